What follows belongs to an exercise in optimizing a design on an open flow for small area; a production flow would make more cautious choices. Function was checked by simulation only, so behaviour that the tests miss may differ from the original. The runs stand in the order in which they began. Some may have run side by side, so a run need not build on the results above it, and the first need not be the original design. Some runs may be left out. An edit can pass the tests and still lose a function that they never use. The flow treats the clock pin as an ideal source, which a real chip does not have. Power figures rest on the tool's default switching activity, not on a simulated workload.

==> flow/design.v <==
module one_pulse (
    input wire clk,
    input wire pb_in,
    output reg pb_out
);
	reg pb_in_delay;
	always @(posedge clk) begin
		if (pb_in == 1'b1 && pb_in_delay == 1'b0) begin
			pb_out <= 1'b1;
		end else begin
			pb_out <= 1'b0;
		end
	end
	always @(posedge clk) begin
		pb_in_delay <= pb_in;
	end
endmodule
module Map (
    input rst,
    input clk,
    input [2:0] state,
    output [0:899] map  
);
    localparam [0:899] MAZE = {  
                3'd0, 3'd0, 3'd0, 3'd0, 3'd0, 3'd0, 3'd0, 3'd0, 3'd0, 3'd0, 3'd0, 3'd0, 3'd0, 3'd0, 3'd0, 3'd0, 3'd0, 3'd0, 3'd0, 3'd0, 
                3'd0, 3'd1, 3'd1, 3'd1, 3'd0, 3'd0, 3'd0, 3'd0, 3'd0, 3'd1, 3'd0, 3'd1, 3'd0, 3'd0, 3'd1, 3'd0, 3'd1, 3'd1, 3'd1, 3'd0, 
                3'd0, 3'd0, 3'd0, 3'd1, 3'd0, 3'd0, 3'd0, 3'd1, 3'd0, 3'd1, 3'd0, 3'd1, 3'd0, 3'd1, 3'd1, 3'd0, 3'd1, 3'd0, 3'd0, 3'd0, 
                3'd0, 3'd0, 3'd1, 3'd1, 3'd1, 3'd0, 3'd1, 3'd1, 3'd1, 3'd1, 3'd1, 3'd1, 3'd0, 3'd1, 3'd0, 3'd0, 3'd1, 3'd1, 3'd0, 3'd0, 
                3'd0, 3'd0, 3'd1, 3'd0, 3'd1, 3'd0, 3'd1, 3'd0, 3'd0, 3'd0, 3'd0, 3'd1, 3'd0, 3'd1, 3'd1, 3'd1, 3'd1, 3'd1, 3'd1, 3'd0, 
                3'd0, 3'd1, 3'd1, 3'd0, 3'd1, 3'd0, 3'd1, 3'd0, 3'd0, 3'd0, 3'd0, 3'd1, 3'd0, 3'd0, 3'd1, 3'd0, 3'd0, 3'd0, 3'd1, 3'd0, 
                3'd0, 3'd1, 3'd0, 3'd0, 3'd0, 3'd0, 3'd1, 3'd0, 3'd0, 3'd1, 3'd0, 3'd1, 3'd0, 3'd0, 3'd1, 3'd0, 3'd1, 3'd1, 3'd1, 3'd0, 
                3'd0, 3'd1, 3'd0, 3'd0, 3'd0, 3'd0, 3'd0, 3'd0, 3'd0, 3'd1, 3'd1, 3'd1, 3'd1, 3'd0, 3'd1, 3'd0, 3'd0, 3'd0, 3'd1, 3'd0, 
                3'd0, 3'd1, 3'd0, 3'd0, 3'd0, 3'd0, 3'd0, 3'd0, 3'd1, 3'd1, 3'd0, 3'd0, 3'd1, 3'd1, 3'd1, 3'd0, 3'd0, 3'd0, 3'd1, 3'd0, 
                3'd0, 3'd1, 3'd1, 3'd1, 3'd1, 3'd1, 3'd1, 3'd0, 3'd0, 3'd1, 3'd1, 3'd1, 3'd1, 3'd0, 3'd0, 3'd0, 3'd1, 3'd1, 3'd1, 3'd0, 
                3'd0, 3'd0, 3'd0, 3'd0, 3'd0, 3'd1, 3'd0, 3'd0, 3'd0, 3'd0, 3'd0, 3'd1, 3'd0, 3'd0, 3'd0, 3'd0, 3'd1, 3'd0, 3'd0, 3'd0, 
                3'd0, 3'd1, 3'd1, 3'd1, 3'd1, 3'd1, 3'd0, 3'd0, 3'd0, 3'd1, 3'd1, 3'd1, 3'd0, 3'd2, 3'd0, 3'd0, 3'd1, 3'd1, 3'd1, 3'd0, 
                3'd0, 3'd0, 3'd1, 3'd0, 3'd0, 3'd0, 3'd0, 3'd1, 3'd1, 3'd1, 3'd0, 3'd0, 3'd0, 3'd1, 3'd0, 3'd0, 3'd1, 3'd0, 3'd0, 3'd0, 
                3'd0, 3'd0, 3'd1, 3'd1, 3'd1, 3'd1, 3'd1, 3'd1, 3'd0, 3'd1, 3'd1, 3'd0, 3'd0, 3'd1, 3'd1, 3'd1, 3'd1, 3'd0, 3'd0, 3'd0, 
                3'd0, 3'd0, 3'd0, 3'd0, 3'd0, 3'd0, 3'd0, 3'd0, 3'd0, 3'd0, 3'd0, 3'd0, 3'd0, 3'd0, 3'd0, 3'd0, 3'd0, 3'd0, 3'd0, 3'd0
            };
    localparam [0:899] WINMAP = {
                3'd0, 3'd0, 3'd0, 3'd0, 3'd0, 3'd0, 3'd0, 3'd0, 3'd0, 3'd0, 3'd0, 3'd0, 3'd0, 3'd0, 3'd0, 3'd0, 3'd0, 3'd0, 3'd0, 3'd0, 
                3'd0, 3'd1, 3'd0, 3'd0, 3'd0, 3'd0, 3'd0, 3'd1, 3'd0, 3'd0, 3'd0, 3'd0, 3'd0, 3'd0, 3'd0, 3'd0, 3'd0, 3'd0, 3'd0, 3'd0, 
                3'd0, 3'd1, 3'd0, 3'd0, 3'd1, 3'd0, 3'd0, 3'd1, 3'd0, 3'd0, 3'd0, 3'd0, 3'd0, 3'd0, 3'd0, 3'd0, 3'd0, 3'd0, 3'd0, 3'd0, 
                3'd0, 3'd1, 3'd1, 3'd1, 3'd0, 3'd1, 3'd1, 3'd1, 3'd0, 3'd0, 3'd0, 3'd0, 3'd0, 3'd0, 3'd0, 3'd0, 3'd0, 3'd0, 3'd0, 3'd0, 
                3'd0, 3'd1, 3'd1, 3'd0, 3'd0, 3'd0, 3'd1, 3'd1, 3'd0, 3'd1, 3'd1, 3'd1, 3'd0, 3'd0, 3'd0, 3'd0, 3'd0, 3'd0, 3'd0, 3'd0, 
                3'd0, 3'd0, 3'd1, 3'd0, 3'd0, 3'd0, 3'd1, 3'd0, 3'd0, 3'd0, 3'd1, 3'd0, 3'd0, 3'd0, 3'd0, 3'd0, 3'd0, 3'd0, 3'd0, 3'd0, 
                3'd0, 3'd0, 3'd1, 3'd0, 3'd0, 3'd0, 3'd1, 3'd0, 3'd0, 3'd0, 3'd1, 3'd0, 3'd0, 3'd0, 3'd0, 3'd0, 3'd0, 3'd0, 3'd0, 3'd0, 
                3'd0, 3'd0, 3'd0, 3'd0, 3'd0, 3'd0, 3'd0, 3'd0, 3'd0, 3'd0, 3'd1, 3'd0, 3'd0, 3'd0, 3'd0, 3'd0, 3'd0, 3'd0, 3'd0, 3'd0, 
                3'd0, 3'd0, 3'd0, 3'd0, 3'd0, 3'd0, 3'd0, 3'd0, 3'd0, 3'd0, 3'd1, 3'd0, 3'd0, 3'd1, 3'd0, 3'd0, 3'd0, 3'd1, 3'd0, 3'd0, 
                3'd0, 3'd0, 3'd0, 3'd0, 3'd0, 3'd0, 3'd0, 3'd0, 3'd0, 3'd1, 3'd1, 3'd1, 3'd0, 3'd1, 3'd1, 3'd0, 3'd0, 3'd1, 3'd0, 3'd0, 
                3'd0, 3'd0, 3'd0, 3'd0, 3'd0, 3'd0, 3'd0, 3'd0, 3'd0, 3'd0, 3'd0, 3'd0, 3'd0, 3'd1, 3'd1, 3'd1, 3'd0, 3'd1, 3'd0, 3'd0, 
                3'd0, 3'd0, 3'd0, 3'd0, 3'd0, 3'd0, 3'd0, 3'd0, 3'd0, 3'd0, 3'd0, 3'd0, 3'd0, 3'd1, 3'd0, 3'd1, 3'd0, 3'd1, 3'd0, 3'd0,
                3'd0, 3'd0, 3'd0, 3'd0, 3'd0, 3'd0, 3'd0, 3'd0, 3'd0, 3'd0, 3'd0, 3'd0, 3'd0, 3'd1, 3'd0, 3'd0, 3'd1, 3'd1, 3'd0, 3'd0,
                3'd0, 3'd0, 3'd0, 3'd0, 3'd0, 3'd0, 3'd0, 3'd0, 3'd0, 3'd0, 3'd0, 3'd0, 3'd0, 3'd1, 3'd0, 3'd0, 3'd0, 3'd1, 3'd0, 3'd0,
                3'd0, 3'd0, 3'd0, 3'd0, 3'd0, 3'd0, 3'd0, 3'd0, 3'd0, 3'd0, 3'd0, 3'd0, 3'd0, 3'd0, 3'd0, 3'd0, 3'd0, 3'd0, 3'd0, 3'd0
            };
    localparam [0:899] LOSEMAP = {
                3'd0, 3'd0, 3'd0, 3'd0, 3'd0, 3'd0, 3'd0, 3'd0, 3'd0, 3'd0, 3'd0, 3'd0, 3'd0, 3'd0, 3'd0, 3'd0, 3'd0, 3'd0, 3'd0, 3'd0, 
                3'd0, 3'd0, 3'd0, 3'd0, 3'd0, 3'd0, 3'd0, 3'd0, 3'd0, 3'd0, 3'd0, 3'd0, 3'd0, 3'd0, 3'd0, 3'd0, 3'd0, 3'd0, 3'd0, 3'd0, 
                3'd0, 3'd0, 3'd0, 3'd0, 3'd0, 3'd1, 3'd1, 3'd1, 3'd0, 3'd0, 3'd0, 3'd0, 3'd0, 3'd0, 3'd0, 3'd0, 3'd0, 3'd0, 3'd0, 3'd0, 
                3'd0, 3'd0, 3'd0, 3'd0, 3'd1, 3'd0, 3'd0, 3'd0, 3'd1, 3'd0, 3'd0, 3'd0, 3'd0, 3'd0, 3'd0, 3'd1, 3'd1, 3'd1, 3'd1, 3'd0, 
                3'd0, 3'd1, 3'd0, 3'd0, 3'd1, 3'd0, 3'd0, 3'd0, 3'd1, 3'd0, 3'd0, 3'd1, 3'd1, 3'd1, 3'd0, 3'd1, 3'd0, 3'd0, 3'd0, 3'd0, 
                3'd0, 3'd1, 3'd0, 3'd0, 3'd1, 3'd0, 3'd0, 3'd0, 3'd1, 3'd0, 3'd1, 3'd0, 3'd0, 3'd0, 3'd0, 3'd1, 3'd0, 3'd0, 3'd0, 3'd0, 
                3'd0, 3'd1, 3'd0, 3'd0, 3'd1, 3'd0, 3'd0, 3'd0, 3'd1, 3'd0, 3'd1, 3'd0, 3'd0, 3'd0, 3'd0, 3'd1, 3'd1, 3'd1, 3'd1, 3'd0, 
                3'd0, 3'd1, 3'd0, 3'd0, 3'd0, 3'd1, 3'd1, 3'd1, 3'd0, 3'd0, 3'd0, 3'd1, 3'd1, 3'd0, 3'd0, 3'd1, 3'd0, 3'd0, 3'd0, 3'd0, 
                3'd0, 3'd1, 3'd0, 3'd0, 3'd0, 3'd0, 3'd0, 3'd0, 3'd0, 3'd0, 3'd0, 3'd0, 3'd0, 3'd1, 3'd0, 3'd1, 3'd0, 3'd0, 3'd0, 3'd0, 
                3'd0, 3'd1, 3'd1, 3'd1, 3'd1, 3'd0, 3'd0, 3'd0, 3'd0, 3'd0, 3'd0, 3'd0, 3'd0, 3'd1, 3'd0, 3'd1, 3'd1, 3'd1, 3'd1, 3'd0, 
                3'd0, 3'd0, 3'd0, 3'd0, 3'd0, 3'd0, 3'd0, 3'd0, 3'd0, 3'd0, 3'd1, 3'd1, 3'd1, 3'd0, 3'd0, 3'd0, 3'd0, 3'd0, 3'd0, 3'd0, 
                3'd0, 3'd0, 3'd0, 3'd0, 3'd0, 3'd0, 3'd0, 3'd0, 3'd0, 3'd0, 3'd0, 3'd0, 3'd0, 3'd0, 3'd0, 3'd0, 3'd0, 3'd0, 3'd0, 3'd0,
                3'd0, 3'd0, 3'd0, 3'd0, 3'd0, 3'd0, 3'd0, 3'd0, 3'd0, 3'd0, 3'd0, 3'd0, 3'd0, 3'd0, 3'd0, 3'd0, 3'd0, 3'd0, 3'd0, 3'd0,
                3'd0, 3'd0, 3'd0, 3'd0, 3'd0, 3'd0, 3'd0, 3'd0, 3'd0, 3'd0, 3'd0, 3'd0, 3'd0, 3'd0, 3'd0, 3'd0, 3'd0, 3'd0, 3'd0, 3'd0,
                3'd0, 3'd0, 3'd0, 3'd0, 3'd0, 3'd0, 3'd0, 3'd0, 3'd0, 3'd0, 3'd0, 3'd0, 3'd0, 3'd0, 3'd0, 3'd0, 3'd0, 3'd0, 3'd0, 3'd0
            };
    reg [1:0] sel;
    always @(posedge clk or posedge rst) begin
        if(rst) sel <= 2'd0;
        else if(state==3'b010) sel <= 2'd0;
        else if(state==3'b011) sel <= 2'd1;
        else if(state==3'b100) sel <= 2'd2;
    end
    assign map = (sel == 2'd0) ? MAZE : ((sel == 2'd1) ? WINMAP : LOSEMAP);
endmodule
module Charactor (
    input rst,
    input clk,
    input [2:0] state,
    input [2:0] key_num,
    input key,
    input [0:899] map,  
    output reg [8:0] charactor_h,  
    output reg [8:0] charactor_v,  
    output reg charactor_dir  
);  
    parameter MAX_CNT = 32'd500;  
    parameter INIT = 3'b000;
    parameter WAIT = 3'b001;
    parameter GAME = 3'b010;
    parameter WIN  = 3'b011;
    parameter LOSE = 3'b100;
    parameter [2:0] UP    = 3'd0;  
	parameter [2:0] LEFT  = 3'd1; 
	parameter [2:0] DOWN  = 3'd2; 
	parameter [2:0] RIGHT = 3'd3; 
    parameter NONE = 3'd0;
    parameter LINE = 3'd1;
    parameter TERMINAL = 3'd2;
    reg [2:0] target_key;
    reg [31:0] cnt;
    reg [8:0] nxt_charactor_h, nxt_charactor_v;
    reg [4:0] nxt_map_h, nxt_map_v;
    always @(posedge clk or posedge rst) begin
        if(rst) target_key <= UP;
        else if(key && (cnt == 1'b0)) target_key <= key_num;
        else target_key <= target_key;
    end
    always @(posedge clk) begin
        if(key && ((cnt == 1'b0) || (target_key == key_num))) 
            cnt <= ((cnt < MAX_CNT) ? (cnt + 1'b1) : 1'b0);
        else cnt <= 1'b0;
    end
    always @(*) begin
        case (target_key)
            UP: begin
                nxt_charactor_h <= charactor_h;
                nxt_charactor_v <= charactor_v - 1;
            end
            LEFT: begin
                nxt_charactor_h <= charactor_h - 1;
                nxt_charactor_v <= charactor_v;
            end
            DOWN: begin
                nxt_charactor_h <= charactor_h;
                nxt_charactor_v <= charactor_v + 1;
            end
            RIGHT: begin
                nxt_charactor_h <= charactor_h + 1;
                nxt_charactor_v <= charactor_v;
            end
            default: begin
                nxt_charactor_h <= charactor_h;
                nxt_charactor_v <= charactor_v;
            end
        endcase
    end
    always @(posedge clk) begin
        if(cnt == 1'b0) nxt_map_h <= 1'b0;
        else if(((nxt_map_h + 1) * 16) < nxt_charactor_h) 
            nxt_map_h <= nxt_map_h + 1'b1;
        else nxt_map_h <= nxt_map_h;
    end
    always @(posedge clk) begin
        if(cnt == 1'b0) nxt_map_v <= 1'b0;
        else if(((nxt_map_v + 1) * 16) < nxt_charactor_v) 
            nxt_map_v <= nxt_map_v + 1'b1;
        else nxt_map_v <= nxt_map_v;
    end
    always @(posedge clk) begin
        case (state)
            INIT: begin
                charactor_h <= 4*16 + 8;
                charactor_v <= 4*16 + 8;
            end
            WAIT: begin
                charactor_h <= 4*16 + 8;
                charactor_v <= 4*16 + 8;
            end
            GAME: begin
                if((cnt == MAX_CNT) && ( 
                    {map[(nxt_map_h + nxt_map_v*20)*3], 
                    map[(nxt_map_h + nxt_map_v*20)*3 + 1], 
                    map[(nxt_map_h + nxt_map_v*20)*3 + 2]} != NONE
                )) begin 
                    charactor_h <= nxt_charactor_h;
                    charactor_v <= nxt_charactor_v;
                end
                else begin
                    charactor_h <= charactor_h;
                    charactor_v <= charactor_v;
                end
            end
            WIN: begin
                charactor_h <= charactor_h;
                charactor_v <= charactor_v;
            end
            LOSE: begin
                charactor_h <= charactor_h;
                charactor_v <= charactor_v;
            end 
            default: begin
                charactor_h <= charactor_h;
                charactor_v <= charactor_v;
            end
        endcase
    end
    always @(posedge clk or posedge rst) begin
        if(rst) charactor_dir <= 1'b0;
        else if(key && (cnt == 1'b0)) begin
            case (key_num)
                UP:      charactor_dir <= 1'b0;
                LEFT:    charactor_dir <= 1'b0;
                DOWN:    charactor_dir <= 1'b1;
                RIGHT:   charactor_dir <= 1'b1;
                default: charactor_dir <= charactor_dir;
            endcase
        end
    end
endmodule
module Screen (
    input rst,
    input clk,
    input [2:0] state,
    input [0:899] map,
    input [8:0] charactor_h,
    input [8:0] charactor_v,
    input charactor_dir,
    output all_star_collect,  
    output reg star_countA,
    output reg star_countB,
    output reg star_countC,
    output [3:0] vgaRed,    
    output [3:0] vgaGreen,
    output [3:0] vgaBlue,   
    output hsync,           
    output vsync       
);
    parameter INIT = 3'b000;
    parameter WAIT = 3'b001;
    parameter GAME = 3'b010;
    parameter WIN  = 3'b011;
    parameter LOSE = 3'b100;
    wire valid;
    wire [9:0] h_cnt, v_cnt;  
    wire on_char,on_starA,on_starB,on_starC;  
    wire [11:0] pixel_char, pixel_map,pixel_starA,pixel_starB,pixel_starC;
    reg [4:0] map_h, map_v;  
    reg [3:0] pigeon_h, pigeon_v;  
    reg [11:0] pixel;
    assign all_star_collect = star_countA & star_countB & star_countC;
    Vga_controller vga_controller(
        .clk(clk),
        .rst(rst),
        .hsync(hsync),  
        .vsync(vsync),  
        .valid(valid),  
        .h_cnt(h_cnt),  
        .v_cnt(v_cnt)   
    );
    always @(*) map_h = (h_cnt>>5);
    always @(*) map_v = (v_cnt>>5);
    always @(*) pigeon_h = ((h_cnt>>1) - map_h*16);
    always @(*) pigeon_v = ((v_cnt>>1) - map_v*16);
    Data_charactor data_charactor(
        .charactor_h(charactor_h),
        .charactor_v(charactor_v),
        .charactor_dir(charactor_dir),
        .h_cnt(h_cnt),  
        .v_cnt(v_cnt),  
        .on_char(on_char),  
        .pixel_char(pixel_char)
    );
    Data_star data_starA( 
        .star_h(1*16+7),
        .star_v(1*16+7),
        .h_cnt(h_cnt),  
        .v_cnt(v_cnt),  
        .on_star(on_starA),  
        .pixel_star(pixel_starA) 
    );
    Data_star data_starB( 
        .star_h(6*16+7),
        .star_v(6*16+7),
        .h_cnt(h_cnt),  
        .v_cnt(v_cnt),  
        .on_star(on_starB),  
        .pixel_star(pixel_starB) 
    );
    Data_star data_starC( 
        .star_h(14*16+7),
        .star_v(1*16+7),
        .h_cnt(h_cnt),  
        .v_cnt(v_cnt),  
        .on_star(on_starC),  
        .pixel_star(pixel_starC) 
    );
    Data_map data_map( 
        .map(map),
        .map_h(map_h),
        .map_v(map_v),
        .pigeon_h(pigeon_h),
        .pigeon_v(pigeon_v),
        .all_star_collect(all_star_collect),
        .pixel_map(pixel_map)
    );
    reg [5:0] disx,disy;  
    wire [3:0] char_distance,dis;
    always @(*) begin
        if((h_cnt>>1)>charactor_h) begin
            disx = ((h_cnt>>1)-charactor_h)>>4;
        end else begin
            disx = (charactor_h-(h_cnt>>1))>>4;
        end
    end
    always @(*) begin
        if((v_cnt>>1) > charactor_v) begin
            disy = ((v_cnt>>1)-charactor_v)>>4;
        end else begin
            disy = (charactor_v-(v_cnt>>1))>>4;
        end
    end
    assign char_distance = disx+disy > 7 ? 7 :disx+disy;
    always @(*) begin
        case (state)
            GAME: begin
                if(on_char) pixel = pixel_char;
                else if(on_starA && star_countA ==0) pixel = pixel_starA;
                else if(on_starB && star_countB ==0) pixel = pixel_starB;
                else if(on_starC && star_countC ==0) pixel = pixel_starC;
                else pixel = pixel_map;
            end
            WIN: pixel = pixel_map;
            LOSE: pixel = pixel_map;
            default: pixel = 0;
        endcase
    end
    always @(posedge clk) begin
        case (state)
            GAME: begin
                if(on_char) begin
                    if(charactor_h >16 && charactor_h<32 && charactor_v>16 && charactor_v <32) 
                        star_countA <=1;
                    else if(charactor_h>96  && charactor_h < 112 && charactor_v >96 && charactor_v <112) 
                        star_countB <=1;
                    else if(charactor_h>224  && charactor_h < 240 && charactor_v >16 && charactor_v <32)
                        star_countC <=1;
                end
            end
            WIN: ;
            LOSE: ;
            default: begin
                star_countA <=0;
                star_countB <=0;
                star_countC <=0;
            end
        endcase
    end
    wire [3:0] Redtem,Greentem,Bluetem; 
    assign {Redtem,Greentem,Bluetem} = (valid ? pixel : 0);
    assign vgaRed   = (state==GAME) ? ((Redtem>2*char_distance) ? (Redtem   - 2*char_distance ) : 0) : Redtem; 
    assign vgaGreen = (state==GAME) ? ((Greentem>2*char_distance) ? (Greentem -2* char_distance ) : 0) : Greentem;
    assign vgaBlue  = (state==GAME) ? ((Bluetem > 2*char_distance) ? (Bluetem  - 2*char_distance) : 0) : Bluetem;
endmodule
module Vga_controller (
    input wire clk, rst,
    output wire hsync, vsync, valid,
    output wire [9:0] h_cnt,
    output wire [9:0] v_cnt
    );
    reg [9:0]pixel_cnt;
    reg [9:0]line_cnt;
    reg hsync_i,vsync_i;
    parameter HD = 640;
    parameter HF = 16;
    parameter HS = 96;
    parameter HB = 48;
    parameter HT = 800; 
    parameter VD = 480;
    parameter VF = 10;
    parameter VS = 2;
    parameter VB = 33;
    parameter VT = 525;
    parameter hsync_default = 1'b1;
    parameter vsync_default = 1'b1;
    always @(posedge clk)
        if (rst)
            pixel_cnt <= 0;
        else
            if (pixel_cnt < (HT - 1))
                pixel_cnt <= pixel_cnt + 1;
            else
                pixel_cnt <= 0;
    always @(posedge clk)
        if (rst)
            hsync_i <= hsync_default;
        else
            if ((pixel_cnt >= (HD + HF - 1)) && (pixel_cnt < (HD + HF + HS - 1)))
                hsync_i <= ~hsync_default;
            else
                hsync_i <= hsync_default; 
    always @(posedge clk)
        if (rst)
            line_cnt <= 0;
        else
            if (pixel_cnt == (HT -1))
                if (line_cnt < (VT - 1))
                    line_cnt <= line_cnt + 1;
                else
                    line_cnt <= 0;
    always @(posedge clk)
        if (rst)
            vsync_i <= vsync_default; 
        else if ((line_cnt >= (VD + VF - 1)) && (line_cnt < (VD + VF + VS - 1)))
            vsync_i <= ~vsync_default; 
        else
            vsync_i <= vsync_default; 
    assign hsync = hsync_i;
    assign vsync = vsync_i;
    assign valid = ((pixel_cnt < HD) && (line_cnt < VD));
    assign h_cnt = (pixel_cnt < HD) ? pixel_cnt : 10'd0;
    assign v_cnt = (line_cnt < VD) ? line_cnt : 10'd0;
endmodule
module Data_charactor (
    input [8:0] charactor_h,  
    input [8:0] charactor_v,  
    input charactor_dir,  
    input [9:0] h_cnt,  
    input [9:0] v_cnt,  
    output reg on_char,  
    output reg [11:0] pixel_char  
);
    localparam [256*12-1:0] DATA_P = {  
        12'h000, 12'h000, 12'h000, 12'h000, 12'h000, 12'h000, 12'h09F, 12'h09F, 12'h09F, 12'h09F, 12'h09F, 12'h09F, 12'h000, 12'h000, 12'h000, 12'h000,
        12'h000, 12'h000, 12'h000, 12'h000, 12'h000, 12'h09F, 12'hFFF, 12'hFFF, 12'hFFF, 12'hFFF, 12'h09F, 12'h000, 12'h000, 12'h000, 12'h000, 12'h000,
        12'h000, 12'h000, 12'h000, 12'h000, 12'h09F, 12'hFFF, 12'hFFF, 12'hFFF, 12'hFFF, 12'hFFF, 12'h09F, 12'h000, 12'h000, 12'h000, 12'h000, 12'h000,
        12'h000, 12'h000, 12'h000, 12'h000, 12'h09F, 12'hFFF, 12'hF00, 12'hFFF, 12'hF00, 12'hFFF, 12'hFFF, 12'h09F, 12'h000, 12'h000, 12'h000, 12'h000,
        12'h000, 12'h000, 12'h000, 12'h000, 12'h09F, 12'hFFF, 12'hFFF, 12'hFFF, 12'hFFF, 12'hFF0, 12'hFFF, 12'h09F, 12'h000, 12'h000, 12'h000, 12'h000,
        12'h000, 12'h09F, 12'h09F, 12'h09F, 12'hFFF, 12'hFFF, 12'hFF0, 12'hFF0, 12'hFF0, 12'hFFF, 12'hFFF, 12'hFFF, 12'h09F, 12'h09F, 12'h09F, 12'h000,
        12'h000, 12'h09F, 12'hFFF, 12'hFFF, 12'hFFF, 12'hFFF, 12'hFFF, 12'hFFF, 12'hFFF, 12'hFFF, 12'hFFF, 12'hFFF, 12'hFFF, 12'hFFF, 12'h09F, 12'h000,
        12'h000, 12'h000, 12'h09F, 12'hFFF, 12'hFFF, 12'hFFF, 12'hFFF, 12'hFFF, 12'hFFF, 12'hFFF, 12'hFFF, 12'hFFF, 12'hFFF, 12'h09F, 12'h000, 12'h000,
        12'h000, 12'h000, 12'h000, 12'h09F, 12'hFFF, 12'hFFF, 12'hFFF, 12'hFFF, 12'hFFF, 12'hFFF, 12'hFFF, 12'hFFF, 12'h09F, 12'h000, 12'h000, 12'h000,
        12'h000, 12'h000, 12'h000, 12'h09F, 12'hFFF, 12'hFFF, 12'hFFF, 12'hFFF, 12'hFFF, 12'hFFF, 12'hFFF, 12'h09F, 12'h000, 12'h000, 12'h000, 12'h000,
        12'h000, 12'h000, 12'h000, 12'h09F, 12'hFFF, 12'hFFF, 12'hFFF, 12'hFFF, 12'hFFF, 12'hFFF, 12'hFFF, 12'h09F, 12'h000, 12'h000, 12'h000, 12'h000,
        12'h000, 12'h000, 12'h000, 12'h000, 12'h09F, 12'hFFF, 12'hFFF, 12'hFFF, 12'hFFF, 12'hFFF, 12'hFFF, 12'h09F, 12'h000, 12'h000, 12'h000, 12'h000,
        12'h000, 12'h000, 12'h000, 12'h000, 12'h000, 12'h09F, 12'hFFF, 12'hFFF, 12'hFFF, 12'hFFF, 12'h09F, 12'h000, 12'h000, 12'h000, 12'h000, 12'h000,
        12'h000, 12'h000, 12'h000, 12'h000, 12'h000, 12'h000, 12'h09F, 12'h09F, 12'hFFF, 12'hFFF, 12'h09F, 12'h000, 12'h000, 12'h000, 12'h000, 12'h000,
        12'h000, 12'h000, 12'h000, 12'h000, 12'h000, 12'h000, 12'h000, 12'h000, 12'h09F, 12'h09F, 12'h09F, 12'h09F, 12'h000, 12'h000, 12'h000, 12'h000,
        12'h000, 12'h000, 12'h000, 12'h000, 12'h000, 12'h000, 12'h000, 12'h000, 12'h09F, 12'h09F, 12'h000, 12'h000, 12'h000, 12'h000, 12'h000, 12'h000
    };  
    wire [8:0] h, v;
    reg [31:0] char_idx;
    assign h = h_cnt[9:1];  
    assign v = v_cnt[9:1];  
    always @(*) begin
        if((h-8 < charactor_h && charactor_h < h+9) 
        && (v-8 < charactor_v && charactor_v < v+9)) begin
            char_idx = (charactor_dir ? 
                ((15-((h-charactor_h)+7)) + ((v-charactor_v)+7)*16) : 
                (((h-charactor_h)+7) + ((v-charactor_v)+7)*16));
            pixel_char = (char_idx < 256) ? DATA_P[(255-char_idx[7:0])*12 +: 12] : 12'h000;
            on_char = (pixel_char != 12'h000);
        end
        else begin
            char_idx = 32'd0;
            pixel_char = 12'h000;
            on_char = 1'b0;
        end
    end
endmodule
module Data_map (
    input [0:899] map,  
    input [4:0] map_h,  
    input [4:0] map_v,
    input [3:0] pigeon_h,  
    input [3:0] pigeon_v,
    input all_star_collect,
    output reg [11:0] pixel_map  
);  
    parameter NONE = 3'd0;
    parameter LINE = 3'd1;
    parameter TERMINAL = 3'd2;
    parameter STAR = 3'd3;
    localparam [256*12-1:0] DATA_LINE_P = {  
        12'h800, 12'h800, 12'h800, 12'h800, 12'h800, 12'h800, 12'h800, 12'h800, 12'h800, 12'h800, 12'h800, 12'h800, 12'h800, 12'h800, 12'h800, 12'h800,
        12'h800, 12'hA00, 12'hA00, 12'hA00, 12'hA00, 12'hA00, 12'hA00, 12'hA00, 12'hA00, 12'hA00, 12'hA00, 12'hA00, 12'hA00, 12'hA00, 12'hA00, 12'h800,
        12'h800, 12'hA00, 12'hA00, 12'hA00, 12'hA00, 12'hA00, 12'hA00, 12'hA00, 12'hA00, 12'hA00, 12'hA00, 12'hA00, 12'hA00, 12'hA00, 12'hA00, 12'h800,
        12'h800, 12'hA00, 12'hA00, 12'hA00, 12'hA00, 12'hA00, 12'hA00, 12'hA00, 12'hA00, 12'hA00, 12'hA00, 12'hA00, 12'hA00, 12'hA00, 12'hA00, 12'h800,
        12'h800, 12'hA00, 12'hA00, 12'hA00, 12'hA00, 12'hA00, 12'hA00, 12'hA00, 12'hA00, 12'hA00, 12'hA00, 12'hA00, 12'hA00, 12'hA00, 12'hA00, 12'h800,
        12'h800, 12'hA00, 12'hA00, 12'hA00, 12'hA00, 12'hA00, 12'hA00, 12'hA00, 12'hA00, 12'hA00, 12'hA00, 12'hA00, 12'hA00, 12'hA00, 12'hA00, 12'h800,
        12'h800, 12'hA00, 12'hA00, 12'hA00, 12'hA00, 12'hA00, 12'hA00, 12'hA00, 12'hA00, 12'hA00, 12'hA00, 12'hA00, 12'hA00, 12'hA00, 12'hA00, 12'h800,
        12'h800, 12'hA00, 12'hA00, 12'hA00, 12'hA00, 12'hA00, 12'hA00, 12'hA00, 12'hA00, 12'hA00, 12'hA00, 12'hA00, 12'hA00, 12'hA00, 12'hA00, 12'h800,
        12'h800, 12'hA00, 12'hA00, 12'hA00, 12'hA00, 12'hA00, 12'hA00, 12'hA00, 12'hA00, 12'hA00, 12'hA00, 12'hA00, 12'hA00, 12'hA00, 12'hA00, 12'h800,
        12'h800, 12'hA00, 12'hA00, 12'hA00, 12'hA00, 12'hA00, 12'hA00, 12'hA00, 12'hA00, 12'hA00, 12'hA00, 12'hA00, 12'hA00, 12'hA00, 12'hA00, 12'h800,
        12'h800, 12'hA00, 12'hA00, 12'hA00, 12'hA00, 12'hA00, 12'hA00, 12'hA00, 12'hA00, 12'hA00, 12'hA00, 12'hA00, 12'hA00, 12'hA00, 12'hA00, 12'h800,
        12'h800, 12'hA00, 12'hA00, 12'hA00, 12'hA00, 12'hA00, 12'hA00, 12'hA00, 12'hA00, 12'hA00, 12'hA00, 12'hA00, 12'hA00, 12'hA00, 12'hA00, 12'h800,
        12'h800, 12'hA00, 12'hA00, 12'hA00, 12'hA00, 12'hA00, 12'hA00, 12'hA00, 12'hA00, 12'hA00, 12'hA00, 12'hA00, 12'hA00, 12'hA00, 12'hA00, 12'h800,
        12'h800, 12'hA00, 12'hA00, 12'hA00, 12'hA00, 12'hA00, 12'hA00, 12'hA00, 12'hA00, 12'hA00, 12'hA00, 12'hA00, 12'hA00, 12'hA00, 12'hA00, 12'h800,
        12'h800, 12'hA00, 12'hA00, 12'hA00, 12'hA00, 12'hA00, 12'hA00, 12'hA00, 12'hA00, 12'hA00, 12'hA00, 12'hA00, 12'hA00, 12'hA00, 12'hA00, 12'h800,
        12'h800, 12'h800, 12'h800, 12'h800, 12'h800, 12'h800, 12'h800, 12'h800, 12'h800, 12'h800, 12'h800, 12'h800, 12'h800, 12'h800, 12'h800, 12'h800
    };
    wire [2:0] target_pigeon, left, right, up, down;
    assign target_pigeon = {
        map[(map_h + map_v*20)*3], map[(map_h + map_v*20)*3 + 1], map[(map_h + map_v*20)*3 + 2]
    };
    assign left = {
        map[((map_h-1) + map_v*20)*3], map[((map_h-1) + map_v*20)*3 + 1], map[((map_h-1) + map_v*20)*3 + 2]
    };
    assign right = {
        map[((map_h+1) + map_v*20)*3], map[((map_h+1) + map_v*20)*3 + 1], map[((map_h+1) + map_v*20)*3 + 2]
    };
    assign up = {
        map[(map_h + (map_v-1)*20)*3], map[(map_h + (map_v-1)*20)*3 + 1], map[(map_h + (map_v-1)*20)*3 + 2]
    };
    assign down = {
        map[(map_h + (map_v+1)*20)*3], map[(map_h + (map_v+1)*20)*3 + 1], map[(map_h + (map_v+1)*20)*3 + 2]
    };
    always @(*) begin
        case (target_pigeon)
            NONE: begin
                pixel_map = 12'h000;  
            end
            LINE: begin
                pixel_map = DATA_LINE_P[(255-{pigeon_v, pigeon_h})*12 +: 12];  
            end
            TERMINAL: begin
                pixel_map = all_star_collect ? 12'hA0A : 12'h622;  
            end
            default: begin
                pixel_map = 12'h000;  
            end
        endcase
    end
endmodule
module Data_star(
    input [8:0] star_h,
    input [8:0] star_v,
    input [9:0] h_cnt,  
    input [9:0] v_cnt,  
    output reg on_star,  
    output reg [11:0] pixel_star  
);
    wire [8:0] h,v;
    reg [31:0] star_idx;
    assign h = h_cnt[9:1];  
    assign v = v_cnt[9:1];  
    localparam [256*12-1:0] DATA_P = {  
        12'h000, 12'h000, 12'h000, 12'h000, 12'h000, 12'h000, 12'h000, 12'h000, 12'h00F, 12'h000, 12'h000, 12'h000, 12'h000, 12'h000, 12'h000, 12'h000,
        12'h000, 12'h000, 12'h000, 12'h000, 12'h000, 12'h000, 12'h000, 12'h00F, 12'h00F, 12'h00F, 12'h000, 12'h000, 12'h000, 12'h000, 12'h000, 12'h000,
        12'h000, 12'h000, 12'h000, 12'h000, 12'h000, 12'h000, 12'h000, 12'h00F, 12'h00F, 12'h00F, 12'h000, 12'h000, 12'h000, 12'h000, 12'h000, 12'h000,
        12'h000, 12'h000, 12'h000, 12'h000, 12'h000, 12'h000, 12'h00F, 12'h00F, 12'h00F, 12'h00F, 12'h00F, 12'h000, 12'h000, 12'h000, 12'h000, 12'h000,
        12'h000, 12'h00F, 12'h00F, 12'h00F, 12'h00F, 12'h00F, 12'h00F, 12'h00F, 12'h00F, 12'h00F, 12'h00F, 12'h00F, 12'h00F, 12'h00F, 12'h00F, 12'h00F,
        12'h000, 12'h000, 12'h00F, 12'h00F, 12'h00F, 12'h00F, 12'h00F, 12'h00F, 12'h00F, 12'h00F, 12'h00F, 12'h00F, 12'h00F, 12'h00F, 12'h00F, 12'h000,
        12'h000, 12'h000, 12'h000, 12'h00F, 12'h00F, 12'h00F, 12'h00F, 12'h00F, 12'h00F, 12'h00F, 12'h00F, 12'h00F, 12'h00F, 12'h00F, 12'h000, 12'h000,
        12'h000, 12'h000, 12'h000, 12'h000, 12'h00F, 12'h00F, 12'h00F, 12'h00F, 12'h00F, 12'h00F, 12'h00F, 12'h00F, 12'h00F, 12'h000, 12'h000, 12'h000,
        12'h000, 12'h000, 12'h000, 12'h000, 12'h000, 12'h00F, 12'h00F, 12'h00F, 12'h00F, 12'h00F, 12'h00F, 12'h00F, 12'h000, 12'h000, 12'h000, 12'h000,
        12'h000, 12'h000, 12'h000, 12'h000, 12'h000, 12'h000, 12'h00F, 12'h00F, 12'h00F, 12'h00F, 12'h00F, 12'h000, 12'h000, 12'h000, 12'h000, 12'h000,
        12'h000, 12'h000, 12'h000, 12'h000, 12'h000, 12'h00F, 12'h00F, 12'h00F, 12'h00F, 12'h00F, 12'h00F, 12'h00F, 12'h000, 12'h000, 12'h000, 12'h000,
        12'h000, 12'h000, 12'h000, 12'h000, 12'h00F, 12'h00F, 12'h00F, 12'h00F, 12'h00F, 12'h00F, 12'h00F, 12'h00F, 12'h00F, 12'h000, 12'h000, 12'h000,
        12'h000, 12'h000, 12'h000, 12'h000, 12'h00F, 12'h00F, 12'h00F, 12'h00F, 12'h00F, 12'h00F, 12'h00F, 12'h00F, 12'h00F, 12'h000, 12'h000, 12'h000,
        12'h000, 12'h000, 12'h000, 12'h00F, 12'h00F, 12'h00F, 12'h00F, 12'h000, 12'h000, 12'h000, 12'h00F, 12'h00F, 12'h00F, 12'h00F, 12'h000, 12'h000,
        12'h000, 12'h000, 12'h000, 12'h00F, 12'h00F, 12'h000, 12'h000, 12'h000, 12'h000, 12'h000, 12'h000, 12'h000, 12'h00F, 12'h00F, 12'h000, 12'h000,
        12'h000, 12'h000, 12'h00F, 12'h00F, 12'h000, 12'h000, 12'h000, 12'h000, 12'h000, 12'h000, 12'h000, 12'h000, 12'h000, 12'h00F, 12'h00F, 12'h000
    };  
    always @(*) begin
        if((h-8 < star_h && star_h < h+9) 
        && (v-8 < star_v && star_v < v+9)) begin
            star_idx = ((h-star_h)+8) + ((v-star_v)+8)*16;
            pixel_star = DATA_P[(255-star_idx[7:0])*12 +: 12];
            on_star = (pixel_star != 12'h000);
        end
        else begin
            star_idx = 32'd0;
            pixel_star = 12'h000;
            on_star = 1'b0;
        end
    end
endmodule
module Led (
    input rst,
	input clk,
    input div_hsec,
    input [2:0] state,
    input [2:0] curr_hp,
    input [2:0] volume,
    output reg [15:0] LED
);
    parameter INIT = 3'b000;
    parameter WAIT = 3'b001;
    parameter GAME = 3'b010;
    parameter WIN  = 3'b011;
    parameter LOSE = 3'b100;
    wire led_en;
    assign led_en = (((state == WAIT) || (state == LOSE)) ? div_hsec : 1'b1);
    always @(posedge clk) if (led_en) begin
        case (state)
            INIT: begin 
                LED <= {
                    7'b1111111, 4'b0000,
                    (volume > 4), (volume > 3), (volume > 2), (volume > 1), (volume > 0)
                };
            end
            WAIT: begin 
                LED <= {
                    ((LED[15:9] == 7'b1111111) ? 7'b0000000 : 7'b1111111), 4'b0000,
                    (volume > 4), (volume > 3), (volume > 2), (volume > 1), (volume > 0)
                }; 
            end
            GAME: begin 
                LED <= {
                    (curr_hp > 0), (curr_hp > 1), (curr_hp > 1), (curr_hp > 3), 
                    (curr_hp > 4), (curr_hp > 5), (curr_hp > 6), 4'b0000,
                    (volume > 4), (volume > 3), (volume > 2), (volume > 1), (volume > 0)
                };
            end
            WIN: begin
                LED <= 16'b1111111111111111;
            end
            LOSE: begin
                LED <= 16'b0000000000000000;
            end
            default: LED <= 16'b0000000000000000;
        endcase
    end
endmodule
module Seven_segment (
    input rst,
    input clk,
    input div_15,  
    input [15:0] num,
    output reg [6:0] DISPLAY,
    output reg [3:0] DIGIT
);
    reg [3:0] display_num;
    always @(posedge clk or posedge rst) begin
        if(rst) DIGIT <= 4'b1111;
        else if(div_15) begin
            case (DIGIT)
                4'b1110: DIGIT <= 4'b1101;
                4'b1101: DIGIT <= 4'b1011;
                4'b1011: DIGIT <= 4'b0111;
                4'b0111: DIGIT <= 4'b1110;
                default: DIGIT <= 4'b1110;
            endcase
        end
    end
    always @(*) begin
        case (DIGIT)
            4'b1110: display_num = num[3:0];
            4'b1101: display_num = num[7:4];
            4'b1011: display_num = num[11:8];
            4'b0111: display_num = num[15:12];
            default: display_num = 4'd10;
        endcase
    end
    always @(*) begin
        case (display_num)
            4'd0:    DISPLAY = 7'b1000000;
			4'd1:    DISPLAY = 7'b1111001;
			4'd2:    DISPLAY = 7'b0100100;
			4'd3:    DISPLAY = 7'b0110000;
			4'd4:    DISPLAY = 7'b0011001;
			4'd5:    DISPLAY = 7'b0010010;
			4'd6:    DISPLAY = 7'b0000010;
			4'd7:    DISPLAY = 7'b1111000;
			4'd8:    DISPLAY = 7'b0000000;
			4'd9:    DISPLAY = 7'b0010000;
			4'd10:   DISPLAY = 7'b0111111;  
            default: DISPLAY = 7'b0111111;
        endcase
    end
endmodule
module maze_game (
    input clk,
    input rst,          
    input tick15,       
    input tick_hsec,    
    input key,          
    input [2:0] key_num,  
    input [2:0] volume,   
    output [15:0] LED, 
    output [6:0] DISPLAY,  
    output [3:0] DIGIT,    
    output [3:0] vgaRed,     
    output [3:0] vgaGreen,   
    output [3:0] vgaBlue,    
    output hsync,            
    output vsync,            
    output sound_effect      
);
    parameter INIT = 3'b000;
    parameter WAIT = 3'b001;
    parameter GAME = 3'b010;
    parameter WIN  = 3'b011;
    parameter LOSE = 3'b100;
    parameter [2:0] UP    = 3'd0; 
	parameter [2:0] LEFT  = 3'd1; 
	parameter [2:0] DOWN  = 3'd2; 
	parameter [2:0] RIGHT = 3'd3; 
	parameter [2:0] ENTER = 3'd4; 
    wire div_hsec = tick_hsec;  
    wire all_star_collect,star_countA,star_countB,star_countC;  
    wire opA,opB,opC;
    wire [8:0] charactor_h, charactor_v;
    wire charactor_dir; 
    wire [0:899] map;  
    reg [3:0] three_sec_cnt;
    reg time_left_cnt;
    reg [3:0] time_left [0:2];  
    reg [2:0] curr_hp;  
    reg [2:0] state;
    reg [15:0] num;
    always @(posedge clk or posedge rst)
        if(rst) three_sec_cnt <= 4'd0;
        else if(div_hsec) three_sec_cnt <= ((state == WAIT) ? (three_sec_cnt + 1) : 1'b0);
    always @(posedge clk or posedge rst) begin
        if(rst) state <= INIT;
        else begin
            case (state)
                INIT: begin
                    if(key && (key_num == ENTER)) state <= WAIT;
                    else state <= state;
                end
                WAIT: begin
                    if(three_sec_cnt >= 6) state <= GAME;
                    else state <= state;
                end
                GAME: begin
                    if(charactor_h>16*13 && charactor_h <16*14 && charactor_v>16*11 && charactor_v <16*12 && all_star_collect) state <= WIN;  
                    else if((!time_left[0] && !time_left[1] && !time_left[2]) 
                    || (curr_hp == 0)) 
                        state <= LOSE;
                    else state <= state;
                end
                WIN: begin
                    if(key && (key_num == ENTER)) state <= WAIT;
                    else state <= state;
                end
                LOSE: begin
                    if(key && (key_num == ENTER)) state <= WAIT;
                    else state <= state;
                end
                default: state <= state;
            endcase
        end
    end
    one_pulse oA(
        .clk(clk),
        .pb_in(star_countA),
        .pb_out(opA)
    );
    one_pulse oB(
        .clk(clk),
        .pb_in(star_countB),
        .pb_out(opB)
    );
    one_pulse oC(
        .clk(clk),
        .pb_in(star_countC),
        .pb_out(opC)
    );
    assign sound_effect = opA|opB|opC;
    always @(posedge clk) begin
        case (state)
            INIT: curr_hp <=3;
            WAIT: curr_hp <=3;
            GAME: begin
                curr_hp <=3;
            end 
            default: curr_hp <=3;
        endcase
    end
    Led led(
        .rst(rst),
		.clk(clk),
        .div_hsec(div_hsec),
        .state(state),
        .curr_hp(curr_hp),
        .volume(volume), 
        .LED(LED)
    );
    always @(posedge clk or posedge rst)
        if(rst) time_left_cnt <= 1'b0;
        else if(div_hsec) time_left_cnt <= !time_left_cnt;
    always @(posedge clk or posedge rst) begin
        if(rst) begin
            time_left[2] <= 4'd1;
            time_left[1] <= 4'd4;
            time_left[0] <= 4'd7;
        end
        else if(!(div_hsec && !time_left_cnt)) begin
            time_left[2] <= time_left[2];
            time_left[1] <= time_left[1];
            time_left[0] <= time_left[0];
        end
        else if(state == WIN || state == LOSE) begin 
            time_left[2] <= time_left[2];
            time_left[1] <= time_left[1];
            time_left[0] <= time_left[0];
        end
        else if(state != GAME) begin 
            time_left[2] <= 4'd1;
            time_left[1] <= 4'd4;
            time_left[0] <= 4'd7;
        end
        else begin
            time_left[2] <= (((time_left[1]==1'b0) && (time_left[0]==1'b0)) ? (time_left[2]-1) : time_left[2]);
            time_left[1] <= ((time_left[0]==1'b0) ? (((time_left[1]>0) ? (time_left[1]-1) : 4'd5)) : time_left[1]);
            time_left[0] <= ((time_left[0]>0) ? (time_left[0]-1) : 4'd9);
        end
    end
    always @(posedge clk) begin
        case (state)
            INIT: begin
                num <= {4'd10, 4'd10, 4'd10, 4'd10};  
            end
            WAIT: begin
                num <= {4'd10, 4'd10, 4'd10, ((4'd7 - three_sec_cnt)>>1)};
            end
            GAME: begin
                num <= {4'd0, time_left[2], time_left[1], time_left[0]};
            end
            WIN: begin
                num <= {4'd0, time_left[2], time_left[1], time_left[0]};
            end
            LOSE: begin
                num <= {4'd10, 4'd10, 4'd10, 4'd10};  
            end
            default: num <= {4'd10, 4'd10, 4'd10, 4'd10};  
        endcase
    end
    Seven_segment seven_segment(
        .rst(rst),
        .clk(clk),
		.div_15(tick15),
        .num(num),  
        .DISPLAY(DISPLAY),
        .DIGIT(DIGIT)
    );
    Map m(
        .rst(rst),
        .clk(clk),
        .state(state),
        .map(map)  
    );
    Charactor charactor(
        .rst(rst),
        .clk(clk),
        .state(state),
        .key_num(key_num),
        .key(key),
        .map(map),
        .charactor_h(charactor_h),  
        .charactor_v(charactor_v),  
        .charactor_dir(charactor_dir)  
    );
    Screen screen(
        .rst(rst),
		.clk(clk), 
        .state(state),
        .map(map),
        .charactor_h(charactor_h),  
        .charactor_v(charactor_v),  
        .charactor_dir(charactor_dir),  
        .all_star_collect(all_star_collect),
        .star_countA(star_countA),
        .star_countB(star_countB),
        .star_countC(star_countC),
        .vgaRed(vgaRed),    
        .vgaGreen(vgaGreen),  
        .vgaBlue(vgaBlue),   
        .hsync(hsync),           
        .vsync(vsync)
    );
endmodule
==> flow/run.sh <==
#!/bin/bash
# synth_recipe.tcl (not shown) runs the flow's synth.tcl, then flattens the netlist and writes it again
# the make line also repeats each setting of config.mk as NAME=value (left out here)
make -C /OpenROAD-flow-scripts/flow DESIGN_CONFIG=/design/flow/config.mk WORK_HOME=/design/flow/orfs CLKGATE_MAP_FILE= SYNTH_SCRIPT=/design/flow/synth_recipe.tcl finish
==> flow/config.mk <==
export PLATFORM = sky130hd
export DESIGN_NAME = maze_game
export DESIGN_NICKNAME = maze_game
export VERILOG_FILES = /design/flow/design.v
export SDC_FILE = /design/flow/constraint.sdc
export NUM_CORES = 4
export LEC_CHECK = 0
export CAP_MARGIN = 20
export CORE_MARGIN = 2
export CORE_UTILIZATION = 40
export SLEW_MARGIN = 20
export SYNTH_MEMORY_MAX_BITS = 65536
==> flow/constraint.sdc <==
create_clock -name core_clock -period 40.0 [get_ports {clk}]
set_input_delay 8.0000 -clock core_clock [delete_from_list [all_inputs] [get_ports {clk}]]
set_output_delay 8.0000 -clock core_clock [all_outputs]
set_load 0.01 [all_outputs]
==> results.rst, run 1 <==
.. list-table::
   :header-rows: 1

   * - Metric
     - Value
   * - Outcome
     - complete, no violations
   * - Post-route cell area
     - 35800 um2
   * - Global route overflow
     - 0
   * - Core area
     - 83600 um2
   * - Standard cell area after detailed placement
     - 35300 um2
   * - Total of max-cap violations
     - 0
   * - RePlAce Congestion
     - 0.983
   * - Data required time at the worst endpoint
     - 32000 ps
   * - Setup repair after global routing missed its margin
     - false
   * - Vias post-DR
     - 39900
   * - Post-CTS resize count
     - 0
   * - Classification of the worst setup path
     - flip-flop to output port
   * - Synth Flop Type
     - dfxtp_1
   * - Clock transition at the registers of the reported paths
     - 70 ps
   * - Post-detailed-routing wire length
     - 137000 um
   * - Gate count after technology mapping
     - 4950
   * - Hpwl dp
     - 99400 um
   * - Slowest cell on crit path
     - o31ai_1
   * - Die boundary width
     - 294 um
   * - Crit path largest cell delay
     - 840 ps
   * - Buffer count from post-CTS setup fixing
     - 0
   * - CTS Hold Buffers Added
     - 0
   * - Post-synth top area share
     - 0.0994
   * - Proportion of synthesized chip area in sequential cells
     - 0.0976
   * - Hold Path Origin
     - oB.pb_in_delay
   * - Maximum number of pins on one net before global-route repair
     - 50
   * - NumNets Final
     - 5111
   * - Die area
     - 86700 um2
   * - Worst Hold Path Cells
     - 1
   * - CTS tree
     - yes
   * - Distinct cell type count of the synthesized netlist
     - 135
   * - Worst hold slack
     - 387 ps
   * - Syn-to-layout area delta
     - 6.18%
   * - Drt wl/cell
     - 23.1 um
   * - Drt drc
     - 0
   * - Count of antenna-violating nets left after detailed routing
     - 0
   * - Endpoint with the worst hold slack
     - oB.pb_out
   * - Transition time at the pin with the least slew margin
     - 1180 ps
   * - Number of antenna cells inserted
     - 0
   * - Average size of a mapped cell
     - 6.82 um2
   * - Final worst path period need
     - 18890 ps
   * - Reg-to-reg endpoint
     - screen.star_countA
   * - Biggest area contributors in the synthesized netlist
     - ha_1 9.9%, nor2_1 5.5%, a21oi_1 5.5%
   * - Starting DRT DRC Count
     - 5227
   * - Setup crit end kind
     - output port
   * - Worst reg-to-reg setup slack
     - 31450 ps
   * - Remaining max-slew budget at the tightest pin
     - 0.209
   * - Gr usage total
     - 0.301
   * - Area of the mapped netlist
     - 33700 um2
   * - Count of state elements after synthesis
     - 142
   * - Post-route clock skew
     - 10.5 ps
   * - Drt pass-1 iters
     - 7
   * - Final count of negative-setup-slack endpoints
     - 0
   * - Final cycle utilization of the critical path
     - 0.472
   * - Post-detailed-route via-to-cell ratio
     - 6.75
   * - Peak clock frequency supported by timing
     - 0.0529 GHz
   * - Input/output buffers
     - 52
   * - Post-route setup TNS
     - 0 ps
   * - Total CTS buffers
     - 17
   * - EDFF count, synth
     - 29
   * - Reg-to-Reg Start
     - screen.vga_controller.pixel_cnt[8]
   * - Number of global-route vias before repair
     - 36400
   * - Number of H-tree levels
     - 4
   * - Root cell of the clock tree
     - clkbuf_16
   * - Fraction of final layout cells sized beyond drive strength 1
     - 0.0646
   * - Number of antenna violations at the first check in global routing
     - 0
   * - Depth of the worst register-to-register path
     - 35
   * - First-pass GRT wire length
     - 211000 um
   * - Share of flip-flops with an asynchronous set or reset
     - 0.211
   * - Crit-path max FO
     - 19
   * - Count of warnings emitted by yosys
     - 18
   * - Clock latency on the worst-skew pair
     - 470 ps
   * - Buffer levels on the longest clock path
     - 2
   * - TritonCTS sink count
     - 142
   * - Kind of start point of the critical path
     - flip-flop
   * - Top-level I/O count
     - 53
   * - Max-slew violation count
     - 0
   * - Type of the most critical hold path
     - flip-flop to flip-flop
   * - Arrival time reported for the critical path endpoint
     - 10890 ps
   * - Number of endpoints with negative hold slack in the final report
     - 0
   * - Most Frequent Cell on Critical Path
     - ha_1
   * - Die boundary height
     - 294 um
   * - Cell row count
     - 106
   * - Cell type with the highest aggregate area in the netlist
     - ha_1
   * - Initial Utilization
     - 0.404
==> synth_stat cells (all sizes together), types with 29 or more instances <==
| cell type | number |
|---|---|
| a311oi | 40 |
| nor4 | 59 |
| xnor2 | 194 |
| clkbuf | 243 |
| a221oi | 62 |
| nor2b | 58 |
| nand2 | 489 |
| nor3 | 176 |
| a21oi | 371 |
| nand3 | 205 |
| o311ai | 43 |
| o21ai | 384 |
| buf | 116 |
| a32oi | 35 |
| inv | 186 |
| o31ai | 50 |
| mux2i | 42 |
| nand4 | 53 |
| a31oi | 103 |
| xor2 | 80 |
| a22oi | 47 |
| and3 | 49 |
| edfxtp | 29 |
| dfxtp | 83 |
| o21a | 40 |
| a211oi | 99 |
| a21o | 74 |
| nor2 | 503 |
| ha | 268 |
| nand2b | 55 |
| or3 | 39 |
| o211ai | 80 |
| o32ai | 30 |
| o22ai | 73 |
==> per-stage QoR <==
step / worst slack, ps / std cells / util
final: 21110 / 5906 / 0.429
after detailed placement: 21650 / 5874 / 0.422
after CTS: 21110 / 5906 / 0.429
after global routing: 20090 / 5906 / 0.429
after global placement: 21690 / 5874 / 0.422
after floorplan: 23480 / 4976 / -
==> critical path, delay by kind of cell, from the launching register on <==
kind,cells,cell delay (ps)
buf+inv,5,1140
fa+ha+maj,6,1890
flops,1,730
compound gates,22,5050
simple gates,7,1390
xor+xnor,1,180
==> layout by cell type (no fill, tap or decap), types with 45 or more instances in the layout <==
cell / n
nand2b_1: 55
nor4_1: 54
buf_4: 125
a22oi_1: 46
nand3_1: 204
nor3_1: 167
ha_1: 268
clkdlybuf4s50_1: 52
nand2_1: 489
nor2b_1: 57
o22ai_1: 72
o31ai_1: 49
xor2_1: 73
xnor2_1: 180
a221oi_1: 60
nor2_1: 493
o211ai_1: 79
dfxtp_1: 82
a21o_1: 74
o21ai_0: 366
nand4_1: 53
a31oi_1: 102
and3_1: 45
inv_1: 186
a21oi_1: 369
a211oi_1: 93
==> registers in the layout (all words and copies together) (netlist names), 2 cells and up <==
register and count:
state 3, m.sel 2, charactor.nxt_map_h 5, num 13, screen.vga_controller.pixel_cnt 10, charactor.charactor_v 9, led.LED 8, time_left 12
charactor.cnt 32, screen.vga_controller.line_cnt 10, seven_segment.DIGIT 4, three_sec_cnt 4, charactor.charactor_h 9, charactor.target_key 3, charactor.nxt_map_v 5
==> worst max-delay path by stage <==
stage	from	end	slack [ps]	depth (start not counted)
2_1_floorplan	screen.vga_controller.pixel_cnt[8]	vgaGreen[3]	23480	43
3_3_place_gp	screen.vga_controller.pixel_cnt[8]	vgaBlue[3]	21690	41
3_5_place_dp	screen.vga_controller.pixel_cnt[8]	vgaBlue[3]	21650	42
4_1_cts	screen.vga_controller.pixel_cnt[8]	vgaBlue[3]	21110	41
5_1_grt	screen.vga_controller.pixel_cnt[8]	vgaGreen[3]	20090	41
6_report	screen.vga_controller.pixel_cnt[8]	vgaBlue[3]	21110	41
==> area by class of cell <==
cell class                 instances  area, um2
clock buffer                      18        429
clock inverter                    14        109
fill                            8709      47700
inverter                         192        721
multi-input combinational       4283      28500
sequential                       142       3300
tap                             1080       1350
timing repair buffer             177       1460
==> metal layers <==
metal | global-route usage | up-vias | share of wire | wire length [um]
li1 | - | 18500 | - | -
met1 | 0.402 | 18500 | 0.42 | 56900
met2 | 0.482 | 2404 | 0.45 | 61000
met3 | 0.0392 | 485 | 0.089 | 12200
met4 | 0.134 | 0 | 0.047 | 6450
met5 | 0 | - | 0 | 0
==> cell families after synthesis <==
| family | count (synthesis) | synth area share |
|---|---|---|
| AO/OA/AOI/OAI | 1826 | 0.371 |
| XOR/XNOR | 286 | 0.0825 |
| adder cells (fa/ha/maj) | 288 | 0.111 |
| buffers and inverters | 551 | 0.0655 |
| flip-flops | 142 | 0.0976 |
| multiplexers | 62 | 0.0199 |
| other | 2 | 0.000223 |
| AND/OR/NAND/NOR | 1793 | 0.252 |
Power of run 1 is not shown: default switching activity piles up to over one toggle a cycle in this logic, so the estimate is an artifact.
==> run 2, diff against run 1 <==
==> flow/design.v (replaced) <==
module maze_game (
    input clk, input rst, input tick15, input tick_hsec, input key,
    input [2:0] key_num, input [2:0] volume,
    output [15:0] LED, output reg [6:0] DISPLAY, output reg [3:0] DIGIT,
    output [3:0] vgaRed, output [3:0] vgaGreen, output [3:0] vgaBlue,
    output hsync, output vsync, output reg sound_effect
);
    localparam INIT = 3'd0, WAIT = 3'd1, GAME = 3'd2, WIN = 3'd3, LOSE = 3'd4;
    function [2:0] char_rom(input d, input [3:0] uy, input [3:0] ux);
        case ({d, uy, ux})
            9'd23: char_rom = 3'd1;
            9'd24: char_rom = 3'd1;
            9'd25: char_rom = 3'd1;
            9'd26: char_rom = 3'd1;
            9'd27: char_rom = 3'd1;
            9'd28: char_rom = 3'd1;
            9'd38: char_rom = 3'd1;
            9'd39: char_rom = 3'd7;
            9'd40: char_rom = 3'd7;
            9'd41: char_rom = 3'd7;
            9'd42: char_rom = 3'd7;
            9'd43: char_rom = 3'd1;
            9'd53: char_rom = 3'd1;
            9'd54: char_rom = 3'd7;
            9'd55: char_rom = 3'd7;
            9'd56: char_rom = 3'd7;
            9'd57: char_rom = 3'd7;
            9'd58: char_rom = 3'd7;
            9'd59: char_rom = 3'd1;
            9'd69: char_rom = 3'd1;
            9'd70: char_rom = 3'd7;
            9'd71: char_rom = 3'd4;
            9'd72: char_rom = 3'd7;
            9'd73: char_rom = 3'd4;
            9'd74: char_rom = 3'd7;
            9'd75: char_rom = 3'd7;
            9'd76: char_rom = 3'd1;
            9'd85: char_rom = 3'd1;
            9'd86: char_rom = 3'd7;
            9'd87: char_rom = 3'd7;
            9'd88: char_rom = 3'd7;
            9'd89: char_rom = 3'd7;
            9'd90: char_rom = 3'd6;
            9'd91: char_rom = 3'd7;
            9'd92: char_rom = 3'd1;
            9'd98: char_rom = 3'd1;
            9'd99: char_rom = 3'd1;
            9'd100: char_rom = 3'd1;
            9'd101: char_rom = 3'd7;
            9'd102: char_rom = 3'd7;
            9'd103: char_rom = 3'd6;
            9'd104: char_rom = 3'd6;
            9'd105: char_rom = 3'd6;
            9'd106: char_rom = 3'd7;
            9'd107: char_rom = 3'd7;
            9'd108: char_rom = 3'd7;
            9'd109: char_rom = 3'd1;
            9'd110: char_rom = 3'd1;
            9'd111: char_rom = 3'd1;
            9'd114: char_rom = 3'd1;
            9'd115: char_rom = 3'd7;
            9'd116: char_rom = 3'd7;
            9'd117: char_rom = 3'd7;
            9'd118: char_rom = 3'd7;
            9'd119: char_rom = 3'd7;
            9'd120: char_rom = 3'd7;
            9'd121: char_rom = 3'd7;
            9'd122: char_rom = 3'd7;
            9'd123: char_rom = 3'd7;
            9'd124: char_rom = 3'd7;
            9'd125: char_rom = 3'd7;
            9'd126: char_rom = 3'd7;
            9'd127: char_rom = 3'd1;
            9'd131: char_rom = 3'd1;
            9'd132: char_rom = 3'd7;
            9'd133: char_rom = 3'd7;
            9'd134: char_rom = 3'd7;
            9'd135: char_rom = 3'd7;
            9'd136: char_rom = 3'd7;
            9'd137: char_rom = 3'd7;
            9'd138: char_rom = 3'd7;
            9'd139: char_rom = 3'd7;
            9'd140: char_rom = 3'd7;
            9'd141: char_rom = 3'd7;
            9'd142: char_rom = 3'd1;
            9'd148: char_rom = 3'd1;
            9'd149: char_rom = 3'd7;
            9'd150: char_rom = 3'd7;
            9'd151: char_rom = 3'd7;
            9'd152: char_rom = 3'd7;
            9'd153: char_rom = 3'd7;
            9'd154: char_rom = 3'd7;
            9'd155: char_rom = 3'd7;
            9'd156: char_rom = 3'd7;
            9'd157: char_rom = 3'd1;
            9'd164: char_rom = 3'd1;
            9'd165: char_rom = 3'd7;
            9'd166: char_rom = 3'd7;
            9'd167: char_rom = 3'd7;
            9'd168: char_rom = 3'd7;
            9'd169: char_rom = 3'd7;
            9'd170: char_rom = 3'd7;
            9'd171: char_rom = 3'd7;
            9'd172: char_rom = 3'd1;
            9'd180: char_rom = 3'd1;
            9'd181: char_rom = 3'd7;
            9'd182: char_rom = 3'd7;
            9'd183: char_rom = 3'd7;
            9'd184: char_rom = 3'd7;
            9'd185: char_rom = 3'd7;
            9'd186: char_rom = 3'd7;
            9'd187: char_rom = 3'd7;
            9'd188: char_rom = 3'd1;
            9'd197: char_rom = 3'd1;
            9'd198: char_rom = 3'd7;
            9'd199: char_rom = 3'd7;
            9'd200: char_rom = 3'd7;
            9'd201: char_rom = 3'd7;
            9'd202: char_rom = 3'd7;
            9'd203: char_rom = 3'd7;
            9'd204: char_rom = 3'd1;
            9'd214: char_rom = 3'd1;
            9'd215: char_rom = 3'd7;
            9'd216: char_rom = 3'd7;
            9'd217: char_rom = 3'd7;
            9'd218: char_rom = 3'd7;
            9'd219: char_rom = 3'd1;
            9'd231: char_rom = 3'd1;
            9'd232: char_rom = 3'd1;
            9'd233: char_rom = 3'd7;
            9'd234: char_rom = 3'd7;
            9'd235: char_rom = 3'd1;
            9'd249: char_rom = 3'd1;
            9'd250: char_rom = 3'd1;
            9'd251: char_rom = 3'd1;
            9'd252: char_rom = 3'd1;
            9'd277: char_rom = 3'd1;
            9'd278: char_rom = 3'd1;
            9'd279: char_rom = 3'd1;
            9'd280: char_rom = 3'd1;
            9'd281: char_rom = 3'd1;
            9'd282: char_rom = 3'd1;
            9'd294: char_rom = 3'd1;
            9'd295: char_rom = 3'd7;
            9'd296: char_rom = 3'd7;
            9'd297: char_rom = 3'd7;
            9'd298: char_rom = 3'd7;
            9'd299: char_rom = 3'd1;
            9'd310: char_rom = 3'd1;
            9'd311: char_rom = 3'd7;
            9'd312: char_rom = 3'd7;
            9'd313: char_rom = 3'd7;
            9'd314: char_rom = 3'd7;
            9'd315: char_rom = 3'd7;
            9'd316: char_rom = 3'd1;
            9'd325: char_rom = 3'd1;
            9'd326: char_rom = 3'd7;
            9'd327: char_rom = 3'd7;
            9'd328: char_rom = 3'd4;
            9'd329: char_rom = 3'd7;
            9'd330: char_rom = 3'd4;
            9'd331: char_rom = 3'd7;
            9'd332: char_rom = 3'd1;
            9'd341: char_rom = 3'd1;
            9'd342: char_rom = 3'd7;
            9'd343: char_rom = 3'd6;
            9'd344: char_rom = 3'd7;
            9'd345: char_rom = 3'd7;
            9'd346: char_rom = 3'd7;
            9'd347: char_rom = 3'd7;
            9'd348: char_rom = 3'd1;
            9'd354: char_rom = 3'd1;
            9'd355: char_rom = 3'd1;
            9'd356: char_rom = 3'd1;
            9'd357: char_rom = 3'd7;
            9'd358: char_rom = 3'd7;
            9'd359: char_rom = 3'd7;
            9'd360: char_rom = 3'd6;
            9'd361: char_rom = 3'd6;
            9'd362: char_rom = 3'd6;
            9'd363: char_rom = 3'd7;
            9'd364: char_rom = 3'd7;
            9'd365: char_rom = 3'd1;
            9'd366: char_rom = 3'd1;
            9'd367: char_rom = 3'd1;
            9'd370: char_rom = 3'd1;
            9'd371: char_rom = 3'd7;
            9'd372: char_rom = 3'd7;
            9'd373: char_rom = 3'd7;
            9'd374: char_rom = 3'd7;
            9'd375: char_rom = 3'd7;
            9'd376: char_rom = 3'd7;
            9'd377: char_rom = 3'd7;
            9'd378: char_rom = 3'd7;
            9'd379: char_rom = 3'd7;
            9'd380: char_rom = 3'd7;
            9'd381: char_rom = 3'd7;
            9'd382: char_rom = 3'd7;
            9'd383: char_rom = 3'd1;
            9'd387: char_rom = 3'd1;
            9'd388: char_rom = 3'd7;
            9'd389: char_rom = 3'd7;
            9'd390: char_rom = 3'd7;
            9'd391: char_rom = 3'd7;
            9'd392: char_rom = 3'd7;
            9'd393: char_rom = 3'd7;
            9'd394: char_rom = 3'd7;
            9'd395: char_rom = 3'd7;
            9'd396: char_rom = 3'd7;
            9'd397: char_rom = 3'd7;
            9'd398: char_rom = 3'd1;
            9'd404: char_rom = 3'd1;
            9'd405: char_rom = 3'd7;
            9'd406: char_rom = 3'd7;
            9'd407: char_rom = 3'd7;
            9'd408: char_rom = 3'd7;
            9'd409: char_rom = 3'd7;
            9'd410: char_rom = 3'd7;
            9'd411: char_rom = 3'd7;
            9'd412: char_rom = 3'd7;
            9'd413: char_rom = 3'd1;
            9'd421: char_rom = 3'd1;
            9'd422: char_rom = 3'd7;
            9'd423: char_rom = 3'd7;
            9'd424: char_rom = 3'd7;
            9'd425: char_rom = 3'd7;
            9'd426: char_rom = 3'd7;
            9'd427: char_rom = 3'd7;
            9'd428: char_rom = 3'd7;
            9'd429: char_rom = 3'd1;
            9'd437: char_rom = 3'd1;
            9'd438: char_rom = 3'd7;
            9'd439: char_rom = 3'd7;
            9'd440: char_rom = 3'd7;
            9'd441: char_rom = 3'd7;
            9'd442: char_rom = 3'd7;
            9'd443: char_rom = 3'd7;
            9'd444: char_rom = 3'd7;
            9'd445: char_rom = 3'd1;
            9'd453: char_rom = 3'd1;
            9'd454: char_rom = 3'd7;
            9'd455: char_rom = 3'd7;
            9'd456: char_rom = 3'd7;
            9'd457: char_rom = 3'd7;
            9'd458: char_rom = 3'd7;
            9'd459: char_rom = 3'd7;
            9'd460: char_rom = 3'd1;
            9'd470: char_rom = 3'd1;
            9'd471: char_rom = 3'd7;
            9'd472: char_rom = 3'd7;
            9'd473: char_rom = 3'd7;
            9'd474: char_rom = 3'd7;
            9'd475: char_rom = 3'd1;
            9'd486: char_rom = 3'd1;
            9'd487: char_rom = 3'd7;
            9'd488: char_rom = 3'd7;
            9'd489: char_rom = 3'd1;
            9'd490: char_rom = 3'd1;
            9'd501: char_rom = 3'd1;
            9'd502: char_rom = 3'd1;
            9'd503: char_rom = 3'd1;
            9'd504: char_rom = 3'd1;
            default: char_rom = 3'd0;
        endcase
    endfunction
    function star_rom(input [3:0] r, input [3:0] c);
        case ({r, c})
            8'd8: star_rom = 1'b1;
            8'd23: star_rom = 1'b1;
            8'd24: star_rom = 1'b1;
            8'd25: star_rom = 1'b1;
            8'd39: star_rom = 1'b1;
            8'd40: star_rom = 1'b1;
            8'd41: star_rom = 1'b1;
            8'd54: star_rom = 1'b1;
            8'd55: star_rom = 1'b1;
            8'd56: star_rom = 1'b1;
            8'd57: star_rom = 1'b1;
            8'd58: star_rom = 1'b1;
            8'd65: star_rom = 1'b1;
            8'd66: star_rom = 1'b1;
            8'd67: star_rom = 1'b1;
            8'd68: star_rom = 1'b1;
            8'd69: star_rom = 1'b1;
            8'd70: star_rom = 1'b1;
            8'd71: star_rom = 1'b1;
            8'd72: star_rom = 1'b1;
            8'd73: star_rom = 1'b1;
            8'd74: star_rom = 1'b1;
            8'd75: star_rom = 1'b1;
            8'd76: star_rom = 1'b1;
            8'd77: star_rom = 1'b1;
            8'd78: star_rom = 1'b1;
            8'd79: star_rom = 1'b1;
            8'd82: star_rom = 1'b1;
            8'd83: star_rom = 1'b1;
            8'd84: star_rom = 1'b1;
            8'd85: star_rom = 1'b1;
            8'd86: star_rom = 1'b1;
            8'd87: star_rom = 1'b1;
            8'd88: star_rom = 1'b1;
            8'd89: star_rom = 1'b1;
            8'd90: star_rom = 1'b1;
            8'd91: star_rom = 1'b1;
            8'd92: star_rom = 1'b1;
            8'd93: star_rom = 1'b1;
            8'd94: star_rom = 1'b1;
            8'd99: star_rom = 1'b1;
            8'd100: star_rom = 1'b1;
            8'd101: star_rom = 1'b1;
            8'd102: star_rom = 1'b1;
            8'd103: star_rom = 1'b1;
            8'd104: star_rom = 1'b1;
            8'd105: star_rom = 1'b1;
            8'd106: star_rom = 1'b1;
            8'd107: star_rom = 1'b1;
            8'd108: star_rom = 1'b1;
            8'd109: star_rom = 1'b1;
            8'd116: star_rom = 1'b1;
            8'd117: star_rom = 1'b1;
            8'd118: star_rom = 1'b1;
            8'd119: star_rom = 1'b1;
            8'd120: star_rom = 1'b1;
            8'd121: star_rom = 1'b1;
            8'd122: star_rom = 1'b1;
            8'd123: star_rom = 1'b1;
            8'd124: star_rom = 1'b1;
            8'd133: star_rom = 1'b1;
            8'd134: star_rom = 1'b1;
            8'd135: star_rom = 1'b1;
            8'd136: star_rom = 1'b1;
            8'd137: star_rom = 1'b1;
            8'd138: star_rom = 1'b1;
            8'd139: star_rom = 1'b1;
            8'd150: star_rom = 1'b1;
            8'd151: star_rom = 1'b1;
            8'd152: star_rom = 1'b1;
            8'd153: star_rom = 1'b1;
            8'd154: star_rom = 1'b1;
            8'd165: star_rom = 1'b1;
            8'd166: star_rom = 1'b1;
            8'd167: star_rom = 1'b1;
            8'd168: star_rom = 1'b1;
            8'd169: star_rom = 1'b1;
            8'd170: star_rom = 1'b1;
            8'd171: star_rom = 1'b1;
            8'd180: star_rom = 1'b1;
            8'd181: star_rom = 1'b1;
            8'd182: star_rom = 1'b1;
            8'd183: star_rom = 1'b1;
            8'd184: star_rom = 1'b1;
            8'd185: star_rom = 1'b1;
            8'd186: star_rom = 1'b1;
            8'd187: star_rom = 1'b1;
            8'd188: star_rom = 1'b1;
            8'd196: star_rom = 1'b1;
            8'd197: star_rom = 1'b1;
            8'd198: star_rom = 1'b1;
            8'd199: star_rom = 1'b1;
            8'd200: star_rom = 1'b1;
            8'd201: star_rom = 1'b1;
            8'd202: star_rom = 1'b1;
            8'd203: star_rom = 1'b1;
            8'd204: star_rom = 1'b1;
            8'd211: star_rom = 1'b1;
            8'd212: star_rom = 1'b1;
            8'd213: star_rom = 1'b1;
            8'd214: star_rom = 1'b1;
            8'd218: star_rom = 1'b1;
            8'd219: star_rom = 1'b1;
            8'd220: star_rom = 1'b1;
            8'd221: star_rom = 1'b1;
            8'd227: star_rom = 1'b1;
            8'd228: star_rom = 1'b1;
            8'd236: star_rom = 1'b1;
            8'd237: star_rom = 1'b1;
            8'd242: star_rom = 1'b1;
            8'd243: star_rom = 1'b1;
            8'd253: star_rom = 1'b1;
            8'd254: star_rom = 1'b1;
            default: star_rom = 1'b0;
        endcase
    endfunction
    function maze_rom(input [3:0] r, input [4:0] c);
        case ({r, c})
            9'd33: maze_rom = 1'b1;
            9'd34: maze_rom = 1'b1;
            9'd35: maze_rom = 1'b1;
            9'd41: maze_rom = 1'b1;
            9'd43: maze_rom = 1'b1;
            9'd46: maze_rom = 1'b1;
            9'd48: maze_rom = 1'b1;
            9'd49: maze_rom = 1'b1;
            9'd50: maze_rom = 1'b1;
            9'd67: maze_rom = 1'b1;
            9'd71: maze_rom = 1'b1;
            9'd73: maze_rom = 1'b1;
            9'd75: maze_rom = 1'b1;
            9'd77: maze_rom = 1'b1;
            9'd78: maze_rom = 1'b1;
            9'd80: maze_rom = 1'b1;
            9'd98: maze_rom = 1'b1;
            9'd99: maze_rom = 1'b1;
            9'd100: maze_rom = 1'b1;
            9'd102: maze_rom = 1'b1;
            9'd103: maze_rom = 1'b1;
            9'd104: maze_rom = 1'b1;
            9'd105: maze_rom = 1'b1;
            9'd106: maze_rom = 1'b1;
            9'd107: maze_rom = 1'b1;
            9'd109: maze_rom = 1'b1;
            9'd112: maze_rom = 1'b1;
            9'd113: maze_rom = 1'b1;
            9'd130: maze_rom = 1'b1;
            9'd132: maze_rom = 1'b1;
            9'd134: maze_rom = 1'b1;
            9'd139: maze_rom = 1'b1;
            9'd141: maze_rom = 1'b1;
            9'd142: maze_rom = 1'b1;
            9'd143: maze_rom = 1'b1;
            9'd144: maze_rom = 1'b1;
            9'd145: maze_rom = 1'b1;
            9'd146: maze_rom = 1'b1;
            9'd161: maze_rom = 1'b1;
            9'd162: maze_rom = 1'b1;
            9'd164: maze_rom = 1'b1;
            9'd166: maze_rom = 1'b1;
            9'd171: maze_rom = 1'b1;
            9'd174: maze_rom = 1'b1;
            9'd178: maze_rom = 1'b1;
            9'd193: maze_rom = 1'b1;
            9'd198: maze_rom = 1'b1;
            9'd201: maze_rom = 1'b1;
            9'd203: maze_rom = 1'b1;
            9'd206: maze_rom = 1'b1;
            9'd208: maze_rom = 1'b1;
            9'd209: maze_rom = 1'b1;
            9'd210: maze_rom = 1'b1;
            9'd225: maze_rom = 1'b1;
            9'd233: maze_rom = 1'b1;
            9'd234: maze_rom = 1'b1;
            9'd235: maze_rom = 1'b1;
            9'd236: maze_rom = 1'b1;
            9'd238: maze_rom = 1'b1;
            9'd242: maze_rom = 1'b1;
            9'd257: maze_rom = 1'b1;
            9'd264: maze_rom = 1'b1;
            9'd265: maze_rom = 1'b1;
            9'd268: maze_rom = 1'b1;
            9'd269: maze_rom = 1'b1;
            9'd270: maze_rom = 1'b1;
            9'd274: maze_rom = 1'b1;
            9'd289: maze_rom = 1'b1;
            9'd290: maze_rom = 1'b1;
            9'd291: maze_rom = 1'b1;
            9'd292: maze_rom = 1'b1;
            9'd293: maze_rom = 1'b1;
            9'd294: maze_rom = 1'b1;
            9'd297: maze_rom = 1'b1;
            9'd298: maze_rom = 1'b1;
            9'd299: maze_rom = 1'b1;
            9'd300: maze_rom = 1'b1;
            9'd304: maze_rom = 1'b1;
            9'd305: maze_rom = 1'b1;
            9'd306: maze_rom = 1'b1;
            9'd325: maze_rom = 1'b1;
            9'd331: maze_rom = 1'b1;
            9'd336: maze_rom = 1'b1;
            9'd353: maze_rom = 1'b1;
            9'd354: maze_rom = 1'b1;
            9'd355: maze_rom = 1'b1;
            9'd356: maze_rom = 1'b1;
            9'd357: maze_rom = 1'b1;
            9'd361: maze_rom = 1'b1;
            9'd362: maze_rom = 1'b1;
            9'd363: maze_rom = 1'b1;
            9'd365: maze_rom = 1'b1;
            9'd368: maze_rom = 1'b1;
            9'd369: maze_rom = 1'b1;
            9'd370: maze_rom = 1'b1;
            9'd386: maze_rom = 1'b1;
            9'd391: maze_rom = 1'b1;
            9'd392: maze_rom = 1'b1;
            9'd393: maze_rom = 1'b1;
            9'd397: maze_rom = 1'b1;
            9'd400: maze_rom = 1'b1;
            9'd418: maze_rom = 1'b1;
            9'd419: maze_rom = 1'b1;
            9'd420: maze_rom = 1'b1;
            9'd421: maze_rom = 1'b1;
            9'd422: maze_rom = 1'b1;
            9'd423: maze_rom = 1'b1;
            9'd425: maze_rom = 1'b1;
            9'd426: maze_rom = 1'b1;
            9'd429: maze_rom = 1'b1;
            9'd430: maze_rom = 1'b1;
            9'd431: maze_rom = 1'b1;
            9'd432: maze_rom = 1'b1;
            default: maze_rom = 1'b0;
        endcase
    endfunction
    function win_rom(input [3:0] r, input [4:0] c);
        case ({r, c})
            9'd33: win_rom = 1'b1;
            9'd39: win_rom = 1'b1;
            9'd65: win_rom = 1'b1;
            9'd68: win_rom = 1'b1;
            9'd71: win_rom = 1'b1;
            9'd97: win_rom = 1'b1;
            9'd98: win_rom = 1'b1;
            9'd99: win_rom = 1'b1;
            9'd101: win_rom = 1'b1;
            9'd102: win_rom = 1'b1;
            9'd103: win_rom = 1'b1;
            9'd129: win_rom = 1'b1;
            9'd130: win_rom = 1'b1;
            9'd134: win_rom = 1'b1;
            9'd135: win_rom = 1'b1;
            9'd137: win_rom = 1'b1;
            9'd138: win_rom = 1'b1;
            9'd139: win_rom = 1'b1;
            9'd162: win_rom = 1'b1;
            9'd166: win_rom = 1'b1;
            9'd170: win_rom = 1'b1;
            9'd194: win_rom = 1'b1;
            9'd198: win_rom = 1'b1;
            9'd202: win_rom = 1'b1;
            9'd234: win_rom = 1'b1;
            9'd266: win_rom = 1'b1;
            9'd269: win_rom = 1'b1;
            9'd273: win_rom = 1'b1;
            9'd297: win_rom = 1'b1;
            9'd298: win_rom = 1'b1;
            9'd299: win_rom = 1'b1;
            9'd301: win_rom = 1'b1;
            9'd302: win_rom = 1'b1;
            9'd305: win_rom = 1'b1;
            9'd333: win_rom = 1'b1;
            9'd334: win_rom = 1'b1;
            9'd335: win_rom = 1'b1;
            9'd337: win_rom = 1'b1;
            9'd365: win_rom = 1'b1;
            9'd367: win_rom = 1'b1;
            9'd369: win_rom = 1'b1;
            9'd397: win_rom = 1'b1;
            9'd400: win_rom = 1'b1;
            9'd401: win_rom = 1'b1;
            9'd429: win_rom = 1'b1;
            9'd433: win_rom = 1'b1;
            default: win_rom = 1'b0;
        endcase
    endfunction
    function lose_rom(input [3:0] r, input [4:0] c);
        case ({r, c})
            9'd69: lose_rom = 1'b1;
            9'd70: lose_rom = 1'b1;
            9'd71: lose_rom = 1'b1;
            9'd100: lose_rom = 1'b1;
            9'd104: lose_rom = 1'b1;
            9'd111: lose_rom = 1'b1;
            9'd112: lose_rom = 1'b1;
            9'd113: lose_rom = 1'b1;
            9'd114: lose_rom = 1'b1;
            9'd129: lose_rom = 1'b1;
            9'd132: lose_rom = 1'b1;
            9'd136: lose_rom = 1'b1;
            9'd139: lose_rom = 1'b1;
            9'd140: lose_rom = 1'b1;
            9'd141: lose_rom = 1'b1;
            9'd143: lose_rom = 1'b1;
            9'd161: lose_rom = 1'b1;
            9'd164: lose_rom = 1'b1;
            9'd168: lose_rom = 1'b1;
            9'd170: lose_rom = 1'b1;
            9'd175: lose_rom = 1'b1;
            9'd193: lose_rom = 1'b1;
            9'd196: lose_rom = 1'b1;
            9'd200: lose_rom = 1'b1;
            9'd202: lose_rom = 1'b1;
            9'd207: lose_rom = 1'b1;
            9'd208: lose_rom = 1'b1;
            9'd209: lose_rom = 1'b1;
            9'd210: lose_rom = 1'b1;
            9'd225: lose_rom = 1'b1;
            9'd229: lose_rom = 1'b1;
            9'd230: lose_rom = 1'b1;
            9'd231: lose_rom = 1'b1;
            9'd235: lose_rom = 1'b1;
            9'd236: lose_rom = 1'b1;
            9'd239: lose_rom = 1'b1;
            9'd257: lose_rom = 1'b1;
            9'd269: lose_rom = 1'b1;
            9'd271: lose_rom = 1'b1;
            9'd289: lose_rom = 1'b1;
            9'd290: lose_rom = 1'b1;
            9'd291: lose_rom = 1'b1;
            9'd292: lose_rom = 1'b1;
            9'd301: lose_rom = 1'b1;
            9'd303: lose_rom = 1'b1;
            9'd304: lose_rom = 1'b1;
            9'd305: lose_rom = 1'b1;
            9'd306: lose_rom = 1'b1;
            9'd330: lose_rom = 1'b1;
            9'd331: lose_rom = 1'b1;
            9'd332: lose_rom = 1'b1;
            default: lose_rom = 1'b0;
        endcase
    endfunction
    reg [9:0] pixel_cnt, line_cnt;
    reg hsync_i, vsync_i;
    always @(posedge clk)
        if (rst) pixel_cnt <= 10'd0;
        else if (pixel_cnt < 10'd799) pixel_cnt <= pixel_cnt + 10'd1;
        else pixel_cnt <= 10'd0;
    always @(posedge clk)
        if (rst) hsync_i <= 1'b1;
        else hsync_i <= !((pixel_cnt >= 10'd655) && (pixel_cnt < 10'd751));
    always @(posedge clk)
        if (rst) line_cnt <= 10'd0;
        else if (pixel_cnt == 10'd799) line_cnt <= (line_cnt < 10'd524) ? line_cnt + 10'd1 : 10'd0;
    always @(posedge clk)
        if (rst) vsync_i <= 1'b1;
        else vsync_i <= !((line_cnt >= 10'd489) && (line_cnt < 10'd491));
    assign hsync = hsync_i;
    assign vsync = vsync_i;
    wire valid = (pixel_cnt < 10'd640) && (line_cnt < 10'd480);
    wire [8:0] h = pixel_cnt[9:1];
    wire [7:0] v = line_cnt[8:1];
    reg [2:0] state;
    reg [3:0] three_sec_cnt;
    reg time_left_cnt;
    reg t2;               
    reg [2:0] t1;         
    reg [3:0] t0;         
    reg [1:0] sel;        
    reg [8:0] charactor_h;
    reg [7:0] charactor_v;
    reg charactor_dir;
    reg [2:0] target_key;
    reg [8:0] cnt;        
    reg star_countA, star_countB, star_countC;
    wire all_star = star_countA & star_countB & star_countC;
    wire enter = key && (key_num == 3'd4);
    wire time_zero = !t2 && (t1 == 3'd0) && (t0 == 4'd0);
    wire at_exit = (charactor_h[8:4] == 5'd13) && (charactor_h[3:0] != 4'd0) &&
                   (charactor_v[7:4] == 4'd11) && (charactor_v[3:0] != 4'd0);
    always @(posedge clk or posedge rst)
        if (rst) three_sec_cnt <= 4'd0;
        else if (tick_hsec) three_sec_cnt <= (state == WAIT) ? three_sec_cnt + 4'd1 : 4'd0;
    always @(posedge clk or posedge rst)
        if (rst) state <= INIT;
        else case (state)
            INIT, WIN, LOSE: if (enter) state <= WAIT;
            WAIT: if (three_sec_cnt >= 4'd6) state <= GAME;
            GAME: if (at_exit && all_star) state <= WIN;
                  else if (time_zero) state <= LOSE;
            default: ;
        endcase
    always @(posedge clk or posedge rst)
        if (rst) time_left_cnt <= 1'b0;
        else if (tick_hsec) time_left_cnt <= !time_left_cnt;
    always @(posedge clk or posedge rst)
        if (rst) begin
            t2 <= 1'b1; t1 <= 3'd4; t0 <= 4'd7;
        end else if (tick_hsec && !time_left_cnt && state != WIN && state != LOSE) begin
            if (state != GAME) begin
                t2 <= 1'b1; t1 <= 3'd4; t0 <= 4'd7;
            end else begin
                if (t1 == 3'd0 && t0 == 4'd0) t2 <= 1'b0;
                if (t0 == 4'd0) t1 <= (t1 != 3'd0) ? t1 - 3'd1 : 3'd5;
                t0 <= (t0 != 4'd0) ? t0 - 4'd1 : 4'd9;
            end
        end
    always @(posedge clk or posedge rst)
        if (rst) sel <= 2'd0;
        else if (state == GAME) sel <= 2'd0;
        else if (state == WIN) sel <= 2'd1;
        else if (state == LOSE) sel <= 2'd2;
    reg [3:0] digit_n;
    always @(*) begin
        digit_n = DIGIT;
        if (tick15) case (DIGIT)
            4'b1110: digit_n = 4'b1101;
            4'b1101: digit_n = 4'b1011;
            4'b1011: digit_n = 4'b0111;
            default: digit_n = 4'b1110;
        endcase
    end
    always @(posedge clk or posedge rst)
        if (rst) DIGIT <= 4'b1111;
        else DIGIT <= digit_n;
    wire show_time = (state == GAME) || (state == WIN);
    wire [3:0] wait_digit = (4'd7 - three_sec_cnt) >> 1;
    reg [3:0] dnum;
    always @(*) begin
        dnum = 4'd10;
        case (digit_n)
            4'b1110: dnum = show_time ? t0 : (state == WAIT) ? wait_digit : 4'd10;
            4'b1101: dnum = show_time ? {1'b0, t1} : 4'd10;
            4'b1011: dnum = show_time ? {3'b000, t2} : 4'd10;
            4'b0111: dnum = show_time ? 4'd0 : 4'd10;
            default: dnum = 4'd10;
        endcase
    end
    reg [6:0] seg;
    always @(*)
        case (dnum)
            4'd0: seg = 7'b1000000;
            4'd1: seg = 7'b1111001;
            4'd2: seg = 7'b0100100;
            4'd3: seg = 7'b0110000;
            4'd4: seg = 7'b0011001;
            4'd5: seg = 7'b0010010;
            4'd6: seg = 7'b0000010;
            4'd7: seg = 7'b1111000;
            4'd8: seg = 7'b0000000;
            4'd9: seg = 7'b0010000;
            default: seg = 7'b0111111;
        endcase
    always @(posedge clk or posedge rst)
        if (rst) DISPLAY <= 7'b0111111;
        else DISPLAY <= seg;
    reg led_a, led_b, led_c;    
    reg [4:0] led_v;            
    wire led_en = ((state == WAIT) || (state == LOSE)) ? tick_hsec : 1'b1;
    wire [4:0] vol_bar = {(volume > 3'd4), (volume > 3'd3), (volume > 3'd2), (volume > 3'd1), (volume > 3'd0)};
    always @(posedge clk) if (led_en) begin
        case (state)
            INIT: begin led_a <= 1'b1; led_b <= 1'b1; led_c <= 1'b0; led_v <= vol_bar; end
            WAIT: begin led_a <= !(led_a & led_b); led_b <= !(led_a & led_b); led_c <= 1'b0; led_v <= vol_bar; end
            GAME: begin led_a <= 1'b1; led_b <= 1'b0; led_c <= 1'b0; led_v <= vol_bar; end
            WIN:  begin led_a <= 1'b1; led_b <= 1'b1; led_c <= 1'b1; led_v <= 5'b11111; end
            default: begin led_a <= 1'b0; led_b <= 1'b0; led_c <= 1'b0; led_v <= 5'b00000; end
        endcase
    end
    assign LED = {{3{led_a}}, {4{led_b}}, {4{led_c}}, led_v};
    wire cnt_zero = (cnt == 9'd0);
    wire cnt_max = (cnt == 9'd67);
    wire [8:0] cnt_step = {cnt[7:0], !(cnt[8] ^ cnt[4])};
    always @(posedge clk)
        if (key && (cnt_zero || (target_key == key_num))) cnt <= cnt_max ? 9'd0 : cnt_step;
        else cnt <= 9'd0;
    always @(posedge clk or posedge rst)
        if (rst) target_key <= 3'd0;
        else if (key && cnt_zero) target_key <= key_num;
    always @(posedge clk or posedge rst)
        if (rst) charactor_dir <= 1'b0;
        else if (key && cnt_zero && !key_num[2]) charactor_dir <= key_num[1];
    wire mv_up = (target_key == 3'd0), mv_left = (target_key == 3'd1);
    wire mv_down = (target_key == 3'd2), mv_right = (target_key == 3'd3);
    wire [8:0] nxt_h = mv_left ? charactor_h - 9'd1 : mv_right ? charactor_h + 9'd1 : charactor_h;
    wire [7:0] nxt_v = mv_up ? charactor_v - 8'd1 : mv_down ? charactor_v + 8'd1 : charactor_v;
    wire [8:0] nh1 = nxt_h - 9'd1;
    wire [7:0] nv1 = nxt_v - 8'd1;
    wire pass = (sel == 2'd0) ? maze_rom(nv1[7:4], nh1[8:4]) : sel[1];
    always @(posedge clk)
        if (state == INIT || state == WAIT) begin
            charactor_h <= 9'd72; charactor_v <= 8'd72;
        end else if (state == GAME && cnt_max && pass) begin
            charactor_h <= nxt_h; charactor_v <= nxt_v;
        end
    wire [9:0] dx = {1'b0, h} - {1'b0, charactor_h};
    wire [9:0] dy = {2'b0, v} - {2'b0, charactor_v};
    wire win_x = dx[3] ? (dx[9:4] == 6'h3f) : (dx[9:4] == 6'h00);
    wire win_y = dy[3] ? (dy[9:4] == 6'h3f) : (dy[9:4] == 6'h00);
    wire [2:0] ccode = char_rom(charactor_dir, {!dy[3], dy[2:0]}, {!dx[3], dx[2:0]});
    wire on_char = valid && win_x && win_y && (ccode != 3'd0);
    wire [9:0] adx = dx[9] ? -dx : dx;
    wire [9:0] ady = dy[9] ? -dy : dy;
    wire [5:0] dsum = adx[9:4] + ady[9:4];
    wire [2:0] cdist = (dsum > 6'd7) ? 3'd7 : dsum[2:0];
    wire [8:0] hp = h + 9'd1;
    wire [7:0] vp = v + 8'd1;
    wire sbit = star_rom(vp[3:0], hp[3:0]);
    wire sA = (hp[8:4] == 5'd1) && (vp[7:4] == 4'd1) && !star_countA;
    wire sB = (hp[8:4] == 5'd6) && (vp[7:4] == 4'd6) && !star_countB;
    wire sC = (hp[8:4] == 5'd14) && (vp[7:4] == 4'd1) && !star_countC;
    wire on_star = sbit && (sA || sB || sC);
    wire [3:0] mrow = line_cnt[8:5];
    wire [4:0] mcol = pixel_cnt[9:5];
    wire mz = maze_rom(mrow, mcol);
    wire mterm = (mrow == 4'd11) && (mcol == 5'd13);
    wire cell_on = (sel == 2'd0) ? mz : sel[1] ? lose_rom(mrow, mcol) : win_rom(mrow, mcol);
    wire cell_term = (sel == 2'd0) && mterm;
    wire border = (pixel_cnt[4:1] == 4'd0) || (pixel_cnt[4:1] == 4'd15) ||
                  (line_cnt[4:1] == 4'd0) || (line_cnt[4:1] == 4'd15);
    reg [11:0] mpix;
    always @(*)
        if (!cell_on) mpix = 12'h000;
        else if (cell_term) mpix = all_star ? 12'hA0A : 12'h622;
        else mpix = border ? 12'h800 : 12'hA00;
    wire game = (state == GAME);
    reg [11:0] pixel;
    always @(*)
        if (!valid) pixel = 12'h000;
        else if (game) begin
            if (on_char) pixel = {{4{ccode[2]}}, ccode[1] ? 4'hF : (ccode[0] & !ccode[2]) ? 4'h9 : 4'h0, {4{ccode[0]}}};
            else if (on_star) pixel = 12'h00F;
            else pixel = mpix;
        end
        else if (state == WIN || state == LOSE) pixel = mpix;
        else pixel = 12'h000;
    function [3:0] fade(input [3:0] c, input [2:0] d);
        fade = (c > {d, 1'b0}) ? c - {d, 1'b0} : 4'd0;
    endfunction
    assign vgaRed   = game ? fade(pixel[11:8], cdist) : pixel[11:8];
    assign vgaGreen = game ? fade(pixel[7:4], cdist) : pixel[7:4];
    assign vgaBlue  = game ? fade(pixel[3:0], cdist) : pixel[3:0];
    wire in_A = (charactor_h[8:4] == 5'd1) && (charactor_h[3:0] != 4'd0) &&
                (charactor_v[7:4] == 4'd1) && (charactor_v[3:0] != 4'd0);
    wire in_B = (charactor_h[8:4] == 5'd6) && (charactor_h[3:0] != 4'd0) &&
                (charactor_v[7:4] == 4'd6) && (charactor_v[3:0] != 4'd0);
    wire in_C = (charactor_h[8:4] == 5'd14) && (charactor_h[3:0] != 4'd0) &&
                (charactor_v[7:4] == 4'd1) && (charactor_v[3:0] != 4'd0);
    wire pick = game && on_char;
    always @(posedge clk)
        if (pick) begin
            if (in_A) star_countA <= 1'b1;
            else if (in_B) star_countB <= 1'b1;
            else if (in_C) star_countC <= 1'b1;
        end else if (state != GAME && state != WIN && state != LOSE) begin
            star_countA <= 1'b0; star_countB <= 1'b0; star_countC <= 1'b0;
        end
    reg picked;
    always @(posedge clk) begin
        picked <= pick && ((in_A && !star_countA) || (!in_A && in_B && !star_countB) ||
                           (!in_A && !in_B && in_C && !star_countC));
        sound_effect <= picked;
    end
endmodule
--- a/flow/config.mk
+++ b/flow/config.mk
@@ -6,7 +6,8 @@
 export NUM_CORES = 4
 export LEC_CHECK = 0
+export ABC_AREA = 1
 export CAP_MARGIN = 20
 export CORE_MARGIN = 2
-export CORE_UTILIZATION = 40
+export CORE_UTILIZATION = 60
 export SLEW_MARGIN = 20
 export SYNTH_MEMORY_MAX_BITS = 65536
==> run 2 against run 1 <==
Net effect:
- routed wire length down 78%
- sequential share of layout area up 10 points
- critical endpoint is now vgaGreen[2]
- critical path type unchanged
- hold slack worse by 46 ps
- die area down 79%
- non-clock buffer count down 124
- synthesized cell count down 66%
- synthesized area down 69%
==> results.rst, run 2 <==
.. list-table::
   :header-rows: 1

   * - Metric
     - Value
   * - Classification of the worst setup path
     - flip-flop to output port
   * - Fraction of final layout cells sized beyond drive strength 1
     - 0.0375 (-0.0271)
   * - Arrival time reported for the critical path endpoint
     - 6520 ps (-4370 ps)
   * - Number of H-tree levels
     - 3 (-1)
   * - Reg power frac
     - 0.365
   * - Post-synth top area share
     - 0.157 (+0.0575)
   * - Clock transition at the registers of the reported paths
     - 70 ps (about the same)
   * - Peak clock frequency supported by timing
     - 0.0688 GHz (+30%)
   * - Final count of negative-setup-slack endpoints
     - 0 (unchanged)
   * - Drt wl/cell
     - 15.2 um (-34%)
   * - Post-detailed-route via-to-cell ratio
     - 5.74 (-15%)
   * - Input/output buffers
     - 52 (unchanged)
   * - Crit-path max FO
     - 17 (-2)
   * - EDFF count, synth
     - 11 (-62%)
   * - Final worst path period need
     - 14520 ps (-4370 ps)
   * - Area of the mapped netlist
     - 10400 um2 (-69%)
   * - Count of state elements after synthesis
     - 94 (-34%)
   * - Core area
     - 17100 um2 (-80%)
   * - Syn-to-layout area delta
     - 8.50%
   * - Crit path largest cell delay
     - 500 ps (-340 ps)
   * - Static leakage power
     - 5.60 nW
   * - Post-detailed-routing wire length
     - 29700 um (-78%)
   * - Cell type with the highest aggregate area in the netlist
     - nand2_1
   * - Number of global-route vias before repair
     - 10100 (-72%)
   * - Synth Flop Type
     - dfxtp_1
   * - CTS Hold Buffers Added
     - 0 (unchanged)
   * - Gate count after technology mapping
     - 1703 (-66%)
   * - Switching Share
     - 0.393
   * - Number of endpoints with negative hold slack in the final report
     - 0 (unchanged)
   * - Data required time at the worst endpoint
     - 32000 ps (about the same)
   * - Internal power
     - 0.189 mW
   * - Drt pass-1 iters
     - 5 (-2)
   * - Share of flip-flops with an asynchronous set or reset
     - 0.351 (+0.140)
   * - Outcome
     - complete, no violations
   * - Drt drc
     - 0 (unchanged)
   * - Clock share of power
     - 0.279
   * - Total of max-cap violations
     - 0 (unchanged)
   * - Vias post-DR
     - 11200 (-72%)
   * - Kind of start point of the critical path
     - flip-flop
   * - Combinational fraction of design power
     - 0.356
   * - CTS tree
     - yes
   * - Number of antenna violations at the first check in global routing
     - 1 (+1)
   * - PnR worst setup slack
     - 25480 ps (+4370 ps)
   * - Count of warnings emitted by yosys
     - 1 (-17)
   * - Top-level I/O count
     - 53 (unchanged)
   * - Global route overflow
     - 0 (unchanged)
   * - Reported net switching power
     - 0.122 mW
   * - TritonCTS sink count
     - 94 (-34%)
   * - Post-route clock skew
     - 10.5 ps (-0.0417 ps)
   * - Remaining max-slew budget at the tightest pin
     - 0.256 (+0.0467)
   * - Cell area power density
     - 27.7 nW/um2
   * - Setup crit end kind
     - output port
   * - Hpwl dp
     - 23500 um (-76%)
   * - Die boundary width
     - 135 um (-54%)
   * - Post-route setup TNS
     - 0 ps (unchanged)
   * - Average size of a mapped cell
     - 6.08 um2 (-11%)
   * - Number of inserted filler cells in the final layout
     - 1672 (-81%)
   * - RePlAce Congestion
     - 1.01 (+2.3%)
   * - Top-count cell post-synth
     - nand2_1
   * - NumNets Final
     - 1828 (-64%)
   * - Transition time at the pin with the least slew margin
     - 1100 ps (-75.3 ps)
   * - Starting DRT DRC Count
     - 789 (-85%)
   * - Distinct cell type count of the synthesized netlist
     - 57 (-58%)
   * - Clock latency on the worst-skew pair
     - 360 ps (-110 ps)
   * - Total CTS buffers
     - 9 (-8)
   * - Max rail drop VDD
     - 0.0000291 V
   * - Initial Utilization
     - 0.605 (+0.201)
   * - Number of antenna cells inserted
     - 0 (unchanged)
   * - Gr usage total
     - 0.323 (+0.0221)
   * - Most common library cells after synthesis
     - 433 x nand2_1, 234 x inv_1, 214 x nor2_1
   * - Root cell of the clock tree
     - clkbuf_16
   * - Biggest area contributors in the synthesized netlist
     - nand2_1 16%, ha_1 10%, dfxtp_1 9.7%
   * - Setup repair after global routing missed its margin
     - false
   * - Most used cells in the layout excluding fill and tap cells
     - 433 x nand2_1, 234 x inv_1, 214 x nor2_1
   * - Max-slew violation count
     - 0 (unchanged)
   * - First-pass GRT wire length
     - 48100 um (-77%)
   * - Post-CTS resize count
     - 0 (unchanged)
   * - Most frequent standard cell in the layout excluding fill and tap cells
     - nand2_1
   * - Buffer count from post-CTS setup fixing
     - 0 (unchanged)
   * - Cell row count
     - 48 (-55%)
   * - Count of antenna-violating nets left after detailed routing
     - 0 (unchanged)
   * - Setup slack at placement
     - 25930 ps (+4280 ps)
   * - Buffer levels on the longest clock path
     - 2 (unchanged)
   * - Proportion of synthesized chip area in sequential cells
     - 0.210 (+0.112)
   * - Registers with the highest flip-flop counts
     - line_cnt x10, pixel_cnt x10
   * - Die boundary height
     - 135 um (-54%)
   * - Final cycle utilization of the critical path
     - 0.363 (-0.109)
   * - Slowest cell on crit path
     - clkdlybuf4s50_1
   * - Die area
     - 18300 um2 (-79%)
   * - Maximum number of pins on one net before global-route repair
     - 34 (-32%)
   * - Type of the most critical hold path
     - flip-flop to flip-flop
==> run 2: changes by cell type after synthesis, sizes merged, moves of 73 or more <==
| cell | before | now |
|---|---|---|
| a21o | 74 | 1 |
| buf | 116 | 22 |
| xnor2 | 194 | 10 |
| nor3 | 176 | 34 |
| nor2 | 503 | 218 |
| ha | 268 | 84 |
| o21ai | 384 | 104 |
| clkbuf | 243 | 18 |
| a21oi | 371 | 74 |
| a211oi | 99 | 9 |
| a31oi | 103 | 7 |
==> run 2: layer usage <==
layer	track usage	part of all wire	vias to the layer above
met5	0	0.00044	-
met4	0.129	0.035	2
met3	0.0438	0.057	86
met2	0.551	0.46	433
met1	0.414	0.44	5072
li1	-	-	5648
==> run 2: cell families (layout without fill, tap and decap cells) <==
logic type               count (synthesis)  in the layout  share of synthesized area
flip-flops                              94             94                      0.210
XOR/XNOR                                43             43                     0.0364
AND/OR/NAND/NOR                        938            938                      0.389
AO/OA/AOI/OAI                          254            254                      0.142
adder cells (fa/ha/maj)                 90             90                      0.113
buffers and inverters                  284            313                      0.110
==> run 2: per-stage QoR <==
step                      hold slack, ps   util  power [mW]  instances  instance area [um2]
after floorplan                      310      -       0.193       1703                10400
after global placement               316  0.640       0.223       1941                11000
after detailed placement             332  0.640       0.224       1941                11000
after CTS                            350  0.657       0.311       1957                11200
after global routing                 354  0.657       0.330       1957                11200
final                                341  0.657       0.311       1957                11200
==> run 2: power groups by stage <==
| stage | Combinational [mW] | Clock (mW) | Sequential, mW |
|---|---|---|---|
| floorplan | 0.0791 | 0 | 0.114 |
| detailed placement | 0.108 | 0 | 0.115 |
| global route | 0.125 | 0.0909 | 0.115 |
| finish | 0.111 | 0.0868 | 0.114 |
| global placement | 0.108 | 0 | 0.115 |
| CTS | 0.109 | 0.0881 | 0.113 |
==> run 2: critical path, delay by kind of cell (launching register included) <==
family	cells	cell delay, ps
AOI/OAI and AO/OA	6	1240
xor gates and xnor gates	2	340
adders and majority gates	4	1330
buffers and inverters	4	900
DFF	1	430
and+or+nand+nor	13	1910
==> run 2: final timing paths <==
path | slack [ps] | to | from | cells after the start
worst max-delay path | 25480 | vgaGreen[2] | charactor_h[2] | 29
worst min-delay path | 340 | sound_effect | picked | 0
worst max register to register | 35620 | charactor_v[0] | target_key[1] | 28
worst min register to register | 340 | sound_effect | picked | 0
max in group asynchronous | 31340 | t0[0] | rst | 3
min in group asynchronous | 8320 | charactor_dir | rst | 3
==> run 2: final cells by class <==
cell class | count | area, um2 | share of cell area
flip-flops and latches | 94 | 2180 | 0.194
inverters | 244 | 916 | 0.0815
multi-input cells | 1325 | 7050 | 0.627
repair buffers | 53 | 528 | 0.0470
well taps | 225 | 282 | 0.0250
clock inverters | 6 | 51.3 | 0.00456
clock buffers | 10 | 239 | 0.0213
==> run 3, diff against run 2 <==
==> flow/flow/run.sh (new file) <==
#!/bin/bash
# Own flow: the standard synthesis, then its combinational logic is re-optimised for area
# (registers are left exactly as the standard synthesis made them), then the standard layout
# with smaller port buffers and a lighter clock tree. Each tool's output goes to log_*.txt here.
set -euo pipefail
W=$(cd "$(dirname "$0")/.." && pwd)
cd "$W"
LIB=$FLOW_HOME/platforms/sky130hd/lib/sky130_fd_sc_hd__tt_025C_1v80.lib
YOSYS=$(command -v yosys || echo "$FLOW_HOME/../tools/install/yosys/bin/yosys")
R=orfs/results/sky130hd/maze_game/base

bash standard.sh synth > log_1_synth.txt 2>&1
cp $R/1_2_yosys.v synth_standard.v

python3 flow/mkmodels.py "$LIB" comb_models.v > log_2_models.txt 2>&1
DU=$(grep -o "sky130_fd_sc_hd__\(lpflow\|probe\)[a-z0-9_]*" "$FLOW_HOME/platforms/sky130hd/config.mk" | sort -u | sed "s/^/-dont_use /" | tr "\n" " ")
"$YOSYS" -l log_3_resynth.txt -p "read_liberty -lib $LIB; read_verilog -overwrite comb_models.v; \
  read_verilog synth_standard.v; hierarchy -top maze_game; flatten; opt -purge; techmap; opt -fast -purge; \
  abc -liberty $LIB $DU -script $W/flow/resynth.abc; opt_clean -purge; setundef -zero; \
  hilomap -singleton -hicell sky130_fd_sc_hd__conb_1 HI -locell sky130_fd_sc_hd__conb_1 LO; \
  rename -hide w:*.*; opt_clean -purge; insbuf -buf sky130_fd_sc_hd__buf_1 A X; splitnets; opt_clean -purge; \
  write_verilog -noattr resynth.v; tee -o resynth_stat.txt stat -liberty $LIB"
cp resynth.v $R/1_2_yosys.v
rm -f $R/1_synth.odb $R/1_synth.sdc

bash standard.sh "BUFFER_PORTS_ARGS=-buffer_cell sky130_fd_sc_hd__buf_1" \
  "CTS_ARGS=-sink_clustering_enable -repair_clock_nets -dont_use_dummy_load" finish > log_4_layout.txt 2>&1
==> flow/flow/mkmodels.py (new file) <==
# Writes Verilog models of the platform's combinational cells from the liberty file's functions.
import re, sys
lib = open(sys.argv[1]).read()
out = []
for m in re.finditer(r'\n\s*cell\s*\(\s*"?(sky130_fd_sc_hd__\w+)"?\s*\)\s*\{', lib):
    name = m.group(1)
    # cell body: up to next top-level cell
    start = m.end()
    nxt = re.compile(r'\n\s*cell\s*\(').search(lib, start)
    body = lib[start: nxt.start() if nxt else len(lib)]
    if re.search(r'\b(ff|latch|statetable)\s*\(', body):
        continue
    pins = []
    for pm in re.finditer(r'\n\s*pin\s*\(\s*"?(\w+)"?\s*\)\s*\{', body):
        ps = pm.end()
        # pin body until matching brace (approx: next "pin (" or end)
        depth = 1; i = ps
        while depth and i < len(body):
            if body[i] == '{': depth += 1
            elif body[i] == '}': depth -= 1
            i += 1
        pb = body[ps:i]
        d = re.search(r'direction\s*:\s*"?(\w+)"?', pb)
        f = re.search(r'\bfunction\s*:\s*"([^"]*)"', pb)
        pins.append((pm.group(1), d.group(1) if d else None, f.group(1) if f else None))
    outs = [p for p in pins if p[1] == 'output']
    if not outs or any(p[2] is None for p in outs):
        continue
    ins = [p for p in pins if p[1] == 'input']
    ports = [p[0] for p in ins] + [p[0] for p in outs]
    s = ['module %s(%s);' % (name, ', '.join(ports))]
    for p in ins: s.append('  input %s;' % p[0])
    for p in outs:
        e = p[2].replace('!', '~').replace('+', '|').replace('*', '&')
        e = re.sub(r"(\w+)'", r"~\1", e)
        s.append('  output %s;' % p[0])
        s.append('  assign %s = %s;' % (p[0], e))
    s.append('endmodule')
    out.append('\n'.join(s))
open(sys.argv[2], 'w').write('\n'.join(out) + '\n')
print(len(out), 'models')
==> flow/flow/resynth.abc (new file) <==
strash
&get -n
&deepsyn -T 60
&put
dch -f
amap
topo
==> flow/standard.sh (new file) <==
#!/bin/bash
# synth_recipe.tcl (not shown) runs the flow's synth.tcl, then flattens the netlist and writes it again
# the make line also repeats each setting of config.mk as NAME=value (left out here)
make -C /OpenROAD-flow-scripts/flow DESIGN_CONFIG=/design/flow/config.mk WORK_HOME=/design/flow/orfs CLKGATE_MAP_FILE= SYNTH_SCRIPT=/design/flow/synth_recipe.tcl "${@:-finish}"
--- a/flow/config.mk
+++ b/flow/config.mk
@@ -10,4 +10,5 @@
 export CORE_MARGIN = 2
 export CORE_UTILIZATION = 60
+export CTS_BUF_LIST = sky130_fd_sc_hd__clkbuf_4
 export SLEW_MARGIN = 20
 export SYNTH_MEMORY_MAX_BITS = 65536
removed: flow/run.sh
==> run 3 against run 2 <==
Net effect:
- sequential cell count did not move
- count of clock-buffer cells in the layout decreased by 1
- register-to-register slack worse by 2200 ps
- via count is 31% lower
- critical path depth is 9 higher
- largest power group unchanged
- still clean on timing, DRC and antenna
- clock power fell by about 40%
- first-iteration DRC count is 9.6% higher
- total power is 4.0% lower
- critical path type unchanged
- worst setup slack worse by 600 ps
==> results.rst, run 3 <==
.. list-table::
   :header-rows: 1

   * - Metric
     - Value
   * - Outcome
     - complete, no violations
   * - Average size of a mapped cell
     - 6.65 um2 (+9.2%)
   * - Max rail drop VDD
     - 0.0000426 V (+47%)
   * - Classification of the worst setup path
     - flip-flop to output port
   * - Root cell of the clock tree
     - clkbuf_8
   * - Total CTS buffers
     - 9 (unchanged)
   * - Reg-to-Reg Start
     - pixel_cnt[2]
   * - Final cycle utilization of the critical path
     - 0.378 (+0.0150)
   * - Reg-to-reg endpoint
     - star_countC
   * - TritonCTS sink count
     - 94 (unchanged)
   * - Drt wl/cell
     - 17.5 um (+15%)
   * - Buffer levels on the longest clock path
     - 2 (unchanged)
   * - Most frequent standard cell in the layout excluding fill and tap cells
     - nor2_1
   * - Number of antenna violations at the first check in global routing
     - 0 (-1)
   * - Internal power
     - 0.175 mW (-7.3%)
   * - Global route overflow
     - 0 (unchanged)
   * - Initial Utilization
     - 0.617 (+0.0114)
   * - Setup slack at placement
     - 25580 ps (-348 ps)
   * - NumNets Final
     - 1074 (-41%)
   * - Number of inserted filler cells in the final layout
     - 996 (-40%)
   * - Number of buffers and inverters on the critical path
     - 3 (-1)
   * - Die area
     - 12000 um2 (-35%)
   * - Arrival time reported for the critical path endpoint
     - 7130 ps (+610 ps)
   * - Worst reg-to-reg setup slack
     - 33410 ps (-2210 ps)
   * - Gate count after technology mapping
     - 1006 (-41%)
   * - Starting DRT DRC Count
     - 865 (+9.6%)
   * - Static leakage power
     - 2.42 nW (-57%)
   * - Clock latency on the worst-skew pair
     - 390 ps (+30 ps)
   * - Number of antenna cells inserted
     - 0 (unchanged)
   * - Area of the mapped netlist
     - 6690 um2 (-35%)
   * - Family with the most delay on the worst path
     - compound AO/OA/AOI/OAI gates
   * - Post-detailed-routing wire length
     - 21000 um (-29%)
   * - Gr usage total
     - 0.355 (+0.0324)
   * - Peak clock frequency supported by timing
     - 0.0661 GHz (-4.0%)
   * - Post-route clock skew
     - 27.2 ps (+16.8 ps)
   * - Transition time at the pin with the least slew margin
     - 1060 ps (-46.2 ps)
   * - Most Frequent Cell on Critical Path
     - nand2_1
   * - Number of global-route vias before repair
     - 6544 (-35%)
   * - Number of endpoints with negative hold slack in the final report
     - 0 (unchanged)
   * - Post-detailed-route via-to-cell ratio
     - 6.42 (+12%)
   * - Registers with the highest flip-flop counts
     - line_cnt x10, pixel_cnt x10
   * - Met1 routing resource usage after global routing
     - 0.516 (+0.102)
   * - Type of the most critical hold path
     - flip-flop to flip-flop
   * - Worst Hold Path Cells
     - 0 (unchanged)
   * - Slowest cell on crit path
     - dfxtp_1
   * - RePlAce Congestion
     - 1.03 (+2.2%)
   * - Placed cells
     - 1192 (-39%)
   * - Final count of negative-setup-slack endpoints
     - 0 (unchanged)
   * - First-pass GRT wire length
     - 32900 um (-32%)
   * - Layer with the highest usage
     - met1
   * - Data required time at the worst endpoint
     - 32000 ps (about the same)
   * - Post-CTS resize count
     - 0 (unchanged)
   * - Count of warnings emitted by yosys
     - 1 (unchanged)
   * - CTS tree
     - yes
   * - Core area
     - 10800 um2 (-37%)
   * - Input/output buffers
     - 52 (unchanged)
   * - Reg power frac
     - 0.449 (+0.084)
   * - Combinational fraction of design power
     - 0.375 (+0.019)
   * - Final worst path period need
     - 15130 ps (+602 ps)
   * - Die boundary height
     - 110 um (-19%)
   * - Depth of the worst register-to-register path
     - 34 (+21%)
   * - Count of non-filler cells in the finished layout
     - 1201 (-39%)
   * - Top-level I/O count
     - 53 (unchanged)
   * - Standard cell area after detailed placement
     - 7040 um2 (-36%)
   * - Vias post-DR
     - 7714 (-31%)
   * - PnR worst setup slack
     - 24870 ps (-602 ps)
   * - Count of antenna-violating nets left after detailed routing
     - 0 (unchanged)
   * - Buffer count from post-CTS setup fixing
     - 0 (unchanged)
   * - Syn-to-layout area delta
     - 7.22%
   * - Cell area power density
     - 41.7 nW/um2 (+51%)
   * - Maximum number of pins on one net before global-route repair
     - 37 (+8.8%)
   * - Crit path largest cell delay
     - 520 ps (+20 ps)
   * - Drt drc
     - 0 (unchanged)
   * - Fraction of final layout cells sized beyond drive strength 1
     - 0.0254 (-0.0121)
   * - Switching Share
     - 0.414 (+0.0211)
   * - Max-slew violation count
     - 0 (unchanged)
   * - Reported net switching power
     - 0.124 mW (+1.2%)
   * - Post-route setup TNS
     - 0 ps (unchanged)
   * - Cell row count
     - 38 (-21%)
   * - Endpoint with the worst hold slack
     - sound_effect
   * - Clock share of power
     - 0.176 (-0.103)
   * - Most used cells in the layout excluding fill and tap cells
     - 245 x nor2_1, 133 x clkinv_1, 93 x o21ai_0
   * - Die boundary width
     - 110 um (-19%)
   * - CTS Hold Buffers Added
     - 0 (unchanged)
   * - Met2 usage in global routing
     - 0.504 (-0.0475)
   * - Drt pass-1 iters
     - 6 (+1)
   * - Total of max-cap violations
     - 0 (unchanged)
   * - Post-route cell area
     - 7170 um2 (-36%)
   * - Setup repair after global routing missed its margin
     - false
   * - Met3 Use GR
     - 0.0747 (+0.0309)
   * - Kind of start point of the critical path
     - flip-flop
   * - Number of H-tree levels
     - 3 (unchanged)
   * - Clock transition at the registers of the reported paths
     - 100 ps (+30 ps)
   * - Hold Path Origin
     - picked
   * - Remaining max-slew budget at the tightest pin
     - 0.287 (+0.0311)
   * - Crit-path max FO
     - 10 (-7)
   * - Setup crit end kind
     - output port
   * - Hpwl dp
     - 16000 um (-32%)
-- run 3: per-layer routing --
layer  share of wire  wire, um  vias up
met4           0.039       818        0
li1                -         -     3734
met1            0.44      9140     3383
met3            0.12      2560       77
met5               0         0        -
met2            0.40      8460      520
-- run 3: worst reg2reg max path: cells and delay by family (launching register included) --
family / cells / cell delay (ps)
buffers and inverters: 2 / 380
DFF: 1 / 520
AOI/OAI and AO/OA: 13 / 2290
and+or+nand+nor: 19 / 3140
-- run 3: layout make-up --
cell class | instances | area, um2 | area share
Clock buffer | 9 | 124 | 0.0173
Inverter | 133 | 499 | 0.0696
Multi-Input combinational cell | 770 | 3980 | 0.555
Sequential cell | 94 | 2180 | 0.304
Tap cell | 140 | 175 | 0.0244
Timing Repair Buffer | 55 | 218 | 0.0304
-- run 3: stage by stage --
step                      hold WS (ps)  power (mW)   util
final                              348       0.299  0.661
after detailed placement           323       0.247  0.650
after CTS                          349       0.298  0.661
after global routing               355       0.318  0.661
after global placement             313       0.243  0.650
after floorplan                    310       0.212      -
-- run 3: how the worst max path moves through the flow --
stage                 start          end  slack, ps  depth (start not counted)
3_5_place_dp   pixel_cnt[2]  vgaGreen[1]      25580                         38
2_1_floorplan  pixel_cnt[2]  vgaGreen[1]      26460                         37
4_1_cts        pixel_cnt[2]  vgaGreen[1]      25120                         38
5_1_grt        pixel_cnt[2]  vgaGreen[1]      24090                         38
3_3_place_gp   pixel_cnt[2]  vgaGreen[1]      25950                         38
6_report       pixel_cnt[2]  vgaGreen[1]      24870                         38
-- run 3: power by group through the flow --
stage / sequential [mW] / combinational, mW / clock (mW)
CTS: 0.134 / 0.111 / 0.0529
detailed placement: 0.136 / 0.111 / 0
floorplan: 0.136 / 0.0758 / 0
global route: 0.137 / 0.125 / 0.0557
global placement: 0.135 / 0.108 / 0
finish: 0.134 / 0.112 / 0.0524
==> run 4, diff against run 3 <==
--- a/flow/design.v
+++ b/flow/design.v
@@ -2,263 +2,139 @@
     input clk, input rst, input tick15, input tick_hsec, input key,
     input [2:0] key_num, input [2:0] volume,
-    output [15:0] LED, output reg [6:0] DISPLAY, output reg [3:0] DIGIT,
+    output [15:0] LED, output [6:0] DISPLAY, output reg [3:0] DIGIT,
     output [3:0] vgaRed, output [3:0] vgaGreen, output [3:0] vgaBlue,
     output hsync, output vsync, output reg sound_effect
 );
     localparam INIT = 3'd0, WAIT = 3'd1, GAME = 3'd2, WIN = 3'd3, LOSE = 3'd4;
-    function [2:0] char_rom(input d, input [3:0] uy, input [3:0] ux);
-        case ({d, uy, ux})
-            9'd23: char_rom = 3'd1;
-            9'd24: char_rom = 3'd1;
-            9'd25: char_rom = 3'd1;
-            9'd26: char_rom = 3'd1;
-            9'd27: char_rom = 3'd1;
-            9'd28: char_rom = 3'd1;
-            9'd38: char_rom = 3'd1;
-            9'd39: char_rom = 3'd7;
-            9'd40: char_rom = 3'd7;
-            9'd41: char_rom = 3'd7;
-            9'd42: char_rom = 3'd7;
-            9'd43: char_rom = 3'd1;
-            9'd53: char_rom = 3'd1;
-            9'd54: char_rom = 3'd7;
-            9'd55: char_rom = 3'd7;
-            9'd56: char_rom = 3'd7;
-            9'd57: char_rom = 3'd7;
-            9'd58: char_rom = 3'd7;
-            9'd59: char_rom = 3'd1;
-            9'd69: char_rom = 3'd1;
-            9'd70: char_rom = 3'd7;
-            9'd71: char_rom = 3'd4;
-            9'd72: char_rom = 3'd7;
-            9'd73: char_rom = 3'd4;
-            9'd74: char_rom = 3'd7;
-            9'd75: char_rom = 3'd7;
-            9'd76: char_rom = 3'd1;
-            9'd85: char_rom = 3'd1;
-            9'd86: char_rom = 3'd7;
-            9'd87: char_rom = 3'd7;
-            9'd88: char_rom = 3'd7;
-            9'd89: char_rom = 3'd7;
-            9'd90: char_rom = 3'd6;
-            9'd91: char_rom = 3'd7;
-            9'd92: char_rom = 3'd1;
-            9'd98: char_rom = 3'd1;
-            9'd99: char_rom = 3'd1;
-            9'd100: char_rom = 3'd1;
-            9'd101: char_rom = 3'd7;
-            9'd102: char_rom = 3'd7;
-            9'd103: char_rom = 3'd6;
-            9'd104: char_rom = 3'd6;
-            9'd105: char_rom = 3'd6;
-            9'd106: char_rom = 3'd7;
-            9'd107: char_rom = 3'd7;
-            9'd108: char_rom = 3'd7;
-            9'd109: char_rom = 3'd1;
-            9'd110: char_rom = 3'd1;
-            9'd111: char_rom = 3'd1;
-            9'd114: char_rom = 3'd1;
-            9'd115: char_rom = 3'd7;
-            9'd116: char_rom = 3'd7;
-            9'd117: char_rom = 3'd7;
-            9'd118: char_rom = 3'd7;
-            9'd119: char_rom = 3'd7;
-            9'd120: char_rom = 3'd7;
-            9'd121: char_rom = 3'd7;
-            9'd122: char_rom = 3'd7;
-            9'd123: char_rom = 3'd7;
-            9'd124: char_rom = 3'd7;
-            9'd125: char_rom = 3'd7;
-            9'd126: char_rom = 3'd7;
-            9'd127: char_rom = 3'd1;
-            9'd131: char_rom = 3'd1;
-            9'd132: char_rom = 3'd7;
-            9'd133: char_rom = 3'd7;
-            9'd134: char_rom = 3'd7;
-            9'd135: char_rom = 3'd7;
-            9'd136: char_rom = 3'd7;
-            9'd137: char_rom = 3'd7;
-            9'd138: char_rom = 3'd7;
-            9'd139: char_rom = 3'd7;
-            9'd140: char_rom = 3'd7;
-            9'd141: char_rom = 3'd7;
-            9'd142: char_rom = 3'd1;
-            9'd148: char_rom = 3'd1;
-            9'd149: char_rom = 3'd7;
-            9'd150: char_rom = 3'd7;
-            9'd151: char_rom = 3'd7;
-            9'd152: char_rom = 3'd7;
-            9'd153: char_rom = 3'd7;
-            9'd154: char_rom = 3'd7;
-            9'd155: char_rom = 3'd7;
-            9'd156: char_rom = 3'd7;
-            9'd157: char_rom = 3'd1;
-            9'd164: char_rom = 3'd1;
-            9'd165: char_rom = 3'd7;
-            9'd166: char_rom = 3'd7;
-            9'd167: char_rom = 3'd7;
-            9'd168: char_rom = 3'd7;
-            9'd169: char_rom = 3'd7;
-            9'd170: char_rom = 3'd7;
-            9'd171: char_rom = 3'd7;
-            9'd172: char_rom = 3'd1;
-            9'd180: char_rom = 3'd1;
-            9'd181: char_rom = 3'd7;
-            9'd182: char_rom = 3'd7;
-            9'd183: char_rom = 3'd7;
-            9'd184: char_rom = 3'd7;
-            9'd185: char_rom = 3'd7;
-            9'd186: char_rom = 3'd7;
-            9'd187: char_rom = 3'd7;
-            9'd188: char_rom = 3'd1;
-            9'd197: char_rom = 3'd1;
-            9'd198: char_rom = 3'd7;
-            9'd199: char_rom = 3'd7;
-            9'd200: char_rom = 3'd7;
-            9'd201: char_rom = 3'd7;
-            9'd202: char_rom = 3'd7;
-            9'd203: char_rom = 3'd7;
-            9'd204: char_rom = 3'd1;
-            9'd214: char_rom = 3'd1;
-            9'd215: char_rom = 3'd7;
-            9'd216: char_rom = 3'd7;
-            9'd217: char_rom = 3'd7;
-            9'd218: char_rom = 3'd7;
-            9'd219: char_rom = 3'd1;
-            9'd231: char_rom = 3'd1;
-            9'd232: char_rom = 3'd1;
-            9'd233: char_rom = 3'd7;
-            9'd234: char_rom = 3'd7;
-            9'd235: char_rom = 3'd1;
-            9'd249: char_rom = 3'd1;
-            9'd250: char_rom = 3'd1;
-            9'd251: char_rom = 3'd1;
-            9'd252: char_rom = 3'd1;
-            9'd277: char_rom = 3'd1;
-            9'd278: char_rom = 3'd1;
-            9'd279: char_rom = 3'd1;
-            9'd280: char_rom = 3'd1;
-            9'd281: char_rom = 3'd1;
-            9'd282: char_rom = 3'd1;
-            9'd294: char_rom = 3'd1;
-            9'd295: char_rom = 3'd7;
-            9'd296: char_rom = 3'd7;
-            9'd297: char_rom = 3'd7;
-            9'd298: char_rom = 3'd7;
-            9'd299: char_rom = 3'd1;
-            9'd310: char_rom = 3'd1;
-            9'd311: char_rom = 3'd7;
-            9'd312: char_rom = 3'd7;
-            9'd313: char_rom = 3'd7;
-            9'd314: char_rom = 3'd7;
-            9'd315: char_rom = 3'd7;
-            9'd316: char_rom = 3'd1;
-            9'd325: char_rom = 3'd1;
-            9'd326: char_rom = 3'd7;
-            9'd327: char_rom = 3'd7;
-            9'd328: char_rom = 3'd4;
-            9'd329: char_rom = 3'd7;
-            9'd330: char_rom = 3'd4;
-            9'd331: char_rom = 3'd7;
-            9'd332: char_rom = 3'd1;
-            9'd341: char_rom = 3'd1;
-            9'd342: char_rom = 3'd7;
-            9'd343: char_rom = 3'd6;
-            9'd344: char_rom = 3'd7;
-            9'd345: char_rom = 3'd7;
-            9'd346: char_rom = 3'd7;
-            9'd347: char_rom = 3'd7;
-            9'd348: char_rom = 3'd1;
-            9'd354: char_rom = 3'd1;
-            9'd355: char_rom = 3'd1;
-            9'd356: char_rom = 3'd1;
-            9'd357: char_rom = 3'd7;
-            9'd358: char_rom = 3'd7;
-            9'd359: char_rom = 3'd7;
-            9'd360: char_rom = 3'd6;
-            9'd361: char_rom = 3'd6;
-            9'd362: char_rom = 3'd6;
-            9'd363: char_rom = 3'd7;
-            9'd364: char_rom = 3'd7;
-            9'd365: char_rom = 3'd1;
-            9'd366: char_rom = 3'd1;
-            9'd367: char_rom = 3'd1;
-            9'd370: char_rom = 3'd1;
-            9'd371: char_rom = 3'd7;
-            9'd372: char_rom = 3'd7;
-            9'd373: char_rom = 3'd7;
-            9'd374: char_rom = 3'd7;
-            9'd375: char_rom = 3'd7;
-            9'd376: char_rom = 3'd7;
-            9'd377: char_rom = 3'd7;
-            9'd378: char_rom = 3'd7;
-            9'd379: char_rom = 3'd7;
-            9'd380: char_rom = 3'd7;
-            9'd381: char_rom = 3'd7;
-            9'd382: char_rom = 3'd7;
-            9'd383: char_rom = 3'd1;
-            9'd387: char_rom = 3'd1;
-            9'd388: char_rom = 3'd7;
-            9'd389: char_rom = 3'd7;
-            9'd390: char_rom = 3'd7;
-            9'd391: char_rom = 3'd7;
-            9'd392: char_rom = 3'd7;
-            9'd393: char_rom = 3'd7;
-            9'd394: char_rom = 3'd7;
-            9'd395: char_rom = 3'd7;
-            9'd396: char_rom = 3'd7;
-            9'd397: char_rom = 3'd7;
-            9'd398: char_rom = 3'd1;
-            9'd404: char_rom = 3'd1;
-            9'd405: char_rom = 3'd7;
-            9'd406: char_rom = 3'd7;
-            9'd407: char_rom = 3'd7;
-            9'd408: char_rom = 3'd7;
-            9'd409: char_rom = 3'd7;
-            9'd410: char_rom = 3'd7;
-            9'd411: char_rom = 3'd7;
-            9'd412: char_rom = 3'd7;
-            9'd413: char_rom = 3'd1;
-            9'd421: char_rom = 3'd1;
-            9'd422: char_rom = 3'd7;
-            9'd423: char_rom = 3'd7;
-            9'd424: char_rom = 3'd7;
-            9'd425: char_rom = 3'd7;
-            9'd426: char_rom = 3'd7;
-            9'd427: char_rom = 3'd7;
-            9'd428: char_rom = 3'd7;
-            9'd429: char_rom = 3'd1;
-            9'd437: char_rom = 3'd1;
-            9'd438: char_rom = 3'd7;
-            9'd439: char_rom = 3'd7;
-            9'd440: char_rom = 3'd7;
-            9'd441: char_rom = 3'd7;
-            9'd442: char_rom = 3'd7;
-            9'd443: char_rom = 3'd7;
-            9'd444: char_rom = 3'd7;
-            9'd445: char_rom = 3'd1;
-            9'd453: char_rom = 3'd1;
-            9'd454: char_rom = 3'd7;
-            9'd455: char_rom = 3'd7;
-            9'd456: char_rom = 3'd7;
-            9'd457: char_rom = 3'd7;
-            9'd458: char_rom = 3'd7;
-            9'd459: char_rom = 3'd7;
-            9'd460: char_rom = 3'd1;
-            9'd470: char_rom = 3'd1;
-            9'd471: char_rom = 3'd7;
-            9'd472: char_rom = 3'd7;
-            9'd473: char_rom = 3'd7;
-            9'd474: char_rom = 3'd7;
-            9'd475: char_rom = 3'd1;
-            9'd486: char_rom = 3'd1;
-            9'd487: char_rom = 3'd7;
-            9'd488: char_rom = 3'd7;
-            9'd489: char_rom = 3'd1;
-            9'd490: char_rom = 3'd1;
-            9'd501: char_rom = 3'd1;
-            9'd502: char_rom = 3'd1;
-            9'd503: char_rom = 3'd1;
-            9'd504: char_rom = 3'd1;
+    function [2:0] char_rom(input [3:0] r, input [3:0] c);
+        case ({r, c})
+            8'd6: char_rom = 3'd1;
+            8'd7: char_rom = 3'd1;
+            8'd8: char_rom = 3'd1;
+            8'd9: char_rom = 3'd1;
+            8'd10: char_rom = 3'd1;
+            8'd11: char_rom = 3'd1;
+            8'd21: char_rom = 3'd1;
+            8'd22: char_rom = 3'd7;
+            8'd23: char_rom = 3'd7;
+            8'd24: char_rom = 3'd7;
+            8'd25: char_rom = 3'd7;
+            8'd26: char_rom = 3'd1;
+            8'd36: char_rom = 3'd1;
+            8'd37: char_rom = 3'd7;
+            8'd38: char_rom = 3'd7;
+            8'd39: char_rom = 3'd7;
+            8'd40: char_rom = 3'd7;
+            8'd41: char_rom = 3'd7;
+            8'd42: char_rom = 3'd1;
+            8'd52: char_rom = 3'd1;
+            8'd53: char_rom = 3'd7;
+            8'd54: char_rom = 3'd4;
+            8'd55: char_rom = 3'd7;
+            8'd56: char_rom = 3'd4;
+            8'd57: char_rom = 3'd7;
+            8'd58: char_rom = 3'd7;
+            8'd59: char_rom = 3'd1;
+            8'd68: char_rom = 3'd1;
+            8'd69: char_rom = 3'd7;
+            8'd70: char_rom = 3'd7;
+            8'd71: char_rom = 3'd7;
+            8'd72: char_rom = 3'd7;
+            8'd73: char_rom = 3'd6;
+            8'd74: char_rom = 3'd7;
+            8'd75: char_rom = 3'd1;
+            8'd81: char_rom = 3'd1;
+            8'd82: char_rom = 3'd1;
+            8'd83: char_rom = 3'd1;
+            8'd84: char_rom = 3'd7;
+            8'd85: char_rom = 3'd7;
+            8'd86: char_rom = 3'd6;
+            8'd87: char_rom = 3'd6;
+            8'd88: char_rom = 3'd6;
+            8'd89: char_rom = 3'd7;
+            8'd90: char_rom = 3'd7;
+            8'd91: char_rom = 3'd7;
+            8'd92: char_rom = 3'd1;
+            8'd93: char_rom = 3'd1;
+            8'd94: char_rom = 3'd1;
+            8'd97: char_rom = 3'd1;
+            8'd98: char_rom = 3'd7;
+            8'd99: char_rom = 3'd7;
+            8'd100: char_rom = 3'd7;
+            8'd101: char_rom = 3'd7;
+            8'd102: char_rom = 3'd7;
+            8'd103: char_rom = 3'd7;
+            8'd104: char_rom = 3'd7;
+            8'd105: char_rom = 3'd7;
+            8'd106: char_rom = 3'd7;
+            8'd107: char_rom = 3'd7;
+            8'd108: char_rom = 3'd7;
+            8'd109: char_rom = 3'd7;
+            8'd110: char_rom = 3'd1;
+            8'd114: char_rom = 3'd1;
+            8'd115: char_rom = 3'd7;
+            8'd116: char_rom = 3'd7;
+            8'd117: char_rom = 3'd7;
+            8'd118: char_rom = 3'd7;
+            8'd119: char_rom = 3'd7;
+            8'd120: char_rom = 3'd7;
+            8'd121: char_rom = 3'd7;
+            8'd122: char_rom = 3'd7;
+            8'd123: char_rom = 3'd7;
+            8'd124: char_rom = 3'd7;
+            8'd125: char_rom = 3'd1;
+            8'd131: char_rom = 3'd1;
+            8'd132: char_rom = 3'd7;
+            8'd133: char_rom = 3'd7;
+            8'd134: char_rom = 3'd7;
+            8'd135: char_rom = 3'd7;
+            8'd136: char_rom = 3'd7;
+            8'd137: char_rom = 3'd7;
+            8'd138: char_rom = 3'd7;
+            8'd139: char_rom = 3'd7;
+            8'd140: char_rom = 3'd1;
+            8'd147: char_rom = 3'd1;
+            8'd148: char_rom = 3'd7;
+            8'd149: char_rom = 3'd7;
+            8'd150: char_rom = 3'd7;
+            8'd151: char_rom = 3'd7;
+            8'd152: char_rom = 3'd7;
+            8'd153: char_rom = 3'd7;
+            8'd154: char_rom = 3'd7;
+            8'd155: char_rom = 3'd1;
+            8'd163: char_rom = 3'd1;
+            8'd164: char_rom = 3'd7;
+            8'd165: char_rom = 3'd7;
+            8'd166: char_rom = 3'd7;
+            8'd167: char_rom = 3'd7;
+            8'd168: char_rom = 3'd7;
+            8'd169: char_rom = 3'd7;
+            8'd170: char_rom = 3'd7;
+            8'd171: char_rom = 3'd1;
+            8'd180: char_rom = 3'd1;
+            8'd181: char_rom = 3'd7;
+            8'd182: char_rom = 3'd7;
+            8'd183: char_rom = 3'd7;
+            8'd184: char_rom = 3'd7;
+            8'd185: char_rom = 3'd7;
+            8'd186: char_rom = 3'd7;
+            8'd187: char_rom = 3'd1;
+            8'd197: char_rom = 3'd1;
+            8'd198: char_rom = 3'd7;
+            8'd199: char_rom = 3'd7;
+            8'd200: char_rom = 3'd7;
+            8'd201: char_rom = 3'd7;
+            8'd202: char_rom = 3'd1;
+            8'd214: char_rom = 3'd1;
+            8'd215: char_rom = 3'd1;
+            8'd216: char_rom = 3'd7;
+            8'd217: char_rom = 3'd7;
+            8'd218: char_rom = 3'd1;
+            8'd232: char_rom = 3'd1;
+            8'd233: char_rom = 3'd1;
+            8'd234: char_rom = 3'd1;
+            8'd235: char_rom = 3'd1;
+            8'd248: char_rom = 3'd1;
+            8'd249: char_rom = 3'd1;
             default: char_rom = 3'd0;
         endcase
@@ -608,22 +484,19 @@
     endfunction
     reg [9:0] pixel_cnt, line_cnt;
-    reg hsync_i, vsync_i;
-    always @(posedge clk)
-        if (rst) pixel_cnt <= 10'd0;
-        else if (pixel_cnt < 10'd799) pixel_cnt <= pixel_cnt + 10'd1;
-        else pixel_cnt <= 10'd0;
+    wire pix_end = pixel_cnt[9] & pixel_cnt[8] & (&pixel_cnt[4:0]);    
+    wire line_end = line_cnt[9] & line_cnt[3] & line_cnt[2];           
     always @(posedge clk)
-        if (rst) hsync_i <= 1'b1;
-        else hsync_i <= !((pixel_cnt >= 10'd655) && (pixel_cnt < 10'd751));
+        if (rst || pix_end) pixel_cnt <= 10'd0;
+        else pixel_cnt <= pixel_cnt + 10'd1;
     always @(posedge clk)
         if (rst) line_cnt <= 10'd0;
-        else if (pixel_cnt == 10'd799) line_cnt <= (line_cnt < 10'd524) ? line_cnt + 10'd1 : 10'd0;
-    always @(posedge clk)
-        if (rst) vsync_i <= 1'b1;
-        else vsync_i <= !((line_cnt >= 10'd489) && (line_cnt < 10'd491));
-    assign hsync = hsync_i;
-    assign vsync = vsync_i;
+        else if (pix_end) line_cnt <= line_end ? 10'd0 : line_cnt + 10'd1;
+    assign hsync = !((pixel_cnt >= 10'd656) && (pixel_cnt < 10'd752));
+    assign vsync = (pixel_cnt == 10'd0) ? !((line_cnt == 10'd490) || (line_cnt == 10'd491))
+                                        : !((line_cnt == 10'd489) || (line_cnt == 10'd490));
     wire valid = (pixel_cnt < 10'd640) && (line_cnt < 10'd480);
     wire [8:0] h = pixel_cnt[9:1];
+    wire [3:0] mrow = line_cnt[8:5];
+    wire [4:0] mcol = pixel_cnt[9:5];
     wire [7:0] v = line_cnt[8:1];
     reg [2:0] state;
@@ -641,4 +514,9 @@
     reg star_countA, star_countB, star_countC;
     wire all_star = star_countA & star_countB & star_countC;
+    wire st_init = !(state[2] | state[1] | state[0]);
+    wire st_wait = state[0] & !state[1];
+    wire st_game = state[1] & !state[0];
+    wire st_win  = state[1] & state[0];
+    wire st_lose = state[2];
     wire enter = key && (key_num == 3'd4);
     wire time_zero = !t2 && (t1 == 3'd0) && (t0 == 4'd0);
@@ -647,14 +525,11 @@
     always @(posedge clk or posedge rst)
         if (rst) three_sec_cnt <= 4'd0;
-        else if (tick_hsec) three_sec_cnt <= (state == WAIT) ? three_sec_cnt + 4'd1 : 4'd0;
+        else if (tick_hsec) three_sec_cnt <= st_wait ? three_sec_cnt + 4'd1 : 4'd0;
     always @(posedge clk or posedge rst)
         if (rst) state <= INIT;
-        else case (state)
-            INIT, WIN, LOSE: if (enter) state <= WAIT;
-            WAIT: if (three_sec_cnt >= 4'd6) state <= GAME;
-            GAME: if (at_exit && all_star) state <= WIN;
-                  else if (time_zero) state <= LOSE;
-            default: ;
-        endcase
+        else if ((st_init | st_win | st_lose) & enter) state <= WAIT;
+        else if (st_wait & (three_sec_cnt[3] | (three_sec_cnt[2] & three_sec_cnt[1]))) state <= GAME;
+        else if (st_game & at_exit & all_star) state <= WIN;
+        else if (st_game & time_zero) state <= LOSE;
     always @(posedge clk or posedge rst)
         if (rst) time_left_cnt <= 1'b0;
@@ -663,6 +538,6 @@
         if (rst) begin
             t2 <= 1'b1; t1 <= 3'd4; t0 <= 4'd7;
-        end else if (tick_hsec && !time_left_cnt && state != WIN && state != LOSE) begin
-            if (state != GAME) begin
+        end else if (tick_hsec && !time_left_cnt && !st_win && !st_lose) begin
+            if (!st_game) begin
                 t2 <= 1'b1; t1 <= 3'd4; t0 <= 4'd7;
             end else begin
@@ -674,7 +549,7 @@
     always @(posedge clk or posedge rst)
         if (rst) sel <= 2'd0;
-        else if (state == GAME) sel <= 2'd0;
-        else if (state == WIN) sel <= 2'd1;
-        else if (state == LOSE) sel <= 2'd2;
+        else if (st_game) sel <= 2'd0;
+        else if (st_win) sel <= 2'd1;
+        else if (st_lose) sel <= 2'd2;
     reg [3:0] digit_n;
     always @(*) begin
@@ -690,5 +565,5 @@
         if (rst) DIGIT <= 4'b1111;
         else DIGIT <= digit_n;
-    wire show_time = (state == GAME) || (state == WIN);
+    wire show_time = state[1];
     wire [3:0] wait_digit = (4'd7 - three_sec_cnt) >> 1;
     reg [3:0] dnum;
@@ -696,5 +571,5 @@
         dnum = 4'd10;
         case (digit_n)
-            4'b1110: dnum = show_time ? t0 : (state == WAIT) ? wait_digit : 4'd10;
+            4'b1110: dnum = show_time ? t0 : st_wait ? wait_digit : 4'd10;
             4'b1101: dnum = show_time ? {1'b0, t1} : 4'd10;
             4'b1011: dnum = show_time ? {3'b000, t2} : 4'd10;
@@ -703,7 +578,8 @@
         endcase
     end
+    reg [3:0] dnum_r;    
     reg [6:0] seg;
     always @(*)
-        case (dnum)
+        case (dnum_r)
             4'd0: seg = 7'b1000000;
             4'd1: seg = 7'b1111001;
@@ -718,21 +594,22 @@
             default: seg = 7'b0111111;
         endcase
+    assign DISPLAY = seg;
     always @(posedge clk or posedge rst)
-        if (rst) DISPLAY <= 7'b0111111;
-        else DISPLAY <= seg;
+        if (rst) dnum_r <= 4'd10;
+        else dnum_r <= dnum;
     reg led_a, led_b, led_c;    
-    reg [4:0] led_v;            
-    wire led_en = ((state == WAIT) || (state == LOSE)) ? tick_hsec : 1'b1;
+    reg [2:0] led_s;            
+    wire led_en = (st_wait | st_lose) ? tick_hsec : 1'b1;
     wire [4:0] vol_bar = {(volume > 3'd4), (volume > 3'd3), (volume > 3'd2), (volume > 3'd1), (volume > 3'd0)};
     always @(posedge clk) if (led_en) begin
         case (state)
-            INIT: begin led_a <= 1'b1; led_b <= 1'b1; led_c <= 1'b0; led_v <= vol_bar; end
-            WAIT: begin led_a <= !(led_a & led_b); led_b <= !(led_a & led_b); led_c <= 1'b0; led_v <= vol_bar; end
-            GAME: begin led_a <= 1'b1; led_b <= 1'b0; led_c <= 1'b0; led_v <= vol_bar; end
-            WIN:  begin led_a <= 1'b1; led_b <= 1'b1; led_c <= 1'b1; led_v <= 5'b11111; end
-            default: begin led_a <= 1'b0; led_b <= 1'b0; led_c <= 1'b0; led_v <= 5'b00000; end
+            INIT: begin led_a <= 1'b1; led_b <= 1'b1; led_c <= 1'b0; led_s <= volume; end
+            WAIT: begin led_a <= !(led_a & led_b); led_b <= !(led_a & led_b); led_c <= 1'b0; led_s <= volume; end
+            GAME: begin led_a <= 1'b1; led_b <= 1'b0; led_c <= 1'b0; led_s <= volume; end
+            WIN:  begin led_a <= 1'b1; led_b <= 1'b1; led_c <= 1'b1; led_s <= 3'd7; end
+            default: begin led_a <= 1'b0; led_b <= 1'b0; led_c <= 1'b0; led_s <= 3'd0; end
         endcase
     end
-    assign LED = {{3{led_a}}, {4{led_b}}, {4{led_c}}, led_v};
+    assign LED = {{3{led_a}}, {4{led_b}}, {4{led_c}}, (led_s > 3'd4), (led_s > 3'd3), (led_s > 3'd2), (led_s > 3'd1), (led_s > 3'd0)};
     wire cnt_zero = (cnt == 9'd0);
     wire cnt_max = (cnt == 9'd67);
@@ -749,20 +626,28 @@
     wire mv_up = (target_key == 3'd0), mv_left = (target_key == 3'd1);
     wire mv_down = (target_key == 3'd2), mv_right = (target_key == 3'd3);
-    wire [8:0] nxt_h = mv_left ? charactor_h - 9'd1 : mv_right ? charactor_h + 9'd1 : charactor_h;
-    wire [7:0] nxt_v = mv_up ? charactor_v - 8'd1 : mv_down ? charactor_v + 8'd1 : charactor_v;
-    wire [8:0] nh1 = nxt_h - 9'd1;
-    wire [7:0] nv1 = nxt_v - 8'd1;
-    wire pass = (sel == 2'd0) ? maze_rom(nv1[7:4], nh1[8:4]) : sel[1];
+    wire [4:0] ncell_h = charactor_h[8:4] - {4'd0, (charactor_h[3:0] == 4'd0 && !mv_right) ||
+                                                   (charactor_h[3:0] == 4'd1 && mv_left)};
+    wire [3:0] ncell_v = charactor_v[7:4] - {3'd0, (charactor_v[3:0] == 4'd0 && !mv_down) ||
+                                                   (charactor_v[3:0] == 4'd1 && mv_up)};
+    wire slot = (pixel_cnt[4:0] == 5'd16);
+    reg pass_r;
+    wire rom_z;
+    always @(posedge clk) if (slot) pass_r <= rom_z;
+    wire pass = sel[1] | (!sel[0] & pass_r);
+    wire go = st_game && cnt_max && pass;
     always @(posedge clk)
-        if (state == INIT || state == WAIT) begin
+        if (!(state[2] | state[1])) begin
             charactor_h <= 9'd72; charactor_v <= 8'd72;
-        end else if (state == GAME && cnt_max && pass) begin
-            charactor_h <= nxt_h; charactor_v <= nxt_v;
+        end else begin
+            charactor_h <= charactor_h + {{8{go & mv_left}}, go & (mv_left | mv_right)};
+            charactor_v <= charactor_v + {{7{go & mv_up}}, go & (mv_up | mv_down)};
         end
     wire [9:0] dx = {1'b0, h} - {1'b0, charactor_h};
     wire [9:0] dy = {2'b0, v} - {2'b0, charactor_v};
-    wire win_x = dx[3] ? (dx[9:4] == 6'h3f) : (dx[9:4] == 6'h00);
-    wire win_y = dy[3] ? (dy[9:4] == 6'h3f) : (dy[9:4] == 6'h00);
-    wire [2:0] ccode = char_rom(charactor_dir, {!dy[3], dy[2:0]}, {!dx[3], dx[2:0]});
+    wire [9:0] ex = dx + 10'd7;
+    wire [9:0] ey = dy + 10'd7;
+    wire win_x = (ex[9:4] == 6'd0) && (ex[3:0] != 4'd15);
+    wire win_y = (ey[9:4] == 6'd0) && (ey[3:0] != 4'd15);
+    wire [2:0] ccode = char_rom(ey[3:0], ex[3:0] ^ {4{charactor_dir}});
     wire on_char = valid && win_x && win_y && (ccode != 3'd0);
     wire [9:0] adx = dx[9] ? -dx : dx;
@@ -777,10 +662,18 @@
     wire sC = (hp[8:4] == 5'd14) && (vp[7:4] == 4'd1) && !star_countC;
     wire on_star = sbit && (sA || sB || sC);
-    wire [3:0] mrow = line_cnt[8:5];
-    wire [4:0] mcol = pixel_cnt[9:5];
-    wire mz = maze_rom(mrow, mcol);
+    wire [3:0] arow = slot ? ncell_v : mrow;
+    wire [4:0] acol = slot ? ncell_h : mcol;
+    assign rom_z = maze_rom(arow, acol);
+    wire rom_w = win_rom(arow, acol), rom_l = lose_rom(arow, acol);
+    reg last_z, last_w, last_l;
+    always @(posedge clk) begin
+        last_z <= rom_z; last_w <= rom_w; last_l <= rom_l;
+    end
+    wire mz = slot ? last_z : rom_z;
+    wire mw = slot ? last_w : rom_w;
+    wire ml = slot ? last_l : rom_l;
     wire mterm = (mrow == 4'd11) && (mcol == 5'd13);
-    wire cell_on = (sel == 2'd0) ? mz : sel[1] ? lose_rom(mrow, mcol) : win_rom(mrow, mcol);
-    wire cell_term = (sel == 2'd0) && mterm;
+    wire cell_on = sel[1] ? ml : sel[0] ? mw : mz;
+    wire cell_term = !(sel[1] | sel[0]) && mterm;
     wire border = (pixel_cnt[4:1] == 4'd0) || (pixel_cnt[4:1] == 4'd15) ||
                   (line_cnt[4:1] == 4'd0) || (line_cnt[4:1] == 4'd15);
@@ -790,5 +683,5 @@
         else if (cell_term) mpix = all_star ? 12'hA0A : 12'h622;
         else mpix = border ? 12'h800 : 12'hA00;
-    wire game = (state == GAME);
+    wire game = st_game;
     reg [11:0] pixel;
     always @(*)
@@ -799,5 +692,5 @@
             else pixel = mpix;
         end
-        else if (state == WIN || state == LOSE) pixel = mpix;
+        else if (st_win | st_lose) pixel = mpix;
         else pixel = 12'h000;
     function [3:0] fade(input [3:0] c, input [2:0] d);
@@ -814,12 +707,11 @@
                 (charactor_v[7:4] == 4'd1) && (charactor_v[3:0] != 4'd0);
     wire pick = game && on_char;
-    always @(posedge clk)
-        if (pick) begin
-            if (in_A) star_countA <= 1'b1;
-            else if (in_B) star_countB <= 1'b1;
-            else if (in_C) star_countC <= 1'b1;
-        end else if (state != GAME && state != WIN && state != LOSE) begin
-            star_countA <= 1'b0; star_countB <= 1'b0; star_countC <= 1'b0;
-        end
+    wire clr = !(state[2] | state[1]);
+    wire setA = pick & in_A, setB = pick & !in_A & in_B, setC = pick & !in_A & !in_B & in_C;
+    always @(posedge clk) begin
+        star_countA <= setA | (star_countA & !clr);
+        star_countB <= setB | (star_countB & !clr);
+        star_countC <= setC | (star_countC & !clr);
+    end
     reg picked;
     always @(posedge clk) begin
==> flow/flow/run.sh (replaced) <==
#!/bin/bash
# Own flow: the standard synthesis, then its combinational logic is re-optimised for area
# (registers are left exactly as the standard synthesis made them; two ABC scripts are tried
# and the smaller result is kept), then the standard layout with minimum-size port buffers and
# a lighter clock tree. Each tool's output goes to its own log_*.txt here.
set -euo pipefail
W=$(cd "$(dirname "$0")/.." && pwd)
cd "$W"
LIB=$FLOW_HOME/platforms/sky130hd/lib/sky130_fd_sc_hd__tt_025C_1v80.lib
YOSYS=$(command -v yosys || echo "$FLOW_HOME/../tools/install/yosys/bin/yosys")
R=orfs/results/sky130hd/maze_game/base

bash standard.sh synth > log_1_synth.txt 2>&1
cp $R/1_2_yosys.v synth_standard.v

python3 flow/mkmodels.py "$LIB" comb_models.v > log_2_models.txt 2>&1
DU=$(grep -o "sky130_fd_sc_hd__\(lpflow\|probe\)[a-z0-9_]*" "$FLOW_HOME/platforms/sky130hd/config.mk" | sort -u | sed "s/^/-dont_use /" | tr "\n" " ")
resynth() {
  "$YOSYS" -l log_3_resynth_$1.txt -p "read_liberty -lib $LIB; read_verilog -overwrite comb_models.v; \
    read_verilog synth_standard.v; hierarchy -top maze_game; flatten; opt -purge; techmap; opt -fast -purge; \
    abc -liberty $LIB $DU -script $W/flow/resynth_$1.abc; opt_clean -purge; setundef -zero; \
    hilomap -singleton -hicell sky130_fd_sc_hd__conb_1 HI -locell sky130_fd_sc_hd__conb_1 LO; \
    rename -hide w:*.*; opt_clean -purge; insbuf -buf sky130_fd_sc_hd__buf_1 A X; splitnets; opt_clean -purge; \
    write_verilog -noattr resynth_$1.v; tee -o resynth_stat_$1.txt stat -liberty $LIB" > /dev/null
}
resynth a & PA=$!
resynth b & PB=$!
wait $PA; wait $PB
AA=$(awk '/Chip area/ {print $NF}' resynth_stat_a.txt)
AB=$(awk '/Chip area/ {print $NF}' resynth_stat_b.txt)
if awk -v a="$AA" -v b="$AB" 'BEGIN {exit !(a <= b)}'; then BEST=a; else BEST=b; fi
echo "resynth a: $AA  b: $AB  kept: $BEST" > log_3_resynth_choice.txt
cp resynth_$BEST.v $R/1_2_yosys.v
rm -f $R/1_synth.odb $R/1_synth.sdc

bash standard.sh "BUFFER_PORTS_ARGS=-buffer_cell sky130_fd_sc_hd__buf_1" \
  "CTS_ARGS=-sink_clustering_enable -repair_clock_nets -dont_use_dummy_load" \
  finish > log_4_layout.txt 2>&1
==> flow/flow/resynth_a.abc (new file) <==
strash
&get -n
&deepsyn -T 60
&put
dch -f
amap -F 10 -A 30
topo
==> flow/flow/resynth_b.abc (new file) <==
strash
&get -n
&deepsyn -T 60
&put
strash
&get -n
&dch -f
&nf -R 1000
&put
topo
--- a/flow/config.mk
+++ b/flow/config.mk
@@ -10,5 +10,4 @@
 export CORE_MARGIN = 2
 export CORE_UTILIZATION = 60
-export CTS_BUF_LIST = sky130_fd_sc_hd__clkbuf_4
 export SLEW_MARGIN = 20
 export SYNTH_MEMORY_MAX_BITS = 65536
removed: flow/flow/resynth.abc
==> run 4 against run 3 <==
Net effect:
- still clean on timing, DRC and antenna
- non-clock buffer count is 3 higher
- sequential power is 4% lower
- clock skew is 4.1 ps higher
- total power is 2.9% lower
- fmax is 1.1% higher
- sequential share of layout area is 0.32 points lower
- synthesized area is 5.3% lower
- combinational power hardly changed
- clock power is 6.5% lower
- critical path depth is 8 lower
- global-route usage is 0.62 points higher
- register-to-register slack better by 1000 ps
- critical endpoint is now vgaRed[2]
- highest routed layer unchanged
==> results.rst, run 4 <==
.. list-table::
   :header-rows: 1

   * - Metric
     - Value
   * - Outcome
     - complete, no violations
   * - Crit-path max FO
     - 8 (-2)
   * - Registers with the highest flip-flop counts
     - line_cnt x10, pixel_cnt x10
   * - Number of endpoints with negative hold slack in the final report
     - 0 (unchanged)
   * - Number of global-route vias before repair
     - 7010 (+7.1%)
   * - Number of buffers and inverters on the critical path
     - 3 (unchanged)
   * - Post-route cell area
     - 6840 um2 (-4.5%)
   * - Post-route setup TNS
     - 0 ps (unchanged)
   * - Gr usage total
     - 0.362 (+0.00622)
   * - Global route overflow
     - 0 (unchanged)
   * - Kind of start point of the critical path
     - flip-flop
   * - Number of antenna cells inserted
     - 0 (unchanged)
   * - Peak clock frequency supported by timing
     - 0.0668 GHz (+1.1%)
   * - Max-slew violation count
     - 0 (unchanged)
   * - NumNets Final
     - 1025 (-4.6%)
   * - CTS Hold Buffers Added
     - 0 (unchanged)
   * - Buffer count from post-CTS setup fixing
     - 0 (unchanged)
   * - Clock transition at the registers of the reported paths
     - 90 ps (about the same)
   * - Count of warnings emitted by yosys
     - 1 (unchanged)
   * - Final worst path period need
     - 14960 ps (-167 ps)
   * - Post-detailed-route via-to-cell ratio
     - 6.57 (+2.3%)
   * - Fraction of final layout cells sized beyond drive strength 1
     - 0.0277 (+0.00222)
   * - Arrival time reported for the critical path endpoint
     - 6960 ps (-170 ps)
   * - Setup repair after global routing missed its margin
     - false
   * - Initial Utilization
     - 0.616 (-0.000912)
   * - RePlAce Congestion
     - 1.03 (+0.31%)
   * - Top-level I/O count
     - 53 (unchanged)
   * - CTS tree
     - yes
   * - Most used cells in the layout excluding fill and tap cells
     - 202 x nor2_1, 150 x clkinv_1, 87 x o21ai_0
   * - Die area
     - 11400 um2 (-5.1%)
   * - Family with the most delay on the worst path
     - compound AO/OA/AOI/OAI gates
   * - Input/output buffers
     - 52 (unchanged)
   * - Final count of negative-setup-slack endpoints
     - 0 (unchanged)
   * - PnR worst setup slack
     - 25040 ps (+167 ps)
   * - Post-route clock skew
     - 31.4 ps (+4.13 ps)
   * - Syn-to-layout area delta
     - 8.15%
   * - Post-detailed-routing wire length
     - 20300 um (-3.4%)
   * - Number of inserted filler cells in the final layout
     - 901 (-9.5%)
   * - Average size of a mapped cell
     - 6.63 um2 (-0.17%)
   * - Cell area power density
     - 42.4 nW/um2 (+1.7%)
   * - Root cell of the clock tree
     - clkbuf_8
   * - Number of antenna violations at the first check in global routing
     - 0 (unchanged)
   * - Area of the mapped netlist
     - 6330 um2 (-5.3%)
   * - Hpwl dp
     - 15700 um (-2.3%)
   * - Max rail drop VDD
     - 0.0000350 V (-18%)
   * - Number of H-tree levels
     - 3 (unchanged)
   * - Drt wl/cell
     - 17.6 um (+1.0%)
   * - Type of the most critical hold path
     - flip-flop to flip-flop
   * - Starting DRT DRC Count
     - 1012 (+17%)
   * - Data required time at the worst endpoint
     - 32000 ps (about the same)
   * - Most Frequent Cell on Critical Path
     - o21ai_0
   * - Drt drc
     - 0 (unchanged)
   * - Final cycle utilization of the critical path
     - 0.374 (-0.00418)
   * - Standard cell area after detailed placement
     - 6720 um2 (-4.6%)
   * - Core area
     - 10300 um2 (-5.2%)
   * - Slowest cell on crit path
     - o22ai_1
   * - Static leakage power
     - 2.29 nW (-5.0%)
   * - Gate count after technology mapping
     - 954 (-5.2%)
   * - Crit path largest cell delay
     - 570 ps (+50 ps)
   * - Total of max-cap violations
     - 0 (unchanged)
   * - Transition time at the pin with the least slew margin
     - 1050 ps (-10.9 ps)
   * - Classification of the worst setup path
     - flip-flop to output port
   * - Post-CTS resize count
     - 0 (unchanged)
   * - Remaining max-slew budget at the tightest pin
     - 0.296 (+0.00938)
   * - Maximum number of pins on one net before global-route repair
     - 32 (-14%)
   * - Die boundary height
     - 107 um (-2.6%)
   * - Vias post-DR
     - 7543 (-2.2%)
   * - Cell row count
     - 37 (-2.6%)
   * - Total CTS buffers
     - 9 (unchanged)
   * - Setup slack at placement
     - 25820 ps (+238 ps)
   * - Setup crit end kind
     - output port
   * - Buffer levels on the longest clock path
     - 2 (unchanged)
   * - First-pass GRT wire length
     - 33000 um (+0.32%)
   * - Count of antenna-violating nets left after detailed routing
     - 0 (unchanged)
   * - Die boundary width
     - 107 um (-2.6%)
   * - Drt pass-1 iters
     - 5 (-1)
   * - TritonCTS sink count
     - 91 (-3.2%)
   * - Clock latency on the worst-skew pair
     - 380 ps (about the same)
   * - Most frequent standard cell in the layout excluding fill and tap cells
     - nor2_1
[run 4: cell types whose count changed in the layout (fill, tap and decap cells not counted), moves of 7 or more]
cell      delta
a211oi_1    -15
o22ai_1     +24
a22oi_1     -12
o21a_1      -15
nor2_1      -43
clkinv_1    +17
a21oi_1     +12
nand2_1     -23
nor4_1      -10
nand3_1      +7
[run 4: per-layer routing]
| metal | GRT usage | wire length, um | vias to the layer above |
|---|---|---|---|
| li1 | - | - | 3556 |
| met1 | 0.464 | 8260 | 3378 |
| met2 | 0.581 | 9130 | 503 |
| met3 | 0.0784 | 2020 | 106 |
| met4 | 0.170 | 844 | 0 |
| met5 | 0 | 0 | - |
[run 4: cell type report]
type | instances | area [um2] | share of cell area
multi-input cells | 704 | 3690 | 0.539
flip-flops and latches | 91 | 2060 | 0.300
well taps | 136 | 170 | 0.0249
repair buffers | 58 | 240 | 0.0351
inverters | 150 | 563 | 0.0823
clock buffers | 9 | 124 | 0.0181
[run 4: power breakdown]
part           internal, mW  total [mW]  switching [mW]
Clock                0.0202      0.0490          0.0288
Sequential            0.113       0.129          0.0157
Combinational        0.0348       0.112          0.0775
Total                 0.168       0.290           0.122
[run 4: worst paths after layout]
kind | start | end | slack [ps] | cells past startpoint
worst min-delay path | picked | sound_effect | 340 | 0
worst min register to register | picked | sound_effect | 340 | 0
worst max-delay path | charactor_h[3] | vgaRed[2] | 25040 | 30
min in group asynchronous | rst | state[0] | 7850 | 3
worst max register to register | line_cnt[2] | picked | 34410 | 27
max in group asynchronous | rst | DIGIT[1] | 31810 | 3
[run 4: per-stage QoR]
step	power (mW)	hold WS [ps]	util	cells
floorplan	0.205	310	-	954
CTS	0.288	341	0.666	1148
detailed placement	0.239	315	0.654	1139
global placement	0.234	322	0.654	1139
global route	0.309	348	0.666	1148
finish	0.290	341	0.666	1148
==> run 5, diff against run 4 <==
==> flow/flow/run.sh (replaced) <==
#!/bin/bash
# Own flow: the standard synthesis, then its combinational logic is re-optimised for area
# (registers are left exactly as the standard synthesis made them; ABC's deepsyn runs with four
# seeds in parallel and the smallest result is kept), then the standard layout with
# minimum-size port buffers and no CTS dummy loads. Each tool's output goes to its own
# log_*.txt here.
set -euo pipefail
W=$(cd "$(dirname "$0")/.." && pwd)
cd "$W"
LIB=$FLOW_HOME/platforms/sky130hd/lib/sky130_fd_sc_hd__tt_025C_1v80.lib
YOSYS=$(command -v yosys || echo "$FLOW_HOME/../tools/install/yosys/bin/yosys")
R=orfs/results/sky130hd/maze_game/base

bash standard.sh synth > log_1_synth.txt 2>&1
cp $R/1_2_yosys.v synth_standard.v

python3 flow/mkmodels.py "$LIB" comb_models.v > log_2_models.txt 2>&1
DU=$(grep -o "sky130_fd_sc_hd__\(lpflow\|probe\)[a-z0-9_]*" "$FLOW_HOME/platforms/sky130hd/config.mk" | sort -u | sed "s/^/-dont_use /" | tr "\n" " ")
resynth() {
  S=$1
  printf 'strash\n&get -n\n&deepsyn -S %d -T 60\n&put\ndch -f\namap -F 10 -A 30\nstrash\n&get -n\n&deepsyn -S %d -T 60\n&put\ndch -f\namap -F 10 -A 30\ntopo\n' \
    "$S" "$((S + 10))" > resynth_$S.abc
  "$YOSYS" -l log_3_resynth_$S.txt -p "read_liberty -lib $LIB; read_verilog -overwrite comb_models.v; \
    read_verilog synth_standard.v; hierarchy -top maze_game; flatten; opt -purge; techmap; opt -fast -purge; \
    abc -liberty $LIB $DU -script $W/resynth_$S.abc; opt_clean -purge; setundef -zero; \
    hilomap -singleton -hicell sky130_fd_sc_hd__conb_1 HI -locell sky130_fd_sc_hd__conb_1 LO; \
    rename -hide w:*.*; opt_clean -purge; insbuf -buf sky130_fd_sc_hd__buf_1 A X; splitnets; opt_clean -purge; \
    write_verilog -noattr resynth_$S.v; tee -o resynth_stat_$S.txt stat -liberty $LIB" > /dev/null
}
PIDS=""
for S in 1 2 3 4; do resynth $S & PIDS="$PIDS $!"; done
for P in $PIDS; do wait $P; done
BEST=""; BA=""
for S in 1 2 3 4; do
  A=$(awk '/Chip area/ {print $NF}' resynth_stat_$S.txt)
  echo "seed $S: $A" >> log_3_resynth_choice.txt
  if [ -z "$BA" ] || awk -v a="$A" -v b="$BA" 'BEGIN {exit !(a < b)}'; then BEST=$S; BA=$A; fi
done
echo "kept seed $BEST: $BA" >> log_3_resynth_choice.txt
cp resynth_$BEST.v $R/1_2_yosys.v
rm -f $R/1_synth.odb $R/1_synth.sdc

bash standard.sh "BUFFER_PORTS_ARGS=-buffer_cell sky130_fd_sc_hd__buf_1" \
  "CTS_ARGS=-sink_clustering_enable -repair_clock_nets -dont_use_dummy_load" \
  finish > log_4_layout.txt 2>&1
--- a/flow/config.mk
+++ b/flow/config.mk
@@ -10,4 +10,5 @@
 export CORE_MARGIN = 2
 export CORE_UTILIZATION = 60
+export GPL_TIMING_DRIVEN = 0
 export SLEW_MARGIN = 20
 export SYNTH_MEMORY_MAX_BITS = 65536
removed: flow/flow/resynth_a.abc
removed: flow/flow/resynth_b.abc
==> run 5 against run 4 <==
Net effect:
- utilization decreased by 0.87 points
- final area fell by 2.2%
- fmax decreased by 3.2%
- die area fell by 2.0%
- worst setup slack got worse by 500 ps
- synthesized cell count decreased by 3.7%
- routed wire length is 8.6% lower
==> results.rst, run 5 <==
.. list-table::
   :header-rows: 1

   * - Metric
     - Value
   * - Outcome
     - complete, no violations
   * - Clock transition at the registers of the reported paths
     - 80 ps (about the same)
   * - Endpoint with the worst hold slack
     - sound_effect
   * - Depth of the worst register-to-register path
     - 27 (unchanged)
   * - Gate count after technology mapping
     - 919 (-3.7%)
   * - Worst Hold Path Cells
     - 0 (unchanged)
   * - Fraction of final layout cells sized beyond drive strength 1
     - 0.0234 (-0.00422)
   * - NumNets Final
     - 994 (-3.0%)
   * - Post-route setup TNS
     - 0 ps (unchanged)
   * - Syn-to-layout area delta
     - 8.06% (about the same)
   * - Crit-path max FO
     - 11 (+3)
   * - Number of H-tree levels
     - 3 (unchanged)
   * - Family with the most delay on the worst path
     - simple AND/OR/NAND/NOR gates
   * - Count of non-filler cells in the finished layout
     - 1117 (-2.7%)
   * - Number of global-route vias before repair
     - 6547 (-6.6%)
   * - Total routed wire length on the met1 layer
     - 7630 um (-7.6%)
   * - Placed cells
     - 1107 (-2.8%)
   * - Area of the mapped netlist
     - 6190 um2 (-2.1%)
   * - Classification of the worst setup path
     - flip-flop to output port
   * - Total power
     - 0.277 mW (-4.6%)
   * - Input/output buffers
     - 52 (unchanged)
   * - Vias post-DR
     - 7107 (-5.8%)
   * - Cell row count
     - 37 (unchanged)
   * - RePlAce Congestion
     - 1.00 (-2.9%)
   * - First-pass GRT wire length
     - 30400 um (-7.9%)
   * - Most Frequent Cell on Critical Path
     - nor2_1
   * - Top metal layer carrying routed signals
     - met4
   * - Buffer count from post-CTS setup fixing
     - 0 (unchanged)
   * - Starting DRT DRC Count
     - 791 (-22%)
   * - Most frequent standard cell in the layout excluding fill and tap cells
     - nor2_1
   * - Cell area power density
     - 41.3 nW/um2 (-2.5%)
   * - TritonCTS sink count
     - 91 (unchanged)
   * - Drt drc
     - 0 (unchanged)
   * - Max-slew violation count
     - 0 (unchanged)
   * - Amount of wire on met2 after detailed routing
     - 8800 um (-3.7%)
   * - Reg-to-reg endpoint
     - picked
   * - Final worst path period need
     - 15460 ps (+497 ps)
   * - Post-route cell area
     - 6690 um2 (-2.2%)
   * - Static leakage power
     - 2.22 nW (-3.1%)
   * - Hold Path Origin
     - picked
   * - Post-detailed-route via-to-cell ratio
     - 6.36 (-3.2%)
   * - Max rail drop VDD
     - 0.0000347 V (-0.71%)
   * - CTS tree
     - yes
   * - Setup crit end kind
     - output port
   * - Drt pass-1 iters
     - 8 (+3)
   * - Setup repair after global routing missed its margin
     - false
   * - Number of antenna cells inserted
     - 0 (unchanged)
   * - Maximum number of pins on one net before global-route repair
     - 31 (-3.1%)
   * - Average size of a mapped cell
     - 6.74 um2 (+1.6%)
   * - Hpwl dp
     - 14400 um (-7.8%)
   * - Routed length on met3
     - 1410 um (-30%)
   * - Number of buffers and inverters on the critical path
     - 5 (+2)
   * - Final cycle utilization of the critical path
     - 0.386 (+0.0124)
   * - Crit path largest cell delay
     - 960 ps (+390 ps)
   * - Count of warnings emitted by yosys
     - 1 (unchanged)
   * - Buffer levels on the longest clock path
     - 2 (unchanged)
   * - Count of antenna-violating nets left after detailed routing
     - 0 (unchanged)
   * - Final count of negative-setup-slack endpoints
     - 0 (unchanged)
   * - Die area
     - 11200 um2 (-2.0%)
   * - Arrival time reported for the critical path endpoint
     - 7460 ps (+500 ps)
   * - Core area
     - 10200 um2 (-0.90%)
   * - Number of antenna violations at the first check in global routing
     - 0 (unchanged)
   * - Gr usage total
     - 0.334 (-0.0281)
   * - Reg-to-Reg Start
     - pixel_cnt[2]
   * - Most used cells in the layout excluding fill and tap cells
     - 186 x nor2_1, 147 x clkinv_1, 93 x o21ai_0
   * - Registers with the highest flip-flop counts
     - line_cnt x10, pixel_cnt x10
   * - Die boundary width
     - 106 um (-1.0%)
   * - Type of the most critical hold path
     - flip-flop to flip-flop
   * - Standard cell area after detailed placement
     - 6560 um2 (-2.3%)
   * - Transition time at the pin with the least slew margin
     - 980 ps (-67.7 ps)
   * - Peak clock frequency supported by timing
     - 0.0647 GHz (-3.2%)
   * - Die boundary height
     - 106 um (-1.0%)
   * - Kind of start point of the critical path
     - flip-flop
   * - Data required time at the worst endpoint
     - 32000 ps (about the same)
   * - Post-CTS resize count
     - 0 (unchanged)
   * - Total CTS buffers
     - 9 (unchanged)
   * - Drt wl/cell
     - 16.6 um (-6.0%)
   * - Post-detailed-routing wire length
     - 18500 um (-8.6%)
   * - Initial Utilization
     - 0.608 (-0.00755)
   * - Total of max-cap violations
     - 0 (unchanged)
   * - Root cell of the clock tree
     - clkbuf_8
   * - Slowest cell on crit path
     - o32ai_1
   * - Remaining max-slew budget at the tightest pin
     - 0.345 (+0.0485)
   * - Number of endpoints with negative hold slack in the final report
     - 0 (unchanged)
   * - Top-level I/O count
     - 53 (unchanged)
   * - Clock latency on the worst-skew pair
     - 380 ps (about the same)
   * - CTS Hold Buffers Added
     - 0 (unchanged)
   * - Post-route clock skew
     - 38.8 ps (+7.45 ps)
   * - Global route overflow
     - 0 (unchanged)
   * - Worst reg-to-reg setup slack
     - 34300 ps (-110 ps)
==> run 5: report_power, final <==
group / leakage [nW] / internal (mW) / switching, mW / total [mW]
registers: 0.858 / 0.113 / 0.0160 / 0.130
logic: 1.30 / 0.0323 / 0.0661 / 0.0984
clock network: 0.0647 / 0.0202 / 0.0286 / 0.0488
==> run 5: area by class of cell <==
cell class,count,area [um2]
buffer,9,33.8
clock buffer,9,124
fill,908,3490
inverter,148,556
multi-input combinational,671,3550
sequential,91,2060
tap,136,170
timing repair buffer,53,203
==> run 5: worst max path at each step <==
| stage | end | from | cells after the start | slack (ps) |
|---|---|---|---|---|
| 2_1_floorplan | vgaRed[2] | pixel_cnt[3] | 26 | 26830 |
| 3_3_place_gp | vgaBlue[3] | pixel_cnt[3] | 27 | 25230 |
| 3_5_place_dp | vgaBlue[3] | pixel_cnt[3] | 26 | 25150 |
| 4_1_cts | vgaBlue[3] | pixel_cnt[3] | 26 | 24770 |
| 5_1_grt | vgaBlue[3] | pixel_cnt[3] | 26 | 24020 |
| 6_report | vgaBlue[3] | pixel_cnt[3] | 27 | 24540 |
==> run 5: per-stage QoR <==
step	utilization	worst slack, ps	hold slack, ps
after global placement	0.644	25230	310
after global routing	0.657	24020	351
after floorplan	-	26830	310
after CTS	0.657	24770	341
after detailed placement	0.644	25150	323
final	0.657	24540	348
==> run 5: worst register-to-register path: stages, from the launching register on <==
cell      delay (ps)
dfxtp_1          390
clkinv_1         220
a21oi_1          380
clkinv_1         200
o21ai_0          300
o21ai_0          140
o21ai_0          130
nor2_1            90
a21oi_1          260
nor2_1            90
a21oi_1          170
nor2_1            80
a21oi_1          170
nor2_1            70
a21oi_1          220
nor2_1            60
a21oi_1          300
clkinv_1         210
or2_0            290
o41ai_1          270
and3_1           250
o21ai_0          160
nand2_1          180
nand2_1          130
or3_1            340
nor4_1           340
a222oi_1         140
clkinv_1          60
==> run 5: routing by layer <==
layer	GRT usage	vias up
met5	0	-
met4	0.135	0
met3	0.0501	62
met2	0.571	356
met1	0.421	3254
li1	-	3435
==> run 6, diff against run 5 <==
--- a/flow/design.v
+++ b/flow/design.v
@@ -137,4 +137,6 @@
             8'd248: char_rom = 3'd1;
             8'd249: char_rom = 3'd1;
+            8'd250: char_rom = 3'd1;
+            8'd251: char_rom = 3'd1;
             default: char_rom = 3'd0;
         endcase
@@ -269,4 +271,7 @@
             9'd49: maze_rom = 1'b1;
             9'd50: maze_rom = 1'b1;
+            9'd57: maze_rom = 1'b1;
+            9'd59: maze_rom = 1'b1;
+            9'd62: maze_rom = 1'b1;
             9'd67: maze_rom = 1'b1;
             9'd71: maze_rom = 1'b1;
@@ -276,4 +281,9 @@
             9'd78: maze_rom = 1'b1;
             9'd80: maze_rom = 1'b1;
+            9'd87: maze_rom = 1'b1;
+            9'd89: maze_rom = 1'b1;
+            9'd91: maze_rom = 1'b1;
+            9'd93: maze_rom = 1'b1;
+            9'd94: maze_rom = 1'b1;
             9'd98: maze_rom = 1'b1;
             9'd99: maze_rom = 1'b1;
@@ -288,4 +298,12 @@
             9'd112: maze_rom = 1'b1;
             9'd113: maze_rom = 1'b1;
+            9'd116: maze_rom = 1'b1;
+            9'd118: maze_rom = 1'b1;
+            9'd119: maze_rom = 1'b1;
+            9'd120: maze_rom = 1'b1;
+            9'd121: maze_rom = 1'b1;
+            9'd122: maze_rom = 1'b1;
+            9'd123: maze_rom = 1'b1;
+            9'd125: maze_rom = 1'b1;
             9'd130: maze_rom = 1'b1;
             9'd132: maze_rom = 1'b1;
@@ -298,4 +316,10 @@
             9'd145: maze_rom = 1'b1;
             9'd146: maze_rom = 1'b1;
+            9'd148: maze_rom = 1'b1;
+            9'd150: maze_rom = 1'b1;
+            9'd155: maze_rom = 1'b1;
+            9'd157: maze_rom = 1'b1;
+            9'd158: maze_rom = 1'b1;
+            9'd159: maze_rom = 1'b1;
             9'd161: maze_rom = 1'b1;
             9'd162: maze_rom = 1'b1;
@@ -305,4 +329,8 @@
             9'd174: maze_rom = 1'b1;
             9'd178: maze_rom = 1'b1;
+            9'd180: maze_rom = 1'b1;
+            9'd182: maze_rom = 1'b1;
+            9'd187: maze_rom = 1'b1;
+            9'd190: maze_rom = 1'b1;
             9'd193: maze_rom = 1'b1;
             9'd198: maze_rom = 1'b1;
@@ -313,4 +341,8 @@
             9'd209: maze_rom = 1'b1;
             9'd210: maze_rom = 1'b1;
+            9'd214: maze_rom = 1'b1;
+            9'd217: maze_rom = 1'b1;
+            9'd219: maze_rom = 1'b1;
+            9'd222: maze_rom = 1'b1;
             9'd225: maze_rom = 1'b1;
             9'd233: maze_rom = 1'b1;
@@ -320,4 +352,9 @@
             9'd238: maze_rom = 1'b1;
             9'd242: maze_rom = 1'b1;
+            9'd249: maze_rom = 1'b1;
+            9'd250: maze_rom = 1'b1;
+            9'd251: maze_rom = 1'b1;
+            9'd252: maze_rom = 1'b1;
+            9'd254: maze_rom = 1'b1;
             9'd257: maze_rom = 1'b1;
             9'd264: maze_rom = 1'b1;
@@ -327,4 +364,9 @@
             9'd270: maze_rom = 1'b1;
             9'd274: maze_rom = 1'b1;
+            9'd280: maze_rom = 1'b1;
+            9'd281: maze_rom = 1'b1;
+            9'd284: maze_rom = 1'b1;
+            9'd285: maze_rom = 1'b1;
+            9'd286: maze_rom = 1'b1;
             9'd289: maze_rom = 1'b1;
             9'd290: maze_rom = 1'b1;
@@ -340,7 +382,16 @@
             9'd305: maze_rom = 1'b1;
             9'd306: maze_rom = 1'b1;
+            9'd308: maze_rom = 1'b1;
+            9'd309: maze_rom = 1'b1;
+            9'd310: maze_rom = 1'b1;
+            9'd313: maze_rom = 1'b1;
+            9'd314: maze_rom = 1'b1;
+            9'd315: maze_rom = 1'b1;
+            9'd316: maze_rom = 1'b1;
             9'd325: maze_rom = 1'b1;
             9'd331: maze_rom = 1'b1;
             9'd336: maze_rom = 1'b1;
+            9'd341: maze_rom = 1'b1;
+            9'd347: maze_rom = 1'b1;
             9'd353: maze_rom = 1'b1;
             9'd354: maze_rom = 1'b1;
@@ -355,4 +406,10 @@
             9'd369: maze_rom = 1'b1;
             9'd370: maze_rom = 1'b1;
+            9'd372: maze_rom = 1'b1;
+            9'd373: maze_rom = 1'b1;
+            9'd377: maze_rom = 1'b1;
+            9'd378: maze_rom = 1'b1;
+            9'd379: maze_rom = 1'b1;
+            9'd381: maze_rom = 1'b1;
             9'd386: maze_rom = 1'b1;
             9'd391: maze_rom = 1'b1;
@@ -361,4 +418,8 @@
             9'd397: maze_rom = 1'b1;
             9'd400: maze_rom = 1'b1;
+            9'd407: maze_rom = 1'b1;
+            9'd408: maze_rom = 1'b1;
+            9'd409: maze_rom = 1'b1;
+            9'd413: maze_rom = 1'b1;
             9'd418: maze_rom = 1'b1;
             9'd419: maze_rom = 1'b1;
@@ -373,4 +434,25 @@
             9'd431: maze_rom = 1'b1;
             9'd432: maze_rom = 1'b1;
+            9'd436: maze_rom = 1'b1;
+            9'd437: maze_rom = 1'b1;
+            9'd438: maze_rom = 1'b1;
+            9'd439: maze_rom = 1'b1;
+            9'd441: maze_rom = 1'b1;
+            9'd442: maze_rom = 1'b1;
+            9'd445: maze_rom = 1'b1;
+            9'd446: maze_rom = 1'b1;
+            9'd447: maze_rom = 1'b1;
+            9'd481: maze_rom = 1'b1;
+            9'd489: maze_rom = 1'b1;
+            9'd490: maze_rom = 1'b1;
+            9'd491: maze_rom = 1'b1;
+            9'd492: maze_rom = 1'b1;
+            9'd494: maze_rom = 1'b1;
+            9'd498: maze_rom = 1'b1;
+            9'd505: maze_rom = 1'b1;
+            9'd506: maze_rom = 1'b1;
+            9'd507: maze_rom = 1'b1;
+            9'd508: maze_rom = 1'b1;
+            9'd510: maze_rom = 1'b1;
             default: maze_rom = 1'b0;
         endcase
@@ -380,7 +462,10 @@
             9'd33: win_rom = 1'b1;
             9'd39: win_rom = 1'b1;
+            9'd55: win_rom = 1'b1;
             9'd65: win_rom = 1'b1;
             9'd68: win_rom = 1'b1;
             9'd71: win_rom = 1'b1;
+            9'd84: win_rom = 1'b1;
+            9'd87: win_rom = 1'b1;
             9'd97: win_rom = 1'b1;
             9'd98: win_rom = 1'b1;
@@ -389,4 +474,7 @@
             9'd102: win_rom = 1'b1;
             9'd103: win_rom = 1'b1;
+            9'd117: win_rom = 1'b1;
+            9'd118: win_rom = 1'b1;
+            9'd119: win_rom = 1'b1;
             9'd129: win_rom = 1'b1;
             9'd130: win_rom = 1'b1;
@@ -396,14 +484,26 @@
             9'd138: win_rom = 1'b1;
             9'd139: win_rom = 1'b1;
+            9'd150: win_rom = 1'b1;
+            9'd151: win_rom = 1'b1;
+            9'd153: win_rom = 1'b1;
+            9'd154: win_rom = 1'b1;
+            9'd155: win_rom = 1'b1;
             9'd162: win_rom = 1'b1;
             9'd166: win_rom = 1'b1;
             9'd170: win_rom = 1'b1;
+            9'd182: win_rom = 1'b1;
+            9'd186: win_rom = 1'b1;
             9'd194: win_rom = 1'b1;
             9'd198: win_rom = 1'b1;
             9'd202: win_rom = 1'b1;
+            9'd214: win_rom = 1'b1;
+            9'd218: win_rom = 1'b1;
             9'd234: win_rom = 1'b1;
+            9'd250: win_rom = 1'b1;
             9'd266: win_rom = 1'b1;
             9'd269: win_rom = 1'b1;
             9'd273: win_rom = 1'b1;
+            9'd282: win_rom = 1'b1;
+            9'd285: win_rom = 1'b1;
             9'd297: win_rom = 1'b1;
             9'd298: win_rom = 1'b1;
@@ -412,16 +512,30 @@
             9'd302: win_rom = 1'b1;
             9'd305: win_rom = 1'b1;
+            9'd313: win_rom = 1'b1;
+            9'd314: win_rom = 1'b1;
+            9'd315: win_rom = 1'b1;
+            9'd317: win_rom = 1'b1;
+            9'd318: win_rom = 1'b1;
             9'd333: win_rom = 1'b1;
             9'd334: win_rom = 1'b1;
             9'd335: win_rom = 1'b1;
             9'd337: win_rom = 1'b1;
+            9'd349: win_rom = 1'b1;
+            9'd350: win_rom = 1'b1;
+            9'd351: win_rom = 1'b1;
             9'd365: win_rom = 1'b1;
             9'd367: win_rom = 1'b1;
             9'd369: win_rom = 1'b1;
+            9'd381: win_rom = 1'b1;
+            9'd383: win_rom = 1'b1;
             9'd397: win_rom = 1'b1;
             9'd400: win_rom = 1'b1;
             9'd401: win_rom = 1'b1;
+            9'd413: win_rom = 1'b1;
             9'd429: win_rom = 1'b1;
             9'd433: win_rom = 1'b1;
+            9'd445: win_rom = 1'b1;
+            9'd490: win_rom = 1'b1;
+            9'd506: win_rom = 1'b1;
             default: win_rom = 1'b0;
         endcase
@@ -432,4 +546,7 @@
             9'd70: lose_rom = 1'b1;
             9'd71: lose_rom = 1'b1;
+            9'd85: lose_rom = 1'b1;
+            9'd86: lose_rom = 1'b1;
+            9'd87: lose_rom = 1'b1;
             9'd100: lose_rom = 1'b1;
             9'd104: lose_rom = 1'b1;
@@ -438,4 +555,7 @@
             9'd113: lose_rom = 1'b1;
             9'd114: lose_rom = 1'b1;
+            9'd116: lose_rom = 1'b1;
+            9'd120: lose_rom = 1'b1;
+            9'd127: lose_rom = 1'b1;
             9'd129: lose_rom = 1'b1;
             9'd132: lose_rom = 1'b1;
@@ -445,4 +565,10 @@
             9'd141: lose_rom = 1'b1;
             9'd143: lose_rom = 1'b1;
+            9'd148: lose_rom = 1'b1;
+            9'd152: lose_rom = 1'b1;
+            9'd155: lose_rom = 1'b1;
+            9'd156: lose_rom = 1'b1;
+            9'd157: lose_rom = 1'b1;
+            9'd159: lose_rom = 1'b1;
             9'd161: lose_rom = 1'b1;
             9'd164: lose_rom = 1'b1;
@@ -450,4 +576,8 @@
             9'd170: lose_rom = 1'b1;
             9'd175: lose_rom = 1'b1;
+            9'd180: lose_rom = 1'b1;
+            9'd184: lose_rom = 1'b1;
+            9'd186: lose_rom = 1'b1;
+            9'd191: lose_rom = 1'b1;
             9'd193: lose_rom = 1'b1;
             9'd196: lose_rom = 1'b1;
@@ -458,4 +588,8 @@
             9'd209: lose_rom = 1'b1;
             9'd210: lose_rom = 1'b1;
+            9'd212: lose_rom = 1'b1;
+            9'd216: lose_rom = 1'b1;
+            9'd218: lose_rom = 1'b1;
+            9'd223: lose_rom = 1'b1;
             9'd225: lose_rom = 1'b1;
             9'd229: lose_rom = 1'b1;
@@ -465,7 +599,15 @@
             9'd236: lose_rom = 1'b1;
             9'd239: lose_rom = 1'b1;
+            9'd245: lose_rom = 1'b1;
+            9'd246: lose_rom = 1'b1;
+            9'd247: lose_rom = 1'b1;
+            9'd251: lose_rom = 1'b1;
+            9'd252: lose_rom = 1'b1;
+            9'd255: lose_rom = 1'b1;
             9'd257: lose_rom = 1'b1;
             9'd269: lose_rom = 1'b1;
             9'd271: lose_rom = 1'b1;
+            9'd285: lose_rom = 1'b1;
+            9'd287: lose_rom = 1'b1;
             9'd289: lose_rom = 1'b1;
             9'd290: lose_rom = 1'b1;
@@ -477,7 +619,26 @@
             9'd305: lose_rom = 1'b1;
             9'd306: lose_rom = 1'b1;
+            9'd308: lose_rom = 1'b1;
+            9'd317: lose_rom = 1'b1;
+            9'd319: lose_rom = 1'b1;
             9'd330: lose_rom = 1'b1;
             9'd331: lose_rom = 1'b1;
             9'd332: lose_rom = 1'b1;
+            9'd346: lose_rom = 1'b1;
+            9'd347: lose_rom = 1'b1;
+            9'd348: lose_rom = 1'b1;
+            9'd481: lose_rom = 1'b1;
+            9'd485: lose_rom = 1'b1;
+            9'd486: lose_rom = 1'b1;
+            9'd487: lose_rom = 1'b1;
+            9'd491: lose_rom = 1'b1;
+            9'd492: lose_rom = 1'b1;
+            9'd495: lose_rom = 1'b1;
+            9'd501: lose_rom = 1'b1;
+            9'd502: lose_rom = 1'b1;
+            9'd503: lose_rom = 1'b1;
+            9'd507: lose_rom = 1'b1;
+            9'd508: lose_rom = 1'b1;
+            9'd511: lose_rom = 1'b1;
             default: lose_rom = 1'b0;
         endcase
==> run 6 against run 5 <==
Net effect:
- cell count shrank 0.54%
- die area is 0.37% lower
- critical path depth grew 1
- worst setup slack got worse by 290 ps
- hold slack lost 14 ps
- sequential power is 5% lower
- fmax down 1.9%
- global-route usage rose by 0.33 points
- final area shrank 0.36%
- critical endpoint is now vgaGreen[1]
- highest routed layer unchanged
- count of clock-buffer cells in the layout is the same
- largest cell class unchanged
- sequential cell count stayed put
- largest power group unchanged
==> results.rst, run 6 <==
.. list-table::
   :header-rows: 1

   * - Metric
     - Value
   * - Outcome
     - complete, no violations
   * - Cell row count
     - 37 (unchanged)
   * - First-pass GRT wire length
     - 30400 um (about the same)
   * - Clock share of power
     - 0.189 (+0.013)
   * - Count of antenna-violating nets left after detailed routing
     - 0 (unchanged)
   * - Drt pass-1 iters
     - 6 (-2)
   * - Top-level I/O count
     - 53 (unchanged)
   * - Vias post-DR
     - 7209 (+1.4%)
   * - Peak clock frequency supported by timing
     - 0.0635 GHz (-1.9%)
   * - Number of inserted filler cells in the final layout
     - 896 (-1.3%)
   * - Global route overflow
     - 0 (unchanged)
   * - Drt drc
     - 0 (unchanged)
   * - Post-detailed-routing wire length
     - 19100 um (+3.1%)
   * - Internal power
     - 0.159 mW (-4.1%)
   * - NumNets Final
     - 988 (-0.60%)
   * - CTS Hold Buffers Added
     - 0 (unchanged)
   * - Fraction of final layout cells sized beyond drive strength 1
     - 0.0236 (+0.000144)
   * - Max-slew violation count
     - 0 (unchanged)
   * - Total CTS buffers
     - 9 (unchanged)
   * - Crit-path max FO
     - 10 (-1)
   * - Max rail drop VDD
     - 0.0000237 V (-32%)
   * - Number of global-route vias before repair
     - 6468 (-1.2%)
   * - Post-CTS resize count
     - 0 (unchanged)
   * - Final cycle utilization of the critical path
     - 0.394 (+0.00731)
   * - Drt wl/cell
     - 17.2 um (+3.7%)
   * - Registers with the highest flip-flop counts
     - line_cnt x10, pixel_cnt x10
   * - Kind of start point of the critical path
     - flip-flop
   * - Type of the most critical hold path
     - flip-flop to flip-flop
   * - Number of endpoints with negative hold slack in the final report
     - 0 (unchanged)
   * - Input/output buffers
     - 52 (unchanged)
   * - Area occupied by multi-input gates
     - 3550 um2 (about the same)
   * - Transition time at the pin with the least slew margin
     - 1000 ps (+25.0 ps)
   * - Classification of the worst setup path
     - flip-flop to output port
   * - Standard cell area after detailed placement
     - 6540 um2 (-0.29%)
   * - Crit path largest cell delay
     - 700 ps (-260 ps)
   * - Die boundary width
     - 105 um (-0.18%)
   * - Buffer count from post-CTS setup fixing
     - 0 (unchanged)
   * - Static leakage power
     - 2.19 nW (-1.5%)
   * - Root cell of the clock tree
     - clkbuf_8
   * - Most used cells in the layout excluding fill and tap cells
     - 192 x nor2_1, 142 x clkinv_1, 91 x o21ai_0
   * - Final worst path period need
     - 15750 ps (+292 ps)
   * - Reported net switching power
     - 0.108 mW (-2.4%)
   * - Average size of a mapped cell
     - 6.75 um2 (+0.16%)
   * - Slowest cell on crit path
     - o22ai_1
   * - CTS tree
     - yes
   * - Area of the mapped netlist
     - 6170 um2 (-0.38%)
   * - Count of warnings emitted by yosys
     - 1 (unchanged)
   * - Data required time at the worst endpoint
     - 32000 ps (about the same)
   * - Syn-to-layout area delta
     - 8.09% (about the same)
   * - Number of H-tree levels
     - 3 (unchanged)
   * - Number of antenna violations at the first check in global routing
     - 0 (unchanged)
   * - Post-route setup TNS
     - 0 ps (unchanged)
   * - Final count of negative-setup-slack endpoints
     - 0 (unchanged)
   * - Most frequent standard cell in the layout excluding fill and tap cells
     - nor2_1
   * - Gr usage total
     - 0.337 (+0.00330)
   * - RePlAce Congestion
     - 0.977 (-2.4%)
   * - Core area
     - 10100 um2 (-0.45%)
   * - Buffer levels on the longest clock path
     - 2 (unchanged)
   * - Combinational fraction of design power
     - 0.347 (-0.009)
   * - Hpwl dp
     - 14600 um (+1.3%)
   * - Setup repair after global routing missed its margin
     - false
   * - Gate count after technology mapping
     - 914 (-0.54%)
   * - Arrival time reported for the critical path endpoint
     - 7750 ps (+290 ps)
   * - Initial Utilization
     - 0.609 (about the same)
   * - Clock latency on the worst-skew pair
     - 380 ps (about the same)
   * - Post-route cell area
     - 6670 um2 (-0.36%)
   * - Count of non-filler cells in the finished layout
     - 1111 (-0.54%)
   * - Cell area power density
     - 40.1 nW/um2 (-3.1%)
   * - TritonCTS sink count
     - 91 (unchanged)
   * - Total of max-cap violations
     - 0 (unchanged)
   * - Post-detailed-route via-to-cell ratio
     - 6.49 (+2.0%)
   * - Die boundary height
     - 105 um (-0.18%)
   * - Area taken by flip-flops and latches
     - 2060 um2 (unchanged)
   * - Starting DRT DRC Count
     - 895 (+13%)
   * - Most Frequent Cell on Critical Path
     - o21ai_0
   * - Setup crit end kind
     - output port
   * - Placed cells
     - 1102 (-0.45%)
   * - Switching Share
     - 0.404 (+0.00415)
   * - Number of antenna cells inserted
     - 0 (unchanged)
   * - Remaining max-slew budget at the tightest pin
     - 0.323 (-0.0217)
   * - Post-route clock skew
     - 31.4 ps (-7.37 ps)
   * - Final Util
     - 0.658 (about the same)
   * - Number of buffers and inverters on the critical path
     - 4 (-1)
   * - Clock transition at the registers of the reported paths
     - 90 ps (about the same)
   * - Family with the most delay on the worst path
     - compound AO/OA/AOI/OAI gates
   * - Die area
     - 11100 um2 (-0.37%)
   * - Reg power frac
     - 0.463 (-0.005)
   * - Maximum number of pins on one net before global-route repair
     - 34 (+9.7%)
==> run 6: worst reg2reg max path, delay by kind of cell (launching register included) <==
family,cells,cell delay [ps]
flops,1,480
buf+inv,4,650
simple gates,14,2570
compound gates,14,2780
==> run 6: per-layer routing <==
metal	track usage	part of all wire	vias to the layer above
met1	0.463	0.41	3270
met3	0.0550	0.11	66
met5	0	0	-
li1	-	-	3421
met4	0.124	0.025	0
met2	0.535	0.45	452
==> run 6: path summary, 6_finish.rpt <==
kind | end | slack (ps) | start | cells after the start
max | vgaGreen[1] | 24250 | target_key[1] | 28
min | sound_effect | 330 | picked | 0
max reg2reg | picked | 33460 | pixel_cnt[1] | 32
min reg2reg | sound_effect | 330 | picked | 0
max in group asynchronous | sel[1] | 31860 | rst | 2
min in group asynchronous | target_key[2] | 7730 | rst | 2
==> run 6: metrics by stage <==
| step | hold slack, ps | power, mW | setup WS, ps |
|---|---|---|---|
| 2_1_floorplan | 310 | 0.185 | 26500 |
| 4_1_cts | 335 | 0.265 | 24640 |
| 3_3_place_gp | 316 | 0.209 | 25060 |
| 3_5_place_dp | 316 | 0.216 | 25040 |
| 5_1_grt | 360 | 0.281 | 23660 |
| 6_report | 333 | 0.267 | 24250 |
==> run 6: area by class of cell <==
type | instances | share of cell area
buffer | 9 | 0.00506
inverter | 143 | 0.0807
tap | 136 | 0.0255
multi-input combinational | 671 | 0.533
sequential | 91 | 0.308
clock buffer | 9 | 0.0186
timing repair buffer | 52 | 0.0293
==> run 6: power groups by stage <==
stage / logic [mW] / registers (mW) / clock network, mW
6_report: 0.0928 / 0.124 / 0.0506
5_1_grt: 0.103 / 0.126 / 0.0532
4_1_cts: 0.0914 / 0.123 / 0.0503
3_5_place_dp: 0.0910 / 0.125 / 0
3_3_place_gp: 0.0857 / 0.124 / 0
2_1_floorplan: 0.0619 / 0.123 / 0
==> run 7, diff against run 6 <==
--- a/flow/design.v
+++ b/flow/design.v
@@ -708,9 +708,8 @@
             end
         end
+    wire [1:0] sel_n = st_game ? 2'd0 : st_win ? 2'd1 : st_lose ? 2'd2 : sel;
     always @(posedge clk or posedge rst)
         if (rst) sel <= 2'd0;
-        else if (st_game) sel <= 2'd0;
-        else if (st_win) sel <= 2'd1;
-        else if (st_lose) sel <= 2'd2;
+        else sel <= sel_n;
     reg [3:0] digit_n;
     always @(*) begin
@@ -827,13 +826,8 @@
     assign rom_z = maze_rom(arow, acol);
     wire rom_w = win_rom(arow, acol), rom_l = lose_rom(arow, acol);
-    reg last_z, last_w, last_l;
-    always @(posedge clk) begin
-        last_z <= rom_z; last_w <= rom_w; last_l <= rom_l;
-    end
-    wire mz = slot ? last_z : rom_z;
-    wire mw = slot ? last_w : rom_w;
-    wire ml = slot ? last_l : rom_l;
+    reg last_on;
+    always @(posedge clk) last_on <= sel_n[1] ? rom_l : sel_n[0] ? rom_w : rom_z;
     wire mterm = (mrow == 4'd11) && (mcol == 5'd13);
-    wire cell_on = sel[1] ? ml : sel[0] ? mw : mz;
+    wire cell_on = slot ? last_on : sel[1] ? rom_l : sel[0] ? rom_w : rom_z;
     wire cell_term = !(sel[1] | sel[0]) && mterm;
     wire border = (pixel_cnt[4:1] == 4'd0) || (pixel_cnt[4:1] == 4'd15) ||
==> run 7 against run 6 <==
Net effect:
- routed wire length increased by 1.5%
- count of clock-buffer cells in the layout is the same
- register-to-register slack worse by 1200 ps
- sequential cell count down 2
- via count increased by 1.1%
- sequential share of layout area shrank 0.65 points
==> results.rst, run 7 <==
.. list-table::
   :header-rows: 1

   * - Metric
     - Value
   * - Final Util
     - 0.659 (+0.000988)
   * - Number of inserted filler cells in the final layout
     - 903 (+0.78%)
   * - PnR worst setup slack
     - 23020 ps (-1230 ps)
   * - Setup slack at placement
     - 23940 ps (-1100 ps)
   * - Number of antenna violations at the first check in global routing
     - 0 (unchanged)
   * - Final count of negative-setup-slack endpoints
     - 0 (unchanged)
   * - Arrival time reported for the critical path endpoint
     - 8980 ps (+1230 ps)
   * - Gr usage total
     - 0.349 (+0.0119)
   * - Crit path largest cell delay
     - 530 ps (-170 ps)
   * - Count of antenna-violating nets left after detailed routing
     - 0 (unchanged)
   * - Hpwl dp
     - 15000 um (+2.5%)
   * - Most Frequent Cell on Critical Path
     - nor2_1
   * - Cell area power density
     - 45.1 nW/um2 (+13%)
   * - Fraction of final layout cells sized beyond drive strength 1
     - 0.0234 (-0.000192)
   * - Number of endpoints with negative hold slack in the final report
     - 0 (unchanged)
   * - Average size of a mapped cell
     - 6.70 um2 (-0.79%)
   * - NumNets Final
     - 996 (+0.81%)
   * - Cell row count
     - 37 (unchanged)
   * - Registers with the highest flip-flop counts
     - line_cnt x10, pixel_cnt x10
   * - Top-level I/O count
     - 53 (unchanged)
   * - Final worst path period need
     - 16980 ps (+1230 ps)
   * - Reg-to-Reg Start
     - pixel_cnt[2]
   * - Most used cells in the layout excluding fill and tap cells
     - 183 x nor2_1, 141 x clkinv_1, 92 x o21ai_0
   * - TritonCTS sink count
     - 89 (-2.2%)
   * - Total power
     - 0.301 mW (+13%)
   * - First-pass GRT wire length
     - 31600 um (+4.0%)
   * - Post-detailed-routing wire length
     - 19400 um (+1.5%)
   * - Post-route setup TNS
     - 0 ps (unchanged)
   * - Final cycle utilization of the critical path
     - 0.424 (+0.0307)
   * - Outcome
     - complete, no violations
   * - Kind of start point of the critical path
     - flip-flop
   * - Data required time at the worst endpoint
     - 32000 ps (about the same)
   * - Remaining max-slew budget at the tightest pin
     - 0.296 (-0.0268)
   * - Buffer levels on the longest clock path
     - 2 (unchanged)
   * - Total CTS buffers
     - 9 (unchanged)
   * - Worst hold slack
     - 342 ps (+8.46 ps)
   * - Total of max-cap violations
     - 0 (unchanged)
   * - Number of global-route vias before repair
     - 6772 (+4.7%)
   * - Static leakage power
     - 2.18 nW (-0.17%)
   * - Hold Path Origin
     - picked
   * - Setup repair after global routing missed its margin
     - false
   * - Initial Utilization
     - 0.609 (about the same)
   * - Number of H-tree levels
     - 3 (unchanged)
   * - Max-slew violation count
     - 0 (unchanged)
   * - Transition time at the pin with the least slew margin
     - 1040 ps (+37.1 ps)
   * - Gate count after technology mapping
     - 922 (+0.88%)
   * - Slowest cell on crit path
     - dfxtp_1
   * - Vias post-DR
     - 7286 (+1.1%)
   * - Post-detailed-route via-to-cell ratio
     - 6.51 (+0.35%)
   * - Critical Path Start
     - pixel_cnt[2]
   * - Buffer count from post-CTS setup fixing
     - 0 (unchanged)
   * - Type of the most critical hold path
     - flip-flop to flip-flop
   * - Root cell of the clock tree
     - clkbuf_8
   * - Area of the mapped netlist
     - 6180 um2 (about the same)
   * - Syn-to-layout area delta
     - 8.16% (about the same)
   * - Most frequent standard cell in the layout excluding fill and tap cells
     - nor2_1
   * - Setup crit end kind
     - output port
   * - Peak clock frequency supported by timing
     - 0.0589 GHz (-7.2%)
   * - Clock latency on the worst-skew pair
     - 380 ps (about the same)
   * - Post-CTS resize count
     - 0 (unchanged)
   * - Global route overflow
     - 0 (unchanged)
   * - Number of antenna cells inserted
     - 0 (unchanged)
   * - Die area
     - 11100 um2 (about the same)
   * - RePlAce Congestion
     - 0.975 (-0.23%)
   * - Drt drc
     - 0 (unchanged)
   * - Maximum number of pins on one net before global-route repair
     - 33 (-2.9%)
   * - Drt pass-1 iters
     - 7 (+1)
   * - Post-route clock skew
     - 34.9 ps (+3.51 ps)
   * - Die boundary height
     - 105 um (about the same)
   * - Count of warnings emitted by yosys
     - 1 (unchanged)
   * - Input/output buffers
     - 52 (unchanged)
   * - Die boundary width
     - 105 um (about the same)
   * - Crit-path max FO
     - 9 (-1)
   * - Core area
     - 10100 um2 (unchanged)
   * - Classification of the worst setup path
     - flip-flop to output port
   * - Drt wl/cell
     - 17.3 um (+0.80%)
   * - CTS Hold Buffers Added
     - 0 (unchanged)
   * - Starting DRT DRC Count
     - 890 (-0.56%)
   * - Max rail drop VDD
     - 0.0000318 V (+34%)
   * - Clock transition at the registers of the reported paths
     - 80 ps (about the same)
   * - CTS tree
     - yes
[run 7: path summary, 6_finish.rpt]
kind                                      to  slack (ps)  cells after the start
worst min-delay path            sound_effect         340                      0
min in group asynchronous           state[2]        7840                      2
worst min register to register  sound_effect         340                      0
worst max register to register        picked       32220                     37
max in group asynchronous              t0[1]       31780                      2
worst max-delay path             vgaGreen[1]       23020                     45
[run 7: metal layers]
| layer | track usage | up-vias | routed length (um) |
|---|---|---|---|
| met5 | 0 | - | 0 |
| met4 | 0.210 | 0 | 959 |
| met3 | 0.0600 | 101 | 1560 |
| met2 | 0.589 | 431 | 9180 |
| met1 | 0.413 | 3309 | 7680 |
| li1 | - | 3445 | - |
[run 7: critical path: cells and delay by family (launching register included)]
kind / cells / cell delay, ps
buf+inv: 6 / 1030
compound gates: 21 / 4830
simple gates: 18 / 2160
flops: 1 / 530
[run 7: power breakdown]
group / internal [mW] / total, mW / switching (mW) / leakage (nW)
Combinational: 0.0396 / 0.125 / 0.0856 / 1.28
Clock: 0.0202 / 0.0500 / 0.0298 / 0.0647
Sequential: 0.111 / 0.126 / 0.0151 / 0.843
[run 7: final cells by class]
class                      instances  area (um2)  share of cell area
tap                              136         170              0.0255
sequential                        89        2020               0.302
clock buffer                       9         124              0.0185
buffer                             9        33.8             0.00506
inverter                         142         534              0.0800
multi-input combinational        682        3610               0.540
timing repair buffer              52         195              0.0292
[run 7: through the flow]
step	instances	cell area, um2
floorplan	922	6180
global placement	1110	6540
detailed placement	1110	6560
CTS	1119	6680
global route	1119	6680
finish	1119	6680
==> run 8, diff against run 7 <==
--- a/flow/flow/run.sh
+++ b/flow/flow/run.sh
@@ -3,5 +3,6 @@
 # (registers are left exactly as the standard synthesis made them; ABC's deepsyn runs with four
 # seeds in parallel and the smallest result is kept), then the standard layout with
-# minimum-size port buffers and no CTS dummy loads. Each tool's output goes to its own
+# minimum-size port buffers, no CTS dummy loads and clock buffers downsized where the
+# clock-pin slew allows. Each tool's output goes to its own
 # log_*.txt here.
 set -euo pipefail
@@ -41,5 +42,7 @@
 rm -f $R/1_synth.odb $R/1_synth.sdc
 
-bash standard.sh "BUFFER_PORTS_ARGS=-buffer_cell sky130_fd_sc_hd__buf_1" \
-  "CTS_ARGS=-sink_clustering_enable -repair_clock_nets -dont_use_dummy_load" \
-  finish > log_4_layout.txt 2>&1
+KNOBS=("BUFFER_PORTS_ARGS=-buffer_cell sky130_fd_sc_hd__buf_1"
+       "CTS_ARGS=-sink_clustering_enable -repair_clock_nets -dont_use_dummy_load")
+bash standard.sh "${KNOBS[@]}" cts > log_4_to_cts.txt 2>&1
+RESULTS="$W/$R" LIB="$LIB" openroad -no_init -exit flow/downsize_clk.tcl > log_5_clock_downsize.txt 2>&1
+bash standard.sh "${KNOBS[@]}" finish > log_6_layout.txt 2>&1
==> flow/flow/downsize_clk.tcl (new file) <==
set results $::env(RESULTS)
read_liberty $::env(LIB)
read_db $results/4_cts.odb
read_sdc $results/4_cts.sdc
source $::env(FLOW_HOME)/platforms/sky130hd/setRC.tcl
set_propagated_clock [all_clocks]
estimate_parasitics -placement
proc worst_clk_slew {} {
  set worst 0
  foreach pin [get_pins -hierarchical */CLK] {
    set s [get_property $pin slew_max]
    if {$s > $worst} { set worst $s }
  }
  return $worst
}
set limit 0.110
puts "worst clock-pin slew before: [worst_clk_slew]"
set bufs {}
foreach inst [get_cells *] {
  set m [get_property $inst ref_name]
  if {$m eq "sky130_fd_sc_hd__clkbuf_8" || $m eq "sky130_fd_sc_hd__clkbuf_16"} {
    lappend bufs [list [get_property $inst full_name] $m]
  }
}
foreach b $bufs {
  lassign $b name m
  replace_cell [get_cells $name] sky130_fd_sc_hd__clkbuf_4
  estimate_parasitics -placement
  set w [worst_clk_slew]
  if {$w > $limit} {
    replace_cell [get_cells $name] $m
    estimate_parasitics -placement
    puts "kept $name as $m (clkbuf_4 would give $w)"
  } else {
    puts "$name: $m -> sky130_fd_sc_hd__clkbuf_4 (worst clock-pin slew $w)"
  }
}
puts "worst clock-pin slew after: [worst_clk_slew]"
report_clock_skew
write_db $results/4_cts.odb
==> run 8 against run 7 <==
Net effect:
- via count increased by 0.82%
- worst setup slack worse by 180 ps
- total power decreased by 1.8%
- combinational power about the same
- sequential cell count stayed put
- clock power decreased by 11%
- routed wire length is 0.15% higher
==> results.rst, run 8 <==
.. list-table::
   :header-rows: 1

   * - Metric
     - Value
   * - Outcome
     - complete, no violations
   * - Data required time at the worst endpoint
     - 32000 ps (about the same)
   * - Fraction of final layout cells sized beyond drive strength 1
     - 0.0234 (unchanged)
   * - Arrival time reported for the critical path endpoint
     - 9160 ps (+180 ps)
   * - Final worst path period need
     - 17160 ps (+183 ps)
   * - Core area
     - 10100 um2 (unchanged)
   * - Post-route setup TNS
     - 0 ps (unchanged)
   * - Starting DRT DRC Count
     - 911 (+2.4%)
   * - TritonCTS sink count
     - 89 (unchanged)
   * - Syn-to-layout area delta
     - 7.76%
   * - Most frequent standard cell in the layout excluding fill and tap cells
     - nor2_1
   * - Post-detailed-routing wire length
     - 19400 um (+0.15%)
   * - Setup repair after global routing missed its margin
     - false
   * - Kind of start point of the critical path
     - flip-flop
   * - Hpwl dp
     - 15000 um (unchanged)
   * - CTS tree
     - yes
   * - CTS Hold Buffers Added
     - 0 (unchanged)
   * - Root cell of the clock tree
     - clkbuf_8
   * - Buffer levels on the longest clock path
     - 2 (unchanged)
   * - Cell row count
     - 37 (unchanged)
   * - Final cycle utilization of the critical path
     - 0.429 (+0.00458)
   * - Number of antenna cells inserted
     - 0 (unchanged)
   * - Final count of negative-setup-slack endpoints
     - 0 (unchanged)
   * - Number of H-tree levels
     - 3 (unchanged)
   * - Die area
     - 11100 um2 (unchanged)
   * - Most Frequent Cell on Critical Path
     - nor2_1
   * - Top-level I/O count
     - 53 (unchanged)
   * - Classification of the worst setup path
     - flip-flop to output port
   * - Max rail drop VDD
     - 0.0000317 V (-0.19%)
   * - Max-slew violation count
     - 0 (unchanged)
   * - Maximum number of pins on one net before global-route repair
     - 33 (unchanged)
   * - Static leakage power
     - 2.17 nW (-0.47%)
   * - Clock transition at the registers of the reported paths
     - 100 ps (+20 ps)
   * - Worst Hold Path Cells
     - 0 (unchanged)
   * - Worst reg-to-reg setup slack
     - 32140 ps (-80 ps)
   * - Die boundary width
     - 105 um (unchanged)
   * - Peak clock frequency supported by timing
     - 0.0583 GHz (-1.1%)
   * - Number of global-route vias before repair
     - 6775 (+0.044%)
   * - Registers with the highest flip-flop counts
     - line_cnt x10, pixel_cnt x10
   * - Post-detailed-route via-to-cell ratio
     - 6.56 (+0.82%)
   * - Global route overflow
     - 0 (unchanged)
   * - Crit-path max FO
     - 9 (unchanged)
   * - Drt drc
     - 0 (unchanged)
   * - Cell area power density
     - 44.5 nW/um2 (-1.4%)
   * - Total CTS buffers
     - 9 (unchanged)
   * - Gr usage total
     - 0.349 (unchanged)
   * - Count of antenna-violating nets left after detailed routing
     - 0 (unchanged)
   * - Drt wl/cell
     - 17.4 um (+0.15%)
   * - NumNets Final
     - 996 (unchanged)
   * - Buffer count from post-CTS setup fixing
     - 0 (unchanged)
   * - Reg-to-Reg Start
     - pixel_cnt[2]
   * - Worst hold slack
     - 351 ps (+9.22 ps)
   * - Type of the most critical hold path
     - flip-flop to flip-flop
   * - Post-CTS resize count
     - 0 (unchanged)
   * - Number of endpoints with negative hold slack in the final report
     - 0 (unchanged)
   * - Hold Path Origin
     - picked
   * - Setup crit end kind
     - output port
   * - Depth of the worst register-to-register path
     - 37 (unchanged)
   * - Number of antenna violations at the first check in global routing
     - 0 (unchanged)
   * - Crit path largest cell delay
     - 530 ps (about the same)
   * - Transition time at the pin with the least slew margin
     - 1060 ps (+21.5 ps)
   * - First-pass GRT wire length
     - 31600 um (about the same)
   * - Total of max-cap violations
     - 0 (unchanged)
   * - RePlAce Congestion
     - 0.975 (unchanged)
   * - Most used cells in the layout excluding fill and tap cells
     - 183 x nor2_1, 141 x clkinv_1, 92 x o21ai_0
   * - Vias post-DR
     - 7346 (+0.82%)
   * - Initial Utilization
     - 0.609 (unchanged)
   * - Count of warnings emitted by yosys
     - 1 (unchanged)
   * - Slowest cell on crit path
     - dfxtp_1
   * - Average size of a mapped cell
     - 6.70 um2 (unchanged)
   * - Gate count after technology mapping
     - 922 (unchanged)
   * - Remaining max-slew budget at the tightest pin
     - 0.291 (-0.00527)
   * - Drt pass-1 iters
     - 6 (-1)
   * - Die boundary height
     - 105 um (unchanged)
   * - Reg-to-reg endpoint
     - picked
   * - Clock latency on the worst-skew pair
     - 460 ps (+80 ps)
   * - Endpoint with the worst hold slack
     - sound_effect
   * - Post-route clock skew
     - 29.2 ps (-5.70 ps)
   * - Area of the mapped netlist
     - 6180 um2 (unchanged)
   * - Input/output buffers
     - 52 (unchanged)
==> run 8: critical path, delay by kind of cell (launching register included) <==
family / cells / cell delay (ps)
simple gates: 18 / 2180
flops: 1 / 530
buf+inv: 6 / 1060
compound gates: 21 / 4930
==> run 8: metal layers <==
metal	vias up	part of all wire	global-route usage
met2	452	0.47	0.589
met1	3356	0.40	0.413
met4	0	0.050	0.210
li1	3441	-	-
met5	-	0	0
met3	97	0.079	0.0600
==> run 8: stage by stage <==
step / cells / area, um2 / setup slack, ps / util / total power, mW
floorplan: 922 / 6180 / 25770 / - / 0.211
global placement: 1110 / 6540 / 24340 / 0.645 / 0.241
detailed placement: 1110 / 6560 / 23940 / 0.647 / 0.250
CTS: 1119 / 6680 / 23480 / 0.659 / 0.298
global route: 1119 / 6660 / 22040 / 0.656 / 0.315
finish: 1119 / 6660 / 22840 / 0.656 / 0.296
==> run 8: layout make-up <==
class	count	area, um2
Tap cell	136	170
Clock buffer	9	98.8
Inverter	142	534
Buffer	9	33.8
Timing Repair Buffer	52	195
Sequential cell	89	2020
Multi-Input combinational cell	682	3610
Fill cell	908	3480
==> run 8: how the worst max path moves through the flow <==
stage / startpoint / to / cells past startpoint
6_report: pixel_cnt[2] / vgaGreen[1] / 45
3_5_place_dp: pixel_cnt[2] / vgaGreen[1] / 45
5_1_grt: pixel_cnt[2] / vgaGreen[1] / 45
4_1_cts: pixel_cnt[2] / vgaGreen[1] / 45
3_3_place_gp: pixel_cnt[2] / vgaGreen[1] / 46
2_1_floorplan: pixel_cnt[2] / vgaGreen[1] / 42
==> run 8: power breakdown <==
| part | total, mW | switching (mW) | leakage, nW | internal [mW] |
|---|---|---|---|---|
| combinational | 0.125 | 0.0858 | 1.28 | 0.0396 |
| sequential | 0.126 | 0.0151 | 0.843 | 0.111 |
| clock | 0.0445 | 0.0288 | 0.0544 | 0.0157 |
==> run 9, diff against run 8 <==
--- a/flow/flow/run.sh
+++ b/flow/flow/run.sh
@@ -1,6 +1,6 @@
 #!/bin/bash
 # Own flow: the standard synthesis, then its combinational logic is re-optimised for area
-# (registers are left exactly as the standard synthesis made them; ABC's deepsyn runs with four
-# seeds in parallel and the smallest result is kept), then the standard layout with
+# (registers are left exactly as the standard synthesis made them; four rounds of ABC's deepsyn
+# and area mapping run for eight seeds and the smallest result is kept), then the standard layout with
 # minimum-size port buffers, no CTS dummy loads and clock buffers downsized where the
 # clock-pin slew allows. Each tool's output goes to its own
@@ -20,6 +20,9 @@
 resynth() {
   S=$1
-  printf 'strash\n&get -n\n&deepsyn -S %d -T 60\n&put\ndch -f\namap -F 10 -A 30\nstrash\n&get -n\n&deepsyn -S %d -T 60\n&put\ndch -f\namap -F 10 -A 30\ntopo\n' \
-    "$S" "$((S + 10))" > resynth_$S.abc
+  : > resynth_$S.abc
+  for K in 0 1 2 3; do
+    printf 'strash\n&get -n\n&deepsyn -S %d -T 75\n&put\ndch -f\namap -F 10 -A 30\n' "$((S + 10 * K))" >> resynth_$S.abc
+  done
+  echo topo >> resynth_$S.abc
   "$YOSYS" -l log_3_resynth_$S.txt -p "read_liberty -lib $LIB; read_verilog -overwrite comb_models.v; \
     read_verilog synth_standard.v; hierarchy -top maze_game; flatten; opt -purge; techmap; opt -fast -purge; \
@@ -29,9 +32,12 @@
     write_verilog -noattr resynth_$S.v; tee -o resynth_stat_$S.txt stat -liberty $LIB" > /dev/null
 }
-PIDS=""
-for S in 1 2 3 4; do resynth $S & PIDS="$PIDS $!"; done
-for P in $PIDS; do wait $P; done
+# eight seeds, four at a time
+for BATCH in "1 2 3 4" "5 6 7 8"; do
+  PIDS=""
+  for S in $BATCH; do resynth $S & PIDS="$PIDS $!"; done
+  for P in $PIDS; do wait $P; done
+done
 BEST=""; BA=""
-for S in 1 2 3 4; do
+for S in 1 2 3 4 5 6 7 8; do
   A=$(awk '/Chip area/ {print $NF}' resynth_stat_$S.txt)
   echo "seed $S: $A" >> log_3_resynth_choice.txt
==> run 9 against run 8 <==
Net effect:
- highest routed layer unchanged
- die area decreased by 1.2%
- final area decreased by 1.3%
- synthesized cell count decreased by 1.5%
- utilization increased by 1.2 points
- sequential cell count unchanged
- cell count decreased by 1.5%
- critical path depth decreased by 12
- register-to-register slack got worse by 130 ps
- count of clock-buffer cells in the layout unchanged
==> results.rst, run 9 <==
.. list-table::
   :header-rows: 1

   * - Metric
     - Value
   * - Outcome
     - complete, no violations
   * - Worst reg-to-reg setup slack
     - 32010 ps (-130 ps)
   * - Die area
     - 11000 um2 (-1.2%)
   * - Reg-to-reg endpoint
     - picked
   * - Standard cell area after detailed placement
     - 6470 um2 (-1.4%)
   * - Number of global-route vias before repair
     - 6320 (-6.7%)
   * - Reg-to-Reg Start
     - line_cnt[2]
   * - Switching Share
     - 0.408 (-0.0302)
   * - Gr usage total
     - 0.339 (-0.0101)
   * - Total routed wire length on the met1 layer
     - 7490 um (-2.7%)
   * - Setup repair after global routing missed its margin
     - false
   * - Number of antenna violations at the first check in global routing
     - 0 (unchanged)
   * - NumNets Final
     - 982 (-1.4%)
   * - Count of non-filler cells in the finished layout
     - 1102 (-1.5%)
   * - Buffer count from post-CTS setup fixing
     - 0 (unchanged)
   * - Hold Path Origin
     - picked
   * - Transition time at the pin with the least slew margin
     - 1100 ps (+35.2 ps)
   * - RePlAce Congestion
     - 0.977 (+0.19%)
   * - Gate count after technology mapping
     - 908 (-1.5%)
   * - First-pass GRT wire length
     - 30100 um (-4.7%)
   * - Max rail drop VDD
     - 0.0000280 V (-12%)
   * - Total CTS buffers
     - 9 (unchanged)
   * - CTS tree
     - yes
   * - Die boundary height
     - 105 um (-0.62%)
   * - Input/output buffers
     - 52 (unchanged)
   * - Count of antenna-violating nets left after detailed routing
     - 0 (unchanged)
   * - Post-route cell area
     - 6570 um2 (-1.3%)
   * - Type of the most critical hold path
     - flip-flop to flip-flop
   * - Kind of start point of the critical path
     - flip-flop
   * - Drt pass-1 iters
     - 7 (+1)
   * - Most Frequent Cell on Critical Path
     - nor2_1
   * - Worst Hold Path Cells
     - 0 (unchanged)
   * - Final cycle utilization of the critical path
     - 0.408 (-0.0205)
   * - Die boundary width
     - 105 um (-0.62%)
   * - Classification of the worst setup path
     - flip-flop to output port
   * - Post-CTS resize count
     - 0 (unchanged)
   * - Peak clock frequency supported by timing
     - 0.0612 GHz (+5.0%)
   * - Remaining max-slew budget at the tightest pin
     - 0.265 (-0.0262)
   * - Number of antenna cells inserted
     - 0 (unchanged)
   * - Endpoint with the worst hold slack
     - sound_effect
   * - Global route overflow
     - 0 (unchanged)
   * - Combinational fraction of design power
     - 0.343 (-0.081)
   * - Slowest cell on crit path
     - nor3_1
   * - Initial Utilization
     - 0.621 (+0.0118)
   * - Post-detailed-route via-to-cell ratio
     - 6.44 (-1.9%)
   * - Post-route setup TNS
     - 0 ps (unchanged)
   * - Setup crit end kind
     - output port
   * - Starting DRT DRC Count
     - 945 (+3.7%)
   * - Area of the mapped netlist
     - 6100 um2 (-1.3%)
   * - Internal power
     - 0.151 mW (-9.2%)
   * - Most frequent standard cell in the layout excluding fill and tap cells
     - nor2_1
   * - Static leakage power
     - 2.14 nW (-1.8%)
   * - Core area
     - 9820 um2 (-3.1%)
   * - Drt drc
     - 0 (unchanged)
   * - Total of max-cap violations
     - 0 (unchanged)
   * - Clock transition at the registers of the reported paths
     - 110 ps (about the same)
   * - Top-level I/O count
     - 53 (unchanged)
   * - Top metal layer carrying routed signals
     - met4
   * - Post-detailed-routing wire length
     - 18500 um (-4.6%)
   * - Placed cells
     - 1093 (-1.5%)
   * - Amount of wire on met2 after detailed routing
     - 8530 um (-7.6%)
   * - Syn-to-layout area delta
     - 7.70% (about the same)
   * - Registers with the highest flip-flop counts
     - line_cnt x10, pixel_cnt x10
   * - Root cell of the clock tree
     - clkbuf_8
   * - Cell row count
     - 36 (-2.7%)
   * - Data required time at the worst endpoint
     - 32000 ps (about the same)
   * - Reported net switching power
     - 0.104 mW (-20%)
   * - Buffer levels on the longest clock path
     - 2 (unchanged)
   * - CTS Hold Buffers Added
     - 0 (unchanged)
   * - Final worst path period need
     - 16340 ps (-821 ps)
   * - Number of H-tree levels
     - 3 (unchanged)
   * - Reg power frac
     - 0.482 (+0.056)
   * - Hpwl dp
     - 14400 um (-3.6%)
   * - Final count of negative-setup-slack endpoints
     - 0 (unchanged)
   * - Depth of the worst register-to-register path
     - 30 (-19%)
   * - Most used cells in the layout excluding fill and tap cells
     - 188 x nor2_1, 148 x clkinv_1, 82 x o21ai_0
   * - Count of warnings emitted by yosys
     - 1 (unchanged)
   * - Crit path largest cell delay
     - 630 ps (+100 ps)
   * - Average size of a mapped cell
     - 6.71 um2 (+0.25%)
   * - TritonCTS sink count
     - 89 (unchanged)
   * - Vias post-DR
     - 7095 (-3.4%)
   * - Clock latency on the worst-skew pair
     - 510 ps (+50 ps)
   * - Clock share of power
     - 0.175 (+0.025)
   * - Drt wl/cell
     - 16.8 um (-3.1%)
   * - Max-slew violation count
     - 0 (unchanged)
   * - Cell area power density
     - 38.8 nW/um2 (-13%)
   * - Arrival time reported for the critical path endpoint
     - 8340 ps (-820 ps)
   * - Fraction of final layout cells sized beyond drive strength 1
     - 0.0227 (-0.000694)
   * - Maximum number of pins on one net before global-route repair
     - 34 (+3.0%)
   * - Crit-path max FO
     - 12 (+3)
   * - Number of endpoints with negative hold slack in the final report
     - 0 (unchanged)
   * - Post-route clock skew
     - 32.1 ps (+2.85 ps)
   * - Routed length on met3
     - 2000 um (+30%)
## run 9: per-layer routing
layer / global-route usage / up-vias
li1: - / 3399
met5: 0 / -
met4: 0.123 / 0
met3: 0.0711 / 57
met1: 0.445 / 3245
met2: 0.551 / 394
## run 9: per-stage QoR
| stage | utilization | hold slack, ps | setup WS [ps] | total power, mW |
|---|---|---|---|---|
| after global routing | 0.669 | 340 | 22940 | 0.271 |
| after CTS | 0.671 | 336 | 24140 | 0.259 |
| after floorplan | - | 310 | 26480 | 0.180 |
| final | 0.669 | 332 | 23660 | 0.255 |
| after detailed placement | 0.659 | 322 | 24590 | 0.210 |
| after global placement | 0.658 | 313 | 24440 | 0.205 |
## run 9: critical path, delay by kind of cell, from the launching register on
| kind | cells | cell delay, ps |
|---|---|---|
| AOI/OAI and AO/OA | 16 | 3860 |
| buffers and inverters | 3 | 920 |
| DFF | 1 | 400 |
| and+or+nand+nor | 14 | 2630 |
## run 9: power by group through the flow
stage	clock [mW]	sequential, mW	combinational, mW
6_report	0.0446	0.123	0.0874
5_1_grt	0.0485	0.125	0.0972
4_1_cts	0.0495	0.123	0.0869
3_5_place_dp	0	0.124	0.0861
3_3_place_gp	0	0.123	0.0820
2_1_floorplan	0	0.122	0.0580
## run 9: area by class of cell
| type | count | area (um2) |
|---|---|---|
| clock buffers | 9 | 98.8 |
| repair buffers | 52 | 195 |
| fillers | 862 | 3250 |
| flip-flops and latches | 89 | 2020 |
| plain buffers | 9 | 33.8 |
| inverters | 149 | 561 |
| multi-input cells | 661 | 3500 |
| well taps | 133 | 166 |
## run 9: how the worst max path moves through the flow
stage / cells after the start / from / endpoint / slack (ps)
final: 33 / charactor_h[1] / vgaBlue[1] / 23660
after global routing: 35 / line_cnt[2] / vgaBlue[1] / 22940
after CTS: 34 / pixel_cnt[1] / vgaBlue[1] / 24140
after detailed placement: 34 / pixel_cnt[1] / vgaBlue[1] / 24590
after global placement: 34 / pixel_cnt[1] / vgaBlue[1] / 24440
after floorplan: 33 / pixel_cnt[1] / vgaBlue[1] / 26480
==> run 10, diff against run 9 <==
--- a/flow/flow/run.sh
+++ b/flow/flow/run.sh
@@ -4,6 +4,7 @@
 # and area mapping run for eight seeds and the smallest result is kept), then the standard layout with
 # minimum-size port buffers, no CTS dummy loads and clock buffers downsized where the
-# clock-pin slew allows. Each tool's output goes to its own
-# log_*.txt here.
+# clock-pin slew allows. Output ports that share a driver are left as assigns (no extra
+# buffers): the layout's port buffering gives each port a buffer of its own. Each tool's output
+# goes to its own log_*.txt here.
 set -euo pipefail
 W=$(cd "$(dirname "$0")/.." && pwd)
@@ -29,6 +30,6 @@
     abc -liberty $LIB $DU -script $W/resynth_$S.abc; opt_clean -purge; setundef -zero; \
     hilomap -singleton -hicell sky130_fd_sc_hd__conb_1 HI -locell sky130_fd_sc_hd__conb_1 LO; \
-    rename -hide w:*.*; opt_clean -purge; insbuf -buf sky130_fd_sc_hd__buf_1 A X; splitnets; opt_clean -purge; \
-    write_verilog -noattr resynth_$S.v; tee -o resynth_stat_$S.txt stat -liberty $LIB" > /dev/null
+    rename -hide w:*.*; opt_clean -purge; splitnets; opt_clean -purge; \
+    write_verilog -noattr -simple-lhs resynth_$S.v; tee -o resynth_stat_$S.txt stat -liberty $LIB" > /dev/null
 }
 # eight seeds, four at a time
==> run 10 against run 9 <==
Net effect:
- still clean on timing, DRC and antenna
- critical path depth up 2
- total power down 0.46%
- count of clock-buffer cells in the layout is the same
- global-route usage up 0.68 points
- clock power increased by 2%
- die area is 0.48% lower
- sequential power about the same
- worst setup slack better by 63 ps
- non-clock buffer count shrank 8
- critical path type unchanged
==> results.rst, run 10 <==
.. list-table::
   :header-rows: 1

   * - Metric
     - Value
   * - Outcome
     - complete, no violations
   * - Number of endpoints with negative hold slack in the final report
     - 0 (unchanged)
   * - Top-level I/O count
     - 53 (unchanged)
   * - CTS Hold Buffers Added
     - 0 (unchanged)
   * - Count of non-filler cells in the finished layout
     - 1094 (-0.73%)
   * - Kind of start point of the critical path
     - flip-flop
   * - Remaining max-slew budget at the tightest pin
     - 0.252 (-0.0131)
   * - Crit path largest cell delay
     - 660 ps (+30 ps)
   * - Max-slew violation count
     - 0 (unchanged)
   * - Drt wl/cell
     - 17.3 um (+3.0%)
   * - Number of inserted filler cells in the final layout
     - 845 (-2.0%)
   * - Gr usage total
     - 0.345 (+0.00675)
   * - Global route overflow
     - 0 (unchanged)
   * - Core area
     - 9770 um2 (-0.46%)
   * - Slowest cell on crit path
     - nor4b_1
   * - Reg-to-reg endpoint
     - picked
   * - Die area
     - 10900 um2 (-0.48%)
   * - Vias post-DR
     - 7235 (+2.0%)
   * - Drt drc
     - 0 (unchanged)
   * - Starting DRT DRC Count
     - 866 (-8.4%)
   * - RePlAce Congestion
     - 0.991 (+1.5%)
   * - First-pass GRT wire length
     - 30700 um (+1.8%)
   * - Classification of the worst setup path
     - flip-flop to output port
   * - Clock latency on the worst-skew pair
     - 470 ps (-40 ps)
   * - Peak clock frequency supported by timing
     - 0.0614 GHz (+0.39%)
   * - Registers with the highest flip-flop counts
     - line_cnt x10, pixel_cnt x10
   * - Static leakage power
     - 2.13 nW (-0.44%)
   * - Cell area power density
     - 38.8 nW/um2 (about the same)
   * - Clock transition at the registers of the reported paths
     - 110 ps (about the same)
   * - Hold Path Origin
     - picked
   * - Worst Hold Path Cells
     - 0 (unchanged)
   * - Area occupied by multi-input gates
     - 3500 um2 (unchanged)
   * - Gate count after technology mapping
     - 900 (-0.88%)
   * - Maximum number of pins on one net before global-route repair
     - 34 (unchanged)
   * - Input/output buffers
     - 52 (unchanged)
   * - Crit-path max FO
     - 11 (-1)
   * - Syn-to-layout area delta
     - 7.73% (about the same)
   * - Buffer count from post-CTS setup fixing
     - 0 (unchanged)
   * - TritonCTS sink count
     - 89 (unchanged)
   * - Placed cells
     - 1085 (-0.73%)
   * - Data required time at the worst endpoint
     - 32000 ps (about the same)
   * - Final cycle utilization of the critical path
     - 0.407 (-0.00158)
   * - Fraction of final layout cells sized beyond drive strength 1
     - 0.0229 (+0.000189)
   * - Transition time at the pin with the least slew margin
     - 1120 ps (+19.5 ps)
   * - Area of the mapped netlist
     - 6070 um2 (-0.49%)
   * - Post-route clock skew
     - 35.9 ps (+3.80 ps)
   * - Most Frequent Cell on Critical Path
     - nor2_1
   * - Number of global-route vias before repair
     - 6263 (-0.90%)
   * - Setup crit end kind
     - output port
   * - Endpoint with the worst hold slack
     - sound_effect
   * - Die boundary height
     - 105 um (-0.24%)
   * - Total of max-cap violations
     - 0 (unchanged)
   * - Final worst path period need
     - 16280 ps (-63.2 ps)
   * - Average size of a mapped cell
     - 6.74 um2 (+0.39%)
   * - Hpwl dp
     - 14500 um (+0.49%)
   * - Drt pass-1 iters
     - 6 (-1)
   * - Post-detailed-routing wire length
     - 18900 um (+2.2%)
   * - Die boundary width
     - 105 um (-0.24%)
   * - Number of antenna violations at the first check in global routing
     - 0 (unchanged)
   * - Buffer levels on the longest clock path
     - 2 (unchanged)
   * - Worst reg-to-reg setup slack
     - 32020 ps (about the same)
   * - Cell row count
     - 36 (unchanged)
   * - Most used cells in the layout excluding fill and tap cells
     - 188 x nor2_1, 148 x clkinv_1, 82 x o21ai_0
   * - Initial Utilization
     - 0.621 (about the same)
   * - Reg-to-Reg Start
     - line_cnt[2]
   * - Count of warnings emitted by yosys
     - 1 (unchanged)
   * - Total CTS buffers
     - 9 (unchanged)
   * - NumNets Final
     - 974 (-0.81%)
   * - Area taken by flip-flops and latches
     - 2020 um2 (unchanged)
   * - CTS tree
     - yes
   * - Setup repair after global routing missed its margin
     - false
   * - Post-route setup TNS
     - 0 ps (unchanged)
   * - Post-detailed-route via-to-cell ratio
     - 6.61 (+2.7%)
   * - Root cell of the clock tree
     - clkbuf_8
   * - Post-CTS resize count
     - 0 (unchanged)
   * - Depth of the worst register-to-register path
     - 30 (unchanged)
   * - Max rail drop VDD
     - 0.0000274 V (-2.0%)
   * - Final count of negative-setup-slack endpoints
     - 0 (unchanged)
   * - Number of antenna cells inserted
     - 0 (unchanged)
   * - Type of the most critical hold path
     - flip-flop to flip-flop
   * - Number of H-tree levels
     - 3 (unchanged)
   * - Arrival time reported for the critical path endpoint
     - 8280 ps (-60 ps)
   * - Count of antenna-violating nets left after detailed routing
     - 0 (unchanged)
   * - Most frequent standard cell in the layout excluding fill and tap cells
     - nor2_1
-- run 10: worst max path at each step --
stage                   start    endpoint  slack, ps  depth (start not counted)
5_1_grt           line_cnt[2]  vgaBlue[1]      23070                         36
4_1_cts        charactor_h[1]  vgaBlue[1]      24210                         33
3_3_place_gp     pixel_cnt[1]  vgaBlue[1]      24350                         32
3_5_place_dp   charactor_h[1]  vgaBlue[1]      24650                         33
6_report          line_cnt[2]  vgaBlue[1]      23720                         35
2_1_floorplan    pixel_cnt[1]  vgaBlue[1]      26480                         33
-- run 10: cell type report --
cell class	instances	area share
Tap cell	133	0.0255
Clock buffer	9	0.0151
Timing Repair Buffer	52	0.0299
Buffer	1	0.000574
Multi-Input combinational cell	661	0.535
Sequential cell	89	0.308
Inverter	149	0.0858
-- run 10: report_power, final --
part           total (mW)  internal [mW]  leakage (nW)  switching [mW]
Combinational      0.0860         0.0255          1.23          0.0605
Sequential          0.123          0.108         0.839          0.0142
Clock              0.0453         0.0157        0.0544          0.0296
-- run 10: worst max-delay path, delay by kind of cell (launching register included) --
family,cells,cell delay (ps)
AOI/OAI and AO/OA,16,3310
DFF,1,440
and+or+nand+nor,15,3190
buffers and inverters,4,880
-- run 10: through the flow --
stage / cell area [um2] / setup slack, ps / utilization / total power, mW / hold WS [ps]
after global placement: 6430 / 24350 / 0.658 / 0.203 / 314
after CTS: 6560 / 24210 / 0.671 / 0.256 / 337
final: 6540 / 23720 / 0.669 / 0.254 / 336
after global routing: 6540 / 23070 / 0.669 / 0.269 / 347
after detailed placement: 6440 / 24650 / 0.659 / 0.207 / 321
after floorplan: 6070 / 26480 / - / 0.178 / 310
-- run 10: routing by layer --
| layer | global-route usage | part of all wire | vias to the layer above |
|---|---|---|---|
| li1 | - | - | 3369 |
| met1 | 0.468 | 0.40 | 3302 |
| met2 | 0.572 | 0.46 | 499 |
| met3 | 0.0455 | 0.11 | 65 |
| met4 | 0.110 | 0.027 | 0 |
| met5 | 0 | 0 | - |
==> run 11, diff against run 10 <==
--- a/flow/flow/run.sh
+++ b/flow/flow/run.sh
@@ -2,5 +2,5 @@
 # Own flow: the standard synthesis, then its combinational logic is re-optimised for area
 # (registers are left exactly as the standard synthesis made them; four rounds of ABC's deepsyn
-# and area mapping run for eight seeds and the smallest result is kept), then the standard layout with
+# and area mapping run for twelve seeds and the smallest result is kept), then the standard layout with
 # minimum-size port buffers, no CTS dummy loads and clock buffers downsized where the
 # clock-pin slew allows. Output ports that share a driver are left as assigns (no extra
@@ -33,6 +33,6 @@
     write_verilog -noattr -simple-lhs resynth_$S.v; tee -o resynth_stat_$S.txt stat -liberty $LIB" > /dev/null
 }
-# eight seeds, four at a time
-for BATCH in "1 2 3 4" "5 6 7 8"; do
+# twelve seeds, four at a time
+for BATCH in "1 2 3 4" "5 6 7 8" "9 10 11 12"; do
   PIDS=""
   for S in $BATCH; do resynth $S & PIDS="$PIDS $!"; done
@@ -40,5 +40,5 @@
 done
 BEST=""; BA=""
-for S in 1 2 3 4 5 6 7 8; do
+for S in 1 2 3 4 5 6 7 8 9 10 11 12; do
   A=$(awk '/Chip area/ {print $NF}' resynth_stat_$S.txt)
   echo "seed $S: $A" >> log_3_resynth_choice.txt
--- a/flow/config.mk
+++ b/flow/config.mk
@@ -9,5 +9,5 @@
 export CAP_MARGIN = 20
 export CORE_MARGIN = 2
-export CORE_UTILIZATION = 60
+export CORE_UTILIZATION = 70
 export GPL_TIMING_DRIVEN = 0
 export SLEW_MARGIN = 20
==> run 11 against run 10 <==
Net effect:
- synthesized cell count unchanged
- die area fell by 14%
- register-to-register slack lost 180 ps
- critical path type unchanged
- largest cell class unchanged
- via count grew 1.6%
- count of clock-buffer cells in the layout is the same
- sequential cell count unchanged
- combinational power rose by 2%
- clock power down 5.1%
- clock skew up 2.0 ps
- largest power group unchanged
- critical path depth unchanged
==> results.rst, run 11 <==
.. list-table::
   :header-rows: 1

   * - Metric
     - Value
   * - Outcome
     - complete, no violations
   * - Peak clock frequency supported by timing
     - 0.0611 GHz (-0.49%)
   * - Drt pass-1 iters
     - 7 (+1)
   * - Crit path largest cell delay
     - 670 ps (about the same)
   * - Count of warnings emitted by yosys
     - 1 (unchanged)
   * - Average size of a mapped cell
     - 6.74 um2 (unchanged)
   * - Critical Path Start
     - line_cnt[2]
   * - Crit-path max FO
     - 11 (unchanged)
   * - Global route overflow
     - 0 (unchanged)
   * - Syn-to-layout area delta
     - 7.05%
   * - Gr usage total
     - 0.395 (+0.0492)
   * - Static leakage power
     - 2.12 nW (-0.12%)
   * - Number of global-route vias before repair
     - 6539 (+4.4%)
   * - RePlAce Congestion
     - 1.10 (+11%)
   * - Slowest cell on crit path
     - nor4b_1
   * - Setup slack at placement
     - 24690 ps (+42.6 ps)
   * - Remaining max-slew budget at the tightest pin
     - 0.243 (-0.00856)
   * - Count of non-filler cells in the finished layout
     - 1066 (-2.6%)
   * - Starting DRT DRC Count
     - 953 (+10%)
   * - Setup crit end kind
     - output port
   * - Classification of the worst setup path
     - flip-flop to output port
   * - Placed cells
     - 1057 (-2.6%)
   * - Initial Utilization
     - 0.731 (+0.110)
   * - Number of antenna violations at the first check in global routing
     - 0 (unchanged)
   * - Final worst path period need
     - 16360 ps (+80.1 ps)
   * - Cell row count
     - 33 (-8.3%)
   * - Hpwl dp
     - 14300 um (-1.3%)
   * - Die area
     - 9430 um2 (-14%)
   * - Maximum number of pins on one net before global-route repair
     - 34 (unchanged)
   * - Buffer levels on the longest clock path
     - 2 (unchanged)
   * - Drt drc
     - 0 (unchanged)
   * - Number of buffers and inverters on the critical path
     - 4 (unchanged)
   * - Number of antenna cells inserted
     - 0 (unchanged)
   * - Final Util
     - 0.783 (+0.114)
   * - Most Frequent Cell on Critical Path
     - nor2_1
   * - Reg-to-Reg Start
     - line_cnt[2]
   * - Max rail drop VDD
     - 0.0000208 V (-24%)
   * - Die boundary height
     - 97.1 um (-7.1%)
   * - Fraction of final layout cells sized beyond drive strength 1
     - 0.0229 (unchanged)
   * - Arrival time reported for the critical path endpoint
     - 8360 ps (+80 ps)
   * - Total CTS buffers
     - 9 (unchanged)
   * - Die boundary width
     - 97.1 um (-7.1%)
   * - Input/output buffers
     - 52 (unchanged)
   * - Gate count after technology mapping
     - 900 (unchanged)
   * - Total power
     - 0.255 mW (+0.32%)
   * - Drt wl/cell
     - 17.9 um (+3.1%)
   * - Transition time at the pin with the least slew margin
     - 1130 ps (+12.8 ps)
   * - Most frequent standard cell in the layout excluding fill and tap cells
     - nor2_1
   * - Post-detailed-route via-to-cell ratio
     - 6.90 (+4.3%)
   * - Type of the most critical hold path
     - flip-flop to flip-flop
   * - Kind of start point of the critical path
     - flip-flop
   * - Final count of negative-setup-slack endpoints
     - 0 (unchanged)
   * - Total stage count of the critical path
     - 35 (unchanged)
   * - Setup repair after global routing missed its margin
     - false
   * - Cell area power density
     - 39.2 nW/um2 (+0.96%)
   * - Area of the mapped netlist
     - 6070 um2 (unchanged)
   * - Registers with the highest flip-flop counts
     - line_cnt x10, pixel_cnt x10
   * - Number of endpoints with negative hold slack in the final report
     - 0 (unchanged)
   * - Clock transition at the registers of the reported paths
     - 100 ps (about the same)
   * - Family with the most delay on the worst path
     - compound AO/OA/AOI/OAI gates
   * - Depth of the worst register-to-register path
     - 30 (unchanged)
   * - TritonCTS sink count
     - 89 (unchanged)
   * - Top-level I/O count
     - 53 (unchanged)
   * - Total of max-cap violations
     - 0 (unchanged)
   * - Buffer count from post-CTS setup fixing
     - 0 (unchanged)
   * - Clock latency on the worst-skew pair
     - 460 ps (about the same)
   * - Post-route setup TNS
     - 0 ps (unchanged)
   * - Final cycle utilization of the critical path
     - 0.409 (+0.00200)
   * - Core area
     - 8300 um2 (-15%)
   * - NumNets Final
     - 974 (unchanged)
   * - Hold Path Origin
     - picked
   * - CTS Hold Buffers Added
     - 0 (unchanged)
   * - Worst Hold Path Cells
     - 0 (unchanged)
   * - PnR worst setup slack
     - 23640 ps (-80.1 ps)
   * - Max-slew violation count
     - 0 (unchanged)
   * - Number of H-tree levels
     - 3 (unchanged)
   * - Count of antenna-violating nets left after detailed routing
     - 0 (unchanged)
   * - Post-detailed-routing wire length
     - 19000 um (+0.46%)
   * - Post-route clock skew
     - 37.9 ps (+2.03 ps)
   * - CTS tree
     - yes
   * - Data required time at the worst endpoint
     - 32000 ps (about the same)
   * - Most used cells in the layout excluding fill and tap cells
     - 188 x nor2_1, 148 x clkinv_1, 82 x o21ai_0
   * - Vias post-DR
     - 7354 (+1.6%)
   * - First-pass GRT wire length
     - 31000 um (+0.99%)
   * - Root cell of the clock tree
     - clkbuf_8
   * - Post-CTS resize count
     - 0 (unchanged)
[run 11: cell count changes in the layout (fill, tap and decap cells not counted)]
cell      before  now
clkbuf_4       4    5
clkbuf_8       5    4
[run 11: power by group]
group	leakage (nW)	switching, mW	internal (mW)
logic	1.23	0.0625	0.0255
registers	0.839	0.0153	0.108
clock network	0.0518	0.0283	0.0147
[run 11: worst paths after layout]
| kind | endpoint | slack (ps) |
|---|---|---|
| worst max-delay path | vgaBlue[1] | 23640 |
| worst min-delay path | sound_effect | 340 |
| worst max register to register | picked | 31840 |
| worst min register to register | sound_effect | 340 |
| max in group asynchronous | t2 | 31990 |
| min in group asynchronous | target_key[1] | 7590 |
[run 11: metrics by stage]
stage	hold WS (ps)	instance area, um2
6_report	341	6490
5_1_grt	351	6490
4_1_cts	346	6530
3_5_place_dp	316	6400
3_3_place_gp	313	6390
2_1_floorplan	310	6070
[run 11: final cells by class]
cell class,count,area (um2)
clock buffer,9,92.6
buffer,1,3.75
fill,581,1800
timing repair buffer,52,195
sequential,89,2020
inverter,149,561
tap,105,131
multi-input combinational,661,3500
[run 11: routing by layer]
metal,wire length (um),global-route usage,vias to the layer above
met4,778,0.146,0
met5,0,0,-
met1,7130,0.512,3250
met2,8500,0.638,614
li1,-,-,3368
met3,2620,0.101,122

-- static timing again, ports no longer ideal --
Ports are ideal in the flow. The routed layouts listed here were re-timed in OpenROAD.
Step 1: set_driving_cell puts a clkbuf_16 on clk and a buf_2 on each other input, an assumption about the parent block.
Step 2, shift: input delay + t, output delay - t, t = (earliest + latest rising clock arrival at the registers) / 2. This alone moves slack from input paths to output paths.
Slacks: ideal ports / drivers / drivers and shift; pairs: ideal ports / drivers.
| run | t, ns | setup WS [ns] | worst hold slack (ns) | cell pins on the clock port's net |
|---|---|---|---|---|
| run 1 | 0.513 | 21.110 / 21.062 / 21.575 | 0.387 / 0.387 / 0.387 | 1 |
| run 2 | 0.400 | 25.475 / 25.429 / 25.828 | 0.341 / 0.341 / 0.341 | 1 |
| run 3 | 0.417 | 24.873 / 24.838 / 25.255 | 0.348 / 0.348 / 0.348 | 1 |
| run 4 | 0.398 | 25.041 / 25.006 / 25.404 | 0.341 / 0.341 / 0.341 | 1 |
| run 5 | 0.393 | 24.544 / 24.509 / 24.903 | 0.348 / 0.348 / 0.348 | 1 |
| run 6 | 0.398 | 24.251 / 24.217 / 24.615 | 0.333 / 0.333 / 0.333 | 1 |
| run 7 | 0.395 | 23.023 / 22.985 / 23.380 | 0.342 / 0.342 / 0.342 | 1 |
| run 8 | 0.484 | 22.839 / 22.804 / 23.288 | 0.351 / 0.351 / 0.351 | 1 |
| run 9 | 0.520 | 23.660 / 23.630 / 24.150 | 0.332 / 0.332 / 0.332 | 1 |
| run 10 | 0.485 | 23.724 / 23.693 / 24.178 | 0.336 / 0.336 / 0.336 | 1 |
| run 11 | 0.472 | 23.644 / 23.612 / 24.085 | 0.341 / 0.341 / 0.341 | 1 |
After both steps every run listed still meets setup and hold.
